Background: an optimization exercise with open tools, aiming at small area and a short achievable clock period. Do not read the settings as production practice.
RTL that was checked went through simulation tests only; none was proved equivalent to the original.
The runs stand in the order in which they began. Some may have run side by side, so a run need not build on the results above it, and the first need not be the original design.
Not every run is shown, and edits may drop behaviour that the tests do not exercise.
The RTL of runs 2 and 4 to 7 was laid out without a check of its function.
Power is estimated from default activity; no workload was simulated.

`flow/run.sh`:
```
#!/bin/bash
# synth_recipe.tcl (not shown) runs the flow's synth.tcl, then flattens the netlist and writes it again
# the make line also repeats each setting of config.mk as NAME=value (left out here)
make -C /OpenROAD-flow-scripts/flow DESIGN_CONFIG=/design/flow/config.mk WORK_HOME=/design/flow/orfs CLKGATE_MAP_FILE= SYNTH_SCRIPT=/design/flow/synth_recipe.tcl finish
```
`flow/config.mk`:
```
export PLATFORM = sky130hd
export DESIGN_NAME = CPU
export DESIGN_NICKNAME = CPU
export VERILOG_FILES = /design/flow/design.v
export SDC_FILE = /design/flow/constraint.sdc
export NUM_CORES = 4
export LEC_CHECK = 0
export CAP_MARGIN = 20
export CORE_MARGIN = 2
export CORE_UTILIZATION = 40
export SLEW_MARGIN = 20
```
`flow/constraint.sdc`:
```
create_clock -name core_clock -period 28.0 [get_ports {clk}]
set_input_delay 5.6000 -clock core_clock [delete_from_list [all_inputs] [get_ports {clk}]]
set_output_delay 5.6000 -clock core_clock [all_outputs]
set_load 0.01 [all_outputs]
```
`flow/design.v`:
```
module CPU (
    input clk,
    input reset,
    input [18:0] instruction, 
    input [15:0] data_in,     
    output reg [15:0] data_out, 
    output reg [15:0] address,  
    output reg mem_read,       
    output reg mem_write       
);
    reg [15:0] registers [0:15]; 
    reg [18:0] IF_ID_instruction;
    reg [15:0] ID_EX_A, ID_EX_B;
    reg [3:0] ID_EX_opcode;
    reg [3:0] EX_MEM_dest;
    reg [15:0] EX_MEM_result;
    reg [15:0] MEM_WB_result;
    reg [3:0] MEM_WB_dest;
    wire [3:0] opcode = instruction[18:15];
    wire [3:0] rs = instruction[14:11];
    wire [3:0] rt = instruction[10:7];
    wire [3:0] rd = instruction[6:3];
    wire [2:0] func = instruction[2:0];
    wire [11:0] addr = instruction[14:3];  
    reg [15:0] ALU_result;
    always @(*) begin
        case (ID_EX_opcode)
            4'b0000: ALU_result = ID_EX_A + ID_EX_B;     
            4'b0001: ALU_result = ID_EX_A - ID_EX_B;     
            4'b0010: ALU_result = ID_EX_A * ID_EX_B;     
            4'b0011: ALU_result = (ID_EX_B == 16'b0) ? 16'hFFFF : ID_EX_A / ID_EX_B;     
            4'b0100: ALU_result = ID_EX_A + 1;           
            4'b0101: ALU_result = ID_EX_A - 1;           
            4'b0110: ALU_result = ID_EX_A & ID_EX_B;     
            4'b0111: ALU_result = ID_EX_A | ID_EX_B;     
            4'b1000: ALU_result = ID_EX_A ^ ID_EX_B;     
            4'b1001: ALU_result = ~ID_EX_A;              
            default: ALU_result = 16'b0; 
        endcase
    end
    reg [15:0] PC;
    always @(posedge clk or posedge reset) begin
        if (reset) begin
            IF_ID_instruction <= 19'b0;
            ID_EX_A <= 16'b0;
            ID_EX_B <= 16'b0;
            ID_EX_opcode <= 4'b0;
            EX_MEM_dest <= 4'b0;
            EX_MEM_result <= 16'b0;
            MEM_WB_result <= 16'b0;
            MEM_WB_dest <= 4'b0;
            PC <= 16'b0;
        end else begin
            IF_ID_instruction <= instruction;
            ID_EX_A <= registers[rs];
            ID_EX_B <= registers[rt];
            ID_EX_opcode <= opcode;
            EX_MEM_result <= ALU_result;
            EX_MEM_dest <= rd;
            case (opcode)
                4'b1100: PC <= addr;  
                4'b1101: if (registers[rs] == registers[rt]) PC <= addr;  
                4'b1110: if (registers[rs] != registers[rt]) PC <= addr;  
                4'b1111: PC <= addr;  
                default: PC <= PC + 1;  
            endcase
            MEM_WB_result <= EX_MEM_result;
            MEM_WB_dest <= EX_MEM_dest;
        end
    end
    always @(posedge clk) begin
        if (!reset) begin
            if (opcode == 4'b1010) begin  
                mem_read <= 1;
                address <= ALU_result;
            end else if (opcode == 4'b1011) begin  
                mem_write <= 1;
                address <= ALU_result;
                data_out <= registers[rt];
            end else begin
                mem_read <= 0;
                mem_write <= 0;
            end
            if (opcode == 4'b1111)  
                registers[15] <= PC + 1;  
            if (opcode != 4'b1011) begin  
                registers[MEM_WB_dest] <= MEM_WB_result;
            end
        end
    end
endmodule
```
==> out/results.tsv, run 1 <==
stage	metric	value	unit
power_and_ir_drop	power_switching	1.104	mW
sta	timing.final.hold_violations	0	
clock_network	clkSlewWorstSetupHoldPaths	0.06	ns
clock_network	h-tree-depth	2	
sta	slew-limit-headroom	0.3232	
detailed_routing	ant_nets	0	
die	coreArea	71240	um^2
critical_path	critPathMaxFanout	9	
critical_path	crit_path_end_kind	flip-flop	
placement	gp_congestion	0.9564	
yosys	yosysUniqueCellTypes	92	
critical_path	worst-setup-path-type	flip-flop to flip-flop	
placement	io_buffer_count	51	
sta	fin_crit	26.87	ns
power_and_ir_drop	peakVddDrop	0.07334	mV
yosys	syn-mean-instance-area	10.98	um^2
clock_network	numCtsBuffers	35	
detailed_routing	drt_iter0_markers	1909	
clock_network	clockBufferDepth	3	
sta	fin_worst_skew	0.01407	ns
sta	fmax	0.03721	GHz
placement	hpwl	64780	um
critical_path	rr_startpoint	ID_EX_B[6]$_DFF_PP0_	
yosys	ys_ff_latch	382	
power_and_ir_drop	switching_share	0.3960	
detailed_routing	route.detailed.drc	0	
clock_network	cts_root_buf	clkbuf_16	
power_and_ir_drop	power_density	81.45	nW/um^2
yosys	syn_inst	2609	
clock_network	clkLatencyLatePin	0.53	ns
critical_path	slowest_delay	0.59	ns
placement	dp_slack	-0.6015	ns
finish	diodes	0	
die	dieArea	73790	um^2
finish	nFillCells	6445	
clock_network	cts_tree	done	
power_and_ir_drop	clkPwrFrac	0.183	
yosys	ys.flop_type	edfxtp_1	
finish	nNetsFinal	3255	
clock_network	cts_sinks	382	
detailed_routing	drt-wirelength-per-cell	23.92	um
placement	post_dp_cell_area	32170	um^2
critical_path	r2r_setup_slack	1.13	ns
outcome	status	timing/DRC/antenna clean	
clock_network	cts_hold_buf	0	
power_and_ir_drop	power.leakage	13.78	nW
critical_path	cp-start-kind	flip-flop	
power_and_ir_drop	comb_power_share	0.549	
detailed_routing	vias	22950	
critical_path	crit_arrival	27.14	ns
finish	area_growth	19.43	%
yosys	seq_area_frac_synth	0.3843	
detailed_routing	finalWirelength	92690	um
worst_hold_path	holdPathStages	0	
worst_hold_path	holdCritStartpoint	EX_MEM_dest[2]$_DFF_PP0_	
die	io_pins	71	
sta	holdWs	0.3498	ns
sta	setup_viol	0	
global_route	grt_first_pass_wirelength	138300	um
yosys	synthTopCellsByArea	edfxtp_1, ha_1, mux4_2, dfrtp_1, fa_1	
yosys	netlist_area	28650	um^2
power_and_ir_drop	p_seq_frac	0.268	
critical_path	r2r_cells	122	
critical_path	crit_slowest_cell	or4_4	
finish	multi_input_area	17200	um^2
die	start_util	0.4022	
job	cap_violations	0	
finish	regArea	11010	um^2
yosys	synth_edf_count	290	
worst_hold_path	holdPathEnd	MEM_WB_dest[2]$_DFF_PP0_	
yosys	yosysTopAreaCellShare	0.3039	
detailed_routing	drtPass1Iterations	6	
global_route	grt_pass1_vias	23280	
sta	fin_tns_setup	0	ns
global_route	grt_max_degree	54	
worst_hold_path	hold_class	flip-flop to flip-flop	
yosys	synth_fp_nets	2965	
finish	fin_area	34220	um^2
global_route	overflow	0	
yosys	ys_warn_count	1	
yosys	synth_top_cell_by_area	edfxtp_1	
critical_path	timing.rr.end	address[0]$_DFFE_PP_	
critical_path	required	28.27	ns
critical_path	critPathMostFrequentCell	buf_4	
yosys	async_flop_share	0.2408	
yosys	yosysMostFrequentCell	edfxtp_1	
die	die_w	271.6	um
yosys	yosys-top-cells-count	edfxtp_1, ha_1, nand2_1	
finish	drive_gt1_frac	0.2407	
detailed_routing	via_per_inst	5.922	
sta	setup_ws	1.127	ns
global_route	grtUsageTotal	0.2457	
sta	finalCritPeriodShare	0.9598	
power_and_ir_drop	intPower	1.684	mW
die	die_y	271.6	um
sta	tightest_slew	1.015	ns
die	rows	98	
sta	slew_viol_final	0	
global_route	antenna_found_initial	1	
==> placed cells by master (no fill, tap or decap), types with 58 or more instances in the layout <==
cell / instances
ha_1: 223
buf_4: 316
nor3_1: 58
edfxtp_1: 290
nor2_1: 205
xnor2_1: 88
inv_1: 171
fa_1: 81
dfrtp_1: 92
mux4_2: 128
o21ai_0: 93
a22oi_1: 66
a21oi_1: 104
nand2_1: 228
==> registers in the layout (all words and copies together), names as in the netlist, 16 cells and up <==
signal and cells:
data_out 16, registers 256, EX_MEM_result 16, MEM_WB_result 16, address 16, ID_EX_B 16
PC 16, ID_EX_A 16
==> logic make-up (layout without fill, tap and decap cells) <==
kind of cell,after synthesis,count (layout),synth area share
muxes,167,167,0.1157
adders and majority gates,319,319,0.1605
buffers and inverters,294,610,0.03969
and+or+nand+nor,731,731,0.1186
DFF,382,382,0.3843
xor gates and xnor gates,139,139,0.04249
AOI/OAI and AO/OA,577,577,0.1387
==> power groups by stage <==
stage | Combinational, mW | Clock (mW) | Sequential, mW
after global routing | 1.68 | 0.536 | 0.756
after floorplan | 0.995 | 0 | 0.736
after CTS | 1.46 | 0.515 | 0.747
after detailed placement | 1.44 | 0 | 0.758
final | 1.53 | 0.509 | 0.747
after global placement | 1.41 | 0 | 0.754
==> routing by layer <==
| metal | vias to the layer above | track usage | wire [um] |
|---|---|---|---|
| li1 | 10320 | - | - |
| met1 | 11530 | 0.3058 | 36680 |
| met2 | 855 | 0.4283 | 46060 |
| met3 | 237 | 0.02839 | 5481 |
| met4 | 0 | 0.1115 | 4468 |
| met5 | - | 0 | 0 |
==> cell type report <==
class                   count  share of cell area
well taps                 950             0.03473
clock buffers              42             0.02910
repair buffers            370             0.08527
clock inverters            21            0.006874
flip-flops and latches    382              0.3218
multi-input cells        1933              0.5027
inverters                 177             0.01952
==> repair_timing <==
item	CTS	global route
resized for setup	14	122
setup endpoints to repair	2	4
pin swaps	0	46
buffers inserted	0	22
==> stage by stage <==
step / util / cells / total power, mW
floorplan: - / 2609 / 1.731
global placement: 0.4515 / 3790 / 2.162
detailed placement: 0.4515 / 3790 / 2.193
CTS: 0.4696 / 3853 / 2.718
global route: 0.4803 / 3875 / 2.971
finish: 0.4803 / 3875 / 2.787
==> worst max-delay path, delay by kind of cell, from the launching register on <==
| kind | cells | cell delay [ns] |
|---|---|---|
| AO/OA/AOI/OAI | 53 | 11.48 |
| AND/OR/NAND/NOR | 32 | 6.68 |
| adder cells (fa/ha/maj) | 15 | 4.09 |
| buffers and inverters | 18 | 2.55 |
| multiplexers | 4 | 1.41 |
| flip-flops | 1 | 0.39 |
==> worst max path at each step <==
stage	startpoint	end	slack, ns
3_3_place_gp	ID_EX_B[6]$_DFF_PP0_	address[0]$_DFFE_PP_	-0.19
5_1_grt	ID_EX_B[6]$_DFF_PP0_	address[0]$_DFFE_PP_	-0.19
2_1_floorplan	ID_EX_B[12]$_DFF_PP0_	address[0]$_DFFE_PP_	0.05
3_5_place_dp	ID_EX_B[6]$_DFF_PP0_	address[0]$_DFFE_PP_	-0.60
4_1_cts	ID_EX_B[6]$_DFF_PP0_	address[0]$_DFFE_PP_	0.02
6_report	ID_EX_B[6]$_DFF_PP0_	address[0]$_DFFE_PP_	1.13
==> run 2: changes to the inputs <==
==> flow/design.v (replaced) <==
module CPU_divrow #(parameter J = 1) (
    input  [15:0] rin,
    input         abit,
    input  [15:0] b,
    input         bz,       
    output        q,
    output [15:0] rout
);
    wire [J-1:0] x;
    generate
        if (J == 1) begin : g1
            assign x = abit;
        end else begin : gn
            assign x = {rin[J-2:0], abit};
        end
    endgenerate
    wire [J:0] d = {1'b0, x} - {1'b0, b[J-1:0]};
    assign q = bz & ~d[J];
    generate
        if (J < 16) begin : gz
            assign rout[15:J] = {(16-J){1'b0}};
        end
    endgenerate
    assign rout[J-1:0] = q ? d[J-1:0] : x;
endmodule
module CPU (
    input clk,
    input reset,
    input [18:0] instruction,
    input [15:0] data_in,
    output reg [15:0] data_out,
    output [15:0] address,
    output reg mem_read,
    output reg mem_write
);
    localparam K1 = 4;
    localparam K2 = 11;
    reg [15:0] registers [0:15];
    wire [3:0] opcode = instruction[18:15];
    wire [3:0] rs = instruction[14:11];
    wire [3:0] rt = instruction[10:7];
    wire [3:0] rd = instruction[6:3];
    wire [11:0] addr = instruction[14:3];
    wire op_load  = opcode == 4'b1010;
    wire op_store = opcode == 4'b1011;
    wire op_call  = opcode == 4'b1111;
    wire [15:0] ra = registers[rs];
    wire [15:0] rb = registers[rt];
    wire [15:0] rem1 [0:K1];
    wire [K1-1:0] q1;
    assign rem1[0] = 16'b0;
    genvar j;
    generate
        for (j = 1; j <= K1; j = j + 1) begin : s1
            CPU_divrow #(.J(j)) row (.rin(rem1[j-1]), .abit(ra[16-j]), .b(rb),
                .bz(~|rb[15:j]), .q(q1[K1-j]), .rout(rem1[j]));
        end
    endgenerate
    reg [15:0] A2, B2;
    reg [K1-1:0] r2, q2;
    reg [3:0] op2;
    wire [15:0] rem2 [K1:K2];
    wire [K2-K1-1:0] qm;
    assign rem2[K1] = {{(16-K1){1'b0}}, r2};
    generate
        for (j = K1 + 1; j <= K2; j = j + 1) begin : s2
            CPU_divrow #(.J(j)) row (.rin(rem2[j-1]), .abit(A2[16-j]), .b(B2),
                .bz(~|B2[15:j]), .q(qm[K2-j]), .rout(rem2[j]));
        end
    endgenerate
    wire is_add = op2 == 4'd0;
    wire is_sub = op2 == 4'd1;
    wire is_mul = op2 == 4'd2;
    wire is_div = op2 == 4'd3;
    wire is_inc = op2 == 4'd4;
    wire is_dec = op2 == 4'd5;
    wire is_and = op2 == 4'd6;
    wire is_or  = op2 == 4'd7;
    wire is_xor = op2 == 4'd8;
    wire is_not = op2 == 4'd9;
    wire [15:0] addend = is_sub ? ~B2 : is_inc ? 16'h0000 : is_dec ? 16'hFFFF : B2;
    wire [15:0] sum = A2 + addend + {15'b0, is_sub | is_inc};
    wire [15:0] prod = A2 * B2;
    wire [15:0] res2 =
          ({16{is_add | is_sub | is_inc | is_dec}} & sum)
        | ({16{is_mul}} & prod)
        | ({16{is_div}} & {q2, qm, A2[15-K2:0]})
        | ({16{is_and}} & (A2 & B2))
        | ({16{is_or}}  & (A2 | B2))
        | ({16{is_xor}} & (A2 ^ B2))
        | ({16{is_not}} & ~A2);
    reg [15:0] qa3, b3;
    reg [K2-1:0] r3;
    reg div3;
    reg sel3;            
    reg [15:0] addr_hold;
    reg ex_zero;         
    wire [15:0] rem3 [K2:16];
    wire [15-K2:0] ql;
    assign rem3[K2] = {{(16-K2){1'b0}}, r3};
    generate
        for (j = K2 + 1; j <= 16; j = j + 1) begin : s3
            CPU_divrow #(.J(j)) row (.rin(rem3[j-1]), .abit(qa3[16-j]), .b(b3),
                .bz(j == 16 ? 1'b1 : ~|b3[15:(j == 16 ? 15 : j)]), .q(ql[16-j]), .rout(rem3[j]));
        end
    endgenerate
    wire [15:0] ex_res = div3 ? {qa3[15:16-K2], ql} : qa3;
    assign address = sel3 ? ex_res : addr_hold;
    reg [3:0] EXdst, WBdst;
    reg [15:0] WBres;
    reg [15:0] pc_base;
    reg [11:0] pc_tgt;
    reg [1:0] pc_mode;   
    wire eq2 = A2 == B2;
    wire pc_taken = pc_mode == 2'd1 | (pc_mode == 2'd2 & eq2) | (pc_mode == 2'd3 & ~eq2);
    wire [15:0] pc = pc_taken ? {4'b0, pc_tgt} : pc_base;
    wire [15:0] pc_inc = pc + 16'd1;
    always @(posedge clk or posedge reset) begin
        if (reset) begin
            op2 <= 4'b1010;
            EXdst <= 4'b0;
            WBdst <= 4'b0;
            WBres <= 16'b0;
            pc_base <= 16'b0;
            pc_mode <= 2'd0;
        end else begin
            op2 <= opcode;
            EXdst <= rd;
            WBdst <= EXdst;
            WBres <= ex_zero ? 16'b0 : ex_res;
            pc_base <= (opcode == 4'b1101 || opcode == 4'b1110) ? pc : pc_inc;
            case (opcode)
                4'b1100, 4'b1111: pc_mode <= 2'd1;
                4'b1101: pc_mode <= 2'd2;
                4'b1110: pc_mode <= 2'd3;
                default: pc_mode <= 2'd0;
            endcase
        end
    end
    always @(posedge clk or posedge reset) begin
        if (reset)
            ex_zero <= 1'b1;
        else
            ex_zero <= 1'b0;
    end
    always @(posedge clk) begin
        A2 <= ra;
        B2 <= rb;
        r2 <= rem1[K1][K1-1:0];
        q2 <= q1;
        pc_tgt <= addr;
        qa3 <= res2;
        b3 <= B2;
        r3 <= rem2[K2][K2-1:0];
        div3 <= is_div;
        sel3 <= ~reset & (op_load | op_store);
        addr_hold <= address;
    end
    always @(posedge clk) begin
        if (!reset) begin
            if (op_load) begin
                mem_read <= 1'b1;
            end else if (op_store) begin
                mem_write <= 1'b1;
                data_out <= rb;
            end else begin
                mem_read <= 1'b0;
                mem_write <= 1'b0;
            end
            if (op_call)
                registers[15] <= pc_inc;
            if (!op_store)
                registers[WBdst] <= WBres;
        end
    end
endmodule
==> out/results.tsv, run 2 <==
stage	metric	value	unit	change
critical_path	required	22.40	ns	was 28.27 ns
clock_network	post-cts-setup-buffer-count	0		unchanged
die	io_pins	71		unchanged
global_route	overflow	0		unchanged
clock_network	cts_hold_buf	0		unchanged
sta	timing.final.hold_violations	0		unchanged
detailed_routing	ant_nets	0		unchanged
sta	tightest_slew	1.050	ns	was 1.015 ns
clock_network	cts_tree	done		unchanged
critical_path	r2r_cells	54		was 122
detailed_routing	vias	21080		was 22.95k
yosys	syn_inst	2585		was 2,609
finish	nNetsFinal	3013		was 3,255
clock_network	clkSlewWorstSetupHoldPaths	0.06	ns	about the same
detailed_routing	route.detailed.drc	0		unchanged
finish	final_cell_mix	edfxtp_1, ha_1, inv_1		was buf_4, edfxtp_1, nand2_1
die	die_w	275.6	um	was 271.6 um
finish	fin_util	0.4495		was 0.4803
yosys	netlist_area	29500	um^2	was 28,650 um^2
worst_hold_path	holdPathStages	0		unchanged
clock_network	numCtsBuffers	45		was 35
worst_hold_path	hold_class	flip-flop to flip-flop		unchanged
finish	drive_gt1_frac	0.1448		was 0.2407
die	start_util	0.4043		was 0.4022
critical_path	critPathMaxFanout	24		was 9
yosys	ys_ff_latch	434		was 382
outcome	status	timing/DRC/antenna clean		unchanged
critical_path	crit_slowest_cell	a311o_1		was or4_4
detailed_routing	drtPass1Iterations	6		unchanged
detailed_routing	via_per_inst	5.795		was 5.922
sta	fin_worst_skew	0.04374	ns	was 0.01407 ns
clock_network	clkLatencyLatePin	0.61	ns	was 0.53 ns
clock_network	cts_resized	0		was 14
yosys	ys.flop_type	edfxtp_1		unchanged
critical_path	r2r_setup_slack	11.77	ns	was 1.13 ns
yosys	yosys-top-cells-count	edfxtp_1, ha_1, inv_1		was edfxtp_1, ha_1, nand2_1
yosys	yosysMostFrequentCell	edfxtp_1		unchanged
clock_network	cts_sinks	434		was 382
finish	layout_commonest_cell	edfxtp_1		was buf_4
global_route	grtUsageTotal	0.2245		was 0.2457
sta	fin_tns_setup	0	ns	unchanged
critical_path	timing.rr.end	r3[1]$_DFF_P_		was address[0]$_DFFE_PP_
worst_hold_path	holdPathEnd	WBdst[2]$_DFF_PP0_		was MEM_WB_dest[2]$_DFF_PP0_
yosys	yosysUniqueCellTypes	78		was 92
die	coreArea	72960	um^2	was 71,240 um^2
critical_path	critPathTopFamily	compound AO/OA/AOI/OAI gates		unchanged
critical_path	slowest_delay	0.75	ns	was 0.59 ns
power_and_ir_drop	power_density	95.07	nW/um^2	was 81.45 nW/um^2
critical_path	crit_buf_inv	6		was 18
detailed_routing	drt-wirelength-per-cell	23.39	um	was 23.92 um
finish	largest-register	registers		unchanged
sta	fin_crit	18.73	ns	was 26.87 ns
yosys	async_flop_share	0.1083		was 0.2408
clock_network	clockBufferDepth	3		unchanged
placement	gp_congestion	0.8963		was 0.9564
finish	area_growth	11.17	%	was 19.43%
yosys	synth_edf_count	274		was 290
sta	slew-limit-headroom	0.3001		was 0.3232
clock_network	cts_root_buf	clkbuf_16		unchanged
critical_path	crit_path_end_kind	output pin		was flip-flop
sta	fmax	0.05340	GHz	was 0.03721 GHz
yosys	synthTopCellsByArea	edfxtp_1, mux4_2, ha_1, dfxtp_1, fa_1		was edfxtp_1, ha_1, mux4_2, dfrtp_1, fa_1
global_route	antenna_found_initial	4		was 1
power_and_ir_drop	peakVddDrop	0.09222	mV	was 0.07334 mV
placement	io_buffer_count	51		unchanged
yosys	synth_fp_nets	2955		was 2,965
job	cap_violations	0		unchanged
worst_hold_path	holdCritStartpoint	EXdst[2]$_DFF_PP0_		was EX_MEM_dest[2]$_DFF_PP0_
finish	diodes	0		unchanged
clock_network	h-tree-depth	2		unchanged
yosys	yosysTopAreaCellShare	0.2789		was 0.3039
sta	finalCritPeriodShare	0.6688		was 0.9598
sta	setup_viol	0		unchanged
critical_path	critPathMostFrequentCell	a21o_1		was buf_4
sta	rsz0062_at_grt	false		
critical_path	crit_arrival	13.13	ns	was 27.14 ns
yosys	synth_top_cell_by_area	edfxtp_1		unchanged
die	rows	99		was 98
global_route	grt_pass1_vias	21420		was 23.28k
critical_path	rr_startpoint	B2[1]$_DFF_P_		was ID_EX_B[6]$_DFF_PP0_
critical_path	worst-setup-path-type	flip-flop to output pin		was flip-flop to flip-flop
global_route	grt_first_pass_wirelength	129000	um	was 138,300 um
sta	slew_viol_final	0		unchanged
global_route	grt_max_degree	54		unchanged
detailed_routing	finalWirelength	85100	um	was 92,690 um
critical_path	cp-start-kind	flip-flop		unchanged
yosys	seq_area_frac_synth	0.3956		was 0.3843
yosys	ys_warn_count	1		unchanged
yosys	syn-mean-instance-area	11.41	um^2	was 10.98 um^2
detailed_routing	drt_iter0_markers	1608		was 1,909
power_and_ir_drop	power.leakage	13.06	nW	was 13.78 nW
die	dieArea	75940	um^2	was 73,790 um^2
die	die_y	275.6	um	was 271.6 um
placement	hpwl	60370	um	was 64,780 um
finish	largest_register_ffs	256		unchanged
## run 2: changes by cell type in the layout (fill, tap and decap cells not counted), sizes merged, moves of 43 or more
cell / before / now
a22oi: 66 / 23
dfxtp: 0 / 113
inv: 174 / 230
dfrtp: 92 / 44
buf: 323 / 57
mux2: 27 / 71
## run 2: worst max-delay path by stage
stage	endpoint	from	slack, ns	cells past startpoint
floorplan	address[0]	b3[1]$_DFF_P_	11.37	51
global placement	address[0]	b3[1]$_DFF_P_	10.08	47
detailed placement	address[0]	b3[1]$_DFF_P_	9.95	47
CTS	address[0]	b3[1]$_DFF_P_	9.22	47
global route	address[0]	b3[1]$_DFF_P_	8.11	47
finish	address[0]	b3[1]$_DFF_P_	9.27	47
## run 2: cell families after synthesis
family,count (synthesis),share of synthesized area
AO/OA/AOI/OAI,459,0.1024
XOR/XNOR,149,0.04424
adder cells (fa/ha/maj),333,0.1657
buffers and inverters,325,0.04161
flip-flops,434,0.3956
multiplexers,251,0.1507
other,1,0.0001271
AND/OR/NAND/NOR,633,0.09972
## run 2: per-layer routing
layer  global-route usage  part of all wire
met4              0.08407             0.040
met5                    0           0.00025
met1               0.2870              0.40
met2               0.3877              0.49
met3              0.03010             0.064
## run 2: through the flow
stage | power (mW) | cell area, um^2 | worst slack, ns | instances | hold WS (ns)
floorplan | 2.085 | 29500 | 11.37 | 2585 | 0.3312
detailed placement | 2.493 | 31310 | 9.951 | 3554 | 0.3410
global route | 3.366 | 32790 | 8.108 | 3638 | 0.3586
CTS | 3.116 | 32790 | 9.222 | 3637 | 0.3542
global placement | 2.456 | 31300 | 10.08 | 3553 | 0.3314
finish | 3.118 | 32790 | 9.275 | 3638 | 0.3486
## run 2: where the power goes
part	switching, mW	internal (mW)
clock network	0.262	0.344
logic	0.941	0.762
registers	0.0591	0.750
total	1.26	1.86
## run 2: final cells by class
class                   count  area [um^2]
clock buffers              57         1235
inverters                 231        868.3
multi-input cells        1826        16670
flip-flops and latches    434        11670
repair buffers            105        900.9
clock inverters            26        245.2
well taps                 959         1200
fillers                  6634        40160
## run 2: worst reg2reg max path: cells and delay by family, from the launching register on
family          cells  cell delay (ns)
mux                 4             1.51
buf+inv             4             1.64
fa+ha+maj           7             2.71
simple gates       12             2.70
compound gates     27             7.21
flops               1             0.31
==> run 3: changes to the inputs <==
--- a/flow/design.v
+++ b/flow/design.v
@@ -1,25 +1,42 @@
-module CPU_divrow #(parameter J = 1) (
+module CPU_div4 #(parameter W = 2) (
     input  [15:0] rin,
-    input         abit,
+    input  [1:0]  abits,
     input  [15:0] b,
-    input         bz,       
-    output        q,
+    input  [17:0] b3,
+    output [1:0]  q,
     output [15:0] rout
 );
-    wire [J-1:0] x;
-    generate
-        if (J == 1) begin : g1
-            assign x = abit;
+    wire [W-1:0] x;
+    generate
+        if (W == 2) begin : g2
+            assign x = abits;
         end else begin : gn
-            assign x = {rin[J-2:0], abit};
-        end
-    endgenerate
-    wire [J:0] d = {1'b0, x} - {1'b0, b[J-1:0]};
-    assign q = bz & ~d[J];
-    generate
-        if (J < 16) begin : gz
-            assign rout[15:J] = {(16-J){1'b0}};
-        end
-    endgenerate
-    assign rout[J-1:0] = q ? d[J-1:0] : x;
+            assign x = {rin[W-3:0], abits};
+        end
+    endgenerate
+    wire bz1, bz2;
+    generate
+        if (W < 16) begin : gb
+            assign bz1 = ~|b[15:W];
+        end else begin : gb16
+            assign bz1 = 1'b1;
+        end
+    endgenerate
+    assign bz2 = ~|b[15:W-1];
+    wire bz3 = ~|b3[17:W];
+    wire [W:0] d1 = {1'b0, x} - {1'b0, b[W-1:0]};
+    wire [W:0] d2 = {1'b0, x} - {1'b0, b[W-2:0], 1'b0};
+    wire [W:0] d3 = {1'b0, x} - {1'b0, b3[W-1:0]};
+    wire ge1 = bz1 & ~d1[W];
+    wire ge2 = bz2 & ~d2[W];
+    wire ge3 = bz3 & ~d3[W];
+    assign q = {ge2, ge3 | (ge1 & ~ge2)};
+    wire [W-1:0] mhi = ge3 ? d3[W-1:0] : d2[W-1:0];
+    wire [W-1:0] mlo = ge1 ? d1[W-1:0] : x;
+    generate
+        if (W < 16) begin : gz
+            assign rout[15:W] = {(16-W){1'b0}};
+        end
+    endgenerate
+    assign rout[W-1:0] = ge2 ? mhi : mlo;
 endmodule
@@ -35,4 +52,6 @@
 );
-    localparam K1 = 4;
-    localparam K2 = 11;
+    localparam N1 = 1;
+    localparam N2 = 6;
+    localparam K1 = 2 * N1;
+    localparam K2 = 2 * N2;
     reg [15:0] registers [0:15];
@@ -48,3 +67,4 @@
     wire [15:0] rb = registers[rt];
-    wire [15:0] rem1 [0:K1];
+    wire [17:0] rb3 = {2'b0, rb} + {1'b0, rb, 1'b0};
+    wire [15:0] rem1 [0:N1];
     wire [K1-1:0] q1;
@@ -53,5 +73,5 @@
     generate
-        for (j = 1; j <= K1; j = j + 1) begin : s1
-            CPU_divrow #(.J(j)) row (.rin(rem1[j-1]), .abit(ra[16-j]), .b(rb),
-                .bz(~|rb[15:j]), .q(q1[K1-j]), .rout(rem1[j]));
+        for (j = 1; j <= N1; j = j + 1) begin : s1
+            CPU_div4 #(.W(2*j)) st (.rin(rem1[j-1]), .abits(ra[17-2*j:16-2*j]), .b(rb), .b3(rb3),
+                .q(q1[K1-2*j+1:K1-2*j]), .rout(rem1[j]));
         end
@@ -59,11 +79,12 @@
     reg [15:0] A2, B2;
+    reg [17:0] B3_2;
     reg [K1-1:0] r2, q2;
     reg [3:0] op2;
-    wire [15:0] rem2 [K1:K2];
+    wire [15:0] rem2 [N1:N2];
     wire [K2-K1-1:0] qm;
-    assign rem2[K1] = {{(16-K1){1'b0}}, r2};
-    generate
-        for (j = K1 + 1; j <= K2; j = j + 1) begin : s2
-            CPU_divrow #(.J(j)) row (.rin(rem2[j-1]), .abit(A2[16-j]), .b(B2),
-                .bz(~|B2[15:j]), .q(qm[K2-j]), .rout(rem2[j]));
+    assign rem2[N1] = {{(16-K1){1'b0}}, r2};
+    generate
+        for (j = N1 + 1; j <= N2; j = j + 1) begin : s2
+            CPU_div4 #(.W(2*j)) st (.rin(rem2[j-1]), .abits(A2[17-2*j:16-2*j]), .b(B2), .b3(B3_2),
+                .q(qm[K2-2*j+1:K2-2*j]), .rout(rem2[j]));
         end
@@ -92,2 +113,3 @@
     reg [15:0] qa3, b3;
+    reg [17:0] b3x3;
     reg [K2-1:0] r3;
@@ -97,9 +119,9 @@
     reg ex_zero;         
-    wire [15:0] rem3 [K2:16];
+    wire [15:0] rem3 [N2:8];
     wire [15-K2:0] ql;
-    assign rem3[K2] = {{(16-K2){1'b0}}, r3};
-    generate
-        for (j = K2 + 1; j <= 16; j = j + 1) begin : s3
-            CPU_divrow #(.J(j)) row (.rin(rem3[j-1]), .abit(qa3[16-j]), .b(b3),
-                .bz(j == 16 ? 1'b1 : ~|b3[15:(j == 16 ? 15 : j)]), .q(ql[16-j]), .rout(rem3[j]));
+    assign rem3[N2] = {{(16-K2){1'b0}}, r3};
+    generate
+        for (j = N2 + 1; j <= 8; j = j + 1) begin : s3
+            CPU_div4 #(.W(2*j)) st (.rin(rem3[j-1]), .abits(qa3[17-2*j:16-2*j]), .b(b3), .b3(b3x3),
+                .q(ql[17-2*j:16-2*j]), .rout(rem3[j]));
         end
@@ -148,3 +170,4 @@
         B2 <= rb;
-        r2 <= rem1[K1][K1-1:0];
+        B3_2 <= rb3;
+        r2 <= rem1[N1][K1-1:0];
         q2 <= q1;
@@ -153,3 +176,4 @@
         b3 <= B2;
-        r3 <= rem2[K2][K2-1:0];
+        b3x3 <= B3_2;
+        r3 <= rem2[N2][K2-1:0];
         div3 <= is_div;
==> out/results.tsv, run 3 <==
stage	metric	value	unit	change
outcome	status	timing/DRC/antenna clean		unchanged
critical_path	cp-start-kind	flip-flop		unchanged
sta	setup_viol	0		unchanged
detailed_routing	route.detailed.drc	0		unchanged
critical_path	critPathTopFamily	compound AO/OA/AOI/OAI gates		unchanged
sta	slew-limit-headroom	0.2372		was 0.3001
detailed_routing	finalWirelength	101300	um	was 85,100 um
critical_path	crit_buf_inv	7		was 6
die	die_w	293.4	um	was 275.6 um
power_and_ir_drop	power_density	96.63	nW/um^2	was 95.07 nW/um^2
critical_path	crit_arrival	13.28	ns	was 13.13 ns
finish	largest-register	registers		unchanged
finish	layout_commonest_cell	ha_1		was edfxtp_1
yosys	seq_area_frac_synth	0.3668		was 0.3956
finish	final_cell_mix	ha_1, edfxtp_1, inv_1		was edfxtp_1, ha_1, inv_1
global_route	grt_first_pass_wirelength	152100	um	was 129,000 um
power_and_ir_drop	peakVddDrop	0.1874	mV	was 0.09222 mV
die	io_pins	71		unchanged
clock_network	cts_resized	0		unchanged
sta	fmax	0.07792	GHz	was 0.05340 GHz
placement	hpwl	72150	um	was 60,370 um
yosys	yosys-top-cells-count	ha_1, edfxtp_1, inv_1		was edfxtp_1, ha_1, inv_1
job	cap_violations	0		unchanged
critical_path	crit_slowest_cell	o31ai_4		was a311o_1
yosys	yosysTopAreaCellShare	0.2456		was 0.2789
yosys	netlist_area	33510	um^2	was 29,500 um^2
detailed_routing	ant_nets	0		unchanged
global_route	antenna_found_initial	6		was 4
clock_network	cts_tree	done		unchanged
sta	fin_worst_skew	0.05471	ns	was 0.04374 ns
placement	gp_congestion	0.9069		was 0.8963
global_route	overflow	0		unchanged
clock_network	clkLatencyLatePin	0.64	ns	was 0.61 ns
finish	largest_register_ffs	256		unchanged
sta	timing.final.hold_violations	0		unchanged
clock_network	cts_root_buf	clkbuf_16		unchanged
yosys	async_flop_share	0.1011		was 0.1083
die	dieArea	86100	um^2	was 75,940 um^2
detailed_routing	drtPass1Iterations	7		was 6
detailed_routing	drt_iter0_markers	2188		was 1,608
power_and_ir_drop	power.leakage	15.07	nW	was 13.06 nW
critical_path	required	28.44	ns	was 22.40 ns
sta	fin_tns_setup	0	ns	unchanged
finish	top_regs	registers (256), B3_2 (18), b3x3 (18)		
yosys	ys.flop_type	edfxtp_1		unchanged
global_route	grt_pass1_vias	24270		was 21.42k
sta	slew_viol_final	0		unchanged
detailed_routing	drt-wirelength-per-cell	23.98	um	was 23.39 um
detailed_routing	vias	24580		was 21.08k
critical_path	crit_path_end_kind	flip-flop		was output pin
die	start_util	0.4023		was 0.4043
placement	io_buffer_count	51		unchanged
worst_hold_path	hold_class	flip-flop to flip-flop		unchanged
finish	layout.cells.non_filler	4224		was 3,638
finish	nNetsFinal	3579		was 3,013
yosys	synth_edf_count	274		unchanged
critical_path	critPathMaxFanout	17		was 24
yosys	yosysMostFrequentCell	ha_1		was edfxtp_1
yosys	ys_ff_latch	465		was 434
clock_network	clkSlewWorstSetupHoldPaths	0.06	ns	about the same
yosys	syn-mean-instance-area	11.02	um^2	was 11.41 um^2
yosys	yosysUniqueCellTypes	87		was 78
finish	drive_gt1_frac	0.1244		was 0.1448
sta	tightest_slew	1.129	ns	was 1.050 ns
die	rows	106		was 99
die	die_y	293.4	um	was 275.6 um
global_route	grt_max_degree	49		was 54
placement	dp.cells	4128		was 3,554
sta	fin_crit	12.83	ns	was 18.73 ns
sta	finalCritPeriodShare	0.4583		was 0.6688
clock_network	h-tree-depth	2		unchanged
critical_path	worst-setup-path-type	flip-flop to flip-flop		was flip-flop to output pin
sta	rsz0062_at_grt	false		unchanged
clock_network	numCtsBuffers	50		was 45
critical_path	slowest_delay	0.66	ns	was 0.75 ns
finish	area_growth	11.31	%	was 11.17%
global_route	grtUsageTotal	0.2359		was 0.2245
yosys	synth_top_cell_by_area	edfxtp_1		unchanged
die	coreArea	83290	um^2	was 72,960 um^2
yosys	synthTopCellsByArea	edfxtp_1, ha_1, mux4_2, dfxtp_1, fa_1		was edfxtp_1, mux4_2, ha_1, dfxtp_1, fa_1
clock_network	post-cts-setup-buffer-count	0		unchanged
clock_network	cts_hold_buf	0		unchanged
clock_network	cts_sinks	465		was 434
clock_network	clockBufferDepth	3		unchanged
yosys	synth_fp_nets	3519		was 2,955
yosys	ys_warn_count	1		unchanged
yosys	syn_inst	3040		was 2,585
detailed_routing	via_per_inst	5.819		was 5.795
==> run 3: cell count changes in the layout (fill, tap and decap cells not counted), moves of 31 or more <==
cell / change
dfxtp_1: +31
ha_1: +102
inv_1: +32
o21ai_0: +55
mux2_2: -49
a21oi_1: +42
==> run 3: worst register-to-register path, delay by kind of cell (launching register included) <==
family                     cells  cell delay, ns
and+or+nand+nor                7            0.96
adders and majority gates      5            1.33
AOI/OAI and AO/OA             24            6.79
DFF                            1            0.29
buffers and inverters          7            1.49
muxes                          5            1.82
==> run 3: power breakdown <==
part | total [mW] | leakage (nW) | internal [mW] | switching, mW
sequential | 0.906 | 4.32 | 0.816 | 0.0898
combinational | 1.98 | 9.88 | 0.792 | 1.19
clock | 0.719 | 0.868 | 0.423 | 0.296
==> run 3: cell type report <==
cell class / count / area, um^2
Multi-Input combinational cell: 2215 / 19990
Clock buffer: 62 / 1326
Sequential cell: 465 / 12290
Timing Repair Buffer: 106 / 903.4
Tap cell: 1080 / 1351
Clock inverter: 32 / 450.4
Inverter: 262 / 983.4
Antenna cell: 2 / 5.005
Fill cell: 7824 / 45990
==> run 3: final timing paths <==
| path | to | cells past startpoint | from | slack [ns] |
|---|---|---|---|---|
| min in group asynchronous | WBres[14]$_DFF_PP0_ | 3 | reset | 5.64 |
| max in group asynchronous | WBres[11]$_DFF_PP0_ | 3 | reset | 21.82 |
| min reg2reg | WBdst[0]$_DFF_PP0_ | 0 | EXdst[0]$_DFF_PP0_ | 0.35 |
| max reg2reg | qa3[4]$_DFF_P_ | 48 | B2[2]$_DFF_P_ | 15.17 |
| max | qa3[4]$_DFF_P_ | 48 | B2[2]$_DFF_P_ | 15.17 |
| min | WBdst[0]$_DFF_PP0_ | 0 | EXdst[0]$_DFF_PP0_ | 0.35 |
==> run 3: kinds of logic after synthesis <==
logic type / synth area share
and+or+nand+nor: 0.1073
AOI/OAI and AO/OA: 0.1218
DFF: 0.3668
adders and majority gates: 0.1881
buffers and inverters: 0.04078
muxes: 0.1262
xor gates and xnor gates: 0.04888
other: 0.0001119
==> run 3: per-stage QoR <==
stage          cell area (um^2)  hold slack, ns    util  setup WS, ns  total power, mW
2_1_floorplan             33510          0.3308       -         16.91            2.238
3_3_place_gp              35510          0.3324  0.4264         15.45            2.871
3_5_place_dp              35510          0.3362  0.4264         15.43            2.875
4_1_cts                   37290          0.3499  0.4477         15.36            3.609
5_1_grt                   37290          0.3671  0.4477         14.42            3.852
6_report                  37300          0.3479  0.4478         15.17            3.604
==> run 3: per-layer routing <==
layer	track usage	share of wire	up-vias	wire (um)
li1	-	-	11300	-
met1	0.3105	0.42	12180	42240
met2	0.3857	0.47	866	47230
met3	0.03563	0.068	231	6851
met4	0.1053	0.049	2	4946
met5	0	0.00013	-	13
==> run 4: changes to the inputs <==
--- a/flow/design.v
+++ b/flow/design.v
@@ -1 +1,23 @@
+module CPU_cmpsub #(parameter W = 2) (
+    input  [W-1:0] x,
+    input  [W-1:0] m,
+    output         ge,
+    output [W-1:0] d
+);
+    reg [W-1:0] g, t;
+    integer i, k;
+    always @* begin
+        g = x & ~m;
+        t = x | ~m;
+        g[0] = t[0];
+        for (k = 1; k < W; k = k * 2)
+            for (i = W - 1; i >= k; i = i - 1) begin
+                g[i] = g[i] | (t[i] & g[i-k]);
+                t[i] = t[i] & t[i-k];
+            end
+    end
+    assign ge = g[W-1];
+    wire [W-1:0] cin = {g[W-2:0], 1'b1};
+    assign d = ~(x ^ m) ^ cin;
+endmodule
 module CPU_div4 #(parameter W = 2) (
@@ -25,12 +47,16 @@
     assign bz2 = ~|b[15:W-1];
-    wire bz3 = ~|b3[17:W];
-    wire [W:0] d1 = {1'b0, x} - {1'b0, b[W-1:0]};
-    wire [W:0] d2 = {1'b0, x} - {1'b0, b[W-2:0], 1'b0};
-    wire [W:0] d3 = {1'b0, x} - {1'b0, b3[W-1:0]};
-    wire ge1 = bz1 & ~d1[W];
-    wire ge2 = bz2 & ~d2[W];
-    wire ge3 = bz3 & ~d3[W];
+    wire bz3 = b <= ((1 << W) - 1) / 3;
+    wire c1, c2, c3;
+    wire [W-1:0] d1, d2, d3;
+    CPU_cmpsub #(.W(W)) k1 (.x(x), .m(b[W-1:0]), .ge(c1), .d(d1));
+    CPU_cmpsub #(.W(W)) k2 (.x(x), .m({b[W-2:0], 1'b0}), .ge(c2), .d(d2));
+    CPU_cmpsub #(.W(W)) k3 (.x(x), .m(b3[W-1:0]), .ge(c3), .d(d3));
+    wire ge1 = bz1 & c1;
+    wire ge2 = bz2 & c2;
+    wire ge3 = bz3 & c3;
     assign q = {ge2, ge3 | (ge1 & ~ge2)};
-    wire [W-1:0] mhi = ge3 ? d3[W-1:0] : d2[W-1:0];
-    wire [W-1:0] mlo = ge1 ? d1[W-1:0] : x;
+    wire s3 = ge3;
+    wire s2 = ge2 & ~ge3;
+    wire s1 = ge1 & ~ge2;
+    wire s0 = ~ge1;
     generate
@@ -40,3 +66,3 @@
     endgenerate
-    assign rout[W-1:0] = ge2 ? mhi : mlo;
+    assign rout[W-1:0] = ({W{s0}} & x) | ({W{s1}} & d1) | ({W{s2}} & d2) | ({W{s3}} & d3);
 endmodule
==> out/results.tsv, run 4 <==
stage	metric	value	unit	change
die	coreArea	85550	um^2	was 83,290 um^2
clock_network	cts_sinks	461		was 465
power_and_ir_drop	power.leakage	15.56	nW	was 15.07 nW
detailed_routing	drtPass1Iterations	6		was 7
critical_path	r2r_cells	56		was 48
yosys	syn-mean-instance-area	10.95	um^2	was 11.02 um^2
yosys	yosysMostFrequentCell	ha_1		unchanged
critical_path	required	28.48	ns	was 28.44 ns
critical_path	critPathLaunch	B2[2]$_DFF_P_		unchanged
finish	regArea	12210	um^2	was 12,290 um^2
global_route	overflow	0		unchanged
finish	multi_input_area	20730	um^2	was 19,990 um^2
finish	nNetsFinal	3743		was 3,579
die	die_y	298.3	um	was 293.4 um
yosys	synth_fp_nets	3682		was 3,519
job	cap_violations	0		unchanged
global_route	grt_max_degree	66		was 49
yosys	async_flop_share	0.1020		was 0.1011
outcome	status	timing/DRC/antenna clean		unchanged
yosys	synth-simple-area-share	0.09236		was 0.1073
critical_path	critPathCapture	r3[5]$_DFF_P_		was qa3[4]$_DFF_P_
sta	slew_viol_final	0		unchanged
global_route	antenna_found_initial	5		was 6
clock_network	clkLatencyLatePin	0.63	ns	was 0.64 ns
sta	slew-limit-headroom	0.2515		was 0.2372
critical_path	rr_startpoint	B2[2]$_DFF_P_		unchanged
detailed_routing	route.detailed.drc	0		unchanged
clock_network	cts_resized	0		unchanged
placement	hpwl	75430	um	was 72,150 um
critical_path	timing.rr.end	r3[5]$_DFF_P_		was qa3[4]$_DFF_P_
clock_network	numCtsBuffers	48		was 50
worst_hold_path	hold_class	flip-flop to flip-flop		unchanged
yosys	ys.flop_type	edfxtp_1		unchanged
sta	rsz0062_at_grt	false		unchanged
global_route	grt_first_pass_wirelength	157700	um	was 152,100 um
yosys	yosys-top-cells-count	ha_1, inv_1, edfxtp_1, nor2_1, nand2_1		was ha_1, edfxtp_1, inv_1
yosys	synthTopCellsByArea	edfxtp_1, ha_1, mux4_2, dfxtp_1, fa_1		unchanged
clock_network	cts_tree	done		unchanged
power_and_ir_drop	peakVddDrop	0.1309	mV	was 0.1874 mV
sta	timing.final.hold_violations	0		unchanged
sta	finalCritPeriodShare	0.5057		was 0.4583
yosys	syn_inst	3164		was 3,040
yosys	ys_ff_latch	461		was 465
finish	drive_gt1_frac	0.1312		was 0.1244
clock_network	clkSlewWorstSetupHoldPaths	0.06	ns	about the same
critical_path	critPathMostFrequentCell	nor2_1		
yosys	synth_edf_count	274		unchanged
yosys	synth-adder-area-share	0.2070		was 0.1881
critical_path	critPathMaxFanout	34		was 17
finish	fin_area	38390	um^2	was 37,300 um^2
clock_network	clockBufferDepth	3		unchanged
global_route	grt_pass1_vias	25160		was 24.27k
sta	setup_viol	0		unchanged
sta	tightest_slew	1.123	ns	was 1.129 ns
clock_network	h-tree-depth	2		unchanged
detailed_routing	via_per_inst	5.711		was 5.819
clock_network	cts_root_buf	clkbuf_16		unchanged
sta	fin_tns_setup	0	ns	unchanged
critical_path	worst-setup-path-type	flip-flop to flip-flop		unchanged
finish	largest_register_ffs	256		unchanged
yosys	synth_compound_area_frac	0.1250		was 0.1218
die	die_w	298.3	um	was 293.4 um
critical_path	cp-start-kind	flip-flop		unchanged
critical_path	r2r_setup_slack	13.84	ns	was 15.17 ns
yosys	synth_top_family_by_area	adder cells		unchanged
yosys	synth_xor_area_frac	0.05712		was 0.04888
finish	layout_commonest_cell	ha_1		unchanged
finish	nFillCells	7917		was 7,824
placement	post_dp_cell_area	36720	um^2	was 35,510 um^2
die	start_util	0.4051		was 0.4023
sta	fin_crit	14.16	ns	was 12.83 ns
die	rows	107		was 106
yosys	seq_area_frac_synth	0.3524		was 0.3668
detailed_routing	vias	25180		was 24.58k
detailed_routing	drt_iter0_markers	2371		was 2,188
finish	largest-register	registers		unchanged
finish	final_cell_mix	ha_1, inv_1, edfxtp_1		was ha_1, edfxtp_1, inv_1
sta	fmax	0.07062	GHz	was 0.07792 GHz
placement	gp_congestion	0.9323		was 0.9069
yosys	yosysTopAreaCellShare	0.2374		was 0.2456
critical_path	crit_arrival	14.64	ns	was 13.28 ns
critical_path	crit_slowest_cell	a21oi_1		was o31ai_4
yosys	muxShareOfSynthArea	0.1147		was 0.1262
power_and_ir_drop	power_density	87.74	nW/um^2	was 96.63 nW/um^2
yosys	ys_warn_count	9		was 1
critical_path	crit_path_end_kind	flip-flop		unchanged
clock_network	cts_hold_buf	0		unchanged
detailed_routing	finalWirelength	104800	um	was 101,300 um
die	dieArea	89000	um^2	was 86,100 um^2
critical_path	slowest_delay	0.77	ns	was 0.66 ns
yosys	yosysUniqueCellTypes	112		was 87
sta	fin_worst_skew	0.07839	ns	was 0.05471 ns
finish	area_growth	10.80	%	was 11.31%
clock_network	post-cts-setup-buffer-count	0		unchanged
detailed_routing	drt-wirelength-per-cell	23.76	um	was 23.98 um
placement	io_buffer_count	51		unchanged
yosys	synth_top_cell_by_area	edfxtp_1		unchanged
detailed_routing	ant_nets	0		unchanged
die	io_pins	71		unchanged
yosys	netlist_area	34650	um^2	was 33,510 um^2
global_route	grtUsageTotal	0.2327		was 0.2359
==> run 4: cell types whose count changed after synthesis, moves of 36 or more <==
cell      delta
nor2_1      +49
ha_1        +45
inv_1       +84
o21ai_0     -53
xnor2_1     +36
o21bai_1    +51
maj3_1      +38
nor2b_1     -36
nor3_1      -36
==> run 4: stage by stage <==
step                      setup WS [ns]  power [mW]  instances  utilization  hold WS (ns)
after global placement            13.85       2.680       4319       0.4292        0.3148
after global routing              12.74       3.620       4407       0.4487        0.3500
after CTS                         13.73       3.369       4407       0.4487        0.3295
final                             13.84       3.369       4409       0.4488        0.3278
after detailed placement          13.82       2.689       4319       0.4292        0.3158
after floorplan                   17.17       2.194       3164            -        0.3096
==> run 4: cells by family after synthesis <==
kind of cell | Yosys count
and+or+nand+nor | 692
AOI/OAI and AO/OA | 605
adders and majority gates | 523
DFF | 461
buffers and inverters | 461
xor gates and xnor gates | 226
muxes | 195
other | 1
==> run 4: routing by layer <==
| metal | share of wire | GRT usage | wire length (um) | vias up |
|---|---|---|---|---|
| met3 | 0.066 | 0.03090 | 6878 | 213 |
| li1 | - | - | - | 11510 |
| met5 | 0.00013 | 0 | 14 | - |
| met2 | 0.48 | 0.3920 | 50180 | 952 |
| met4 | 0.033 | 0.07454 | 3490 | 2 |
| met1 | 0.42 | 0.3110 | 44190 | 12510 |
==> run 4: worst min path at each step <==
stage / startpoint / slack (ns) / end / depth (start not counted)
after detailed placement: B3_2[15]$_DFF_P_ / 0.32 / b3x3[15]$_DFF_P_ / 0
after floorplan: B3_2[12]$_DFF_P_ / 0.31 / b3x3[12]$_DFF_P_ / 0
final: B3_2[14]$_DFF_P_ / 0.33 / b3x3[14]$_DFF_P_ / 0
after CTS: B3_2[12]$_DFF_P_ / 0.33 / b3x3[12]$_DFF_P_ / 0
after global routing: B3_2[14]$_DFF_P_ / 0.35 / b3x3[14]$_DFF_P_ / 0
after global placement: B3_2[12]$_DFF_P_ / 0.31 / b3x3[12]$_DFF_P_ / 0
==> run 4: area by class of cell <==
| type | count | share of cell area |
|---|---|---|
| inverter | 350 | 0.03422 |
| antenna | 2 | 0.0001304 |
| multi-input combinational | 2242 | 0.5400 |
| clock inverter | 23 | 0.005214 |
| timing repair buffer | 122 | 0.02679 |
| tap | 1144 | 0.03728 |
| clock buffer | 65 | 0.03823 |
| sequential | 461 | 0.3181 |
==> run 4: where the power goes <==
| group | switching (mW) | internal, mW | total [mW] |
|---|---|---|---|
| combinational | 1.04 | 0.755 | 1.79 |
| clock | 0.284 | 0.381 | 0.665 |
| sequential | 0.0995 | 0.810 | 0.909 |
==> run 4: worst max-delay path: cells and delay by family (launching register included) <==
family,cells,cell delay (ns)
fa+ha+maj,5,1.53
simple gates,24,4.73
flops,1,0.31
buf+inv,7,2.14
compound gates,20,5.29
==> run 5: changes to the inputs <==
--- a/flow/design.v
+++ b/flow/design.v
@@ -1,23 +1 @@
-module CPU_cmpsub #(parameter W = 2) (
-    input  [W-1:0] x,
-    input  [W-1:0] m,
-    output         ge,
-    output [W-1:0] d
-);
-    reg [W-1:0] g, t;
-    integer i, k;
-    always @* begin
-        g = x & ~m;
-        t = x | ~m;
-        g[0] = t[0];
-        for (k = 1; k < W; k = k * 2)
-            for (i = W - 1; i >= k; i = i - 1) begin
-                g[i] = g[i] | (t[i] & g[i-k]);
-                t[i] = t[i] & t[i-k];
-            end
-    end
-    assign ge = g[W-1];
-    wire [W-1:0] cin = {g[W-2:0], 1'b1};
-    assign d = ~(x ^ m) ^ cin;
-endmodule
 module CPU_div4 #(parameter W = 2) (
@@ -48,15 +26,11 @@
     wire bz3 = b <= ((1 << W) - 1) / 3;
-    wire c1, c2, c3;
-    wire [W-1:0] d1, d2, d3;
-    CPU_cmpsub #(.W(W)) k1 (.x(x), .m(b[W-1:0]), .ge(c1), .d(d1));
-    CPU_cmpsub #(.W(W)) k2 (.x(x), .m({b[W-2:0], 1'b0}), .ge(c2), .d(d2));
-    CPU_cmpsub #(.W(W)) k3 (.x(x), .m(b3[W-1:0]), .ge(c3), .d(d3));
-    wire ge1 = bz1 & c1;
-    wire ge2 = bz2 & c2;
-    wire ge3 = bz3 & c3;
+    wire [W:0] d1 = {1'b0, x} - {1'b0, b[W-1:0]};
+    wire [W:0] d2 = {1'b0, x} - {1'b0, b[W-2:0], 1'b0};
+    wire [W:0] d3 = {1'b0, x} - {1'b0, b3[W-1:0]};
+    wire ge1 = bz1 & ~d1[W];
+    wire ge2 = bz2 & ~d2[W];
+    wire ge3 = bz3 & ~d3[W];
     assign q = {ge2, ge3 | (ge1 & ~ge2)};
-    wire s3 = ge3;
-    wire s2 = ge2 & ~ge3;
-    wire s1 = ge1 & ~ge2;
-    wire s0 = ~ge1;
+    wire [W-1:0] mhi = ge3 ? d3[W-1:0] : d2[W-1:0];
+    wire [W-1:0] mlo = ge1 ? d1[W-1:0] : x;
     generate
@@ -66,3 +40,3 @@
     endgenerate
-    assign rout[W-1:0] = ({W{s0}} & x) | ({W{s1}} & d1) | ({W{s2}} & d2) | ({W{s3}} & d3);
+    assign rout[W-1:0] = ge2 ? mhi : mlo;
 endmodule
@@ -78,3 +52,3 @@
 );
-    localparam N1 = 1;
+    localparam N1 = 2;
     localparam N2 = 6;
@@ -105,5 +79,5 @@
     reg [15:0] A2, B2;
-    reg [17:0] B3_2;
     reg [K1-1:0] r2, q2;
     reg [3:0] op2;
+    wire [17:0] B3_2 = {2'b0, B2} + {1'b0, B2, 1'b0};
     wire [15:0] rem2 [N1:N2];
@@ -158,9 +132,4 @@
     reg [15:0] WBres;
-    reg [15:0] pc_base;
-    reg [11:0] pc_tgt;
-    reg [1:0] pc_mode;   
-    wire eq2 = A2 == B2;
-    wire pc_taken = pc_mode == 2'd1 | (pc_mode == 2'd2 & eq2) | (pc_mode == 2'd3 & ~eq2);
-    wire [15:0] pc = pc_taken ? {4'b0, pc_tgt} : pc_base;
-    wire [15:0] pc_inc = pc + 16'd1;
+    reg [15:0] PC;
+    wire [15:0] pc_inc = PC + 16'd1;
     always @(posedge clk or posedge reset) begin
@@ -171,4 +140,3 @@
             WBres <= 16'b0;
-            pc_base <= 16'b0;
-            pc_mode <= 2'd0;
+            PC <= 16'b0;
         end else begin
@@ -178,8 +146,7 @@
             WBres <= ex_zero ? 16'b0 : ex_res;
-            pc_base <= (opcode == 4'b1101 || opcode == 4'b1110) ? pc : pc_inc;
             case (opcode)
-                4'b1100, 4'b1111: pc_mode <= 2'd1;
-                4'b1101: pc_mode <= 2'd2;
-                4'b1110: pc_mode <= 2'd3;
-                default: pc_mode <= 2'd0;
+                4'b1100, 4'b1111: PC <= {4'b0, addr};
+                4'b1101: if (ra == rb) PC <= {4'b0, addr};
+                4'b1110: if (ra != rb) PC <= {4'b0, addr};
+                default: PC <= pc_inc;
             endcase
@@ -196,6 +163,4 @@
         B2 <= rb;
-        B3_2 <= rb3;
         r2 <= rem1[N1][K1-1:0];
         q2 <= q1;
-        pc_tgt <= addr;
         qa3 <= res2;
==> out/results.tsv, run 5 <==
stage	metric	value	unit	change
outcome	status	timing/DRC/antenna clean		unchanged
detailed_routing	drt-wirelength-per-cell	23.68	um	was 23.76 um
yosys	syn-mean-instance-area	10.67	um^2	was 10.95 um^2
sta	fmax	0.07829	GHz	was 0.07062 GHz
die	start_util	0.4049		was 0.4051
detailed_routing	finalWirelength	101400	um	was 104,800 um
yosys	synth-simple-area-share	0.1123		was 0.09236
detailed_routing	vias	24950		was 25.18k
critical_path	crit_path_end_kind	output pin		was flip-flop
finish	drive_gt1_frac	0.1109		was 0.1312
die	coreArea	82370	um^2	was 85,550 um^2
yosys	async_flop_share	0.1032		was 0.1020
yosys	synth_top_cell_by_area	edfxtp_1		unchanged
die	die_w	292.7	um	was 298.3 um
power_and_ir_drop	power.leakage	15.00	nW	was 15.56 nW
critical_path	rr_startpoint	B2[0]$_DFF_P_		was B2[2]$_DFF_P_
global_route	overflow	0		unchanged
die	rows	105		was 107
detailed_routing	met3_length	7337	um	was 6878 um
sta	finalCritPeriodShare	0.4562		was 0.5057
sta	setup_viol	0		unchanged
yosys	synthTopCellsByArea	edfxtp_1, ha_1, mux4_2, dfxtp_1, fa_1		unchanged
detailed_routing	route.detailed.drc	0		unchanged
clock_network	cts_sinks	436		was 461
power_and_ir_drop	peakVddDrop	0.1636	mV	was 0.1309 mV
finish	layout_commonest_cell	ha_1		unchanged
sta	rsz0062_at_grt	false		unchanged
yosys	ys.flop_type	edfxtp_1		unchanged
yosys	synth_edf_count	274		unchanged
yosys	synth_compound_area_frac	0.1343		was 0.1250
clock_network	post-cts-setup-buffer-count	0		unchanged
sta	timing.final.hold_violations	0		unchanged
finish	nNetsFinal	3661		was 3,743
clock_network	clockBufferDepth	3		unchanged
yosys	muxShareOfSynthArea	0.1162		was 0.1147
yosys	yosysTopAreaCellShare	0.2467		was 0.2374
die	dieArea	85700	um^2	was 89,000 um^2
critical_path	crit_arrival	7.17	ns	was 14.64 ns
placement	gp_congestion	0.9184		was 0.9323
detailed_routing	wirelength_met1	43560	um	was 44,190 um
yosys	yosysUniqueCellTypes	94		was 112
yosys	synth-adder-area-share	0.1918		was 0.2070
global_route	grtUsageTotal	0.2351		was 0.2327
clock_network	cts_hold_buf	0		unchanged
die	io_pins	71		unchanged
clock_network	clkSlewWorstSetupHoldPaths	0.06	ns	about the same
critical_path	critPathCapture	address[0]		was r3[5]$_DFF_P_
worst_hold_path	hold_class	flip-flop to flip-flop		unchanged
critical_path	critPathLaunch	b3x3[0]$_DFF_P_		was B2[2]$_DFF_P_
finish	nFillCells	7694		was 7,917
critical_path	r2r_cells	41		was 56
yosys	seq_area_frac_synth	0.3508		was 0.3524
yosys	synth_xor_area_frac	0.04832		was 0.05712
sta	fin_worst_skew	0.03426	ns	was 0.07839 ns
critical_path	cp-start-kind	flip-flop		unchanged
clock_network	cts_root_buf	clkbuf_16		unchanged
finish	largest_register_ffs	256		unchanged
power_and_ir_drop	finalPower	3.212	mW	was 3.369 mW
yosys	yosysMostFrequentCell	ha_1		unchanged
critical_path	worst-setup-path-type	flip-flop to output pin		was flip-flop to flip-flop
yosys	netlist_area	33350	um^2	was 34,650 um^2
clock_network	clkLatencyLatePin	0.59	ns	was 0.63 ns
finish	area_growth	10.28	%	was 10.80%
placement	io_buffer_count	51		unchanged
detailed_routing	drt_iter0_markers	2082		was 2,371
yosys	synth_fp_nets	3611		was 3,682
detailed_routing	met2_length	47220	um	was 50,180 um
die	die_y	292.7	um	was 298.3 um
power_and_ir_drop	power_density	87.33	nW/um^2	was 87.74 nW/um^2
detailed_routing	drtPass1Iterations	6		unchanged
global_route	grt_first_pass_wirelength	152700	um	was 157,700 um
finish	multi_input_area	20230	um^2	was 20,730 um^2
critical_path	critPathMaxFanout	18		was 34
sta	tightest_slew	1.086	ns	was 1.123 ns
clock_network	cts_resized	0		unchanged
clock_network	numCtsBuffers	43		was 48
yosys	syn_inst	3126		was 3,164
yosys	ys_warn_count	1		was 9
detailed_routing	dr.max_layer_used	met4		was met5
sta	fin_crit	12.77	ns	was 14.16 ns
critical_path	required	22.40	ns	was 28.48 ns
finish	final_cell_mix	ha_1, edfxtp_1, inv_1		was ha_1, inv_1, edfxtp_1
global_route	antenna_found_initial	3		was 5
clock_network	h-tree-depth	2		unchanged
sta	slew-limit-headroom	0.2748		was 0.2515
sta	fin_tns_setup	0	ns	unchanged
finish	largest-register	registers		unchanged
sta	slew_viol_final	0		unchanged
global_route	grt_max_degree	60		was 66
yosys	ys_ff_latch	436		was 461
critical_path	r2r_setup_slack	15.60	ns	was 13.84 ns
clock_network	cts_tree	done		unchanged
critical_path	timing.rr.end	r3[0]$_DFF_P_		was r3[5]$_DFF_P_
job	cap_violations	0		unchanged
yosys	yosys-top-cells-count	ha_1, edfxtp_1, inv_1		was ha_1, inv_1, edfxtp_1, nor2_1, nand2_1
global_route	grt_pass1_vias	24480		was 25.16k
yosys	synth_top_family_by_area	adder cells		unchanged
detailed_routing	via_per_inst	5.827		was 5.711
detailed_routing	ant_nets	0		unchanged
placement	hpwl	72500	um	was 75,430 um
finish	regArea	11700	um^2	was 12,210 um^2
## run 5: cell types whose count changed after synthesis, moves of 35 or more
cell / before / now
inv_1: 343 / 268
o21bai_1: 60 / 11
nor2b_1: 27 / 68
ha_1: 384 / 344
o21ai_0: 87 / 126
maj3_1: 38 / 1
nor2_1: 274 / 237
a21o_1: 14 / 50
mux2i_1: 19 / 54
## run 5: kinds of logic after synthesis
logic type	count (synthesis)
AO/OA/AOI/OAI	674
XOR/XNOR	184
adder cells (fa/ha/maj)	449
buffers and inverters	378
flip-flops	436
multiplexers	217
other	1
AND/OR/NAND/NOR	787
## run 5: how the worst min path moves through the flow
stage / from / end / slack [ns] / cells past startpoint
after floorplan: EXdst[0]$_DFF_PP0_ / WBdst[0]$_DFF_PP0_ / 0.33 / 0
after global placement: EXdst[2]$_DFF_PP0_ / WBdst[2]$_DFF_PP0_ / 0.33 / 0
after detailed placement: EXdst[3]$_DFF_PP0_ / WBdst[3]$_DFF_PP0_ / 0.33 / 0
after CTS: EXdst[1]$_DFF_PP0_ / WBdst[1]$_DFF_PP0_ / 0.35 / 0
after global routing: EXdst[1]$_DFF_PP0_ / WBdst[1]$_DFF_PP0_ / 0.35 / 0
final: EXdst[1]$_DFF_PP0_ / WBdst[1]$_DFF_PP0_ / 0.34 / 0
## run 5: area by class of cell
| cell class | count | share of cell area |
|---|---|---|
| Sequential cell | 436 | 0.3181 |
| Timing Repair Buffer | 109 | 0.02531 |
| Antenna cell | 1 | 0.00006804 |
| Inverter | 274 | 0.02800 |
| Multi-Input combinational cell | 2312 | 0.5500 |
| Clock buffer | 52 | 0.03303 |
| Tap cell | 1070 | 0.03640 |
| Clock inverter | 27 | 0.009083 |
## run 5: stage by stage
step | cell area [um^2] | utilization | std cells | hold WS [ns] | setup WS (ns)
6_report | 36780 | 0.4465 | 4281 | 0.3445 | 15.23
5_1_grt | 36780 | 0.4464 | 4280 | 0.3548 | 14.70
4_1_cts | 36770 | 0.4464 | 4280 | 0.3484 | 15.23
3_5_place_dp | 35220 | 0.4276 | 4201 | 0.3347 | 15.81
3_3_place_gp | 35220 | 0.4276 | 4201 | 0.3327 | 15.87
2_1_floorplan | 33350 | - | 3126 | 0.3312 | 17.26
## run 5: critical path, stage by stage (launching register included)
cell and delay (ns):
dfxtp_1 0.51, ha_1 0.27, inv_1 0.09, fa_1 0.41
a21o_1 0.18, a21oi_1 0.28, o21ai_0 0.17, nor3b_1 0.19
nor3_1 0.40, nor4_1 0.15, o21a_1 0.20, o211ai_1 0.17
buf_4 0.31, mux2_2 0.37, o21ai_0 0.46, ha_1 0.33
o21a_1 0.16, o21a_1 0.18, o221ai_1 0.17, o21ai_0 0.15
nand2_1 0.09, a21oi_1 0.11, o31ai_1 0.59, clkdlybuf4s50_1 0.66
## run 5: metal layers
layer | vias to the layer above | track usage
met5 | - | 0
met1 | 12320 | 0.3196
met3 | 165 | 0.03286
met2 | 904 | 0.3885
met4 | 0 | 0.07317
li1 | 11560 | -
## run 5: report_power, final
part | switching, mW | internal (mW)
sequential | 0.0718 | 0.761
clock | 0.259 | 0.369
combinational | 1.00 | 0.749
total | 1.33 | 1.88
==> run 6: changes to the inputs <==
--- a/flow/config.mk
+++ b/flow/config.mk
@@ -9,3 +9,4 @@
 export CORE_MARGIN = 2
-export CORE_UTILIZATION = 40
+export CORE_UTILIZATION = 60
+export PLACE_DENSITY = 0.75
 export SLEW_MARGIN = 20
==> out/results.tsv, run 6 <==
stage	metric	value	unit	change
job	cap_violations	0		unchanged
detailed_routing	drtPass1Iterations	5		was 6
finish	regArea	11700	um^2	unchanged
finish	largest_register_ffs	256		unchanged
critical_path	worst-setup-path-type	flip-flop to output pin		unchanged
sta	tightest_slew	1.090	ns	was 1.086 ns
sta	fin_worst_skew	0.02730	ns	was 0.03426 ns
clock_network	cts_tree	done		unchanged
critical_path	critPathTopFamily	compound AO/OA/AOI/OAI gates		unchanged
die	io_pins	71		unchanged
critical_path	critPathMaxFanout	18		unchanged
worst_hold_path	holdPathStages	0		unchanged
global_route	use_met2	0.6066		was 0.3885
yosys	seq_area_frac_synth	0.3508		unchanged
sta	setup_viol	0		unchanged
yosys	netlist_area	33350	um^2	unchanged
placement	hpwl	73190	um	was 72,500 um
critical_path	critPathLaunch	b3x3[0]$_DFF_P_		unchanged
power_and_ir_drop	power_density	88.98	nW/um^2	was 87.33 nW/um^2
die	dieArea	57480	um^2	was 85,700 um^2
global_route	use_met1	0.4291		was 0.3196
detailed_routing	ant_nets	0		unchanged
yosys	ys_warn_count	1		unchanged
detailed_routing	vias	26210		was 24.95k
placement	gp_congestion	0.9919		was 0.9184
yosys	synth_fp_nets	3611		unchanged
sta	rsz0062_at_grt	false		unchanged
sta	fin_crit	12.75	ns	was 12.77 ns
clock_network	cts_hold_buf	0		unchanged
critical_path	crit_slowest_cell	clkdlybuf4s50_1		unchanged
placement	dp_slack	15.62	ns	was 15.81 ns
yosys	yosysTopAreaCellShare	0.2467		unchanged
yosys	syn-mean-instance-area	10.67	um^2	unchanged
critical_path	crit_arrival	7.15	ns	was 7.17 ns
worst_hold_path	hold_class	flip-flop to flip-flop		unchanged
sta	slew-limit-headroom	0.2693		was 0.2748
clock_network	clkSlewWorstSetupHoldPaths	0.06	ns	about the same
global_route	overflow	0		unchanged
critical_path	rr_startpoint	B2[2]$_DFF_P_		was B2[0]$_DFF_P_
critical_path	r2r_cells	39		was 41
global_route	grt_max_degree	60		unchanged
critical_path	required	22.40	ns	about the same
detailed_routing	finalWirelength	102000	um	was 101,400 um
worst_hold_path	holdPathEnd	WBdst[2]$_DFF_PP0_		was WBdst[1]$_DFF_PP0_
sta	timing.final.hold_violations	0		unchanged
clock_network	cts_sinks	436		unchanged
critical_path	crit_chain	ha_1 > inv_1 > fa_1 > a21o_1 > a21oi_1 > o21ai_0 > nor3b_1 > nor3_1 > nor4_1 > o21a_1 > o211ai_1 > buf_4 > mux2_2 > o21ai_0 > ha_1 > o21a_1 > o21a_1 > o221ai_1 > o21ai_0 > nand2_1 > a21oi_1 > o31ai_1 > clkdlybuf4s50_1		unchanged
die	start_util	0.6065		was 0.4049
clock_network	numCtsBuffers	42		was 43
outcome	status	timing/DRC/antenna clean		unchanged
critical_path	crit_buf_inv	3		unchanged
finish	multi_input_area	20180	um^2	was 20,230 um^2
global_route	busiest_layer	met2		unchanged
detailed_routing	drt-wirelength-per-cell	25.73	um	was 23.68 um
clock_network	post-cts-setup-buffer-count	0		unchanged
yosys	ys.flop_type	edfxtp_1		unchanged
detailed_routing	route.detailed.drc	0		unchanged
global_route	grt_first_pass_wirelength	154800	um	was 152,700 um
global_route	globalRouteMet3Util	0.05359		was 0.03286
clock_network	h-tree-depth	2		unchanged
critical_path	crit_path_end_kind	output pin		unchanged
yosys	async_flop_share	0.1032		unchanged
detailed_routing	drt_iter0_markers	2702		was 2,082
sta	slew_viol_final	0		unchanged
clock_network	clockBufferDepth	3		unchanged
placement	io_buffer_count	51		unchanged
clock_network	cts_root_buf	clkbuf_16		unchanged
yosys	ys_ff_latch	436		unchanged
yosys	synth_top_cell_by_area	edfxtp_1		unchanged
global_route	grt_pass1_vias	26580		was 24.48k
critical_path	cp-start-kind	flip-flop		unchanged
critical_path	slowest_delay	0.66	ns	about the same
power_and_ir_drop	peakVddDrop	0.1722	mV	was 0.1636 mV
die	die_w	239.8	um	was 292.7 um
placement	dp.cells	3885		was 4,201
finish	layout_commonest_cell	ha_1		unchanged
die	coreArea	54990	um^2	was 82,370 um^2
critical_path	timing.rr.end	qa3[4]$_DFF_P_		was r3[0]$_DFF_P_
critical_path	r2r_setup_slack	15.36	ns	was 15.60 ns
yosys	yosysUniqueCellTypes	94		unchanged
finish	largest-register	registers		unchanged
worst_hold_path	holdCritStartpoint	EXdst[2]$_DFF_PP0_		was EXdst[1]$_DFF_PP0_
finish	nNetsFinal	3666		was 3,661
yosys	synth_edf_count	274		unchanged
finish	nFillCells	4180		was 7,694
finish	final_cell_mix	ha_1, edfxtp_1, inv_1		unchanged
sta	fin_tns_setup	0	ns	unchanged
global_route	grtUsageTotal	0.3580		was 0.2351
yosys	yosys-top-cells-count	ha_1, edfxtp_1, inv_1		unchanged
die	die_y	239.8	um	was 292.7 um
finish	area_growth	8.565	%	was 10.28%
clock_network	clkLatencyLatePin	0.57	ns	was 0.59 ns
yosys	syn_inst	3126		unchanged
detailed_routing	via_per_inst	6.613		was 5.827
global_route	antenna_found_initial	1		was 3
sta	setup_ws	15.25	ns	was 15.23 ns
power_and_ir_drop	power.leakage	14.95	nW	was 15.00 nW
yosys	yosysMostFrequentCell	ha_1		unchanged
finish	layout.cells.non_filler	3963		was 4,281
finish	drive_gt1_frac	0.1080		was 0.1109
clock_network	cts_resized	0		unchanged
sta	fmax	0.07844	GHz	was 0.07829 GHz
die	rows	86		was 105
sta	finalCritPeriodShare	0.4553		was 0.4562
yosys	synthTopCellsByArea	edfxtp_1, ha_1, mux4_2, dfxtp_1, fa_1		unchanged
[run 6: changes by cell type in the layout (fill, tap and decap cells not counted), sizes merged]
cell,previous run,this run
buf,62,68
clkinv,21,19
clkinvlp,3,2
diode,1,2
bufinv,6,4
clkbuf,52,54
[run 6: how the worst max path moves through the flow]
stage                     endpoint  slack, ns  cells after the start
global placement    qa3[4]$_DFF_P_      15.77                     41
CTS                     address[0]      15.37                     25
global route        qa3[4]$_DFF_P_      14.61                     40
finish                  address[0]      15.25                     23
detailed placement  qa3[4]$_DFF_P_      15.62                     42
floorplan               address[0]      17.26                     23
[run 6: metrics by stage]
stage                 util  cell area, um^2  hold WS (ns)  power, mW
finish              0.6585            36210        0.3522      3.222
detailed placement  0.6333            34820        0.3434      2.624
floorplan                -            33350        0.3312      2.091
global placement    0.6333            34820        0.3329      2.569
CTS                 0.6584            36200        0.3577      3.212
global route        0.6584            36200        0.3595      3.443
[run 6: routing by layer]
metal / wire length [um] / vias up
met5: 0 / -
met4: 7171 / 0
met3: 8792 / 384
met2: 49160 / 1497
met1: 36830 / 12760
li1: - / 11570
[run 6: cell families (layout without fill, tap and decap cells)]
group / count (synthesis) / count (layout) / synth area share
and+or+nand+nor: 787 / 787 / 0.1123
AOI/OAI and AO/OA: 674 / 674 / 0.1343
adders and majority gates: 449 / 449 / 0.1918
DFF: 436 / 436 / 0.3508
buffers and inverters: 378 / 465 / 0.04626
muxes: 217 / 217 / 0.1162
xor gates and xnor gates: 184 / 184 / 0.04832
other: 1 / 3 / 0.0001124
[run 6: layout make-up]
type | instances | share of cell area
flip-flops and latches | 436 | 0.3232
inverters | 274 | 0.02844
clock buffers | 54 | 0.03179
repair buffers | 115 | 0.02696
well taps | 748 | 0.02585
multi-input cells | 2312 | 0.5573
clock inverters | 22 | 0.006359
diodes | 2 | 0.0001382
[run 6: report_power, final]
group	leakage (nW)	internal, mW	switching, mW
Combinational	10.2	0.748	1.06
Sequential	4.06	0.761	0.0746
Clock	0.678	0.330	0.247
Total	15.0	1.84	1.38
==> run 7: changes to the inputs <==
==> flow/flow/run.sh (new file) <==
#!/bin/bash
# Standard ORFS flow (standard.sh) with faster port buffers and a
# setup-repair margin, so that repair_timing works towards a shorter period
# than the design's clock. Constraints (SDC) are the design's, unchanged.
set -euo pipefail
export BUFFER_PORTS_ARGS="-buffer_cell sky130_fd_sc_hd__buf_4"
export SETUP_SLACK_MARGIN=16
bash standard.sh > standard.log 2>&1
==> flow/standard.sh (new file) <==
#!/bin/bash
# synth_recipe.tcl (not shown) runs the flow's synth.tcl, then flattens the netlist and writes it again
# the make line also repeats each setting of config.mk as NAME=value (left out here)
make -C /OpenROAD-flow-scripts/flow DESIGN_CONFIG=/design/flow/config.mk WORK_HOME=/design/flow/orfs CLKGATE_MAP_FILE= SYNTH_SCRIPT=/design/flow/synth_recipe.tcl "${@:-finish}"
--- a/flow/config.mk
+++ b/flow/config.mk
@@ -9,4 +9,3 @@
 export CORE_MARGIN = 2
-export CORE_UTILIZATION = 60
-export PLACE_DENSITY = 0.75
+export CORE_UTILIZATION = 40
 export SLEW_MARGIN = 20
removed: flow/run.sh
==> out/results.tsv, run 7 <==
stage	metric	value	unit	change
outcome	status	timing/DRC/antenna clean		unchanged
global_route	grt_first_pass_wirelength	151400	um	was 154,800 um
placement	io_buffer_count	51		unchanged
critical_path	critPathMaxFanout	18		unchanged
finish	layout_commonest_cell	ha_1		unchanged
sta	tightest_slew	1.037	ns	was 1.090 ns
critical_path	crit_path_end_kind	output pin		unchanged
finish	area_growth	9.871	%	was 8.565%
critical_path	cp-start-kind	flip-flop		unchanged
detailed_routing	finalWirelength	101100	um	was 102,000 um
die	die_w	292.7	um	was 239.8 um
yosys	yosys-top-cells-count	ha_1, edfxtp_1, inv_1		unchanged
finish	largest-register	registers		unchanged
yosys	synth_edf_count	274		unchanged
sta	fin_tns_setup	0	ns	unchanged
sta	fin_crit	11.68	ns	was 12.75 ns
detailed_routing	vias	25150		was 26.21k
yosys	synthTopCellsByArea	edfxtp_1, ha_1, mux4_2, dfxtp_1, fa_1		unchanged
yosys	yosysUniqueCellTypes	94		unchanged
critical_path	r2r_cells	44		was 39
power_and_ir_drop	power_switching	1.363	mW	was 1.383 mW
clock_network	clockBufferDepth	3		unchanged
power_and_ir_drop	intPower	1.810	mW	was 1.839 mW
worst_hold_path	hold_class	flip-flop to flip-flop		unchanged
critical_path	worst-setup-path-type	flip-flop to output pin		unchanged
placement	dp_slack	15.83	ns	was 15.62 ns
die	dieArea	85700	um^2	was 57,480 um^2
job	cap_violations	0		unchanged
die	die_y	292.7	um	was 239.8 um
yosys	yosysTopAreaCellShare	0.2467		unchanged
power_and_ir_drop	power_density	86.57	nW/um^2	was 88.98 nW/um^2
power_and_ir_drop	finalPower	3.172	mW	was 3.222 mW
sta	finalCritPeriodShare	0.4172		was 0.4553
clock_network	clkLatencyLatePin	0.59	ns	was 0.57 ns
detailed_routing	drtPass1Iterations	5		unchanged
yosys	synth_top_cell_by_area	edfxtp_1		unchanged
power_and_ir_drop	power.leakage	15.00	nW	was 14.95 nW
die	coreArea	82370	um^2	was 54,990 um^2
clock_network	cts_tree	done		unchanged
detailed_routing	drt_iter0_markers	2044		was 2,702
clock_network	clkSlewWorstSetupHoldPaths	0.06	ns	about the same
power_and_ir_drop	clkPwrFrac	0.174		was 0.179
yosys	syn_inst	3126		unchanged
die	rows	105		was 86
clock_network	numCtsBuffers	43		was 42
sta	rsz0062_at_grt	false		unchanged
sta	slew_viol_final	0		unchanged
clock_network	cts_sinks	436		unchanged
sta	timing.final.hold_violations	0		unchanged
yosys	ys.flop_type	edfxtp_1		unchanged
sta	fmax	0.08561	GHz	was 0.07844 GHz
yosys	synth_fp_nets	3611		unchanged
die	io_pins	71		unchanged
finish	largest_register_ffs	256		unchanged
critical_path	required	22.40	ns	about the same
global_route	grtUsageTotal	0.2323		was 0.3580
finish	drive_gt1_frac	0.1312		was 0.1080
clock_network	cts_root_buf	clkbuf_16		unchanged
yosys	ys_ff_latch	436		unchanged
power_and_ir_drop	comb_power_share	0.564		was 0.561
yosys	async_flop_share	0.1032		unchanged
sta	slew-limit-headroom	0.3084		was 0.2693
yosys	seq_area_frac_synth	0.3508		unchanged
power_and_ir_drop	p_seq_frac	0.263		was 0.260
worst_hold_path	holdPathStages	0		unchanged
finish	final_cell_mix	ha_1, edfxtp_1, inv_1		unchanged
sta	setup_ws	16.32	ns	was 15.25 ns
yosys	yosysMostFrequentCell	ha_1		unchanged
yosys	ys_warn_count	1		unchanged
placement	hpwl	72450	um	was 73,190 um
finish	fin_area	36640	um^2	was 36,210 um^2
clock_network	h-tree-depth	2		unchanged
finish	diodes	0		was 2
die	start_util	0.4049		was 0.6065
global_route	overflow	0		unchanged
global_route	grt_max_degree	60		unchanged
detailed_routing	route.detailed.drc	0		unchanged
placement	gp_congestion	0.9281		was 0.9919
detailed_routing	ant_nets	0		unchanged
finish	nNetsFinal	3673		was 3,666
sta	setup_viol	0		unchanged
power_and_ir_drop	switching_share	0.4295		was 0.4292
yosys	syn-mean-instance-area	10.67	um^2	unchanged
detailed_routing	via_per_inst	5.859		was 6.613
global_route	grt_pass1_vias	24330		was 26.58k
detailed_routing	drt-wirelength-per-cell	23.54	um	was 25.73 um
sta	fin_worst_skew	0.02908	ns	was 0.02730 ns
global_route	antenna_found_initial	1		unchanged
critical_path	crit_arrival	6.08	ns	was 7.15 ns
yosys	netlist_area	33350	um^2	unchanged
power_and_ir_drop	peakVddDrop	0.1543	mV	was 0.1722 mV
placement	post_dp_cell_area	35130	um^2	was 34,820 um^2
run 7: final cells by class:
type,count,area (um^2)
fill,7650,45730
multi-input combinational,2312,20330
sequential,436,11700
tap,1070,1339
clock buffer,59,1176
inverter,274,1030
timing repair buffer,121,915.9
clock inverter,21,147.6
run 7: worst paths after layout:
path / start / endpoint / slack, ns
worst max register to register: B2[3]$_DFF_P_ / r3[10]$_DFF_P_ / 16.59
worst max-delay path: b3x3[0]$_DFF_P_ / address[0] / 16.32
worst min register to register: EXdst[3]$_DFF_PP0_ / WBdst[3]$_DFF_PP0_ / 0.35
worst min-delay path: EXdst[3]$_DFF_PP0_ / WBdst[3]$_DFF_PP0_ / 0.35
max in group asynchronous: reset / WBres[7]$_DFF_PP0_ / 22.24
min in group asynchronous: reset / WBres[11]$_DFF_PP0_ / 5.28
run 7: through the flow:
| stage | hold slack [ns] | std cells | util |
|---|---|---|---|
| 6_report | 0.3485 | 4293 | 0.4448 |
| 5_1_grt | 0.3533 | 4293 | 0.4448 |
| 4_1_cts | 0.3503 | 4286 | 0.4430 |
| 3_5_place_dp | 0.3362 | 4206 | 0.4265 |
| 3_3_place_gp | 0.3316 | 4205 | 0.4263 |
| 2_1_floorplan | 0.3312 | 3126 | - |
run 7: power groups by stage:
| stage | Combinational, mW | Clock [mW] | Sequential, mW |
|---|---|---|---|
| global placement | 1.74 | 0 | 0.844 |
| CTS | 1.77 | 0.558 | 0.833 |
| global route | 1.98 | 0.584 | 0.841 |
| detailed placement | 1.75 | 0 | 0.845 |
| finish | 1.79 | 0.550 | 0.834 |
| floorplan | 1.28 | 0 | 0.814 |
run 7: repair_timing:
item,CTS,global route
endpoints found under the setup margin,16,16
buffers inserted,0,7
pin swaps,0,1
resized for setup,10,21
hold buffers,0,0
run 7: cells by family after synthesis:
logic type      synth area share
compound gates            0.1343
buf+inv                  0.04626
xor+xnor                 0.04832
mux                       0.1162
fa+ha+maj                 0.1918
simple gates              0.1123
flops                     0.3508
other cells            0.0001124
run 7: worst max-delay path, stage by stage, from the launching register on:
cell and delay [ns]:
dfxtp_2 0.41, ha_1 0.25, inv_1 0.10, fa_1 0.42, a21o_1 0.19, a21oi_2 0.22
o21ai_0 0.16, nor3b_2 0.21, nor3_2 0.27, nor4_1 0.13, o21a_1 0.19, o211ai_1 0.20
buf_6 0.27, o21ai_0 0.13, mux2i_1 0.27, ha_1 0.28, a21o_1 0.16, a21o_1 0.16
a21o_1 0.17, a21o_1 0.17, a211oi_1 0.21, o21ai_0 0.18, nand2_1 0.12, a21oi_2 0.09
o31ai_4 0.36, buf_4 0.19
run 7: routing by layer:
| metal | GRT usage | wire [um] |
|---|---|---|
| met1 | 0.3154 | 43520 |
| met2 | 0.3821 | 46840 |
| met3 | 0.03506 | 7313 |
| met4 | 0.07342 | 3376 |
| met5 | 0 | 9 |
==> run 8: changes to the inputs <==
--- a/flow/design.v
+++ b/flow/design.v
@@ -42,2 +42,221 @@
 endmodule
+module CPU_mul16lo (
+    input  [15:0] a,
+    input  [15:0] b,
+    output [15:0] p
+);
+    wire s1 = (a[0] & b[2]) ^ (a[1] & b[1]) ^ (a[2] & b[0]);
+    wire c1 = ((a[0] & b[2]) & (a[1] & b[1])) | ((a[0] & b[2]) & (a[2] & b[0])) | ((a[1] & b[1]) & (a[2] & b[0]));
+    wire s2 = (a[0] & b[3]) ^ (a[1] & b[2]) ^ (a[2] & b[1]);
+    wire c2 = ((a[0] & b[3]) & (a[1] & b[2])) | ((a[0] & b[3]) & (a[2] & b[1])) | ((a[1] & b[2]) & (a[2] & b[1]));
+    wire s3 = (a[0] & b[4]) ^ (a[1] & b[3]) ^ (a[2] & b[2]);
+    wire c3 = ((a[0] & b[4]) & (a[1] & b[3])) | ((a[0] & b[4]) & (a[2] & b[2])) | ((a[1] & b[3]) & (a[2] & b[2]));
+    wire s4 = (a[0] & b[5]) ^ (a[1] & b[4]) ^ (a[2] & b[3]);
+    wire c4 = ((a[0] & b[5]) & (a[1] & b[4])) | ((a[0] & b[5]) & (a[2] & b[3])) | ((a[1] & b[4]) & (a[2] & b[3]));
+    wire s5 = (a[3] & b[2]) ^ (a[4] & b[1]) ^ (a[5] & b[0]);
+    wire c5 = ((a[3] & b[2]) & (a[4] & b[1])) | ((a[3] & b[2]) & (a[5] & b[0])) | ((a[4] & b[1]) & (a[5] & b[0]));
+    wire s6 = (a[0] & b[6]) ^ (a[1] & b[5]) ^ (a[2] & b[4]);
+    wire c6 = ((a[0] & b[6]) & (a[1] & b[5])) | ((a[0] & b[6]) & (a[2] & b[4])) | ((a[1] & b[5]) & (a[2] & b[4]));
+    wire s7 = (a[3] & b[3]) ^ (a[4] & b[2]) ^ (a[5] & b[1]);
+    wire c7 = ((a[3] & b[3]) & (a[4] & b[2])) | ((a[3] & b[3]) & (a[5] & b[1])) | ((a[4] & b[2]) & (a[5] & b[1]));
+    wire s8 = (a[0] & b[7]) ^ (a[1] & b[6]) ^ (a[2] & b[5]);
+    wire c8 = ((a[0] & b[7]) & (a[1] & b[6])) | ((a[0] & b[7]) & (a[2] & b[5])) | ((a[1] & b[6]) & (a[2] & b[5]));
+    wire s9 = (a[3] & b[4]) ^ (a[4] & b[3]) ^ (a[5] & b[2]);
+    wire c9 = ((a[3] & b[4]) & (a[4] & b[3])) | ((a[3] & b[4]) & (a[5] & b[2])) | ((a[4] & b[3]) & (a[5] & b[2]));
+    wire s10 = (a[0] & b[8]) ^ (a[1] & b[7]) ^ (a[2] & b[6]);
+    wire c10 = ((a[0] & b[8]) & (a[1] & b[7])) | ((a[0] & b[8]) & (a[2] & b[6])) | ((a[1] & b[7]) & (a[2] & b[6]));
+    wire s11 = (a[3] & b[5]) ^ (a[4] & b[4]) ^ (a[5] & b[3]);
+    wire c11 = ((a[3] & b[5]) & (a[4] & b[4])) | ((a[3] & b[5]) & (a[5] & b[3])) | ((a[4] & b[4]) & (a[5] & b[3]));
+    wire s12 = (a[6] & b[2]) ^ (a[7] & b[1]) ^ (a[8] & b[0]);
+    wire c12 = ((a[6] & b[2]) & (a[7] & b[1])) | ((a[6] & b[2]) & (a[8] & b[0])) | ((a[7] & b[1]) & (a[8] & b[0]));
+    wire s13 = (a[0] & b[9]) ^ (a[1] & b[8]) ^ (a[2] & b[7]);
+    wire c13 = ((a[0] & b[9]) & (a[1] & b[8])) | ((a[0] & b[9]) & (a[2] & b[7])) | ((a[1] & b[8]) & (a[2] & b[7]));
+    wire s14 = (a[3] & b[6]) ^ (a[4] & b[5]) ^ (a[5] & b[4]);
+    wire c14 = ((a[3] & b[6]) & (a[4] & b[5])) | ((a[3] & b[6]) & (a[5] & b[4])) | ((a[4] & b[5]) & (a[5] & b[4]));
+    wire s15 = (a[6] & b[3]) ^ (a[7] & b[2]) ^ (a[8] & b[1]);
+    wire c15 = ((a[6] & b[3]) & (a[7] & b[2])) | ((a[6] & b[3]) & (a[8] & b[1])) | ((a[7] & b[2]) & (a[8] & b[1]));
+    wire s16 = (a[0] & b[10]) ^ (a[1] & b[9]) ^ (a[2] & b[8]);
+    wire c16 = ((a[0] & b[10]) & (a[1] & b[9])) | ((a[0] & b[10]) & (a[2] & b[8])) | ((a[1] & b[9]) & (a[2] & b[8]));
+    wire s17 = (a[3] & b[7]) ^ (a[4] & b[6]) ^ (a[5] & b[5]);
+    wire c17 = ((a[3] & b[7]) & (a[4] & b[6])) | ((a[3] & b[7]) & (a[5] & b[5])) | ((a[4] & b[6]) & (a[5] & b[5]));
+    wire s18 = (a[6] & b[4]) ^ (a[7] & b[3]) ^ (a[8] & b[2]);
+    wire c18 = ((a[6] & b[4]) & (a[7] & b[3])) | ((a[6] & b[4]) & (a[8] & b[2])) | ((a[7] & b[3]) & (a[8] & b[2]));
+    wire s19 = (a[0] & b[11]) ^ (a[1] & b[10]) ^ (a[2] & b[9]);
+    wire c19 = ((a[0] & b[11]) & (a[1] & b[10])) | ((a[0] & b[11]) & (a[2] & b[9])) | ((a[1] & b[10]) & (a[2] & b[9]));
+    wire s20 = (a[3] & b[8]) ^ (a[4] & b[7]) ^ (a[5] & b[6]);
+    wire c20 = ((a[3] & b[8]) & (a[4] & b[7])) | ((a[3] & b[8]) & (a[5] & b[6])) | ((a[4] & b[7]) & (a[5] & b[6]));
+    wire s21 = (a[6] & b[5]) ^ (a[7] & b[4]) ^ (a[8] & b[3]);
+    wire c21 = ((a[6] & b[5]) & (a[7] & b[4])) | ((a[6] & b[5]) & (a[8] & b[3])) | ((a[7] & b[4]) & (a[8] & b[3]));
+    wire s22 = (a[9] & b[2]) ^ (a[10] & b[1]) ^ (a[11] & b[0]);
+    wire c22 = ((a[9] & b[2]) & (a[10] & b[1])) | ((a[9] & b[2]) & (a[11] & b[0])) | ((a[10] & b[1]) & (a[11] & b[0]));
+    wire s23 = (a[0] & b[12]) ^ (a[1] & b[11]) ^ (a[2] & b[10]);
+    wire c23 = ((a[0] & b[12]) & (a[1] & b[11])) | ((a[0] & b[12]) & (a[2] & b[10])) | ((a[1] & b[11]) & (a[2] & b[10]));
+    wire s24 = (a[3] & b[9]) ^ (a[4] & b[8]) ^ (a[5] & b[7]);
+    wire c24 = ((a[3] & b[9]) & (a[4] & b[8])) | ((a[3] & b[9]) & (a[5] & b[7])) | ((a[4] & b[8]) & (a[5] & b[7]));
+    wire s25 = (a[6] & b[6]) ^ (a[7] & b[5]) ^ (a[8] & b[4]);
+    wire c25 = ((a[6] & b[6]) & (a[7] & b[5])) | ((a[6] & b[6]) & (a[8] & b[4])) | ((a[7] & b[5]) & (a[8] & b[4]));
+    wire s26 = (a[9] & b[3]) ^ (a[10] & b[2]) ^ (a[11] & b[1]);
+    wire c26 = ((a[9] & b[3]) & (a[10] & b[2])) | ((a[9] & b[3]) & (a[11] & b[1])) | ((a[10] & b[2]) & (a[11] & b[1]));
+    wire s27 = (a[0] & b[13]) ^ (a[1] & b[12]) ^ (a[2] & b[11]);
+    wire c27 = ((a[0] & b[13]) & (a[1] & b[12])) | ((a[0] & b[13]) & (a[2] & b[11])) | ((a[1] & b[12]) & (a[2] & b[11]));
+    wire s28 = (a[3] & b[10]) ^ (a[4] & b[9]) ^ (a[5] & b[8]);
+    wire c28 = ((a[3] & b[10]) & (a[4] & b[9])) | ((a[3] & b[10]) & (a[5] & b[8])) | ((a[4] & b[9]) & (a[5] & b[8]));
+    wire s29 = (a[6] & b[7]) ^ (a[7] & b[6]) ^ (a[8] & b[5]);
+    wire c29 = ((a[6] & b[7]) & (a[7] & b[6])) | ((a[6] & b[7]) & (a[8] & b[5])) | ((a[7] & b[6]) & (a[8] & b[5]));
+    wire s30 = (a[9] & b[4]) ^ (a[10] & b[3]) ^ (a[11] & b[2]);
+    wire c30 = ((a[9] & b[4]) & (a[10] & b[3])) | ((a[9] & b[4]) & (a[11] & b[2])) | ((a[10] & b[3]) & (a[11] & b[2]));
+    wire s31 = (a[0] & b[14]) ^ (a[1] & b[13]) ^ (a[2] & b[12]);
+    wire c31 = ((a[0] & b[14]) & (a[1] & b[13])) | ((a[0] & b[14]) & (a[2] & b[12])) | ((a[1] & b[13]) & (a[2] & b[12]));
+    wire s32 = (a[3] & b[11]) ^ (a[4] & b[10]) ^ (a[5] & b[9]);
+    wire c32 = ((a[3] & b[11]) & (a[4] & b[10])) | ((a[3] & b[11]) & (a[5] & b[9])) | ((a[4] & b[10]) & (a[5] & b[9]));
+    wire s33 = (a[6] & b[8]) ^ (a[7] & b[7]) ^ (a[8] & b[6]);
+    wire c33 = ((a[6] & b[8]) & (a[7] & b[7])) | ((a[6] & b[8]) & (a[8] & b[6])) | ((a[7] & b[7]) & (a[8] & b[6]));
+    wire s34 = (a[9] & b[5]) ^ (a[10] & b[4]) ^ (a[11] & b[3]);
+    wire c34 = ((a[9] & b[5]) & (a[10] & b[4])) | ((a[9] & b[5]) & (a[11] & b[3])) | ((a[10] & b[4]) & (a[11] & b[3]));
+    wire s35 = (a[12] & b[2]) ^ (a[13] & b[1]) ^ (a[14] & b[0]);
+    wire c35 = ((a[12] & b[2]) & (a[13] & b[1])) | ((a[12] & b[2]) & (a[14] & b[0])) | ((a[13] & b[1]) & (a[14] & b[0]));
+    wire s36 = (a[0] & b[15]) ^ (a[1] & b[14]) ^ (a[2] & b[13]);
+    wire c36 = ((a[0] & b[15]) & (a[1] & b[14])) | ((a[0] & b[15]) & (a[2] & b[13])) | ((a[1] & b[14]) & (a[2] & b[13]));
+    wire s37 = (a[3] & b[12]) ^ (a[4] & b[11]) ^ (a[5] & b[10]);
+    wire c37 = ((a[3] & b[12]) & (a[4] & b[11])) | ((a[3] & b[12]) & (a[5] & b[10])) | ((a[4] & b[11]) & (a[5] & b[10]));
+    wire s38 = (a[6] & b[9]) ^ (a[7] & b[8]) ^ (a[8] & b[7]);
+    wire c38 = ((a[6] & b[9]) & (a[7] & b[8])) | ((a[6] & b[9]) & (a[8] & b[7])) | ((a[7] & b[8]) & (a[8] & b[7]));
+    wire s39 = (a[9] & b[6]) ^ (a[10] & b[5]) ^ (a[11] & b[4]);
+    wire c39 = ((a[9] & b[6]) & (a[10] & b[5])) | ((a[9] & b[6]) & (a[11] & b[4])) | ((a[10] & b[5]) & (a[11] & b[4]));
+    wire s40 = (a[12] & b[3]) ^ (a[13] & b[2]) ^ (a[14] & b[1]);
+    wire c40 = ((a[12] & b[3]) & (a[13] & b[2])) | ((a[12] & b[3]) & (a[14] & b[1])) | ((a[13] & b[2]) & (a[14] & b[1]));
+    wire s41 = c1 ^ s2 ^ (a[3] & b[0]);
+    wire c41 = (c1 & s2) | (c1 & (a[3] & b[0])) | (s2 & (a[3] & b[0]));
+    wire s42 = c2 ^ s3 ^ (a[3] & b[1]);
+    wire c42 = (c2 & s3) | (c2 & (a[3] & b[1])) | (s3 & (a[3] & b[1]));
+    wire s43 = c3 ^ s4 ^ s5;
+    wire c43 = (c3 & s4) | (c3 & s5) | (s4 & s5);
+    wire s44 = c4 ^ c5 ^ s6;
+    wire c44 = (c4 & c5) | (c4 & s6) | (c5 & s6);
+    wire s45 = c6 ^ c7 ^ s8;
+    wire c45 = (c6 & c7) | (c6 & s8) | (c7 & s8);
+    wire s46 = s9 ^ (a[6] & b[1]) ^ (a[7] & b[0]);
+    wire c46 = (s9 & (a[6] & b[1])) | (s9 & (a[7] & b[0])) | ((a[6] & b[1]) & (a[7] & b[0]));
+    wire s47 = c8 ^ c9 ^ s10;
+    wire c47 = (c8 & c9) | (c8 & s10) | (c9 & s10);
+    wire s48 = c10 ^ c11 ^ c12;
+    wire c48 = (c10 & c11) | (c10 & c12) | (c11 & c12);
+    wire s49 = s13 ^ s14 ^ s15;
+    wire c49 = (s13 & s14) | (s13 & s15) | (s14 & s15);
+    wire s50 = c13 ^ c14 ^ c15;
+    wire c50 = (c13 & c14) | (c13 & c15) | (c14 & c15);
+    wire s51 = s16 ^ s17 ^ s18;
+    wire c51 = (s16 & s17) | (s16 & s18) | (s17 & s18);
+    wire s52 = c16 ^ c17 ^ c18;
+    wire c52 = (c16 & c17) | (c16 & c18) | (c17 & c18);
+    wire s53 = s19 ^ s20 ^ s21;
+    wire c53 = (s19 & s20) | (s19 & s21) | (s20 & s21);
+    wire s54 = c19 ^ c20 ^ c21;
+    wire c54 = (c19 & c20) | (c19 & c21) | (c20 & c21);
+    wire s55 = c22 ^ s23 ^ s24;
+    wire c55 = (c22 & s23) | (c22 & s24) | (s23 & s24);
+    wire s56 = s25 ^ s26 ^ (a[12] & b[0]);
+    wire c56 = (s25 & s26) | (s25 & (a[12] & b[0])) | (s26 & (a[12] & b[0]));
+    wire s57 = c23 ^ c24 ^ c25;
+    wire c57 = (c23 & c24) | (c23 & c25) | (c24 & c25);
+    wire s58 = c26 ^ s27 ^ s28;
+    wire c58 = (c26 & s27) | (c26 & s28) | (s27 & s28);
+    wire s59 = s29 ^ s30 ^ (a[12] & b[1]);
+    wire c59 = (s29 & s30) | (s29 & (a[12] & b[1])) | (s30 & (a[12] & b[1]));
+    wire s60 = c27 ^ c28 ^ c29;
+    wire c60 = (c27 & c28) | (c27 & c29) | (c28 & c29);
+    wire s61 = c30 ^ s31 ^ s32;
+    wire c61 = (c30 & s31) | (c30 & s32) | (s31 & s32);
+    wire s62 = s33 ^ s34 ^ s35;
+    wire c62 = (s33 & s34) | (s33 & s35) | (s34 & s35);
+    wire s63 = c31 ^ c32 ^ c33;
+    wire c63 = (c31 & c32) | (c31 & c33) | (c32 & c33);
+    wire s64 = c34 ^ c35 ^ s36;
+    wire c64 = (c34 & c35) | (c34 & s36) | (c35 & s36);
+    wire s65 = s37 ^ s38 ^ s39;
+    wire c65 = (s37 & s38) | (s37 & s39) | (s38 & s39);
+    wire s66 = c41 ^ s42 ^ (a[4] & b[0]);
+    wire c66 = (c41 & s42) | (c41 & (a[4] & b[0])) | (s42 & (a[4] & b[0]));
+    wire s67 = c43 ^ s44 ^ s7;
+    wire c67 = (c43 & s44) | (c43 & s7) | (s44 & s7);
+    wire s68 = c44 ^ s45 ^ s46;
+    wire c68 = (c44 & s45) | (c44 & s46) | (s45 & s46);
+    wire s69 = c45 ^ c46 ^ s47;
+    wire c69 = (c45 & c46) | (c45 & s47) | (c46 & s47);
+    wire s70 = c47 ^ s48 ^ s49;
+    wire c70 = (c47 & s48) | (c47 & s49) | (s48 & s49);
+    wire s71 = c48 ^ c49 ^ s50;
+    wire c71 = (c48 & c49) | (c48 & s50) | (c49 & s50);
+    wire s72 = s51 ^ (a[9] & b[1]) ^ (a[10] & b[0]);
+    wire c72 = (s51 & (a[9] & b[1])) | (s51 & (a[10] & b[0])) | ((a[9] & b[1]) & (a[10] & b[0]));
+    wire s73 = c50 ^ c51 ^ s52;
+    wire c73 = (c50 & c51) | (c50 & s52) | (c51 & s52);
+    wire s74 = c52 ^ c53 ^ s54;
+    wire c74 = (c52 & c53) | (c52 & s54) | (c53 & s54);
+    wire s75 = c54 ^ c55 ^ c56;
+    wire c75 = (c54 & c55) | (c54 & c56) | (c55 & c56);
+    wire s76 = s57 ^ s58 ^ s59;
+    wire c76 = (s57 & s58) | (s57 & s59) | (s58 & s59);
+    wire s77 = c57 ^ c58 ^ c59;
+    wire c77 = (c57 & c58) | (c57 & c59) | (c58 & c59);
+    wire s78 = s60 ^ s61 ^ s62;
+    wire c78 = (s60 & s61) | (s60 & s62) | (s61 & s62);
+    wire s79 = c60 ^ c61 ^ c62;
+    wire c79 = (c60 & c61) | (c60 & c62) | (c61 & c62);
+    wire s80 = s63 ^ s64 ^ s65;
+    wire c80 = (s63 & s64) | (s63 & s65) | (s64 & s65);
+    wire s81 = c66 ^ c42 ^ s43;
+    wire c81 = (c66 & c42) | (c66 & s43) | (c42 & s43);
+    wire s82 = c68 ^ s69 ^ s11;
+    wire c82 = (c68 & s69) | (c68 & s11) | (s69 & s11);
+    wire s83 = c69 ^ s70 ^ (a[9] & b[0]);
+    wire c83 = (c69 & s70) | (c69 & (a[9] & b[0])) | (s70 & (a[9] & b[0]));
+    wire s84 = c70 ^ s71 ^ s72;
+    wire c84 = (c70 & s71) | (c70 & s72) | (s71 & s72);
+    wire s85 = c71 ^ c72 ^ s73;
+    wire c85 = (c71 & c72) | (c71 & s73) | (c72 & s73);
+    wire s86 = c73 ^ s74 ^ s55;
+    wire c86 = (c73 & s74) | (c73 & s55) | (s74 & s55);
+    wire s87 = c74 ^ s75 ^ s76;
+    wire c87 = (c74 & s75) | (c74 & s76) | (s75 & s76);
+    wire s88 = c75 ^ c76 ^ s77;
+    wire c88 = (c75 & c76) | (c75 & s77) | (c76 & s77);
+    wire s89 = c77 ^ c78 ^ s79;
+    wire c89 = (c77 & c78) | (c77 & s79) | (c78 & s79);
+    wire s90 = s80 ^ s40 ^ (a[15] & b[0]);
+    wire c90 = (s80 & s40) | (s80 & (a[15] & b[0])) | (s40 & (a[15] & b[0]));
+    wire s91 = c81 ^ s67 ^ (a[6] & b[0]);
+    wire c91 = (c81 & s67) | (c81 & (a[6] & b[0])) | (s67 & (a[6] & b[0]));
+    wire s92 = c84 ^ s85 ^ s53;
+    wire c92 = (c84 & s85) | (c84 & s53) | (s85 & s53);
+    wire s93 = c85 ^ s86 ^ s56;
+    wire c93 = (c85 & s86) | (c85 & s56) | (s86 & s56);
+    wire s94 = c86 ^ s87 ^ (a[13] & b[0]);
+    wire c94 = (c86 & s87) | (c86 & (a[13] & b[0])) | (s87 & (a[13] & b[0]));
+    wire s95 = c87 ^ s88 ^ s78;
+    wire c95 = (c87 & s88) | (c87 & s78) | (s88 & s78);
+    wire s96 = c88 ^ s89 ^ s90;
+    wire c96 = (c88 & s89) | (c88 & s90) | (s89 & s90);
+    wire s97 = c91 ^ c67 ^ s68;
+    wire c97 = (c91 & c67) | (c91 & s68) | (c67 & s68);
+    wire s98 = c97 ^ s82 ^ s12;
+    wire c98 = (c97 & s82) | (c97 & s12) | (s82 & s12);
+    wire s99 = c98 ^ c82 ^ s83;
+    wire c99 = (c98 & c82) | (c98 & s83) | (c82 & s83);
+    wire s100 = c99 ^ c83 ^ s84;
+    wire c100 = (c99 & c83) | (c99 & s84) | (c83 & s84);
+    wire s101 = c100 ^ s92 ^ s22;
+    wire c101 = (c100 & s92) | (c100 & s22) | (s92 & s22);
+    wire s102 = c101 ^ c92 ^ s93;
+    wire c102 = (c101 & c92) | (c101 & s93) | (c92 & s93);
+    wire s103 = c102 ^ c93 ^ s94;
+    wire c103 = (c102 & c93) | (c102 & s94) | (c93 & s94);
+    wire s104 = c103 ^ c94 ^ s95;
+    wire c104 = (c103 & c94) | (c103 & s95) | (c94 & s95);
+    wire s105 = c104 ^ c95 ^ s96;
+    wire c105 = (c104 & c95) | (c104 & s96) | (c95 & s96);
+    wire [15:0] r0 = {s105, s104, s103, s102, s101, s100, s99, s98, s97, s91, s81, s66, s41, s1, (a[0] & b[1]), (a[0] & b[0])};
+    wire [15:0] r1 = {1'b0, 1'b0, 1'b0, 1'b0, 1'b0, 1'b0, 1'b0, 1'b0, 1'b0, 1'b0, 1'b0, 1'b0, 1'b0, 1'b0, (a[1] & b[0]), 1'b0};
+    assign p = r0 + r1;
+endmodule
 module CPU (
@@ -103,3 +322,4 @@
     wire [15:0] sum = A2 + addend + {15'b0, is_sub | is_inc};
-    wire [15:0] prod = A2 * B2;
+    wire [15:0] prod;
+    CPU_mul16lo mul (.a(A2), .b(B2), .p(prod));
     wire [15:0] res2 =
==> flow/run.sh (new file) <==
#!/bin/bash
# synth_recipe.tcl (not shown) runs the flow's synth.tcl, then flattens the netlist and writes it again
# the make line also repeats each setting of config.mk as NAME=value (left out here)
make -C /OpenROAD-flow-scripts/flow DESIGN_CONFIG=/design/flow/config.mk WORK_HOME=/design/flow/orfs CLKGATE_MAP_FILE= SYNTH_SCRIPT=/design/flow/synth_recipe.tcl finish
removed: flow/flow/run.sh
removed: flow/standard.sh
==> out/results.tsv, run 8 <==
stage	metric	value	unit	change
outcome	status	timing/DRC/antenna clean		unchanged
yosys	yosys-top-cells-count	ha_1, edfxtp_1, nor2_1		was ha_1, edfxtp_1, inv_1
yosys	synthTopCellsByArea	edfxtp_1, ha_1, mux4_2, dfxtp_1, fa_1		unchanged
yosys	ys_warn_count	1		unchanged
yosys	synth_top_cell_by_area	edfxtp_1		unchanged
yosys	synth_edf_count	274		unchanged
critical_path	worst-setup-path-type	flip-flop to output pin		unchanged
die	start_util	0.4017		was 0.4049
sta	finalCritPeriodShare	0.4573		was 0.4172
power_and_ir_drop	peakVddDrop	0.1025	mV	was 0.1543 mV
yosys	synth_fp_nets	3396		was 3,611
global_route	antenna_found_initial	1		unchanged
critical_path	r2r_setup_slack	15.35	ns	was 16.59 ns
finish	nNetsFinal	3467		was 3,673
clock_network	post-cts-setup-buffer-count	0		unchanged
global_route	grtUsageTotal	0.2343		was 0.2323
finish	layout.cells.non_filler	4115		was 4,293
critical_path	slowest_delay	0.55	ns	was 0.42 ns
job	cap_violations	0		unchanged
worst_hold_path	holdCritStartpoint	EXdst[2]$_DFF_PP0_		was EXdst[3]$_DFF_PP0_
sta	fmax	0.07810	GHz	was 0.08561 GHz
finish	nFillCells	7520		was 7,650
worst_hold_path	holdPathStages	0		unchanged
finish	final_cell_mix	ha_1, edfxtp_1, nor2_1		was ha_1, edfxtp_1, inv_1
yosys	seq_area_frac_synth	0.3634		was 0.3508
sta	rsz0062_at_grt	false		unchanged
critical_path	critPathCapture	address[0]		unchanged
placement	dp.cells	4030		was 4,206
sta	timing.final.hold_violations	0		unchanged
detailed_routing	ant_nets	0		unchanged
global_route	grt_pass1_vias	23630		was 24.33k
finish	fin_util	0.4471		was 0.4448
sta	fin_tns_setup	0	ns	unchanged
placement	hpwl	68160	um	was 72,450 um
die	rows	104		was 105
critical_path	r2r_cells	43		was 44
clock_network	h-tree-depth	2		unchanged
critical_path	timing.rr.end	r3[11]$_DFF_P_		was r3[10]$_DFF_P_
die	dieArea	82780	um^2	was 85,700 um^2
clock_network	cts_tree	done		unchanged
detailed_routing	drt-wirelength-per-cell	23.29	um	was 23.54 um
detailed_routing	finalWirelength	95830	um	was 101,100 um
yosys	ys.flop_type	edfxtp_1		unchanged
finish	largest-register	registers		unchanged
die	io_pins	71		unchanged
sta	tightest_slew	1.091	ns	was 1.037 ns
yosys	ys_ff_latch	436		unchanged
sta	fin_crit	12.80	ns	was 11.68 ns
global_route	grt_first_pass_wirelength	146300	um	was 151,400 um
clock_network	clkLatencyLatePin	0.59	ns	about the same
critical_path	required	22.40	ns	about the same
power_and_ir_drop	power_density	89.65	nW/um^2	was 86.57 nW/um^2
detailed_routing	drt_iter0_markers	1870		was 2,044
placement	gp_congestion	0.9166		was 0.9281
detailed_routing	route.detailed.drc	0		unchanged
yosys	yosysMostFrequentCell	ha_1		unchanged
die	die_y	287.7	um	was 292.7 um
sta	setup_viol	0		unchanged
critical_path	crit_slowest_cell	clkdlybuf4s50_1		was fa_1
critical_path	critPathLaunch	b3x3[0]$_DFF_P_		unchanged
detailed_routing	drtPass1Iterations	5		unchanged
global_route	overflow	0		unchanged
die	die_w	287.7	um	was 292.7 um
clock_network	cts_hold_buf	0		unchanged
clock_network	clockBufferDepth	3		unchanged
worst_hold_path	hold_class	flip-flop to flip-flop		unchanged
yosys	syn_inst	2948		was 3,126
detailed_routing	via_per_inst	5.722		was 5.859
critical_path	crit_path_end_kind	output pin		unchanged
clock_network	cts_resized	0		was 10
sta	fin_worst_skew	0.03170	ns	was 0.02908 ns
placement	io_buffer_count	51		unchanged
yosys	netlist_area	32200	um^2	was 33,350 um^2
clock_network	clkSlewWorstSetupHoldPaths	0.06	ns	about the same
finish	drive_gt1_frac	0.1205		was 0.1312
critical_path	rr_startpoint	B2[2]$_DFF_P_		was B2[3]$_DFF_P_
finish	layout_commonest_cell	ha_1		unchanged
clock_network	cts_root_buf	clkbuf_16		unchanged
clock_network	cts_sinks	436		unchanged
global_route	grt_max_degree	48		was 60
yosys	yosysUniqueCellTypes	81		was 94
sta	slew_viol_final	0		unchanged
finish	diodes	0		unchanged
finish	largest_register_ffs	256		unchanged
critical_path	critPathMostFrequentCell	o21ai_0		was a21o_1
detailed_routing	vias	23550		was 25.15k
yosys	async_flop_share	0.1032		unchanged
yosys	yosysTopAreaCellShare	0.2555		was 0.2467
power_and_ir_drop	power.leakage	14.15	nW	was 15.00 nW
critical_path	critPathMaxFanout	26		was 18
die	coreArea	80160	um^2	was 82,370 um^2
critical_path	crit_arrival	7.20	ns	was 6.08 ns
yosys	syn-mean-instance-area	10.92	um^2	was 10.67 um^2
critical_path	cp-start-kind	flip-flop		unchanged
finish	area_growth	11.30	%	was 9.871%
sta	slew-limit-headroom	0.2716		was 0.3084
clock_network	numCtsBuffers	47		was 43
-- run 8: routing by layer --
metal | GRT usage | vias up | routed length (um)
li1 | - | 10930 | -
met1 | 0.3175 | 11700 | 41180
met2 | 0.3959 | 756 | 46090
met3 | 0.02924 | 150 | 5945
met4 | 0.06308 | 2 | 2601
met5 | 0 | - | 13
-- run 8: cell families (layout without fill, tap and decap cells) --
| kind of cell | after synthesis | after routing | synth area share |
|---|---|---|---|
| and+or+nand+nor | 722 | 722 | 0.1036 |
| AOI/OAI and AO/OA | 645 | 645 | 0.1265 |
| DFF | 436 | 436 | 0.3634 |
| adders and majority gates | 412 | 412 | 0.1868 |
| buffers and inverters | 334 | 441 | 0.04096 |
| muxes | 210 | 210 | 0.1275 |
| xor gates and xnor gates | 188 | 188 | 0.05114 |
| other | 1 | 1 | 0.0001165 |
-- run 8: critical path: cells and delay by family (launching register included) --
| kind | cells | cell delay, ns |
|---|---|---|
| AO/OA/AOI/OAI | 18 | 3.53 |
| adder cells (fa/ha/maj) | 3 | 0.98 |
| buffers and inverters | 3 | 0.93 |
| flip-flops | 1 | 0.41 |
| multiplexers | 2 | 0.58 |
| AND/OR/NAND/NOR | 2 | 0.19 |
-- run 8: worst min-delay path by stage --
stage                               endpoint  slack [ns]
after global placement    WBdst[3]$_DFF_PP0_        0.33
after CTS                 WBdst[2]$_DFF_PP0_        0.35
after detailed placement  WBdst[2]$_DFF_PP0_        0.34
after floorplan           WBdst[0]$_DFF_PP0_        0.33
final                     WBdst[2]$_DFF_PP0_        0.35
after global routing      WBdst[1]$_DFF_PP0_        0.37
-- run 8: cell type report --
class,instances,area [um^2],share of cell area
multi-input combinational,2178,19280,0.5380
clock inverter,21,322.8,0.009008
tap,1060,1326,0.03701
clock buffer,64,1331,0.03715
sequential,436,11700,0.3265
timing repair buffer,115,970.9,0.02709
inverter,241,904.6,0.02524
-- run 8: metrics by stage --
| stage | hold slack (ns) | power [mW] | worst slack, ns | instance area [um^2] |
|---|---|---|---|---|
| after floorplan | 0.3312 | 2.070 | 17.52 | 32200 |
| after global placement | 0.3321 | 2.532 | 15.60 | 34180 |
| after detailed placement | 0.3411 | 2.533 | 15.57 | 34180 |
| after CTS | 0.3544 | 3.211 | 15.16 | 35840 |
| after global routing | 0.3677 | 3.454 | 14.44 | 35840 |
| final | 0.3507 | 3.213 | 15.20 | 35840 |
-- run 8: report_power, final --
group / switching [mW] / leakage [nW] / internal [mW]
Sequential: 0.0714 / 4.06 / 0.763
Clock: 0.265 / 0.811 / 0.392
Combinational: 0.985 / 9.28 / 0.737
==> run 9: changes to the inputs <==
==> flow/flow/run.sh (new file) <==
#!/bin/bash
# Standard ORFS flow (standard.sh) with faster port buffers and a
# setup-repair margin, so that repair_timing works towards a shorter period
# than the design's clock. The constraints (SDC) are the design's, unchanged.
set -euo pipefail
export BUFFER_PORTS_ARGS="-buffer_cell sky130_fd_sc_hd__buf_4"
export SETUP_SLACK_MARGIN=18.5
export MATCH_CELL_FOOTPRINT=0
bash standard.sh > standard.log 2>&1
==> flow/standard.sh (new file) <==
#!/bin/bash
# synth_recipe.tcl (not shown) runs the flow's synth.tcl, then flattens the netlist and writes it again
# the make line also repeats each setting of config.mk as NAME=value (left out here)
make -C /OpenROAD-flow-scripts/flow DESIGN_CONFIG=/design/flow/config.mk WORK_HOME=/design/flow/orfs CLKGATE_MAP_FILE= SYNTH_SCRIPT=/design/flow/synth_recipe.tcl "${@:-finish}"
removed: flow/run.sh
==> out/results.tsv, run 9 <==
stage	metric	value	unit	change
die	die_y	287.7	um	unchanged
detailed_routing	finalWirelength	102300	um	was 95,830 um
finish	drive_gt1_frac	0.2223		was 0.1205
global_route	grt_first_pass_wirelength	150400	um	was 146,300 um
die	rows	104		unchanged
sta	slew_viol_final	0		unchanged
clock_network	clkSlewWorstSetupHoldPaths	0.06	ns	about the same
critical_path	crit_slowest_cell	fa_2		was clkdlybuf4s50_1
clock_network	cts_sinks	436		unchanged
yosys	seq_area_frac_synth	0.3634		unchanged
yosys	synth_fp_nets	3396		unchanged
sta	setup_ws	16.63	ns	was 15.20 ns
clock_network	numCtsBuffers	46		was 47
placement	hpwl	69040	um	was 68,160 um
finish	fin_area	38050	um^2	was 35,840 um^2
worst_hold_path	hold_class	flip-flop to flip-flop		unchanged
yosys	syn_inst	2948		unchanged
clock_network	cts_tree	done		unchanged
placement	io_buffer_count	51		unchanged
yosys	async_flop_share	0.1032		unchanged
clock_network	cts_hold_buf	0		unchanged
job	cap_violations	0		unchanged
critical_path	crit_arrival	5.77	ns	was 7.20 ns
finish	nNetsFinal	3595		was 3,467
yosys	yosys-top-cells-count	ha_1, edfxtp_1, nor2_1		unchanged
detailed_routing	drt-wirelength-per-cell	24.09	um	was 23.29 um
sta	tightest_slew	1.104	ns	was 1.091 ns
critical_path	worst-setup-path-type	flip-flop to output pin		unchanged
placement	dp_slack	15.75	ns	was 15.57 ns
finish	nFillCells	7392		was 7,520
sta	fin_crit	11.37	ns	was 12.80 ns
global_route	grtUsageTotal	0.2423		was 0.2343
yosys	synthTopCellsByArea	edfxtp_1, ha_1, mux4_2, dfxtp_1, fa_1		unchanged
sta	fmax	0.08791	GHz	was 0.07810 GHz
die	dieArea	82780	um^2	unchanged
clock_network	cts_root_buf	clkbuf_16		unchanged
detailed_routing	via_per_inst	5.808		was 5.722
die	io_pins	71		unchanged
yosys	yosysTopAreaCellShare	0.2555		unchanged
yosys	netlist_area	32200	um^2	unchanged
sta	fin_worst_skew	0.02467	ns	was 0.03170 ns
finish	multi_input_area	20220	um^2	was 19,280 um^2
die	die_w	287.7	um	unchanged
detailed_routing	drtPass1Iterations	5		unchanged
sta	rsz0062_at_grt	true		was false
yosys	ys_ff_latch	436		unchanged
critical_path	cp-start-kind	flip-flop		unchanged
clock_network	clkLatencyLatePin	0.60	ns	was 0.59 ns
critical_path	critPathMostFrequentCell	a21o_1		was o21ai_0
detailed_routing	drt_iter0_markers	2059		was 1,870
placement	post_dp_cell_area	34110	um^2	was 34,180 um^2
power_and_ir_drop	power_density	88.22	nW/um^2	was 89.65 nW/um^2
finish	fin_util	0.4747		was 0.4471
finish	largest_register_ffs	256		unchanged
sta	slew-limit-headroom	0.2634		was 0.2716
finish	layout_commonest_cell	ha_1		unchanged
clock_network	clockBufferDepth	3		unchanged
finish	largest-register	registers		unchanged
global_route	antenna_found_initial	1		unchanged
sta	fin_tns_setup	0	ns	unchanged
global_route	grt_max_degree	48		unchanged
yosys	yosysMostFrequentCell	ha_1		unchanged
critical_path	required	22.40	ns	about the same
finish	regArea	11720	um^2	was 11,700 um^2
sta	timing.final.hold_violations	0		unchanged
critical_path	critPathMaxFanout	5		was 26
die	coreArea	80160	um^2	unchanged
power_and_ir_drop	power.leakage	15.15	nW	was 14.15 nW
sta	holdWs	0.3581	ns	was 0.3507 ns
yosys	synth_edf_count	274		unchanged
global_route	grt_pass1_vias	24260		was 23.63k
yosys	ys_warn_count	1		unchanged
yosys	yosysUniqueCellTypes	81		unchanged
finish	diodes	0		unchanged
clock_network	h-tree-depth	2		unchanged
power_and_ir_drop	peakVddDrop	0.1106	mV	was 0.1025 mV
die	start_util	0.4017		unchanged
yosys	synth_top_cell_by_area	edfxtp_1		unchanged
critical_path	slowest_delay	0.34	ns	was 0.55 ns
finish	final_cell_mix	ha_1, edfxtp_1, nor2_1		unchanged
detailed_routing	ant_nets	0		unchanged
global_route	overflow	0		unchanged
sta	setup_viol	0		unchanged
detailed_routing	vias	24650		was 23.55k
yosys	ys.flop_type	edfxtp_1		unchanged
critical_path	crit_path_end_kind	output pin		unchanged
sta	finalCritPeriodShare	0.4062		was 0.4573
yosys	syn-mean-instance-area	10.92	um^2	unchanged
detailed_routing	route.detailed.drc	0		unchanged
placement	gp_congestion	0.9285		was 0.9166
outcome	status	timing/DRC/antenna clean		unchanged
finish	area_growth	18.18	%	was 11.30%
-- run 9: cell types whose count changed in the layout (fill, tap and decap cells not counted), sizes merged --
cell,previous run,this run
bufinv,6,1
clkbuf,64,71
clkdlybuf4s50,46,0
buf,69,233
clkinvlp,0,5
bufbuf,0,4
inv,233,231
nand3,45,46
clkinv,23,25
-- run 9: path summary, 6_finish.rpt --
kind	startpoint	endpoint	slack [ns]	cells past startpoint
max in group asynchronous	reset	WBres[3]$_DFF_PP0_	22.26	3
max	qa3[2]$_DFF_P_	address[0]	16.63	28
min in group asynchronous	reset	EXdst[1]$_DFF_PP0_	5.23	3
min	EXdst[3]$_DFF_PP0_	WBdst[3]$_DFF_PP0_	0.36	0
max reg2reg	B2[1]$_DFF_P_	r3[5]$_DFF_P_	18.68	47
min reg2reg	EXdst[3]$_DFF_PP0_	WBdst[3]$_DFF_PP0_	0.36	0
-- run 9: stage by stage --
| stage | power, mW | std cells |
|---|---|---|
| 3_3_place_gp | 2.553 | 4022 |
| 2_1_floorplan | 2.078 | 2948 |
| 5_1_grt | 3.566 | 4245 |
| 4_1_cts | 3.261 | 4167 |
| 3_5_place_dp | 2.565 | 4022 |
| 6_report | 3.357 | 4245 |
-- run 9: logic make-up after synthesis --
kind of cell | synth area share
AO/OA/AOI/OAI | 0.1265
flip-flops | 0.3634
buffers and inverters | 0.04096
adder cells (fa/ha/maj) | 0.1868
multiplexers | 0.1275
XOR/XNOR | 0.05114
other | 0.0001165
AND/OR/NAND/NOR | 0.1036
-- run 9: power breakdown --
group          switching (mW)  internal [mW]  total [mW]
Combinational            1.08          0.820        1.90
Clock                   0.268          0.352       0.620
Sequential             0.0755          0.763       0.838
Total                    1.42           1.94        3.36
-- run 9: metal layers --
| layer | wire, um | global-route usage | vias up |
|---|---|---|---|
| met5 | 11 | 0 | - |
| li1 | - | - | 11190 |
| met3 | 6790 | 0.02916 | 242 |
| met2 | 48760 | 0.4066 | 956 |
| met1 | 42690 | 0.3236 | 12260 |
| met4 | 4020 | 0.08575 | 2 |
-- run 9: timing repair --
item | CTS | global route
gates resized for setup | 134 | 137
gates cloned | 7 | 4
pin swaps | 36 | 72
buffers inserted | 52 | 74
endpoints found under the setup margin | 41 | 23
-- run 9: layout make-up --
type                            instances  area share
Multi-Input combinational cell       2179      0.5313
Sequential cell                       436      0.3081
Timing Repair Buffer                  243     0.06027
Clock buffer                           65     0.03568
Tap cell                             1060     0.03485
Inverter                              241     0.02466
Clock inverter                         21    0.005195
-- run 9: critical path: cells and delay by family (launching register included) --
kind	cells	cell delay [ns]
compound gates	17	3.06
fa+ha+maj	3	0.75
mux	2	0.49
buf+inv	4	0.37
flops	1	0.33
simple gates	2	0.17
==> run 10: changes to the inputs <==
--- a/flow/flow/run.sh
+++ b/flow/flow/run.sh
@@ -6,3 +6,3 @@
 export BUFFER_PORTS_ARGS="-buffer_cell sky130_fd_sc_hd__buf_4"
-export SETUP_SLACK_MARGIN=18.5
+export SETUP_SLACK_MARGIN=17.5
 export MATCH_CELL_FOOTPRINT=0
==> out/results.tsv, run 10 <==
stage	metric	value	unit	change
yosys	muxShareOfSynthArea	0.1275		unchanged
sta	fin_worst_skew	0.02531	ns	was 0.02467 ns
clock_network	clockBufferDepth	3		unchanged
yosys	async_flop_share	0.1032		unchanged
sta	fin_tns_setup	0	ns	unchanged
finish	nNetsFinal	3501		was 3,595
finish	diodes	0		unchanged
critical_path	critPathMaxFanout	7		was 5
worst_hold_path	holdCritStartpoint	EXdst[3]$_DFF_PP0_		unchanged
critical_path	critPathMostFrequentCell	a21o_1		unchanged
detailed_routing	finalWirelength	97770	um	was 102,300 um
sta	tightest_slew	1.164	ns	was 1.104 ns
yosys	synth_compound_area_frac	0.1265		unchanged
sta	timing.final.hold_violations	0		unchanged
clock_network	cts_sinks	436		unchanged
global_route	grt_first_pass_wirelength	146900	um	was 150,400 um
critical_path	r2r_cells	46		was 47
global_route	antenna_found_initial	0		was 1
yosys	seq_area_frac_synth	0.3634		unchanged
finish	area_growth	13.49	%	was 18.18%
worst_hold_path	hold_class	flip-flop to flip-flop		unchanged
global_route	grtUsageTotal	0.2359		was 0.2423
power_and_ir_drop	peakVddDrop	0.1172	mV	was 0.1106 mV
finish	largest-register	registers		unchanged
yosys	yosys-top-cells-count	ha_1, edfxtp_1, nor2_1		unchanged
critical_path	worst-setup-path-type	flip-flop to output pin		unchanged
yosys	syn_inst	2948		unchanged
clock_network	cts_root_buf	clkbuf_16		unchanged
yosys	yosysMostFrequentCell	ha_1		unchanged
finish	layout_commonest_cell	ha_1		unchanged
yosys	synth_edf_count	274		unchanged
critical_path	crit_arrival	5.73	ns	was 5.77 ns
sta	slew-limit-headroom	0.2230		was 0.2634
clock_network	numCtsBuffers	44		was 46
yosys	ys_warn_count	1		unchanged
power_and_ir_drop	power_density	89.29	nW/um^2	was 88.22 nW/um^2
die	coreArea	80160	um^2	unchanged
sta	fmax	0.08827	GHz	was 0.08791 GHz
yosys	netlist_area	32200	um^2	unchanged
critical_path	timing.rr.end	r3[11]$_DFF_P_		was r3[5]$_DFF_P_
yosys	synthTopCellsByArea	edfxtp_1, ha_1, mux4_2, dfxtp_1, fa_1		unchanged
finish	largest_register_ffs	256		unchanged
clock_network	cts_tree	done		unchanged
detailed_routing	route.detailed.drc	0		unchanged
die	start_util	0.4017		unchanged
sta	holdWs	0.3481	ns	was 0.3581 ns
yosys	synth_top_family_by_area	adder cells		unchanged
yosys	ys_ff_latch	436		unchanged
sta	setup_viol	0		unchanged
critical_path	slowest_delay	0.35	ns	was 0.34 ns
sta	finalCritPeriodShare	0.4046		was 0.4062
global_route	overflow	0		unchanged
clock_network	clkLatencyLatePin	0.59	ns	was 0.60 ns
die	die_y	287.7	um	unchanged
worst_hold_path	holdPathStages	0		unchanged
detailed_routing	vias	23870		was 24.65k
die	io_pins	71		unchanged
finish	drive_gt1_frac	0.1748		was 0.2223
die	die_w	287.7	um	unchanged
detailed_routing	drt-wirelength-per-cell	23.56	um	was 24.09 um
placement	post_dp_cell_area	34010	um^2	was 34,110 um^2
clock_network	clkSlewWorstSetupHoldPaths	0.06	ns	about the same
yosys	synth_fp_nets	3396		unchanged
detailed_routing	drt_iter0_markers	2160		was 2,059
global_route	grt_max_degree	50		was 48
sta	slew_viol_final	0		unchanged
die	rows	104		unchanged
critical_path	r2r_setup_slack	17.96	ns	was 18.68 ns
worst_hold_path	holdPathEnd	WBdst[3]$_DFF_PP0_		unchanged
critical_path	crit_slowest_cell	fa_2		unchanged
critical_path	rr_startpoint	B2[0]$_DFF_P_		was B2[1]$_DFF_P_
yosys	yosysTopAreaCellShare	0.2555		unchanged
yosys	synth_top_cell_by_area	edfxtp_1		unchanged
placement	gp_congestion	0.9384		was 0.9285
yosys	syn-mean-instance-area	10.92	um^2	unchanged
placement	hpwl	68520	um	was 69,040 um
detailed_routing	via_per_inst	5.752		was 5.808
finish	final_cell_mix	ha_1, edfxtp_1, nor2_1		unchanged
yosys	yosysUniqueCellTypes	81		unchanged
sta	fin_crit	11.33	ns	was 11.37 ns
critical_path	cp-start-kind	flip-flop		unchanged
critical_path	crit_path_end_kind	output pin		unchanged
yosys	synth-simple-area-share	0.1036		unchanged
yosys	ys.flop_type	edfxtp_1		unchanged
yosys	synth_xor_area_frac	0.05114		unchanged
global_route	grt_pass1_vias	23620		was 24.26k
power_and_ir_drop	power.leakage	14.47	nW	was 15.15 nW
job	cap_violations	0		unchanged
critical_path	required	22.40	ns	about the same
outcome	status	timing/DRC/antenna clean		unchanged
clock_network	h-tree-depth	2		unchanged
finish	fin_area	36540	um^2	was 38,050 um^2
placement	io_buffer_count	51		unchanged
detailed_routing	ant_nets	0		unchanged
yosys	synth-adder-area-share	0.1868		unchanged
sta	rsz0062_at_grt	true		unchanged
detailed_routing	drtPass1Iterations	6		was 5
die	dieArea	82780	um^2	unchanged
==> run 10: cell counts after synthesis <==
Identical to the previous run, type by type.
==> run 10: worst max-delay path by stage <==
| stage | start | slack [ns] | cells after the start | to |
|---|---|---|---|---|
| after floorplan | b3x3[0]$_DFF_P_ | 17.52 | 27 | address[1] |
| after global placement | B2[0]$_DFF_P_ | 15.72 | 44 | r3[11]$_DFF_P_ |
| after detailed placement | B2[0]$_DFF_P_ | 15.70 | 44 | r3[11]$_DFF_P_ |
| after CTS | qa3[2]$_DFF_P_ | 16.63 | 29 | address[0] |
| after global routing | qa3[2]$_DFF_P_ | 16.41 | 30 | address[0] |
| final | qa3[2]$_DFF_P_ | 16.67 | 30 | address[0] |
==> run 10: kinds of logic (layout without fill, tap and decap cells) <==
family                     count (synthesis)  after routing
and+or+nand+nor                          722            722
AOI/OAI and AO/OA                        645            645
DFF                                      436            436
adders and majority gates                412            412
buffers and inverters                    334            475
muxes                                    210            210
xor gates and xnor gates                 188            188
other                                      1              1
==> run 10: metal layers <==
metal | track usage | vias to the layer above | wire length [um]
li1 | - | 11000 | -
met1 | 0.3148 | 11830 | 41090
met2 | 0.4046 | 867 | 47400
met3 | 0.02837 | 170 | 6408
met4 | 0.06477 | 0 | 2876
met5 | 0 | - | 0
==> run 10: area by class of cell <==
| cell class | count | area, um^2 |
|---|---|---|
| multi-input combinational | 2178 | 19750 |
| tap | 1060 | 1326 |
| sequential | 436 | 11720 |
| inverter | 241 | 919.6 |
| timing repair buffer | 152 | 1265 |
| clock inverter | 24 | 280.3 |
| clock buffer | 58 | 1289 |
| fill | 7473 | 43620 |
==> run 10: report_power, final <==
part	internal (mW)	leakage [nW]	switching, mW
Sequential	0.763	4.06	0.0733
Combinational	0.780	9.64	1.02
Clock	0.366	0.767	0.261
Total	1.91	14.5	1.35
==> run 10: critical path: cells and delay by family, from the launching register on <==
family / cells / cell delay (ns)
muxes: 2 / 0.47
AOI/OAI and AO/OA: 17 / 2.71
adders and majority gates: 3 / 0.72
buffers and inverters: 6 / 0.71
DFF: 1 / 0.33
and+or+nand+nor: 2 / 0.20
==> run 10: through the flow <==
stage                 util  setup WS [ns]  power, mW  instances
floorplan                -          17.52      2.070       2948
global placement    0.4243          15.72      2.532       4020
detailed placement  0.4243          15.70      2.541       4020
CTS                 0.4505          16.63      3.226       4128
global route        0.4559          16.41      3.493       4149
finish              0.4559          16.67      3.263       4149
==> run 10: repair_timing <==
action / in CTS / in global routing
gates resized for setup: 91 / 69
cloned: 2 / 0
pin swaps: 27 / 19
setup endpoints to repair: 20 / 20
hold buffers: 0 / 0
setup buffers: 24 / 21
endpoints found under the hold margin: 0 / 0
==> run 11: changes to the inputs <==
--- a/flow/config.mk
+++ b/flow/config.mk
@@ -9,3 +9,3 @@
 export CORE_MARGIN = 2
-export CORE_UTILIZATION = 40
+export CORE_UTILIZATION = 55
 export SLEW_MARGIN = 20
==> out/results.tsv, run 11 <==
stage	metric	value	unit	change
outcome	status	timing/DRC/antenna clean		unchanged
detailed_routing	route.detailed.drc	0		unchanged
yosys	synth_fp_nets	3396		unchanged
finish	final_cell_mix	ha_1, edfxtp_1, nor2_1		unchanged
die	die_y	246.0	um	was 287.7 um
sta	setup_viol	0		unchanged
clock_network	clkSlewWorstSetupHoldPaths	0.07	ns	was 0.06 ns
global_route	grt_first_pass_wirelength	147000	um	was 146,900 um
critical_path	crit_path_end_kind	output pin		unchanged
finish	nFillCells	4705		was 7,473
detailed_routing	drtPass1Iterations	5		was 6
finish	area_growth	12.24	%	was 13.49%
clock_network	clockBufferDepth	3		unchanged
sta	fmax	0.08859	GHz	was 0.08827 GHz
die	dieArea	60490	um^2	was 82,780 um^2
detailed_routing	ant_nets	0		unchanged
detailed_routing	drt-wirelength-per-cell	25.18	um	was 23.56 um
power_and_ir_drop	power.leakage	14.43	nW	was 14.47 nW
sta	slew-limit-headroom	0.2523		was 0.2230
critical_path	cp-start-kind	flip-flop		unchanged
detailed_routing	via_per_inst	6.297		was 5.752
global_route	overflow	0		unchanged
clock_network	clkLatencyLatePin	0.58	ns	was 0.59 ns
finish	fin_area	36140	um^2	was 36,540 um^2
sta	tightest_slew	1.120	ns	was 1.164 ns
yosys	yosysMostFrequentCell	ha_1		unchanged
worst_hold_path	hold_class	flip-flop to flip-flop		unchanged
sta	timing.final.hold_violations	0		unchanged
yosys	seq_area_frac_synth	0.3634		unchanged
placement	post_dp_cell_area	33590	um^2	was 34,010 um^2
finish	regArea	11710	um^2	was 11,720 um^2
yosys	synthTopCellsByArea	edfxtp_1, ha_1, mux4_2, dfxtp_1, fa_1		unchanged
clock_network	cts_sinks	436		unchanged
global_route	antenna_found_initial	2		was 0
critical_path	crit_slowest_cell	fa_2		unchanged
yosys	ys.flop_type	edfxtp_1		unchanged
job	cap_violations	0		unchanged
yosys	yosysTopAreaCellShare	0.2555		unchanged
critical_path	worst-setup-path-type	flip-flop to output pin		unchanged
global_route	grt_pass1_vias	24460		was 23.62k
yosys	synth_edf_count	274		unchanged
die	coreArea	57810	um^2	was 80,160 um^2
clock_network	numCtsBuffers	46		was 44
sta	fin_tns_setup	0	ns	unchanged
critical_path	slowest_delay	0.35	ns	about the same
yosys	synth_top_cell_by_area	edfxtp_1		unchanged
critical_path	required	22.40	ns	about the same
placement	io_buffer_count	51		unchanged
clock_network	cts_tree	done		unchanged
detailed_routing	drt_iter0_markers	1797		was 2,160
clock_network	cts_root_buf	clkbuf_16		unchanged
finish	nNetsFinal	3499		was 3,501
yosys	ys_warn_count	1		unchanged
power_and_ir_drop	power_density	88.84	nW/um^2	was 89.29 nW/um^2
die	start_util	0.5570		was 0.4017
critical_path	critPathMaxFanout	3		was 7
sta	fin_crit	11.29	ns	was 11.33 ns
sta	finalCritPeriodShare	0.4031		was 0.4046
die	io_pins	71		unchanged
global_route	grt_max_degree	48		was 50
yosys	syn-mean-instance-area	10.92	um^2	unchanged
yosys	yosysUniqueCellTypes	81		unchanged
yosys	netlist_area	32200	um^2	unchanged
placement	hpwl	69480	um	was 68,520 um
die	die_w	246.0	um	was 287.7 um
detailed_routing	finalWirelength	97040	um	was 97,770 um
sta	rsz0062_at_grt	true		unchanged
yosys	ys_ff_latch	436		unchanged
die	rows	88		was 104
finish	drive_gt1_frac	0.1758		was 0.1748
yosys	async_flop_share	0.1032		unchanged
clock_network	cts_hold_buf	0		unchanged
finish	layout.cells.non_filler	3854		was 4,149
sta	holdWs	0.3467	ns	was 0.3481 ns
yosys	syn_inst	2948		unchanged
sta	fin_worst_skew	0.02057	ns	was 0.02531 ns
placement	dp.cells	3723		was 4,020
power_and_ir_drop	peakVddDrop	0.1099	mV	was 0.1172 mV
power_and_ir_drop	finalPower	3.211	mW	was 3.263 mW
critical_path	crit_arrival	5.69	ns	was 5.73 ns
finish	largest-register	registers		unchanged
yosys	yosys-top-cells-count	ha_1, edfxtp_1, nor2_1		unchanged
placement	gp_congestion	0.9433		was 0.9384
finish	layout_commonest_cell	ha_1		unchanged
detailed_routing	vias	24270		was 23.87k
global_route	grtUsageTotal	0.3239		was 0.2359
finish	largest_register_ffs	256		unchanged
clock_network	h-tree-depth	2		unchanged
finish	multi_input_area	19760	um^2	was 19,750 um^2
sta	slew_viol_final	0		unchanged
## run 11: cell counts after synthesis
Identical to the previous run, type by type.
## run 11: per-stage QoR
stage | utilization | setup slack (ns)
finish | 0.6252 | 16.71
global route | 0.6252 | 16.52
floorplan | - | 17.52
global placement | 0.5811 | 15.08
detailed placement | 0.5811 | 14.99
CTS | 0.6176 | 16.71
## run 11: final cells by class
class	count	area share
Sequential cell	436	0.3240
Clock inverter	18	0.005124
Antenna cell	1	0.00006924
Tap cell	765	0.02648
Inverter	241	0.02562
Multi-Input combinational cell	2179	0.5468
Timing Repair Buffer	147	0.03500
Clock buffer	67	0.03687
## run 11: cells by family (layout without fill, tap and decap cells)
group	Yosys count	in the layout	share of synthesized area
simple gates	722	722	0.1036
compound gates	645	646	0.1265
flops	436	436	0.3634
fa+ha+maj	412	412	0.1868
buf+inv	334	473	0.04096
mux	210	210	0.1275
xor+xnor	188	188	0.05114
other cells	1	2	0.0001165
## run 11: power breakdown
group          switching [mW]  internal (mW)  leakage [nW]  total [mW]
Clock                   0.257          0.352         0.747       0.609
Sequential             0.0699          0.763          4.06       0.833
Combinational           0.998          0.770          9.62        1.77
Total                    1.33           1.89          14.4        3.21
## run 11: worst paths after layout
check                      depth (start not counted)               start                  to  slack, ns
max                                               29      qa3[2]$_DFF_P_          address[0]      16.71
min                                                0  EXdst[3]$_DFF_PP0_  WBdst[3]$_DFF_PP0_       0.35
min in group asynchronous                          3               reset  WBdst[0]$_DFF_PP0_       5.27
max reg2reg                                       40      B2[12]$_DFF_P_      r3[11]$_DFF_P_      17.85
min reg2reg                                        0  EXdst[3]$_DFF_PP0_  WBdst[3]$_DFF_PP0_       0.35
max in group asynchronous                          3               reset  PC[14]$_DFFE_PP0P_      22.19
## run 11: repair_timing
item | in CTS | in global routing
resized for setup | 126 | 57
hold endpoints to repair | 0 | 0
endpoints found under the setup margin | 23 | 20
setup buffers | 15 | 28
pin swaps | 27 | 22
gates cloned | 2 | 0
## run 11: critical path, delay by kind of cell, from the launching register on
family	cells	cell delay, ns
compound gates	18	3.03
fa+ha+maj	3	0.75
buf+inv	4	0.39
flops	1	0.32
mux	2	0.41
simple gates	2	0.17
## run 11: metal layers
layer,track usage,part of all wire,vias up
li1,-,-,11010
met1,0.4130,0.39,12070
met2,0.5468,0.48,925
met3,0.04300,0.067,263
met4,0.1542,0.055,0
met5,0,0,-
==> run 12: changes to the inputs <==
--- a/flow/flow/run.sh
+++ b/flow/flow/run.sh
@@ -6,3 +6,3 @@
 export BUFFER_PORTS_ARGS="-buffer_cell sky130_fd_sc_hd__buf_4"
-export SETUP_SLACK_MARGIN=17.5
+export SETUP_SLACK_MARGIN=18.5
 export MATCH_CELL_FOOTPRINT=0
--- a/flow/config.mk
+++ b/flow/config.mk
@@ -7,5 +7,6 @@
 export LEC_CHECK = 0
+export ABC_AREA = 1
 export CAP_MARGIN = 20
 export CORE_MARGIN = 2
-export CORE_UTILIZATION = 55
+export CORE_UTILIZATION = 40
 export SLEW_MARGIN = 20
==> out/results.tsv, run 12 <==
stage	metric	value	unit	change
placement	gp_congestion	0.9201		was 0.9433
clock_network	cts_sinks	436		unchanged
finish	fin_util	0.4579		was 0.6252
global_route	grt_pass1_vias	27590		was 24.46k
yosys	ys.flop_type	edfxtp_1		unchanged
sta	finalCritPeriodShare	0.3767		was 0.4031
clock_network	clkSlewWorstSetupHoldPaths	0.06	ns	was 0.07 ns
critical_path	critPathMostFrequentCell	nand2_1		
sta	setup_viol	0		unchanged
global_route	grtUsageTotal	0.2452		was 0.3239
clock_network	cts_tree	done		unchanged
finish	layout_commonest_cell	nand2_1		was ha_1
yosys	yosysTopAreaCellShare	0.2450		was 0.2555
sta	slew-limit-headroom	0.3063		was 0.2523
critical_path	critPathMaxFanout	7		was 3
clock_network	cts_root_buf	clkbuf_16		unchanged
critical_path	crit_buf_inv	6		was 4
global_route	antenna_found_initial	5		was 2
power_and_ir_drop	peakVddDrop	0.1110	mV	was 0.1099 mV
critical_path	slowest_delay	0.34	ns	was 0.35 ns
clock_network	clkLatencyLatePin	0.61	ns	was 0.58 ns
global_route	grt_first_pass_wirelength	163000	um	was 147,000 um
detailed_routing	drt_iter0_markers	2616		was 1,797
detailed_routing	via_per_inst	5.532		was 6.297
critical_path	cp-start-kind	flip-flop		unchanged
global_route	use_met1	0.3551		was 0.4130
global_route	overflow	0		unchanged
die	coreArea	83420	um^2	was 57,810 um^2
yosys	synth_fp_nets	4598		was 3,396
finish	area_growth	13.76	%	was 12.24%
yosys	yosys-top-cells-count	nand2_1, inv_1, o21ai_0		was ha_1, edfxtp_1, nor2_1
die	rows	106		was 88
critical_path	required	22.40	ns	about the same
die	dieArea	86290	um^2	was 60,490 um^2
clock_network	clockBufferDepth	3		unchanged
sta	fin_crit	10.55	ns	was 11.29 ns
placement	hpwl	74700	um	was 69,480 um
job	cap_violations	0		unchanged
placement	dp_slack	15.78	ns	was 14.99 ns
yosys	syn_inst	4150		was 2,948
yosys	netlist_area	33580	um^2	was 32,200 um^2
die	start_util	0.4026		was 0.5570
yosys	yosysUniqueCellTypes	59		was 81
die	io_pins	71		unchanged
yosys	ys_warn_count	1		unchanged
yosys	synth_top_cell_by_area	edfxtp_1		unchanged
detailed_routing	vias	29550		was 24.27k
yosys	synth_edf_count	274		unchanged
finish	nNetsFinal	4672		was 3,499
die	die_w	293.8	um	was 246.0 um
clock_network	h-tree-depth	2		unchanged
finish	nFillCells	8084		was 4,705
finish	final_cell_mix	nand2_1, inv_1, o21ai_0		was ha_1, edfxtp_1, nor2_1
sta	fin_tns_setup	0	ns	unchanged
outcome	status	timing/DRC/antenna clean		unchanged
critical_path	crit_slowest_cell	dfxtp_2		was fa_2
sta	rsz0062_at_grt	true		unchanged
critical_path	crit_path_end_kind	output pin		unchanged
yosys	async_flop_share	0.1032		unchanged
finish	largest-register	registers		unchanged
detailed_routing	drtPass1Iterations	6		was 5
global_route	grt_max_degree	95		was 48
yosys	seq_area_frac_synth	0.3484		was 0.3634
sta	fin_worst_skew	0.03645	ns	was 0.02057 ns
sta	slew_viol_final	0		unchanged
critical_path	critPathTopFamily	compound AO/OA/AOI/OAI gates		unchanged
detailed_routing	route.detailed.drc	0		unchanged
clock_network	numCtsBuffers	45		was 46
finish	drive_gt1_frac	0.1077		was 0.1758
sta	timing.final.hold_violations	0		unchanged
detailed_routing	ant_nets	0		unchanged
critical_path	worst-setup-path-type	flip-flop to output pin		unchanged
critical_path	crit_arrival	4.95	ns	was 5.69 ns
placement	io_buffer_count	51		unchanged
yosys	ys_ff_latch	436		unchanged
finish	largest_register_ffs	256		unchanged
detailed_routing	finalWirelength	109100	um	was 97,040 um
global_route	globalRouteMet3Util	0.02946		was 0.04300
worst_hold_path	hold_class	flip-flop to flip-flop		unchanged
sta	fmax	0.09482	GHz	was 0.08859 GHz
yosys	synthTopCellsByArea	edfxtp_1, ha_1, nand2_1, inv_1, dfxtp_1		was edfxtp_1, ha_1, mux4_2, dfxtp_1, fa_1
global_route	use_met2	0.3873		was 0.5468
finish	diodes	0		was 1
die	die_y	293.8	um	was 246.0 um
sta	setup_ws	17.45	ns	was 16.71 ns
power_and_ir_drop	power_density	77.15	nW/um^2	was 88.84 nW/um^2
yosys	syn-mean-instance-area	8.092	um^2	was 10.92 um^2
power_and_ir_drop	power.leakage	17.13	nW	was 14.43 nW
sta	tightest_slew	1.040	ns	was 1.120 ns
global_route	busiest_layer	met2		unchanged
yosys	yosysMostFrequentCell	nand2_1		was ha_1
detailed_routing	drt-wirelength-per-cell	20.42	um	was 25.18 um
[run 12: what timing repair did]
action / in CTS / in global routing
resized for setup: 133 / 121
hold buffers: 0 / 0
endpoints found under the setup margin: 38 / 21
cloned: 4 / 4
setup buffers: 31 / 36
pin swaps: 27 / 59
[run 12: final timing paths]
| kind | startpoint | endpoint | slack, ns | cells after the start |
|---|---|---|---|---|
| setup / recovery | b3[6]$_DFF_P_ | address[0] | 17.45 | 33 |
| hold / removal | EXdst[1]$_DFF_PP0_ | WBdst[1]$_DFF_PP0_ | 0.35 | 0 |
| setup reg to reg | B2[0]$_DFF_P_ | r3[6]$_DFF_P_ | 18.99 | 51 |
| hold reg to reg | EXdst[1]$_DFF_PP0_ | WBdst[1]$_DFF_PP0_ | 0.35 | 0 |
| max in group asynchronous | reset | WBres[13]$_DFF_PP0_ | 22.28 | 2 |
| min in group asynchronous | reset | PC[5]$_DFFE_PP0P_ | 5.19 | 2 |
[run 12: metrics by stage]
stage | cells | hold slack, ns | total power [mW] | area (um^2)
after floorplan | 4150 | 0.3312 | 1.859 | 33590
after CTS | 5301 | 0.3569 | 2.889 | 37370
after global placement | 5182 | 0.3356 | 2.219 | 35070
after global routing | 5341 | 0.3640 | 3.173 | 38200
final | 5341 | 0.3548 | 2.947 | 38200
after detailed placement | 5182 | 0.3379 | 2.236 | 35070
[run 12: area by class of cell]
class | instances | area, um^2 | share of cell area
Clock buffer | 58 | 1205 | 0.03154
Clock inverter | 26 | 239.0 | 0.006256
Timing Repair Buffer | 184 | 1709 | 0.04474
Sequential cell | 436 | 11720 | 0.3069
Inverter | 639 | 2461 | 0.06442
Tap cell | 1080 | 1351 | 0.03537
Multi-Input combinational cell | 2918 | 19510 | 0.5108
[run 12: report_power, final]
group / total [mW] / internal [mW] / switching (mW)
combinational: 1.55 / 0.605 / 0.941
clock: 0.594 / 0.328 / 0.266
sequential: 0.808 / 0.754 / 0.0536
[run 12: logic make-up (layout without fill, tap and decap cells)]
kind of cell / after synthesis / count (layout) / share of synthesized area
buffers and inverters: 797 / 907 / 0.09393
flip-flops: 436 / 436 / 0.3484
adder cells (fa/ha/maj): 411 / 411 / 0.1788
XOR/XNOR: 162 / 162 / 0.04225
other: 1 / 1 / 0.0001117
AND/OR/NAND/NOR: 1337 / 1338 / 0.1653
AO/OA/AOI/OAI: 1006 / 1006 / 0.1712
[run 12: per-layer routing]
metal / vias to the layer above / share of wire
met5: - / 0
met4: 0 / 0.027
met1: 14040 / 0.45
li1: 14130 / -
met3: 201 / 0.083
met2: 1178 / 0.44
[run 12: worst reg2reg max path, delay by kind of cell (launching register included)]
family,cells,cell delay (ns)
DFF,1,0.41
xor gates and xnor gates,1,0.20
buffers and inverters,9,1.18
AOI/OAI and AO/OA,19,2.81
and+or+nand+nor,16,2.20
adders and majority gates,6,2.03
==> run 13: changes to the inputs <==
--- a/flow/flow/run.sh
+++ b/flow/flow/run.sh
@@ -6,3 +6,3 @@
 export BUFFER_PORTS_ARGS="-buffer_cell sky130_fd_sc_hd__buf_4"
-export SETUP_SLACK_MARGIN=18.5
+export SETUP_SLACK_MARGIN=18
 export MATCH_CELL_FOOTPRINT=0
--- a/flow/config.mk
+++ b/flow/config.mk
@@ -10,3 +10,3 @@
 export CORE_MARGIN = 2
-export CORE_UTILIZATION = 40
+export CORE_UTILIZATION = 55
 export SLEW_MARGIN = 20
==> out/results.tsv, run 13 <==
stage	metric	value	unit	change
die	die_y	251.1	um	was 293.8 um
finish	layout_commonest_cell	nand2_1		unchanged
detailed_routing	route.detailed.drc	0		unchanged
finish	nNetsFinal	4665		was 4,672
yosys	synth_top_cell_by_area	edfxtp_1		unchanged
worst_hold_path	hold_class	flip-flop to flip-flop		unchanged
critical_path	critPathLaunch	qa3[2]$_DFF_P_		was b3[6]$_DFF_P_
yosys	synthTopCellsByArea	edfxtp_1, ha_1, nand2_1, inv_1, dfxtp_1		unchanged
global_route	grtUsageTotal	0.3394		was 0.2452
global_route	grt_max_degree	125		was 95
yosys	ys.flop_type	edfxtp_1		unchanged
sta	tightest_slew	1.044	ns	was 1.040 ns
yosys	synth-simple-area-share	0.1653		unchanged
detailed_routing	vias	29170		was 29.55k
sta	setup_viol	0		unchanged
yosys	yosys-top-cells-count	nand2_1, inv_1, o21ai_0		unchanged
clock_network	clkSlewWorstSetupHoldPaths	0.07	ns	was 0.06 ns
finish	drive_gt1_frac	0.09774		was 0.1077
critical_path	slowest_delay	0.37	ns	was 0.34 ns
critical_path	worst-setup-path-type	flip-flop to output pin		unchanged
power_and_ir_drop	peakVddDrop	0.1028	mV	was 0.1110 mV
detailed_routing	drtPass1Iterations	6		unchanged
yosys	syn-mean-instance-area	8.092	um^2	unchanged
critical_path	crit_slowest_cell	dfxtp_4		was dfxtp_2
yosys	ys_warn_count	1		unchanged
clock_network	cts_tree	done		unchanged
yosys	synth_compound_area_frac	0.1712		unchanged
finish	diodes	0		unchanged
placement	io_buffer_count	51		unchanged
detailed_routing	via_per_inst	5.791		was 5.532
yosys	synth_fp_nets	4598		unchanged
yosys	yosysTopAreaCellShare	0.2450		unchanged
finish	fin_util	0.6229		was 0.4579
critical_path	rr_startpoint	B2[1]$_DFF_P_		was B2[0]$_DFF_P_
finish	final_cell_mix	nand2_1, inv_1, o21ai_0		unchanged
yosys	syn_inst	4150		unchanged
critical_path	timing.rr.end	r3[10]$_DFF_P_		was r3[6]$_DFF_P_
die	dieArea	63050	um^2	was 86,290 um^2
placement	post_dp_cell_area	34730	um^2	was 35,070 um^2
sta	timing.final.hold_violations	0		unchanged
critical_path	critPathMaxFanout	5		was 7
yosys	ys_ff_latch	436		unchanged
sta	fin_worst_skew	0.03396	ns	was 0.03645 ns
finish	largest-register	registers		unchanged
clock_network	clkLatencyLatePin	0.60	ns	was 0.61 ns
global_route	grt_pass1_vias	27750		was 27.59k
sta	fin_crit	10.69	ns	was 10.55 ns
finish	area_growth	11.96	%	was 13.76%
detailed_routing	finalWirelength	108500	um	was 109,100 um
clock_network	numCtsBuffers	48		was 45
detailed_routing	drt-wirelength-per-cell	21.54	um	was 20.42 um
placement	hpwl	73510	um	was 74,700 um
finish	fin_area	37600	um^2	was 38,200 um^2
die	coreArea	60360	um^2	was 83,420 um^2
sta	rsz0062_at_grt	true		unchanged
sta	finalCritPeriodShare	0.3817		was 0.3767
yosys	netlist_area	33580	um^2	unchanged
outcome	status	timing/DRC/antenna clean		unchanged
critical_path	r2r_cells	54		was 51
clock_network	h-tree-depth	2		unchanged
critical_path	crit_path_end_kind	output pin		unchanged
clock_network	clockBufferDepth	3		unchanged
yosys	async_flop_share	0.1032		unchanged
critical_path	critPathCapture	address[0]		unchanged
detailed_routing	ant_nets	0		unchanged
critical_path	r2r_setup_slack	18.73	ns	was 18.99 ns
die	io_pins	71		unchanged
yosys	synth_xor_area_frac	0.04225		unchanged
global_route	antenna_found_initial	0		was 5
power_and_ir_drop	power_density	79.10	nW/um^2	was 77.15 nW/um^2
yosys	yosysUniqueCellTypes	59		unchanged
global_route	grt_first_pass_wirelength	163000	um	about the same
yosys	seq_area_frac_synth	0.3484		unchanged
clock_network	cts_root_buf	clkbuf_16		unchanged
job	cap_violations	0		unchanged
worst_hold_path	holdPathStages	0		unchanged
finish	nFillCells	5405		was 8,084
yosys	muxShareOfSynthArea	0		unchanged
die	rows	90		was 106
clock_network	cts_hold_buf	0		unchanged
detailed_routing	drt_iter0_markers	2341		was 2,616
sta	slew_viol_final	0		unchanged
critical_path	crit_arrival	5.09	ns	was 4.95 ns
sta	fmax	0.09358	GHz	was 0.09482 GHz
critical_path	cp-start-kind	flip-flop		unchanged
yosys	synth_top_family_by_area	adder cells		unchanged
clock_network	cts_sinks	436		unchanged
finish	largest_register_ffs	256		unchanged
yosys	synth-adder-area-share	0.1788		unchanged
die	start_util	0.5564		was 0.4026
global_route	overflow	0		unchanged
yosys	synth_edf_count	274		unchanged
power_and_ir_drop	power.leakage	17.12	nW	was 17.13 nW
yosys	yosysMostFrequentCell	nand2_1		unchanged
die	die_w	251.1	um	was 293.8 um
critical_path	required	22.40	ns	about the same
placement	gp_congestion	0.9396		was 0.9201
sta	slew-limit-headroom	0.2996		was 0.3063
sta	fin_tns_setup	0	ns	unchanged
==> run 13: cell counts after synthesis <==
Identical to the previous run, type by type.
==> run 13: worst min path at each step <==
| stage | startpoint | to | slack [ns] |
|---|---|---|---|
| 2_1_floorplan | EXdst[0]$_DFF_PP0_ | WBdst[0]$_DFF_PP0_ | 0.33 |
| 3_3_place_gp | EXdst[3]$_DFF_PP0_ | WBdst[3]$_DFF_PP0_ | 0.33 |
| 3_5_place_dp | EXdst[1]$_DFF_PP0_ | WBdst[1]$_DFF_PP0_ | 0.33 |
| 4_1_cts | EXdst[1]$_DFF_PP0_ | WBdst[1]$_DFF_PP0_ | 0.35 |
| 5_1_grt | EXdst[3]$_DFF_PP0_ | WBdst[3]$_DFF_PP0_ | 0.36 |
| 6_report | EXdst[1]$_DFF_PP0_ | WBdst[1]$_DFF_PP0_ | 0.35 |
==> run 13: cells by family (layout without fill, tap and decap cells) <==
group | count (synthesis) | after routing
simple gates | 1337 | 1340
compound gates | 1006 | 1006
buf+inv | 797 | 900
flops | 436 | 436
fa+ha+maj | 411 | 411
xor+xnor | 162 | 162
other cells | 1 | 1
==> run 13: per-stage QoR <==
step | hold WS, ns | setup WS [ns] | cells | power [mW]
global route | 0.3627 | 17.10 | 5038 | 3.198
finish | 0.3465 | 17.31 | 5038 | 2.974
floorplan | 0.3312 | 18.31 | 4150 | 1.859
global placement | 0.3340 | 16.11 | 4882 | 2.216
detailed placement | 0.3347 | 16.18 | 4884 | 2.230
CTS | 0.3476 | 17.32 | 5015 | 2.933
==> run 13: area by class of cell <==
type                            count  area, um^2  area share
Multi-Input combinational cell   2920       19390      0.5156
Sequential cell                   436       11710      0.3115
Inverter                          639        2432     0.06469
Timing Repair Buffer              172        1488     0.03957
Clock buffer                       74        1460     0.03884
Tap cell                          782       978.4     0.02602
Clock inverter                     15       140.1    0.003727
==> run 13: routing by layer <==
metal	track usage	vias up	part of all wire
li1	-	14110	-
met1	0.4196	13840	0.40
met2	0.5824	949	0.48
met3	0.03686	273	0.055
met4	0.1866	0	0.061
met5	0	-	0
==> run 13: power by group <==
part	internal (mW)	leakage [nW]	switching [mW]	total, mW
Clock	0.369	0.784	0.265	0.634
Sequential	0.754	4.07	0.0552	0.809
Combinational	0.601	12.3	0.930	1.53
==> run 13: what timing repair did <==
action | 4_1_cts | 5_1_grt
setup endpoints to repair | 22 | 21
resized for setup | 115 | 75
pin swaps | 27 | 34
buffers inserted | 38 | 20
cloned | 4 | 3
==> run 13: worst max-delay path: cells and delay by family (launching register included) <==
| kind | cells | cell delay, ns |
|---|---|---|
| compound gates | 11 | 1.49 |
| simple gates | 13 | 1.13 |
| fa+ha+maj | 3 | 0.78 |
| buf+inv | 6 | 0.71 |
| flops | 1 | 0.37 |
==> run 14: changes to the inputs <==
--- a/flow/flow/run.sh
+++ b/flow/flow/run.sh
@@ -6,3 +6,3 @@
 export BUFFER_PORTS_ARGS="-buffer_cell sky130_fd_sc_hd__buf_4"
-export SETUP_SLACK_MARGIN=18
+export SETUP_SLACK_MARGIN=17.5
 export MATCH_CELL_FOOTPRINT=0
--- a/flow/config.mk
+++ b/flow/config.mk
@@ -10,3 +10,3 @@
 export CORE_MARGIN = 2
-export CORE_UTILIZATION = 55
+export CORE_UTILIZATION = 40
 export SLEW_MARGIN = 20
==> out/results.tsv, run 14 <==
stage	metric	value	unit	change
outcome	status	timing/DRC/antenna clean		unchanged
sta	rsz0062_at_grt	true		unchanged
detailed_routing	drt_iter0_markers	2614		was 2,341
yosys	synth_top_cell_by_area	edfxtp_1		unchanged
die	die_y	293.8	um	was 251.1 um
critical_path	worst-setup-path-type	flip-flop to output pin		unchanged
clock_network	clkLatencyLatePin	0.59	ns	was 0.60 ns
yosys	seq_area_frac_synth	0.3484		unchanged
power_and_ir_drop	intPower	1.668	mW	was 1.724 mW
power_and_ir_drop	peakVddDrop	0.09727	mV	was 0.1028 mV
sta	timing.final.hold_violations	0		unchanged
yosys	yosysTopAreaCellShare	0.2450		unchanged
power_and_ir_drop	comb_power_share	0.522		was 0.515
finish	largest-register	registers		unchanged
yosys	ys.flop_type	edfxtp_1		unchanged
sta	fin_crit	10.60	ns	was 10.69 ns
detailed_routing	finalWirelength	107700	um	was 108,500 um
finish	regArea	11720	um^2	was 11,710 um^2
power_and_ir_drop	finalPower	2.915	mW	was 2.974 mW
die	io_pins	71		unchanged
finish	nNetsFinal	4630		was 4,665
global_route	overflow	0		unchanged
clock_network	cts_root_buf	clkbuf_16		unchanged
global_route	grt_first_pass_wirelength	164500	um	was 163,000 um
placement	post_dp_cell_area	35060	um^2	was 34,730 um^2
clock_network	numCtsBuffers	45		was 48
critical_path	critPathMaxFanout	7		was 5
die	die_w	293.8	um	was 251.1 um
sta	slew-limit-headroom	0.3123		was 0.2996
yosys	async_flop_share	0.1032		unchanged
yosys	yosysUniqueCellTypes	59		unchanged
yosys	yosys-top-cells-count	nand2_1, inv_1, o21ai_0		unchanged
sta	fin_tns_setup	0	ns	unchanged
die	start_util	0.4026		was 0.5564
power_and_ir_drop	switching_share	0.4277		was 0.4202
yosys	netlist_area	33580	um^2	unchanged
detailed_routing	drt-wirelength-per-cell	20.34	um	was 21.54 um
global_route	grt_pass1_vias	27740		was 27.75k
sta	tightest_slew	1.032	ns	was 1.044 ns
die	coreArea	83420	um^2	was 60,360 um^2
critical_path	crit_arrival	5.00	ns	was 5.09 ns
finish	diodes	0		unchanged
die	rows	106		was 90
sta	setup_viol	0		unchanged
yosys	synth_edf_count	274		unchanged
yosys	syn-mean-instance-area	8.092	um^2	unchanged
yosys	ys_ff_latch	436		unchanged
finish	fin_util	0.4478		was 0.6229
clock_network	clkSlewWorstSetupHoldPaths	0.06	ns	was 0.07 ns
finish	drive_gt1_frac	0.08614		was 0.09774
detailed_routing	ant_nets	0		unchanged
critical_path	slowest_delay	0.41	ns	was 0.37 ns
yosys	ys_warn_count	1		unchanged
critical_path	crit_path_end_kind	output pin		unchanged
placement	dp.cells	5178		was 4,884
detailed_routing	vias	29190		was 29.17k
finish	layout_commonest_cell	nand2_1		unchanged
finish	nFillCells	8158		was 5,405
power_and_ir_drop	power_switching	1.247	mW	was 1.250 mW
finish	final_cell_mix	nand2_1, inv_1, o21ai_0		unchanged
critical_path	crit_slowest_cell	fa_2		was dfxtp_4
clock_network	cts_sinks	436		unchanged
critical_path	cp-start-kind	flip-flop		unchanged
clock_network	h-tree-depth	2		unchanged
finish	fin_area	37360	um^2	was 37,600 um^2
clock_network	clockBufferDepth	3		unchanged
finish	multi_input_area	19320	um^2	was 19,390 um^2
global_route	grtUsageTotal	0.2472		was 0.3394
power_and_ir_drop	clkPwrFrac	0.201		was 0.213
yosys	yosysMostFrequentCell	nand2_1		unchanged
placement	gp_congestion	0.9276		was 0.9396
finish	area_growth	11.25	%	was 11.96%
placement	io_buffer_count	51		unchanged
sta	fmax	0.09431	GHz	was 0.09358 GHz
finish	largest_register_ffs	256		unchanged
sta	fin_worst_skew	0.03194	ns	was 0.03396 ns
die	dieArea	86290	um^2	was 63,050 um^2
power_and_ir_drop	power_density	78.02	nW/um^2	was 79.10 nW/um^2
yosys	synthTopCellsByArea	edfxtp_1, ha_1, nand2_1, inv_1, dfxtp_1		unchanged
detailed_routing	drtPass1Iterations	6		unchanged
critical_path	critPathMostFrequentCell	nand2_2		
placement	hpwl	74370	um	was 73,510 um
detailed_routing	via_per_inst	5.513		was 5.791
worst_hold_path	hold_class	flip-flop to flip-flop		unchanged
sta	finalCritPeriodShare	0.3787		was 0.3817
detailed_routing	route.detailed.drc	0		unchanged
power_and_ir_drop	power.leakage	16.77	nW	was 17.12 nW
power_and_ir_drop	p_seq_frac	0.277		was 0.272
sta	slew_viol_final	0		unchanged
yosys	syn_inst	4150		unchanged
global_route	grt_max_degree	125		unchanged
finish	layout.cells.non_filler	5294		was 5,038
yosys	synth_fp_nets	4598		unchanged
job	cap_violations	0		unchanged
global_route	antenna_found_initial	2		was 0
clock_network	cts_tree	done		unchanged
critical_path	required	22.40	ns	about the same
==> run 14: cell counts after synthesis <==
Identical to the previous run, type by type.
==> run 14: final cells by class <==
cell class,count,share of cell area
multi-input cells,2919,0.5172
flip-flops and latches,436,0.3136
inverters,639,0.06524
well taps,1080,0.03617
clock buffers,65,0.03406
repair buffers,141,0.03007
clock inverters,14,0.003617
==> run 14: power groups by stage <==
stage	logic, mW	clock network [mW]	registers, mW
final	1.52	0.586	0.807
after global routing	1.73	0.616	0.814
after CTS	1.49	0.593	0.807
after detailed placement	1.42	0	0.818
after global placement	1.41	0	0.817
after floorplan	1.06	0	0.800
==> run 14: path summary, 6_finish.rpt <==
path | start | endpoint | slack [ns] | cells past startpoint
setup reg to reg | B2[1]$_DFF_P_ | r3[10]$_DFF_P_ | 18.11 | 52
hold / removal | EXdst[2]$_DFF_PP0_ | WBdst[2]$_DFF_PP0_ | 0.33 | 0
max in group asynchronous | reset | WBres[11]$_DFF_PP0_ | 22.09 | 2
hold reg to reg | EXdst[2]$_DFF_PP0_ | WBdst[2]$_DFF_PP0_ | 0.33 | 0
min in group asynchronous | reset | WBdst[2]$_DFF_PP0_ | 5.30 | 2
setup / recovery | qa3[2]$_DFF_P_ | address[0] | 17.40 | 37
==> run 14: worst max-delay path, delay by kind of cell (launching register included) <==
| family | cells | cell delay, ns |
|---|---|---|
| compound gates | 11 | 1.19 |
| flops | 1 | 0.35 |
| simple gates | 16 | 1.32 |
| fa+ha+maj | 3 | 0.82 |
| buf+inv | 7 | 0.74 |
==> run 14: metal layers <==
| metal | routed length, um | vias to the layer above | global-route usage |
|---|---|---|---|
| met5 | 0 | - | 0 |
| met4 | 3130 | 0 | 0.06844 |
| met3 | 7918 | 176 | 0.02931 |
| met2 | 47190 | 1080 | 0.3862 |
| met1 | 49430 | 13900 | 0.3600 |
| li1 | - | 14040 | - |
==> run 14: cell families after synthesis <==
family	share of synthesized area
AO/OA/AOI/OAI	0.1712
AND/OR/NAND/NOR	0.1653
flip-flops	0.3484
other	0.0001117
buffers and inverters	0.09393
XOR/XNOR	0.04225
adder cells (fa/ha/maj)	0.1788
==> run 14: per-stage QoR <==
stage               setup slack [ns]  hold WS (ns)
finish                         17.40        0.3320
CTS                            17.32        0.3268
detailed placement             15.83        0.3364
global route                   17.13        0.3304
global placement               15.77        0.3331
floorplan                      18.31        0.3312
==> run 14: repair_timing <==
item	CTS	global route
buffers inserted	29	5
setup endpoints to repair	19	20
hold buffers	0	0
resized for setup	106	56
pin swaps	32	32
endpoints found under the hold margin	0	0
cloned	2	0
==> run 15: changes to the inputs <==
--- a/flow/design.v
+++ b/flow/design.v
@@ -33,4 +33,2 @@
     assign q = {ge2, ge3 | (ge1 & ~ge2)};
-    wire [W-1:0] mhi = ge3 ? d3[W-1:0] : d2[W-1:0];
-    wire [W-1:0] mlo = ge1 ? d1[W-1:0] : x;
     generate
@@ -40,3 +38,4 @@
     endgenerate
-    assign rout[W-1:0] = ge2 ? mhi : mlo;
+    assign rout[W-1:0] = ({W{~ge1}} & x) | ({W{ge1 & ~ge2}} & d1[W-1:0])
+                       | ({W{ge2 & ~ge3}} & d2[W-1:0]) | ({W{ge3}} & d3[W-1:0]);
 endmodule
==> out/results.tsv, run 15 <==
stage	metric	value	unit	change
sta	setup_viol	0		unchanged
worst_hold_path	hold_class	flip-flop to flip-flop		unchanged
critical_path	crit_path_end_kind	output pin		unchanged
power_and_ir_drop	p_seq_frac	0.269		was 0.277
finish	nFillCells	8322		was 8,158
power_and_ir_drop	switching_share	0.4338		was 0.4277
detailed_routing	vias	29460		was 29.19k
detailed_routing	drt_iter0_markers	2626		was 2,614
critical_path	crit_slowest_cell	fa_2		unchanged
yosys	yosysTopAreaCellShare	0.2434		was 0.2450
clock_network	clockBufferDepth	3		unchanged
sta	tightest_slew	0.9796	ns	was 1.032 ns
critical_path	slowest_delay	0.37	ns	was 0.41 ns
clock_network	cts_root_buf	clkbuf_16		unchanged
finish	largest-register	registers		unchanged
sta	fin_worst_skew	0.05118	ns	was 0.03194 ns
finish	fin_area	37540	um^2	was 37,360 um^2
yosys	syn-mean-instance-area	7.965	um^2	was 8.092 um^2
sta	timing.final.hold_violations	0		unchanged
clock_network	clkSlewWorstSetupHoldPaths	0.06	ns	about the same
placement	dp_slack	16.80	ns	was 15.83 ns
die	die_y	294.7	um	was 293.8 um
finish	final_cell_mix	nand2_1, inv_1, nand3_1		was nand2_1, inv_1, o21ai_0
power_and_ir_drop	power_density	80.74	nW/um^2	was 78.02 nW/um^2
global_route	grtUsageTotal	0.2430		was 0.2472
yosys	synth_fp_nets	4693		was 4,598
yosys	seq_area_frac_synth	0.3461		was 0.3484
power_and_ir_drop	comb_power_share	0.530		was 0.522
global_route	grt_pass1_vias	27760		was 27.74k
power_and_ir_drop	power_switching	1.315	mW	was 1.247 mW
global_route	grt_first_pass_wirelength	162100	um	was 164,500 um
finish	diodes	0		unchanged
detailed_routing	ant_nets	0		unchanged
placement	gp_congestion	0.9144		was 0.9276
finish	area_growth	11.04	%	was 11.25%
detailed_routing	drtPass1Iterations	6		unchanged
finish	drive_gt1_frac	0.07723		was 0.08614
sta	rsz0062_at_grt	true		unchanged
detailed_routing	drt-wirelength-per-cell	19.57	um	was 20.34 um
die	coreArea	83690	um^2	was 83,420 um^2
yosys	netlist_area	33800	um^2	was 33,580 um^2
detailed_routing	route.detailed.drc	0		unchanged
yosys	yosys-top-cells-count	nand2_1, inv_1, nand3_1		was nand2_1, inv_1, o21ai_0
global_route	antenna_found_initial	1		was 2
sta	finalCritPeriodShare	0.3691		was 0.3787
sta	fmax	0.09677	GHz	was 0.09431 GHz
critical_path	critPathMaxFanout	5		was 7
sta	fin_tns_setup	0	ns	unchanged
yosys	yosysUniqueCellTypes	49		was 59
power_and_ir_drop	intPower	1.716	mW	was 1.668 mW
die	dieArea	86850	um^2	was 86,290 um^2
clock_network	h-tree-depth	2		unchanged
finish	nNetsFinal	4722		was 4,630
critical_path	worst-setup-path-type	flip-flop to output pin		unchanged
clock_network	clkLatencyLatePin	0.61	ns	was 0.59 ns
detailed_routing	finalWirelength	106600	um	was 107,700 um
critical_path	cp-start-kind	flip-flop		unchanged
critical_path	crit_arrival	4.73	ns	was 5.00 ns
yosys	ys.flop_type	edfxtp_1		unchanged
global_route	overflow	0		unchanged
power_and_ir_drop	clkPwrFrac	0.200		was 0.201
die	io_pins	71		unchanged
job	cap_violations	0		unchanged
sta	slew-limit-headroom	0.3460		was 0.3123
clock_network	cts_tree	done		unchanged
finish	layout_commonest_cell	nand2_1		unchanged
finish	largest_register_ffs	256		unchanged
clock_network	cts_hold_buf	0		unchanged
critical_path	required	22.40	ns	about the same
die	die_w	294.7	um	was 293.8 um
detailed_routing	via_per_inst	5.410		was 5.513
die	rows	106		unchanged
critical_path	critPathMostFrequentCell	nand2_2		unchanged
clock_network	numCtsBuffers	47		was 45
sta	slew_viol_final	0		unchanged
yosys	syn_inst	4244		was 4,150
yosys	ys_ff_latch	436		unchanged
die	start_util	0.4039		was 0.4026
global_route	grt_max_degree	120		was 125
power_and_ir_drop	power.leakage	17.15	nW	was 16.77 nW
yosys	synthTopCellsByArea	edfxtp_1, ha_1, nand2_1, inv_1, dfxtp_1		unchanged
placement	io_buffer_count	51		unchanged
yosys	synth_edf_count	274		unchanged
clock_network	cts_sinks	436		unchanged
sta	fin_crit	10.33	ns	was 10.60 ns
yosys	synth_top_cell_by_area	edfxtp_1		unchanged
outcome	status	timing/DRC/antenna clean		unchanged
yosys	async_flop_share	0.1032		unchanged
yosys	yosysMostFrequentCell	nand2_1		unchanged
yosys	ys_warn_count	1		unchanged
sta	setup_ws	17.67	ns	was 17.40 ns
placement	post_dp_cell_area	35390	um^2	was 35,060 um^2
power_and_ir_drop	peakVddDrop	0.08765	mV	was 0.09727 mV
placement	hpwl	74030	um	was 74,370 um
## run 15: changes by cell type in the layout (fill, tap and decap cells not counted), sizes merged, moves of 25 or more
cell	before	now
nand2	728	881
o21ai	398	265
nand3	223	355
o211ai	103	157
nor2	288	249
o221ai	34	9
## run 15: power groups by stage
stage / sequential [mW] / clock, mW / combinational, mW
3_5_place_dp: 0.830 / 0 / 1.52
6_report: 0.816 / 0.607 / 1.61
2_1_floorplan: 0.805 / 0 / 1.14
4_1_cts: 0.817 / 0.619 / 1.56
3_3_place_gp: 0.829 / 0 / 1.51
5_1_grt: 0.823 / 0.642 / 1.82
## run 15: final timing paths
path                                    start                 end  slack (ns)  cells past startpoint
setup reg to reg                B2[0]$_DFF_P_       r3[4]$_DFF_P_       18.03                     49
max in group asynchronous               reset  WBres[1]$_DFF_PP0_       22.22                      2
hold reg to reg            EXdst[2]$_DFF_PP0_  WBdst[2]$_DFF_PP0_        0.35                      0
hold / removal             EXdst[2]$_DFF_PP0_  WBdst[2]$_DFF_PP0_        0.35                      0
setup / recovery               qa3[2]$_DFF_P_          address[0]       17.67                     33
min in group asynchronous               reset   PC[3]$_DFFE_PP0P_        5.22                      2
## run 15: cell type report
type,instances,area (um^2),area share
Multi-Input combinational cell,3015,19360,0.5157
Sequential cell,436,11710,0.3119
Inverter,636,2410,0.06420
Tap cell,1134,1419,0.03780
Clock buffer,67,1365,0.03637
Timing Repair Buffer,136,1121,0.02987
Clock inverter,21,150.1,0.004000
Timing Repair inverter,1,5.005,0.0001333
## run 15: cell families after synthesis
family / count (synthesis) / synth area share
adder cells (fa/ha/maj): 412 / 0.1780
AND/OR/NAND/NOR: 1607 / 0.2009
XOR/XNOR: 147 / 0.03809
AO/OA/AOI/OAI: 848 / 0.1450
flip-flops: 436 / 0.3461
other: 1 / 0.0001109
buffers and inverters: 793 / 0.09172
## run 15: per-layer routing
| layer | share of wire | global-route usage | vias to the layer above | wire [um] |
|---|---|---|---|---|
| li1 | - | - | 14270 | - |
| met1 | 0.44 | 0.3366 | 13980 | 46850 |
| met2 | 0.46 | 0.3964 | 1042 | 48850 |
| met3 | 0.073 | 0.02888 | 176 | 7769 |
| met4 | 0.029 | 0.07404 | 0 | 3098 |
| met5 | 0 | 0 | - | 0 |
## run 15: what timing repair did
| action | 4_1_cts | 5_1_grt |
|---|---|---|
| pin swaps | 6 | 14 |
| gates cloned | 1 | 1 |
| resized for setup | 41 | 59 |
| setup buffers | 11 | 16 |
| setup endpoints to repair | 15 | 22 |
## run 15: worst max-delay path: cells and delay by family (launching register included)
kind            cells  cell delay (ns)
fa+ha+maj           3             0.76
simple gates       18             1.67
flops               1             0.35
buf+inv             7             0.70
compound gates      5             0.68
## run 15: stage by stage
stage	hold slack (ns)	total power [mW]	cells	util
after CTS	0.3483	2.992	5428	0.4439
after global routing	0.3491	3.281	5446	0.4485
after floorplan	0.3312	1.947	4244	-
final	0.3461	3.031	5446	0.4485
after global placement	0.3327	2.340	5328	0.4229
after detailed placement	0.3371	2.354	5328	0.4229
==> run 16: changes to the inputs <==
--- a/flow/config.mk
+++ b/flow/config.mk
@@ -10,3 +10,4 @@
 export CORE_MARGIN = 2
-export CORE_UTILIZATION = 40
+export CORE_UTILIZATION = 65
+export CTS_BUF_LIST = sky130_fd_sc_hd__clkbuf_8
 export SLEW_MARGIN = 20
==> out/results.tsv, run 16 <==
stage	metric	value	unit	change
yosys	synthTopCellsByArea	edfxtp_1, ha_1, nand2_1, inv_1, dfxtp_1		unchanged
yosys	ys.flop_type	edfxtp_1		unchanged
yosys	yosysUniqueCellTypes	49		unchanged
detailed_routing	drt_iter0_markers	3243		was 2,626
finish	final_cell_mix	nand2_1, inv_1, nand3_1		unchanged
finish	fin_area	36740	um^2	was 37,540 um^2
finish	drive_gt1_frac	0.07973		was 0.07723
power_and_ir_drop	clkPwrFrac	0.192		was 0.200
critical_path	critPathMaxFanout	8		was 5
sta	fin_crit	10.35	ns	was 10.33 ns
global_route	grtUsageTotal	0.3845		was 0.2430
die	coreArea	51410	um^2	was 83,690 um^2
yosys	yosysTopAreaCellShare	0.2434		unchanged
placement	post_dp_cell_area	34750	um^2	was 35,390 um^2
detailed_routing	via_per_inst	5.957		was 5.410
sta	slew_viol_final	0		unchanged
detailed_routing	route.detailed.drc	0		unchanged
yosys	syn-mean-instance-area	7.965	um^2	unchanged
detailed_routing	drt-wirelength-per-cell	20.55	um	was 19.57 um
sta	rsz0062_at_grt	false		was true
power_and_ir_drop	switching_share	0.4382		was 0.4338
die	start_util	0.6576		was 0.4039
sta	timing.final.hold_violations	0		unchanged
yosys	synth_edf_count	274		unchanged
worst_hold_path	hold_class	flip-flop to flip-flop		unchanged
die	die_w	232.1	um	was 294.7 um
global_route	grt_pass1_vias	27780		was 27.76k
clock_network	numCtsBuffers	76		was 47
sta	finalCritPeriodShare	0.3697		was 0.3691
global_route	use_met2	0.6312		was 0.3964
yosys	yosysMostFrequentCell	nand2_1		unchanged
detailed_routing	finalWirelength	103500	um	was 106,600 um
placement	gp_congestion	0.9576		was 0.9144
global_route	busiest_layer	met2		unchanged
finish	nFillCells	4291		was 8,322
power_and_ir_drop	power.leakage	17.19	nW	was 17.15 nW
yosys	yosys-top-cells-count	nand2_1, inv_1, nand3_1		unchanged
clock_network	clockBufferDepth	3		unchanged
job	cap_violations	0		unchanged
clock_network	clkSlewWorstSetupHoldPaths	0.06	ns	about the same
finish	largest_register_ffs	256		unchanged
global_route	use_met1	0.4936		was 0.3366
die	die_y	232.1	um	was 294.7 um
sta	fin_worst_skew	0.05889	ns	was 0.05118 ns
global_route	overflow	0		unchanged
finish	layout_commonest_cell	nand2_1		unchanged
clock_network	h-tree-depth	3		was 2
power_and_ir_drop	comb_power_share	0.531		was 0.530
critical_path	crit_slowest_cell	fa_2		unchanged
sta	fin_tns_setup	0	ns	unchanged
sta	tightest_slew	1.108	ns	was 0.9796 ns
clock_network	cts_tree	done		unchanged
critical_path	crit_path_end_kind	output pin		unchanged
yosys	synth_top_cell_by_area	edfxtp_1		unchanged
die	io_pins	71		unchanged
yosys	synth_fp_nets	4693		unchanged
detailed_routing	drtPass1Iterations	6		unchanged
finish	area_growth	8.690	%	was 11.04%
detailed_routing	vias	29990		was 29.46k
yosys	netlist_area	33800	um^2	unchanged
sta	setup_viol	0		unchanged
power_and_ir_drop	intPower	1.660	mW	was 1.716 mW
yosys	seq_area_frac_synth	0.3461		unchanged
detailed_routing	ant_nets	0		unchanged
critical_path	crit_arrival	4.75	ns	was 4.73 ns
power_and_ir_drop	finalPower	2.955	mW	was 3.031 mW
global_route	globalRouteMet3Util	0.07662		was 0.02888
critical_path	worst-setup-path-type	flip-flop to output pin		unchanged
clock_network	cts_sinks	436		unchanged
global_route	antenna_found_initial	1		unchanged
clock_network	clkLatencyLatePin	0.67	ns	was 0.61 ns
critical_path	cp-start-kind	flip-flop		unchanged
yosys	ys_ff_latch	436		unchanged
power_and_ir_drop	peakVddDrop	0.08198	mV	was 0.08765 mV
yosys	ys_warn_count	1		unchanged
sta	fmax	0.09661	GHz	was 0.09677 GHz
clock_network	cts_root_buf	clkbuf_8		was clkbuf_16
sta	slew-limit-headroom	0.2615		was 0.3460
yosys	async_flop_share	0.1032		unchanged
critical_path	required	22.40	ns	about the same
placement	hpwl	71160	um	was 74,030 um
die	rows	83		was 106
power_and_ir_drop	power_density	80.41	nW/um^2	was 80.74 nW/um^2
power_and_ir_drop	power_switching	1.295	mW	was 1.315 mW
yosys	syn_inst	4244		unchanged
die	dieArea	53850	um^2	was 86,850 um^2
clock_network	cts_hold_buf	0		unchanged
critical_path	slowest_delay	0.37	ns	about the same
placement	io_buffer_count	51		unchanged
outcome	status	timing/DRC/antenna clean		unchanged
critical_path	critPathMostFrequentCell	nand2_1		was nand2_2
global_route	grt_first_pass_wirelength	156700	um	was 162,100 um
finish	nNetsFinal	4740		was 4,722
finish	largest-register	registers		unchanged
power_and_ir_drop	p_seq_frac	0.277		was 0.269
global_route	grt_max_degree	155		was 120
## run 16: metal layers
metal | vias up | wire (um)
met5 | - | 26
met4 | 4 | 5159
met3 | 330 | 10140
met2 | 1437 | 47640
met1 | 13880 | 40510
li1 | 14340 | -
## run 16: worst max-delay path, delay by kind of cell (launching register included)
family | cells | cell delay [ns]
DFF | 1 | 0.34
buffers and inverters | 5 | 0.60
adders and majority gates | 3 | 0.82
AOI/OAI and AO/OA | 6 | 0.75
and+or+nand+nor | 16 | 1.59
## run 16: worst paths after layout
path / startpoint / endpoint / slack, ns / cells after the start
setup / recovery: qa3[2]$_DFF_P_ / address[0] / 17.65 / 30
hold / removal: EXdst[3]$_DFF_PP0_ / WBdst[3]$_DFF_PP0_ / 0.35 / 0
setup reg to reg: B2[0]$_DFF_P_ / r3[0]$_DFF_P_ / 18.22 / 48
hold reg to reg: EXdst[3]$_DFF_PP0_ / WBdst[3]$_DFF_PP0_ / 0.35 / 0
max in group asynchronous: reset / WBres[7]$_DFF_PP0_ / 22.36 / 2
min in group asynchronous: reset / PC[15]$_DFFE_PP0P_ / 5.12 / 2
## run 16: logic make-up (layout without fill, tap and decap cells)
logic type,after synthesis,after routing,share of synthesized area
xor+xnor,147,147,0.03809
buf+inv,793,901,0.09172
fa+ha+maj,412,412,0.1780
flops,436,436,0.3461
simple gates,1607,1607,0.2009
other cells,1,4,0.0001109
compound gates,848,848,0.1450
## run 16: repair_timing
item,CTS,global route
resized for setup,28,66
cloned,0,0
pin swaps,5,21
endpoints found under the setup margin,13,20
buffers inserted,11,18
## run 16: final cells by class
cell class | instances | area [um^2] | area share
timing repair buffer | 126 | 987.2 | 0.02687
clock buffer | 83 | 1142 | 0.03109
clock inverter | 56 | 316.6 | 0.008615
tap | 680 | 850.8 | 0.02316
multi-input combinational | 3015 | 19320 | 0.5258
antenna | 3 | 7.507 | 0.0002043
inverter | 636 | 2411 | 0.06562
sequential | 436 | 11710 | 0.3186
## run 16: stage by stage
stage                     setup slack (ns)  instances  hold WS (ns)    util
after global routing                 17.37       5032        0.3593  0.7146
after floorplan                      18.51       4244        0.3312       -
after CTS                            17.49       5014        0.3541  0.7075
after detailed placement             16.82       4864        0.3404  0.6759
after global placement               16.84       4864        0.3330  0.6759
final                                17.65       5035        0.3523  0.7148
## run 16: power by group through the flow
stage                     clock network [mW]  logic (mW)  registers, mW
after floorplan                            0        1.14          0.805
after global placement                     0        1.46          0.830
after detailed placement                   0        1.49          0.831
after CTS                              0.570        1.51          0.818
after global routing                   0.597        1.76          0.826
final                                  0.567        1.57          0.820
==> run 17: changes to the inputs <==
--- a/flow/config.mk
+++ b/flow/config.mk
@@ -11,3 +11,2 @@
 export CORE_UTILIZATION = 65
-export CTS_BUF_LIST = sky130_fd_sc_hd__clkbuf_8
 export SLEW_MARGIN = 20
==> out/results.tsv, run 17 <==
stage	metric	value	unit	change
critical_path	critPathMaxFanout	8		unchanged
power_and_ir_drop	power.leakage	16.97	nW	was 17.19 nW
yosys	synth_fp_nets	4693		unchanged
yosys	synthTopCellsByArea	edfxtp_1, ha_1, nand2_1, inv_1, dfxtp_1		unchanged
die	die_w	232.1	um	unchanged
critical_path	crit_buf_inv	4		was 5
yosys	yosys-top-cells-count	nand2_1, inv_1, nand3_1		unchanged
detailed_routing	drtPass1Iterations	6		unchanged
critical_path	crit_path_end_kind	output pin		unchanged
placement	post_dp_cell_area	34750	um^2	unchanged
finish	final_cell_mix	nand2_1, inv_1, nand3_1		unchanged
clock_network	cts_sinks	436		unchanged
yosys	yosysMostFrequentCell	nand2_1		unchanged
sta	holdWs	0.3517	ns	was 0.3523 ns
yosys	ys_ff_latch	436		unchanged
yosys	async_flop_share	0.1032		unchanged
clock_network	numCtsBuffers	45		was 76
global_route	grt_max_degree	155		unchanged
sta	finalCritPeriodShare	0.3684		was 0.3697
finish	area_growth	8.376	%	was 8.690%
finish	drive_gt1_frac	0.06928		was 0.07973
detailed_routing	vias	29900		was 29.99k
placement	hpwl	71160	um	unchanged
sta	fmax	0.09696	GHz	was 0.09661 GHz
placement	io_buffer_count	51		unchanged
die	rows	83		unchanged
yosys	netlist_area	33800	um^2	unchanged
yosys	seq_area_frac_synth	0.3461		unchanged
global_route	grtUsageTotal	0.3839		was 0.3845
worst_hold_path	hold_class	flip-flop to flip-flop		unchanged
sta	fin_worst_skew	0.05941	ns	was 0.05889 ns
detailed_routing	finalWirelength	103800	um	was 103,500 um
finish	fin_area	36640	um^2	was 36,740 um^2
sta	fin_crit	10.31	ns	was 10.35 ns
yosys	yosysUniqueCellTypes	49		unchanged
global_route	grt_pass1_vias	27700		was 27.78k
finish	nFillCells	4248		was 4,291
die	start_util	0.6576		unchanged
finish	largest-register	registers		unchanged
sta	tightest_slew	1.118	ns	was 1.108 ns
placement	gp_congestion	0.9576		unchanged
job	cap_violations	0		unchanged
sta	slew-limit-headroom	0.2547		was 0.2615
yosys	yosysTopAreaCellShare	0.2434		unchanged
detailed_routing	drt-wirelength-per-cell	20.90	um	was 20.55 um
power_and_ir_drop	power_density	80.86	nW/um^2	was 80.41 nW/um^2
yosys	ys_warn_count	1		unchanged
die	io_pins	71		unchanged
yosys	syn_inst	4244		unchanged
clock_network	clkLatencyLatePin	0.62	ns	was 0.67 ns
critical_path	critPathMostFrequentCell	nand2_2		was nand2_1
sta	fin_tns_setup	0	ns	unchanged
detailed_routing	drt_iter0_markers	3218		was 3,243
die	die_y	232.1	um	unchanged
critical_path	crit_arrival	4.71	ns	was 4.75 ns
sta	timing.final.hold_violations	0		unchanged
sta	rsz0062_at_grt	false		unchanged
yosys	syn-mean-instance-area	7.965	um^2	unchanged
finish	nNetsFinal	4701		was 4,740
power_and_ir_drop	peakVddDrop	0.08151	mV	was 0.08198 mV
critical_path	cp-start-kind	flip-flop		unchanged
clock_network	cts_tree	done		unchanged
clock_network	cts_root_buf	clkbuf_16		was clkbuf_8
global_route	antenna_found_initial	1		unchanged
yosys	ys.flop_type	edfxtp_1		unchanged
global_route	overflow	0		unchanged
detailed_routing	ant_nets	0		unchanged
critical_path	crit_slowest_cell	dfxtp_4		was fa_2
yosys	synth_edf_count	274		unchanged
global_route	grt_first_pass_wirelength	156500	um	was 156,700 um
clock_network	h-tree-depth	2		was 3
sta	slew_viol_final	0		unchanged
outcome	status	timing/DRC/antenna clean		unchanged
clock_network	clockBufferDepth	3		unchanged
detailed_routing	via_per_inst	6.020		was 5.957
critical_path	slowest_delay	0.36	ns	was 0.37 ns
clock_network	clkSlewWorstSetupHoldPaths	0.06	ns	about the same
critical_path	worst-setup-path-type	flip-flop to output pin		unchanged
die	coreArea	51410	um^2	unchanged
critical_path	required	22.40	ns	about the same
sta	setup_viol	0		unchanged
finish	layout_commonest_cell	nand2_1		unchanged
yosys	synth_top_cell_by_area	edfxtp_1		unchanged
finish	largest_register_ffs	256		unchanged
critical_path	critPathTopFamily	simple AND/OR/NAND/NOR gates		unchanged
die	dieArea	53850	um^2	unchanged
detailed_routing	route.detailed.drc	0		unchanged
finish	diodes	0		was 3
-- run 17: cell count changes in the layout (fill, tap and decap cells not counted), sizes merged --
cell    delta
inv       -32
clkbuf    -21
buf        -8
clkinv     -3
diode      -3
bufinv     -1
-- run 17: cell families after synthesis --
kind of cell	share of synthesized area
xor gates and xnor gates	0.03809
other	0.0001109
DFF	0.3461
and+or+nand+nor	0.2009
adders and majority gates	0.1780
AOI/OAI and AO/OA	0.1450
buffers and inverters	0.09172
-- run 17: where the power goes --
part | internal (mW) | switching [mW]
combinational | 0.602 | 0.955
sequential | 0.756 | 0.0640
clock | 0.321 | 0.264
total | 1.68 | 1.28
-- run 17: what timing repair did --
action                                 4_1_cts  5_1_grt
resized for setup                           24       72
endpoints found under the hold margin        0        0
gates cloned                                 0        0
pin swaps                                    4       15
hold buffers                                 0        0
setup endpoints to repair                    9       20
buffers inserted                             9       11
-- run 17: stage by stage --
step           setup slack, ns  total power, mW  cells    util
5_1_grt                  17.47            3.188   4967  0.7127
4_1_cts                  17.41            2.911   4955  0.7062
6_report                 17.69            2.962   4967  0.7127
3_5_place_dp             16.82            2.317   4864  0.6759
3_3_place_gp             16.84            2.291   4864  0.6759
2_1_floorplan            18.51            1.947   4244       -
-- run 17: final cells by class --
cell class | instances | area (um^2) | area share
clock inverters | 20 | 192.7 | 0.005259
repair buffers | 118 | 930.9 | 0.02541
well taps | 680 | 850.8 | 0.02322
inverters | 636 | 2412 | 0.06584
flip-flops and latches | 436 | 11710 | 0.3196
clock buffers | 62 | 1231 | 0.03361
multi-input cells | 3015 | 19310 | 0.5271
-- run 17: per-layer routing --
metal	part of all wire	wire length [um]	track usage	up-vias
met5	0.00039	40	0	-
li1	-	-	-	14220
met3	0.095	9871	0.06778	328
met1	0.39	40490	0.4943	13920
met4	0.051	5337	0.1769	6
met2	0.46	48050	0.6321	1424
-- run 17: path summary, 6_finish.rpt --
kind                                         start  slack, ns            endpoint  cells past startpoint
worst max-delay path                qa3[2]$_DFF_P_      17.69          address[0]                     31
worst min-delay path            EXdst[3]$_DFF_PP0_       0.35  WBdst[3]$_DFF_PP0_                      0
worst max register to register       B2[0]$_DFF_P_      18.06       r3[0]$_DFF_P_                     49
worst min register to register  EXdst[3]$_DFF_PP0_       0.35  WBdst[3]$_DFF_PP0_                      0
max in group asynchronous                    reset      22.28  WBres[0]$_DFF_PP0_                      2
min in group asynchronous                    reset       5.16  EXdst[2]$_DFF_PP0_                      2
-- run 17: worst register-to-register path, delay by kind of cell, from the launching register on --
family | cells | cell delay, ns
AOI/OAI and AO/OA | 12 | 2.43
xor gates and xnor gates | 1 | 0.30
adders and majority gates | 6 | 2.38
buffers and inverters | 5 | 0.76
DFF | 1 | 0.29
and+or+nand+nor | 25 | 3.62
==> run 18: changes to the inputs <==
--- a/flow/flow/run.sh
+++ b/flow/flow/run.sh
@@ -6,3 +6,3 @@
 export BUFFER_PORTS_ARGS="-buffer_cell sky130_fd_sc_hd__buf_4"
-export SETUP_SLACK_MARGIN=17.5
+export SETUP_SLACK_MARGIN=19
 export MATCH_CELL_FOOTPRINT=0
--- a/flow/config.mk
+++ b/flow/config.mk
@@ -11,2 +11,3 @@
 export CORE_UTILIZATION = 65
+export CTS_BUF_LIST = sky130_fd_sc_hd__clkbuf_8
 export SLEW_MARGIN = 20
==> out/results.tsv, run 18 <==
stage	metric	value	unit	change
detailed_routing	drt-wirelength-per-cell	21.05	um	was 20.90 um
clock_network	h-tree-depth	3		was 2
sta	rsz0062_at_grt	true		was false
yosys	syn_inst	4244		unchanged
global_route	grt_max_degree	98		was 155
sta	finalCritPeriodShare	0.3608		was 0.3684
power_and_ir_drop	finalPower	3.050	mW	was 2.962 mW
global_route	use_met2	0.6348		was 0.6321
yosys	netlist_area	33800	um^2	unchanged
finish	fin_area	38030	um^2	was 36,640 um^2
detailed_routing	drtPass1Iterations	6		unchanged
finish	final_cell_mix	nand2_1, inv_1, nand3_1		unchanged
critical_path	crit_arrival	4.50	ns	was 4.71 ns
worst_hold_path	hold_class	flip-flop to flip-flop		unchanged
finish	largest-register	registers		unchanged
finish	nFillCells	4087		was 4,248
critical_path	required	22.40	ns	about the same
outcome	status	timing/DRC/antenna clean		unchanged
die	coreArea	51410	um^2	unchanged
yosys	yosysUniqueCellTypes	49		unchanged
critical_path	cp-start-kind	flip-flop		unchanged
placement	hpwl	72010	um	was 71,160 um
die	die_w	232.1	um	unchanged
placement	dp_slack	16.79	ns	was 16.82 ns
sta	fin_crit	10.10	ns	was 10.31 ns
sta	fmax	0.09898	GHz	was 0.09696 GHz
yosys	ys_warn_count	1		unchanged
finish	largest_register_ffs	256		unchanged
clock_network	numCtsBuffers	75		was 45
die	dieArea	53850	um^2	unchanged
global_route	overflow	0		unchanged
yosys	seq_area_frac_synth	0.3461		unchanged
yosys	yosys-top-cells-count	nand2_1, inv_1, nand3_1		unchanged
clock_network	cts_hold_buf	0		unchanged
finish	drive_gt1_frac	0.1145		was 0.06928
sta	tightest_slew	0.9598	ns	was 1.118 ns
job	cap_violations	0		unchanged
yosys	syn-mean-instance-area	7.965	um^2	unchanged
yosys	ys_ff_latch	436		unchanged
finish	area_growth	12.50	%	was 8.376%
critical_path	r2r_setup_slack	19.23	ns	was 18.06 ns
die	start_util	0.6576		unchanged
clock_network	clockBufferDepth	3		unchanged
critical_path	crit_path_end_kind	output pin		unchanged
clock_network	cts_sinks	436		unchanged
global_route	busiest_layer	met2		unchanged
yosys	ys.flop_type	edfxtp_1		unchanged
yosys	synth_fp_nets	4693		unchanged
sta	fin_tns_setup	0	ns	unchanged
yosys	synth_top_cell_by_area	edfxtp_1		unchanged
sta	timing.final.hold_violations	0		unchanged
global_route	use_met1	0.5061		was 0.4943
yosys	synthTopCellsByArea	edfxtp_1, ha_1, nand2_1, inv_1, dfxtp_1		unchanged
sta	holdWs	0.3446	ns	was 0.3517 ns
die	rows	83		unchanged
clock_network	clkSlewWorstSetupHoldPaths	0.06	ns	about the same
global_route	grt_first_pass_wirelength	160800	um	was 156,500 um
finish	nNetsFinal	4796		was 4,701
global_route	globalRouteMet3Util	0.07466		was 0.06778
detailed_routing	ant_nets	0		unchanged
die	die_y	232.1	um	unchanged
sta	slew_viol_final	0		unchanged
placement	post_dp_cell_area	34800	um^2	was 34,750 um^2
yosys	synth_edf_count	274		unchanged
global_route	grtUsageTotal	0.3938		was 0.3839
global_route	antenna_found_initial	0		was 1
yosys	yosysMostFrequentCell	nand2_1		unchanged
detailed_routing	vias	30860		was 29.90k
critical_path	worst-setup-path-type	flip-flop to output pin		unchanged
sta	setup_ws	17.90	ns	was 17.69 ns
yosys	async_flop_share	0.1032		unchanged
placement	io_buffer_count	51		unchanged
power_and_ir_drop	peakVddDrop	0.1144	mV	was 0.08151 mV
placement	gp_congestion	0.9687		was 0.9576
detailed_routing	finalWirelength	107200	um	was 103,800 um
critical_path	critPathMostFrequentCell	nand2_2		unchanged
critical_path	slowest_delay	0.39	ns	was 0.36 ns
detailed_routing	via_per_inst	6.063		was 6.020
power_and_ir_drop	power.leakage	17.60	nW	was 16.97 nW
yosys	yosysTopAreaCellShare	0.2434		unchanged
finish	layout_commonest_cell	nand2_1		unchanged
die	io_pins	71		unchanged
global_route	grt_pass1_vias	28920		was 27.70k
clock_network	cts_tree	done		unchanged
critical_path	critPathMaxFanout	6		was 8
detailed_routing	drt_iter0_markers	3282		was 3,218
critical_path	crit_slowest_cell	fa_2		was dfxtp_4
sta	fin_worst_skew	0.05164	ns	was 0.05941 ns
clock_network	cts_root_buf	clkbuf_8		was clkbuf_16
clock_network	clkLatencyLatePin	0.68	ns	was 0.62 ns
detailed_routing	route.detailed.drc	0		unchanged
sta	slew-limit-headroom	0.3593		was 0.2547
sta	setup_viol	0		unchanged
power_and_ir_drop	power_density	80.20	nW/um^2	was 80.86 nW/um^2
-- run 18: cell counts after synthesis --
Identical to the previous run, type by type.
-- run 18: logic make-up (layout without fill, tap and decap cells) --
kind of cell | Yosys count | in the layout | share of synthesized area
AND/OR/NAND/NOR | 1607 | 1608 | 0.2009
AO/OA/AOI/OAI | 848 | 848 | 0.1450
buffers and inverters | 793 | 957 | 0.09172
flip-flops | 436 | 436 | 0.3461
adder cells (fa/ha/maj) | 412 | 412 | 0.1780
XOR/XNOR | 147 | 147 | 0.03809
other | 1 | 2 | 0.0001109
-- run 18: path summary, 6_finish.rpt --
path | from | endpoint | cells after the start
setup / recovery | qa3[2]$_DFF_P_ | address[0] | 30
hold / removal | EXdst[3]$_DFF_PP0_ | WBdst[3]$_DFF_PP0_ | 0
setup reg to reg | B2[9]$_DFF_P_ | r3[5]$_DFF_P_ | 44
hold reg to reg | EXdst[3]$_DFF_PP0_ | WBdst[3]$_DFF_PP0_ | 0
max in group asynchronous | reset | WBres[10]$_DFF_PP0_ | 2
min in group asynchronous | reset | WBres[14]$_DFF_PP0_ | 2
-- run 18: timing repair --
item,4_1_cts,5_1_grt
cloned,7,1
endpoints found under the setup margin,36,38
buffers inserted,36,37
hold endpoints to repair,0,0
pin swaps,29,37
resized for setup,132,116
-- run 18: layout make-up --
| type | count | area, um^2 | share of cell area |
|---|---|---|---|
| repair inverters | 1 | 8.758 | 0.0002303 |
| diodes | 1 | 2.502 | 0.00006580 |
| well taps | 680 | 850.8 | 0.02237 |
| multi-input cells | 3016 | 19840 | 0.5216 |
| flip-flops and latches | 436 | 11720 | 0.3081 |
| inverters | 636 | 2462 | 0.06475 |
| clock inverters | 62 | 399.1 | 0.01050 |
| clock buffers | 77 | 1060 | 0.02787 |
| repair buffers | 181 | 1693 | 0.04451 |
-- run 18: metal layers --
layer  share of wire  wire length (um)
met1            0.38             40900
met2            0.46             48790
met3            0.11             11410
met4           0.056              6044
met5               0                 0
-- run 18: through the flow --
stage	utilization	std cells
global route	0.7398	5089
floorplan	-	4244
detailed placement	0.6769	4869
finish	0.7398	5090
CTS	0.7239	5051
global placement	0.6769	4869
-- run 18: power breakdown --
| part | switching [mW] | internal (mW) | leakage (nW) |
|---|---|---|---|
| clock network | 0.279 | 0.290 | 0.816 |
| registers | 0.0667 | 0.756 | 4.08 |
| logic | 1.00 | 0.658 | 12.7 |
| total | 1.35 | 1.70 | 17.6 |
-- run 18: worst max-delay path, delay by kind of cell, from the launching register on --
kind | cells | cell delay, ns
buffers and inverters | 5 | 0.45
AND/OR/NAND/NOR | 17 | 1.60
flip-flops | 1 | 0.36
adder cells (fa/ha/maj) | 3 | 0.77
AO/OA/AOI/OAI | 5 | 0.63
==> run 19: changes to the inputs <==
--- a/flow/flow/run.sh
+++ b/flow/flow/run.sh
@@ -6,3 +6,3 @@
 export BUFFER_PORTS_ARGS="-buffer_cell sky130_fd_sc_hd__buf_4"
-export SETUP_SLACK_MARGIN=19
+export SETUP_SLACK_MARGIN=18
 export MATCH_CELL_FOOTPRINT=0
--- a/flow/config.mk
+++ b/flow/config.mk
@@ -10,3 +10,3 @@
 export CORE_MARGIN = 2
-export CORE_UTILIZATION = 65
+export CORE_UTILIZATION = 70
 export CTS_BUF_LIST = sky130_fd_sc_hd__clkbuf_8
==> out/results.tsv, run 19 <==
stage	metric	value	unit	change
detailed_routing	finalWirelength	104500	um	was 107,200 um
yosys	synthTopCellsByArea	edfxtp_1, ha_1, nand2_1, inv_1, dfxtp_1		unchanged
detailed_routing	drt-wirelength-per-cell	20.94	um	was 21.05 um
sta	holdWs	0.3420	ns	was 0.3446 ns
yosys	ys_warn_count	1		unchanged
global_route	grtUsageTotal	0.4148		was 0.3938
critical_path	slowest_delay	0.36	ns	was 0.39 ns
critical_path	worst-setup-path-type	flip-flop to output pin		unchanged
finish	largest_register_ffs	256		unchanged
finish	nNetsFinal	4765		was 4,796
global_route	overflow	0		unchanged
yosys	syn-mean-instance-area	7.965	um^2	unchanged
yosys	ys_ff_latch	436		unchanged
placement	dp.cells	4808		was 4,869
clock_network	cts_tree	done		unchanged
clock_network	cts_hold_buf	0		unchanged
critical_path	crit_slowest_cell	dfxtp_4		was fa_2
yosys	yosysTopAreaCellShare	0.2434		unchanged
sta	rsz0062_at_grt	true		unchanged
die	die_w	223.8	um	was 232.1 um
yosys	yosysMostFrequentCell	nand2_1		unchanged
yosys	synth_edf_count	274		unchanged
placement	gp_congestion	0.9882		was 0.9687
clock_network	clkSlewWorstSetupHoldPaths	0.06	ns	about the same
sta	fin_crit	10.33	ns	was 10.10 ns
finish	fin_area	37010	um^2	was 38,030 um^2
sta	fmax	0.09677	GHz	was 0.09898 GHz
yosys	syn_inst	4244		unchanged
global_route	grt_first_pass_wirelength	158900	um	was 160,800 um
finish	layout_commonest_cell	nand2_1		unchanged
power_and_ir_drop	finalPower	2.988	mW	was 3.050 mW
placement	io_buffer_count	51		unchanged
critical_path	critPathMostFrequentCell	nand2_2		unchanged
global_route	antenna_found_initial	3		was 0
die	coreArea	47750	um^2	was 51,410 um^2
clock_network	cts_sinks	436		unchanged
die	io_pins	71		unchanged
finish	layout.cells.non_filler	4990		was 5,090
worst_hold_path	hold_class	flip-flop to flip-flop		unchanged
critical_path	crit_arrival	4.73	ns	was 4.50 ns
detailed_routing	ant_nets	0		unchanged
yosys	synth_fp_nets	4693		unchanged
detailed_routing	vias	30870		was 30.86k
yosys	synth_top_cell_by_area	edfxtp_1		unchanged
power_and_ir_drop	power_density	80.73	nW/um^2	was 80.20 nW/um^2
finish	largest-register	registers		unchanged
critical_path	required	22.40	ns	about the same
die	start_util	0.7080		was 0.6576
sta	finalCritPeriodShare	0.3691		was 0.3608
sta	tightest_slew	1.074	ns	was 0.9598 ns
job	cap_violations	0		unchanged
sta	fin_tns_setup	0	ns	unchanged
finish	diodes	0		was 1
detailed_routing	drtPass1Iterations	8		was 6
outcome	status	timing/DRC/antenna clean		unchanged
critical_path	critPathMaxFanout	5		was 6
sta	setup_ws	17.67	ns	was 17.90 ns
yosys	yosys-top-cells-count	nand2_1, inv_1, nand3_1		unchanged
sta	slew_viol_final	0		unchanged
clock_network	clkLatencyLatePin	0.67	ns	was 0.68 ns
clock_network	h-tree-depth	3		unchanged
die	rows	80		was 83
global_route	grt_pass1_vias	29350		was 28.92k
power_and_ir_drop	peakVddDrop	0.08392	mV	was 0.1144 mV
critical_path	crit_path_end_kind	output pin		unchanged
die	dieArea	50070	um^2	was 53,850 um^2
die	die_y	223.8	um	was 232.1 um
global_route	grt_max_degree	167		was 98
finish	nFillCells	3523		was 4,087
placement	hpwl	71010	um	was 72,010 um
yosys	netlist_area	33800	um^2	unchanged
finish	final_cell_mix	nand2_1, inv_1, nand3_1		unchanged
sta	setup_viol	0		unchanged
clock_network	clockBufferDepth	3		unchanged
yosys	async_flop_share	0.1032		unchanged
detailed_routing	via_per_inst	6.187		was 6.063
yosys	ys.flop_type	edfxtp_1		unchanged
power_and_ir_drop	power.leakage	17.33	nW	was 17.60 nW
placement	post_dp_cell_area	34710	um^2	was 34,800 um^2
detailed_routing	drt_iter0_markers	3626		was 3,282
critical_path	cp-start-kind	flip-flop		unchanged
detailed_routing	route.detailed.drc	0		unchanged
placement	dp_slack	16.73	ns	was 16.79 ns
finish	area_growth	9.490	%	was 12.50%
clock_network	numCtsBuffers	74		was 75
sta	slew-limit-headroom	0.2838		was 0.3593
clock_network	cts_root_buf	clkbuf_8		unchanged
yosys	seq_area_frac_synth	0.3461		unchanged
yosys	yosysUniqueCellTypes	49		unchanged
finish	fin_util	0.7752		was 0.7398
sta	fin_worst_skew	0.04945	ns	was 0.05164 ns
finish	drive_gt1_frac	0.08891		was 0.1145
sta	timing.final.hold_violations	0		unchanged
## run 19: timing repair
item | CTS | global route
endpoints found under the setup margin | 21 | 21
gates cloned | 1 | 0
resized for setup | 61 | 66
pin swaps | 25 | 34
setup buffers | 24 | 21
## run 19: cell type report
cell class | count | area [um^2] | area share
well taps | 615 | 769.5 | 0.02079
clock inverters | 53 | 334.1 | 0.009026
clock buffers | 82 | 1129 | 0.03049
multi-input cells | 3015 | 19380 | 0.5237
repair buffers | 153 | 1272 | 0.03438
flip-flops and latches | 436 | 11710 | 0.3163
inverters | 636 | 2417 | 0.06531
## run 19: cells by family after synthesis
| group | count (synthesis) | share of synthesized area |
|---|---|---|
| AO/OA/AOI/OAI | 848 | 0.1450 |
| other | 1 | 0.0001109 |
| buffers and inverters | 793 | 0.09172 |
| AND/OR/NAND/NOR | 1607 | 0.2009 |
| flip-flops | 436 | 0.3461 |
| adder cells (fa/ha/maj) | 412 | 0.1780 |
| XOR/XNOR | 147 | 0.03809 |
## run 19: critical path, delay by kind of cell (launching register included)
kind                       cells  cell delay [ns]
and+or+nand+nor               18             1.67
adders and majority gates      3             0.75
buffers and inverters          6             0.66
AOI/OAI and AO/OA              4             0.61
DFF                            1             0.36
## run 19: worst paths after layout
check                                           to  cells past startpoint               start  slack (ns)
worst max-delay path                    address[0]                     31      qa3[2]$_DFF_P_       17.67
worst min-delay path            WBdst[2]$_DFF_PP0_                      0  EXdst[2]$_DFF_PP0_        0.34
worst max register to register       r3[0]$_DFF_P_                     48       B2[0]$_DFF_P_       18.39
worst min register to register  WBdst[2]$_DFF_PP0_                      0  EXdst[2]$_DFF_PP0_        0.34
max in group asynchronous       WBres[9]$_DFF_PP0_                      2               reset       22.32
min in group asynchronous       WBdst[2]$_DFF_PP0_                      2               reset        5.12
## run 19: power breakdown
part / internal [mW] / switching (mW) / total [mW]
Clock: 0.293 / 0.275 / 0.568
Combinational: 0.623 / 0.984 / 1.61
Sequential: 0.756 / 0.0575 / 0.814
## run 19: metal layers
metal	wire length, um	vias up	global-route usage
li1	-	14370	-
met1	39140	14260	0.5286
met2	47150	1795	0.6622
met3	11370	441	0.07949
met4	6752	6	0.2437
met5	89	-	0.01075
==> run 20: changes to the inputs <==
--- a/flow/config.mk
+++ b/flow/config.mk
@@ -8,6 +8,6 @@
 export ABC_AREA = 1
-export CAP_MARGIN = 20
+export CAP_MARGIN = 0
 export CORE_MARGIN = 2
-export CORE_UTILIZATION = 70
+export CORE_UTILIZATION = 65
 export CTS_BUF_LIST = sky130_fd_sc_hd__clkbuf_8
-export SLEW_MARGIN = 20
+export SLEW_MARGIN = 0
==> out/results.tsv, run 20 <==
stage	metric	value	unit	change
worst_hold_path	holdPathStages	0		unchanged
yosys	yosys-top-cells-count	nand2_1, inv_1, nand3_1		unchanged
global_route	overflow	0		unchanged
die	coreArea	51410	um^2	was 47,750 um^2
finish	area_growth	9.231	%	was 9.490%
die	die_w	232.1	um	was 223.8 um
yosys	seq_area_frac_synth	0.3461		unchanged
finish	fin_util	0.7183		was 0.7752
clock_network	clockBufferDepth	3		unchanged
critical_path	worst-setup-path-type	flip-flop to output pin		unchanged
finish	final_cell_mix	nand2_1, inv_1, nand3_1		unchanged
power_and_ir_drop	power_density	80.10	nW/um^2	was 80.73 nW/um^2
die	io_pins	71		unchanged
global_route	grtUsageTotal	0.3854		was 0.4148
global_route	antenna_found_initial	1		was 3
die	start_util	0.6576		was 0.7080
placement	post_dp_cell_area	34750	um^2	was 34,710 um^2
yosys	synth_top_cell_by_area	edfxtp_1		unchanged
critical_path	critPathMostFrequentCell	nand2_2		unchanged
finish	fin_area	36930	um^2	was 37,010 um^2
critical_path	crit_arrival	4.56	ns	was 4.73 ns
global_route	grt_first_pass_wirelength	157000	um	was 158,900 um
power_and_ir_drop	power.leakage	17.28	nW	was 17.33 nW
critical_path	required	22.40	ns	about the same
sta	slew_viol_final	0		unchanged
critical_path	critPathMaxFanout	8		was 5
placement	io_buffer_count	51		unchanged
clock_network	clkSlewWorstSetupHoldPaths	0.06	ns	about the same
yosys	netlist_area	33800	um^2	unchanged
sta	fin_worst_skew	0.05931	ns	was 0.04945 ns
critical_path	r2r_setup_slack	18.55	ns	was 18.39 ns
detailed_routing	drt-wirelength-per-cell	20.53	um	was 20.94 um
finish	nFillCells	4259		was 3,523
finish	nNetsFinal	4755		was 4,765
sta	rsz0062_at_grt	true		unchanged
die	dieArea	53850	um^2	was 50,070 um^2
yosys	ys.flop_type	edfxtp_1		unchanged
detailed_routing	route.detailed.drc	0		unchanged
detailed_routing	via_per_inst	5.966		was 6.187
critical_path	cp-start-kind	flip-flop		unchanged
critical_path	crit_path_end_kind	output pin		unchanged
clock_network	cts_tree	done		unchanged
sta	fin_tns_setup	0	ns	unchanged
yosys	synthTopCellsByArea	edfxtp_1, ha_1, nand2_1, inv_1, dfxtp_1		unchanged
die	die_y	232.1	um	was 223.8 um
critical_path	timing.rr.end	r3[0]$_DFF_P_		unchanged
worst_hold_path	holdCritStartpoint	EXdst[0]$_DFF_PP0_		was EXdst[2]$_DFF_PP0_
clock_network	clkLatencyLatePin	0.67	ns	about the same
outcome	status	timing/DRC/antenna clean		unchanged
finish	largest-register	registers		unchanged
worst_hold_path	holdPathEnd	WBdst[0]$_DFF_PP0_		was WBdst[2]$_DFF_PP0_
yosys	yosysUniqueCellTypes	49		unchanged
job	cap_violations	0		unchanged
yosys	yosysTopAreaCellShare	0.2434		unchanged
clock_network	cts_hold_buf	0		unchanged
yosys	yosysMostFrequentCell	nand2_1		unchanged
global_route	grt_max_degree	155		was 167
finish	layout_commonest_cell	nand2_1		unchanged
clock_network	cts_sinks	436		unchanged
yosys	syn-mean-instance-area	7.965	um^2	unchanged
yosys	syn_inst	4244		unchanged
clock_network	cts_root_buf	clkbuf_8		unchanged
yosys	synth_edf_count	274		unchanged
critical_path	rr_startpoint	B2[0]$_DFF_P_		unchanged
sta	finalCritPeriodShare	0.3628		was 0.3691
yosys	ys_warn_count	1		unchanged
finish	drive_gt1_frac	0.08610		was 0.08891
worst_hold_path	hold_class	flip-flop to flip-flop		unchanged
detailed_routing	drtPass1Iterations	7		was 8
critical_path	slowest_delay	0.36	ns	about the same
placement	gp_congestion	0.9576		was 0.9882
global_route	grt_pass1_vias	27810		was 29.35k
finish	largest_register_ffs	256		unchanged
yosys	ys_ff_latch	436		unchanged
detailed_routing	finalWirelength	103600	um	was 104,500 um
yosys	synth_fp_nets	4693		unchanged
sta	tightest_slew	1.212	ns	was 1.074 ns
sta	fin_crit	10.16	ns	was 10.33 ns
placement	hpwl	71160	um	was 71,010 um
yosys	async_flop_share	0.1032		unchanged
sta	setup_viol	0		unchanged
sta	timing.final.hold_violations	0		unchanged
power_and_ir_drop	peakVddDrop	0.08077	mV	was 0.08392 mV
critical_path	r2r_cells	50		was 48
detailed_routing	vias	30120		was 30.87k
detailed_routing	drt_iter0_markers	3343		was 3,626
sta	fmax	0.09844	GHz	was 0.09677 GHz
die	rows	83		was 80
detailed_routing	ant_nets	0		unchanged
sta	slew-limit-headroom	0.1909		was 0.2838
critical_path	crit_slowest_cell	dfxtp_4		unchanged
clock_network	h-tree-depth	3		unchanged
clock_network	numCtsBuffers	76		was 74
## run 20: where the power goes
group / switching [mW] / internal, mW / leakage [nW]
clock network: 0.273 / 0.295 / 0.867
logic: 0.958 / 0.612 / 12.3
registers: 0.0639 / 0.756 / 4.08
## run 20: area by class of cell
type | count | area, um^2 | area share
Antenna cell | 1 | 2.502 | 0.00006777
Clock buffer | 83 | 1142 | 0.03094
Clock inverter | 56 | 316.6 | 0.008573
Inverter | 636 | 2422 | 0.06560
Multi-Input combinational cell | 3015 | 19350 | 0.5240
Sequential cell | 436 | 11710 | 0.3172
Tap cell | 680 | 850.8 | 0.02304
Timing Repair Buffer | 141 | 1130 | 0.03060
## run 20: critical path: cells and delay by family, from the launching register on
kind                     cells  cell delay (ns)
AND/OR/NAND/NOR             16             1.51
adder cells (fa/ha/maj)      3             0.74
buffers and inverters        5             0.61
flip-flops                   1             0.36
AO/OA/AOI/OAI                6             0.66
## run 20: per-stage QoR
step,hold WS [ns],setup slack [ns],power (mW),instances
2_1_floorplan,0.3312,18.51,1.947,4244
3_3_place_gp,0.3330,16.84,2.291,4864
3_5_place_dp,0.3404,16.82,2.317,4864
4_1_cts,0.3541,17.71,2.912,5022
5_1_grt,0.3593,17.59,3.188,5047
6_report,0.3537,17.84,2.958,5048
## run 20: what timing repair did
item	CTS	global route
buffers inserted	19	25
resized for setup	63	63
endpoints found under the setup margin	21	22
pin swaps	18	23
endpoints found under the hold margin	0	0
gates cloned	0	0
## run 20: worst max path at each step
stage / from / endpoint / slack (ns) / depth (start not counted)
3_5_place_dp: instruction[7] / r2[2]$_DFF_P_ / 16.82 / 24
4_1_cts: qa3[2]$_DFF_P_ / address[0] / 17.71 / 31
6_report: qa3[2]$_DFF_P_ / address[0] / 17.84 / 30
3_3_place_gp: instruction[7] / r2[0]$_DFF_P_ / 16.84 / 25
2_1_floorplan: b3x3[0]$_DFF_P_ / address[0] / 18.51 / 30
5_1_grt: qa3[2]$_DFF_P_ / address[0] / 17.59 / 30
## run 20: cells by family (layout without fill, tap and decap cells)
| family | Yosys count | count (layout) | synth area share |
|---|---|---|---|
| and+or+nand+nor | 1607 | 1607 | 0.2009 |
| AOI/OAI and AO/OA | 848 | 848 | 0.1450 |
| buffers and inverters | 793 | 916 | 0.09172 |
| DFF | 436 | 436 | 0.3461 |
| adders and majority gates | 412 | 412 | 0.1780 |
| xor gates and xnor gates | 147 | 147 | 0.03809 |
| other | 1 | 2 | 0.0001109 |
## run 20: metal layers
metal  up-vias  wire length [um]  track usage
met5         -                23            0
met4         4              5172       0.1731
met3       330             10800      0.07699
met2      1519             47580       0.6315
met1     13910             40060       0.4946
li1      14360                 -            -
==> run 21: changes to the inputs <==
--- a/flow/config.mk
+++ b/flow/config.mk
@@ -8,3 +8,3 @@
 export ABC_AREA = 1
-export CAP_MARGIN = 0
+export CAP_MARGIN = 20
 export CORE_MARGIN = 2
@@ -12,2 +12,2 @@
 export CTS_BUF_LIST = sky130_fd_sc_hd__clkbuf_8
-export SLEW_MARGIN = 0
+export SLEW_MARGIN = 20
==> out/results.tsv, run 21 <==
stage	metric	value	unit	change
worst_hold_path	hold_class	flip-flop to flip-flop		unchanged
power_and_ir_drop	switching_share	0.4377		about the same
die	io_pins	71		unchanged
sta	fin_worst_skew	0.05611	ns	was 0.05931 ns
outcome	status	timing/DRC/antenna clean		unchanged
power_and_ir_drop	power.leakage	17.28	nW	about the same
clock_network	cts_hold_buf	0		unchanged
finish	largest-register	registers		unchanged
detailed_routing	vias	30070		was 30.12k
finish	layout.cells.non_filler	5049		was 5,048
critical_path	required	22.40	ns	about the same
yosys	yosysTopAreaCellShare	0.2434		unchanged
sta	slew_viol_final	0		unchanged
sta	setup_viol	0		unchanged
power_and_ir_drop	p_seq_frac	0.277		about the same
global_route	overflow	0		unchanged
power_and_ir_drop	comb_power_share	0.531		about the same
global_route	grt_first_pass_wirelength	157000	um	unchanged
finish	final_cell_mix	nand2_1, inv_1, nand3_1		unchanged
clock_network	cts_root_buf	clkbuf_8		unchanged
power_and_ir_drop	intPower	1.663	mW	about the same
job	cap_violations	0		unchanged
yosys	syn_inst	4244		unchanged
yosys	ys_ff_latch	436		unchanged
die	die_y	232.1	um	unchanged
global_route	grt_pass1_vias	27810		unchanged
power_and_ir_drop	power_switching	1.294	mW	was 1.295 mW
critical_path	crit_slowest_cell	dfxtp_4		unchanged
critical_path	cp-start-kind	flip-flop		unchanged
critical_path	critPathMaxFanout	8		unchanged
clock_network	h-tree-depth	3		unchanged
clock_network	cts_sinks	436		unchanged
detailed_routing	route.detailed.drc	0		unchanged
placement	hpwl	71160	um	unchanged
die	coreArea	51410	um^2	unchanged
sta	tightest_slew	1.121	ns	was 1.212 ns
yosys	synthTopCellsByArea	edfxtp_1, ha_1, nand2_1, inv_1, dfxtp_1		unchanged
yosys	ys_warn_count	1		unchanged
detailed_routing	drtPass1Iterations	8		was 7
yosys	synth_edf_count	274		unchanged
yosys	yosysMostFrequentCell	nand2_1		unchanged
critical_path	crit_path_end_kind	output pin		unchanged
critical_path	slowest_delay	0.36	ns	about the same
yosys	netlist_area	33800	um^2	unchanged
finish	nFillCells	4257		was 4,259
clock_network	clkLatencyLatePin	0.67	ns	about the same
detailed_routing	via_per_inst	5.956		was 5.966
sta	rsz0062_at_grt	true		unchanged
detailed_routing	drt-wirelength-per-cell	20.55	um	was 20.53 um
detailed_routing	drt_iter0_markers	3363		was 3,343
yosys	syn-mean-instance-area	7.965	um^2	unchanged
placement	gp_congestion	0.9576		unchanged
sta	fin_crit	10.15	ns	was 10.16 ns
finish	area_growth	9.249	%	was 9.231%
sta	fmax	0.09856	GHz	was 0.09844 GHz
yosys	yosys-top-cells-count	nand2_1, inv_1, nand3_1		unchanged
clock_network	clkSlewWorstSetupHoldPaths	0.06	ns	about the same
power_and_ir_drop	power_density	80.07	nW/um^2	was 80.10 nW/um^2
power_and_ir_drop	clkPwrFrac	0.192		about the same
power_and_ir_drop	peakVddDrop	0.08060	mV	was 0.08077 mV
finish	largest_register_ffs	256		unchanged
die	dieArea	53850	um^2	unchanged
finish	nNetsFinal	4755		unchanged
critical_path	critPathTopFamily	simple AND/OR/NAND/NOR gates		unchanged
yosys	synth_fp_nets	4693		unchanged
sta	slew-limit-headroom	0.2515		was 0.1909
sta	timing.final.hold_violations	0		unchanged
sta	fin_tns_setup	0	ns	unchanged
finish	drive_gt1_frac	0.08656		was 0.08610
critical_path	worst-setup-path-type	flip-flop to output pin		unchanged
yosys	yosysUniqueCellTypes	49		unchanged
yosys	ys.flop_type	edfxtp_1		unchanged
sta	finalCritPeriodShare	0.3624		was 0.3628
yosys	seq_area_frac_synth	0.3461		unchanged
yosys	async_flop_share	0.1032		unchanged
die	die_w	232.1	um	unchanged
global_route	antenna_found_initial	1		unchanged
detailed_routing	finalWirelength	103800	um	was 103,600 um
critical_path	crit_arrival	4.55	ns	was 4.56 ns
clock_network	clockBufferDepth	3		unchanged
placement	dp.cells	4864		unchanged
detailed_routing	ant_nets	0		unchanged
finish	layout_commonest_cell	nand2_1		unchanged
clock_network	numCtsBuffers	76		unchanged
global_route	grt_max_degree	155		unchanged
critical_path	critPathMostFrequentCell	nand2_2		unchanged
global_route	grtUsageTotal	0.3854		unchanged
die	rows	83		unchanged
critical_path	crit_buf_inv	6		was 5
die	start_util	0.6576		unchanged
yosys	synth_top_cell_by_area	edfxtp_1		unchanged
clock_network	cts_tree	done		unchanged
placement	io_buffer_count	51		unchanged
-- run 21: power by group through the flow --
stage	Clock (mW)	Sequential, mW	Combinational (mW)
CTS	0.570	0.819	1.52
global placement	0	0.830	1.46
detailed placement	0	0.831	1.49
finish	0.566	0.820	1.57
global route	0.597	0.827	1.76
floorplan	0	0.805	1.14
-- run 21: what timing repair did --
item                                    in CTS  in global routing
pin swaps                                   18                 23
setup buffers                               19                 25
cloned                                       0                  0
endpoints found under the setup margin      21                 22
resized for setup                           63                 63
-- run 21: final timing paths --
| path | startpoint | cells after the start | slack (ns) | endpoint |
|---|---|---|---|---|
| worst max-delay path | qa3[2]$_DFF_P_ | 30 | 17.85 | address[0] |
| worst min-delay path | EXdst[0]$_DFF_PP0_ | 0 | 0.35 | WBdst[0]$_DFF_PP0_ |
| worst max register to register | B2[0]$_DFF_P_ | 50 | 18.57 | r3[0]$_DFF_P_ |
| worst min register to register | EXdst[0]$_DFF_PP0_ | 0 | 0.35 | WBdst[0]$_DFF_PP0_ |
| max in group asynchronous | reset | 2 | 22.35 | WBres[7]$_DFF_PP0_ |
| min in group asynchronous | reset | 2 | 5.13 | PC[15]$_DFFE_PP0P_ |
-- run 21: routing by layer --
metal  vias up  track usage  share of wire
met5         -            0              0
met4         0       0.1731          0.051
met3       334      0.07699           0.11
met2      1487       0.6315           0.46
met1     13890       0.4946           0.38
li1      14360            -              -
-- run 21: cell type report --
type | count | area (um^2) | area share
multi-input cells | 3015 | 19350 | 0.5240
flip-flops and latches | 436 | 11710 | 0.3171
inverters | 636 | 2424 | 0.06562
clock buffers | 83 | 1142 | 0.03093
repair buffers | 141 | 1130 | 0.03059
well taps | 680 | 850.8 | 0.02304
clock inverters | 56 | 316.6 | 0.008571
diodes | 2 | 5.005 | 0.0001355
-- run 21: metrics by stage --
step	worst slack, ns	hold slack [ns]	utilization	cell area [um^2]	total power, mW
2_1_floorplan	18.51	0.3312	-	33800	1.947
3_3_place_gp	16.84	0.3330	0.6759	34750	2.291
3_5_place_dp	16.82	0.3404	0.6759	34750	2.317
4_1_cts	17.71	0.3541	0.7110	36550	2.912
5_1_grt	17.60	0.3593	0.7183	36930	3.188
6_report	17.85	0.3537	0.7184	36930	2.957
-- run 21: kinds of logic (layout without fill, tap and decap cells) --
group	after synthesis	after routing	share of synthesized area
other	1	3	0.0001109
and+or+nand+nor	1607	1607	0.2009
adders and majority gates	412	412	0.1780
xor gates and xnor gates	147	147	0.03809
DFF	436	436	0.3461
AOI/OAI and AO/OA	848	848	0.1450
buffers and inverters	793	916	0.09172

==> separate check: timing with driven ports <==
How much do the figures lean on ideal ports? The routed layouts below were timed once more, with nothing changed but the port constraints.
Step 1 (the two cells are an assumption about what drives the block):
set clk [get_ports {clk}]
set_driving_cell -lib_cell sky130_fd_sc_hd__clkbuf_16 $clk
set_driving_cell -lib_cell sky130_fd_sc_hd__buf_2 [delete_from_list [all_inputs] $clk]
Step 2 adds t to the input delays and takes it off the output delays; t is the mean of the earliest and latest rising clock arrival at the registers after step 1. Input paths then give back, and output paths get back, about the clock's delay inside the block.
a / b / c = ideal ports / drivers / drivers and shift; a / b = the first two.
run | shift t [ns] | setup slack, ns | slew at the worst register clock pin (ns) | worst data-port slew with drivers (ns)
run 1 | 0.579 | 1.127 / 1.127 / 1.127 | 0.07 / 0.07 | 0.04
run 2 | 0.647 | 9.275 / 9.215 / 9.862 | 0.07 / 0.07 | 0.05
run 3 | 0.678 | 15.167 / 15.167 / 15.167 | 0.07 / 0.07 | 0.03
run 4 | 0.652 | 13.840 / 13.840 / 13.840 | 0.07 / 0.07 | 0.05
run 5 | 0.631 | 15.228 / 15.166 / 15.597 | 0.08 / 0.08 | 0.07
run 6 | 0.609 | 15.251 / 15.195 / 15.360 | 0.07 / 0.07 | 0.06
run 7 | 0.633 | 16.319 / 16.261 / 16.492 | 0.07 / 0.07 | 0.08
run 8 | 0.635 | 15.195 / 15.139 / 15.350 | 0.07 / 0.07 | 0.04
run 9 | 0.640 | 16.625 / 16.569 / 17.209 | 0.07 / 0.07 | 0.17
run 10 | 0.631 | 16.671 / 16.619 / 17.107 | 0.07 / 0.07 | 0.05
run 11 | 0.632 | 16.712 / 16.647 / 17.195 | 0.07 / 0.07 | 0.06
run 12 | 0.646 | 17.454 / 17.396 / 18.042 | 0.07 / 0.07 | 0.21
run 13 | 0.652 | 17.313 / 17.249 / 17.603 | 0.08 / 0.08 | 0.21
run 14 | 0.638 | 17.396 / 17.336 / 17.167 | 0.07 / 0.07 | 0.05
run 15 | 0.642 | 17.666 / 17.603 / 17.336 | 0.07 / 0.07 | 0.04
run 16 | 0.709 | 17.649 / 17.584 / 17.116 | 0.07 / 0.07 | 0.04
run 17 | 0.657 | 17.686 / 17.621 / 17.201 | 0.07 / 0.07 | 0.04
run 18 | 0.718 | 17.897 / 17.837 / 18.489 | 0.07 / 0.07 | 0.20
run 19 | 0.703 | 17.666 / 17.612 / 17.530 | 0.08 / 0.08 | 0.08
run 20 | 0.701 | 17.842 / 17.782 / 17.606 | 0.07 / 0.07 | 0.06
run 21 | 0.702 | 17.854 / 17.790 / 17.593 | 0.07 / 0.07 | 0.06
After both steps setup and hold are still met in every run listed. For run 16, which loses most, drivers alone change the setup slack by -0.065 ns; drivers and shift together by -0.533 ns.
